This design comes from an exercise in tuning for small area on the open sky130 flow, not from production work. Function was checked by simulation only, so behaviour that the tests miss may differ from the original. The runs stand in the order in which they began. Some may have run side by side, so a run need not build on the results above it, and the first need not be the original design. Some runs may be left out. An edit can pass the tests and still lose a function that they never use. No driver is modelled on the clock port, so clocking that relies on it looks cheaper here than on a real chip. Power figures rest on the tool's default switching activity, not on a simulated workload.

==> design.v <==
`timescale 1ns / 1ps
module btn_debounce(
    input clk,
    input reset,
    input i_btn,
    output o_btn
    );
    reg [7:0] q_reg, q_next;     
    reg edge_detect;
    wire btn_debounce;
    parameter DB_COUNT = 16;
    reg [$clog2(DB_COUNT)-1:0] counter;
    reg r_1khz;
    always @(posedge clk, posedge reset) begin
        if (reset) begin
            counter <= 0;
            r_1khz <=0;
        end else begin
            if (counter == DB_COUNT - 1) begin
                counter <= 0;
                r_1khz <= 1'b1;  
            end else begin   
                counter <= counter + 1;
                r_1khz <= 1'b0; 
            end
        end
    end
    always @(posedge clk, posedge reset) begin
        if (reset) begin
            q_reg <= 0;
        end else if (r_1khz) begin
            q_reg <= q_next;
        end
    end
    always @(i_btn, r_1khz) begin    
        q_next = {i_btn,q_reg[7:1]} ;    
    end
    assign btn_debounce = &q_reg;
    always @(posedge clk, posedge reset) begin
        if (reset) begin
            edge_detect <= 1'b0;
        end else begin
            edge_detect <= btn_debounce;
        end
    end
    assign o_btn = btn_debounce & (~edge_detect);
endmodule
`timescale 1ns / 1ps
module stopwatch_cu (
    input clk,
    input reset,
    input mode,
    input i_btn_run,
    input i_btn_clear,
    output reg o_run,
    output reg o_clear
);
    parameter STOP = 2'b00, RUN = 2'b01, CLEAR = 2'b10;
    reg [1:0] state, next;
    always @(posedge clk, posedge reset) begin
        if (reset) begin
            state <= STOP;
        end else begin
            state <= next;
        end
    end
    always @(*) begin
        next = state;
        case (state)
            STOP: begin
                if (!mode & i_btn_run) begin
                    next = RUN;
                end else if (!mode & i_btn_clear) begin
                    next = CLEAR;
                end
            end
            RUN: begin
                if (!mode & i_btn_run) begin
                    next = STOP;
                end
            end
            CLEAR: begin
                if (!mode & i_btn_clear == 0) begin
                    next = STOP;
                end
            end
            default: next = state;
        endcase
    end
    always @(*) begin
        o_run   = 0;
        o_clear = 0;
        case (state)
            STOP: begin
                o_run   = 1'b0;
                o_clear = 1'b0;
            end
            RUN: begin
                o_run   = 1'b1;
                o_clear = 1'b0;
            end
            CLEAR: begin
                o_clear = 1'b1;
            end
        endcase
    end
endmodule
`timescale 1ns / 1ps
module stopwatch_dp (
    input clk,
    input reset,
    input run,
    input clear,
    output [6:0] msec,
    output [6:0] sec,
    output [6:0] min,
    output [6:0] hour
);
    wire w_clk_100hz, tick_sec, tick_min;
    clk_div_100 clk_div_100 (
        .clk  (clk),
        .reset(reset),
        .run  (run),
        .clear(clear),
        .o_clk(w_clk_100hz)
    );
    time_counter #(
        .TICK_COUNT(100)
    ) time_counter_msec (
        .clk(clk),
        .reset(reset),
        .tick(w_clk_100hz),
        .clear(clear),
        .o_time(msec),
        .o_tick(tick_msec)
    );
    time_counter #(
        .TICK_COUNT(60)
    ) time_counter_sec (
        .clk(clk),
        .reset(reset),
        .tick(tick_msec),
        .clear(clear),
        .o_time(sec),
        .o_tick(tick_sec)
    );
    time_counter #(
        .TICK_COUNT(60)
    ) time_counter_min (
        .clk(clk),
        .reset(reset),
        .tick(tick_sec),
        .clear(clear),
        .o_time(min),
        .o_tick(tick_min)
    );
    time_counter #(
        .TICK_COUNT(24)
    ) time_counter_hour (
        .clk(clk),
        .reset(reset),
        .tick(tick_min),
        .clear(clear),
        .o_time(hour),
        .o_tick()
    );
endmodule
module time_counter (
    input clk,
    input reset,
    input tick,
    input clear,
    output [6:0] o_time,
    output o_tick
);
    parameter TICK_COUNT = 100;
    reg [$clog2(TICK_COUNT)-1:0] count_reg, count_next;
    reg tick_reg, tick_next;
    assign o_time = count_reg;
    assign o_tick = tick_reg;
    always @(posedge clk, posedge reset) begin
        if (reset) begin
            count_reg <= 0;
            tick_reg  <= 0;
        end else begin
            count_reg <= count_next;
            tick_reg  <= tick_next;
        end
    end
    always @(*) begin
        count_next = count_reg;
        tick_next  = 1'b0;
        if (clear) begin
            count_next = 0;
        end else if (tick) begin
            if (count_reg == TICK_COUNT - 1) begin
                count_next = 0;
                tick_next  = 1'b1;
            end else begin
                count_next = count_reg + 1;
                tick_next  = 1'b0;
            end
        end
    end
endmodule
module clk_div_100 (
    input  clk,
    input  reset,
    input  run,
    input  clear,
    output o_clk
);
    parameter FCOUNT = 2;   
    reg [$clog2(FCOUNT)-1:0] count_reg, count_next;
    reg clk_reg, clk_next;
    assign o_clk = clk_reg;
    always @(posedge clk, posedge reset) begin
        if (reset) begin
            count_reg <= 0;
            clk_reg   <= 0;
        end else begin
            count_reg <= count_next;
            clk_reg   <= clk_next;
        end
    end
    always @(*) begin
        count_next = count_reg;
        clk_next   = 1'b0;
        if (clear == 1'b1) begin
            count_next = 0;
            clk_next   = 0;
        end else if (run == 1'b1) begin
            if (count_reg == FCOUNT - 1) begin
                count_next = 0;
                clk_next   = 1'b1;
            end else begin
                count_next = count_reg + 1;
                clk_next   = 1'b0;
            end
        end
    end
endmodule
`timescale 1ns / 1ps
module watch_cu (
    input clk,
    input reset,
    input mode,
    input i_btn_sec,
    input i_btn_min,
    input i_btn_hour,
    output reg o_btn_sec,
    output reg o_btn_min,
    output reg o_btn_hour
);
    parameter WATCH = 2'b00, SEC_UP = 2'b01, MIN_UP = 2'b10, HOUR_UP = 2'b11;
    reg [1:0] state, next;
    always @(posedge clk, posedge reset) begin
        if (reset) begin
            state <= WATCH;
        end else begin
            state <= next;
        end
    end
    always @(*) begin
        next = state;
        case (state)
            WATCH: begin
                if (mode & i_btn_sec) begin
                    next = SEC_UP;
                end else if (mode & i_btn_min) begin
                    next = MIN_UP;
                end else if (mode & i_btn_hour) begin
                    next = HOUR_UP;
                end
            end
            SEC_UP: begin
                if (mode & i_btn_sec == 0) begin
                    next = WATCH;
                end
            end
            MIN_UP: begin
                if (mode & i_btn_min == 0) begin
                    next = WATCH;
                end
            end
            HOUR_UP: begin
                if (mode & i_btn_hour == 0) begin
                    next = WATCH;
                end
            end
            default: next = state;
        endcase
    end
    always @(*) begin
        o_btn_sec  = 0;
        o_btn_min  = 0;
        o_btn_hour = 0;
        case (state)
            WATCH: begin
                o_btn_sec  = 1'b0;
                o_btn_min  = 1'b0;
                o_btn_hour = 1'b0;
            end
            SEC_UP: begin
                o_btn_sec  = 1'b1;
                o_btn_min  = 1'b0;
                o_btn_hour = 1'b0;
            end
            MIN_UP: begin
                o_btn_sec  = 1'b0;
                o_btn_min  = 1'b1;
                o_btn_hour = 1'b0;
            end
            HOUR_UP: begin
                o_btn_sec  = 1'b0;
                o_btn_min  = 1'b0;
                o_btn_hour = 1'b1;
            end
        endcase
    end
endmodule
`timescale 1ns / 1ps
module watch_dp (
    input clk,
    input reset,
    input btn_sec,
    input btn_min,
    input btn_hour,
    output [6:0] msec,
    output [6:0] sec,
    output [6:0] min,
    output [6:0] hour
);
    wire w_clk_100hz, tick_sec, tick_min;
    clk_div_100 clk_div_100 (
        .clk  (clk),
        .reset(reset),
        .run  (1),
        .clear(0),
        .o_clk(w_clk_100hz)
    );
    time_show #(
        .TICK_COUNT(100),
        .INITIAL_VALUE(0)
    ) time_msec (
        .clk(clk),
        .reset(reset),
        .tick(w_clk_100hz),
        .btn_up(1'b0),
        .o_time(msec),
        .o_tick(tick_msec)
    );
    time_show #(
        .TICK_COUNT(60),
        .INITIAL_VALUE(0)
    ) time_sec (
        .clk(clk),
        .reset(reset),
        .tick(tick_msec),
        .btn_up(btn_sec),
        .o_time(sec),
        .o_tick(tick_sec)
    );
    time_show #(
        .TICK_COUNT(60),
        .INITIAL_VALUE(0)
    ) time_min (
        .clk(clk),
        .reset(reset),
        .tick(tick_sec),
        .btn_up(btn_min),
        .o_time(min),
        .o_tick(tick_min)
    );
    time_show #(
        .TICK_COUNT(24),
        .INITIAL_VALUE(12)
    ) time_hour (
        .clk(clk),
        .reset(reset),
        .tick(tick_min),
        .btn_up(btn_hour),
        .o_time(hour),
        .o_tick()
    );
endmodule
module time_show (
    input clk,
    input reset,
    input tick,
    input btn_up,
    output [6:0] o_time,
    output o_tick
);
    parameter TICK_COUNT = 100, INITIAL_VALUE = 0;
    reg [$clog2(TICK_COUNT)-1:0] count_reg, count_next;
    reg tick_reg, tick_next;
    assign o_time = count_reg;
    assign o_tick = tick_reg;
    always @(posedge clk, posedge reset) begin
        if (reset) begin
            count_reg <= INITIAL_VALUE;
            tick_reg  <= 0;
        end else begin
            count_reg <= count_next;
            tick_reg  <= tick_next;
        end
    end
    always @(*) begin
        count_next = count_reg;
        tick_next  = 1'b0;
        if (btn_up) begin
            count_next = count_reg + 1;
        end  
        if (tick) begin
            if (count_reg == TICK_COUNT - 1) begin
                count_next = 0;
                tick_next  = 1'b1;
            end else begin
                count_next = count_reg + 1;
                tick_next  = 1'b0;
            end
        end
        if(count_next >= TICK_COUNT) begin
            count_next = 0;
            tick_next = 1'b1;
        end
    end
endmodule
`timescale 1ns / 1ps
module fnd_controller (
    input clk,
    input reset,
    input sw_time_mode,
    input [6:0] msec,
    input [6:0] sec,
    input [6:0] min,
    input [6:0] hour,
    output [7:0] fnd_font,
    output [3:0] fnd_comm
);
    wire [3:0]  w_bcd, w_bcd1, w_bcd2, w_dot,
                w_digit_msec_1, w_digit_msec_10, 
                w_digit_sec_1, w_digit_sec_10,
                w_digit_min_1, w_digit_min_10,
                w_digit_hour_1, w_digit_hour_10;
    wire [2:0] w_seg_sel;
    wire w_clk_100hz;
    clk_divider U_Clk_Divider (
        .clk  (clk),
        .reset(reset),
        .o_clk(w_clk_100hz)
    );
    counter_8 U_Counter_8 (
        .clk  (clk),
        .en   (w_clk_100hz),
        .reset(reset),
        .o_sel(w_seg_sel)
    );
    decoder_3x8 U_decoder_3x8 (
        .seg_sel (w_seg_sel),
        .seg_comm(fnd_comm)
    );
    digit_splitter U_Msec_ds (
        .bcd(msec),
        .digit_1(w_digit_msec_1),
        .digit_10(w_digit_msec_10)
    );
    digit_splitter U_sec_ds (
        .bcd(sec),
        .digit_1(w_digit_sec_1),
        .digit_10(w_digit_sec_10)
    );
    digit_splitter U_min_ds (
        .bcd(min),
        .digit_1(w_digit_min_1),
        .digit_10(w_digit_min_10)
    );
    digit_splitter U_hour_ds (
        .bcd(hour),
        .digit_1(w_digit_hour_1),
        .digit_10(w_digit_hour_10)
    );
    comparator_msec U_Comp_dot (
        .msec(msec),
        .dot (w_dot)
    );
    mux_8x1 U_Mux_8x1_msec_sec (
        .sel(w_seg_sel),
        .x_0(w_digit_msec_1),
        .x_1(w_digit_msec_10),
        .x_2(w_digit_sec_1),
        .x_3(w_digit_sec_10),
        .x_4(4'ha),
        .x_5(4'ha),
        .x_6(w_dot),
        .x_7(4'ha),
        .y  (w_bcd1)
    );
    mux_8x1 U_Mux_8x1_min_hour (
        .sel(w_seg_sel),
        .x_0(w_digit_min_1),
        .x_1(w_digit_min_10),
        .x_2(w_digit_hour_1),
        .x_3(w_digit_hour_10),
        .x_4(4'ha),
        .x_5(4'ha),
        .x_6(w_dot),
        .x_7(4'ha),
        .y  (w_bcd2)
    );
    mux_2x1 U_mux_2x1 (
        .sel(sw_time_mode),
        .x_0(w_bcd1),
        .x_1(w_bcd2),
        .y  (w_bcd)
    );
    bcdtoseg U_bcdtoseg (
        .bcd(w_bcd),     
        .seg(fnd_font)
    );
endmodule
module clk_divider (
    input  clk,
    input  reset,
    output o_clk
);
    parameter FCOUNT = 4;   
    reg [$clog2(FCOUNT)-1:0] r_counter;
    reg r_clk;
    assign o_clk = r_clk;
    always @(posedge clk, posedge reset) begin
        if (reset) begin  
            r_counter <= 0;   
            r_clk <= 1'b0;
        end else begin
            if (r_counter == FCOUNT - 1) begin
                r_counter <= 0;
                r_clk <= 1'b1;   
            end else begin
                r_counter <= r_counter + 1;
                r_clk <= 1'b0;   
            end
        end
    end
endmodule
module comparator_msec (
    input  [6:0] msec,
    output [3:0] dot
);
    assign dot = (msec < 50) ? 4'hf : 4'ha;
endmodule
module counter_8 (
    input        clk,
    input        en,
    input        reset,
    output [3:0] o_sel
);
    reg [3:0] r_counter;
    assign o_sel = r_counter;
    always @(posedge clk, posedge reset) begin
        if (reset) begin
            r_counter <= 0;
        end else if (en) begin
            r_counter <= r_counter + 1;
        end
    end
endmodule
module digit_splitter (
    input  [6:0] bcd,
    output [3:0] digit_1,
    output [3:0] digit_10
);
    assign digit_1  = bcd % 10;   
    assign digit_10 = bcd / 10 % 10;   
endmodule
module decoder_3x8 (
    input [2:0] seg_sel,
    output reg [3:0] seg_comm
);
    always @(seg_sel) begin
        case (seg_sel)
            3'b000:  seg_comm = 4'b1110;
            3'b001:  seg_comm = 4'b1101;
            3'b010:  seg_comm = 4'b1011;
            3'b011:  seg_comm = 4'b0111;
            3'b100:  seg_comm = 4'b1110;
            3'b101:  seg_comm = 4'b1101;
            3'b110:  seg_comm = 4'b1011;
            3'b111:  seg_comm = 4'b0111;
            default: seg_comm = 4'b1110;
        endcase
    end
endmodule
module mux_8x1 (
    input [2:0] sel,
    input [3:0] x_0,
    input [3:0] x_1,
    input [3:0] x_2,
    input [3:0] x_3,
    input [3:0] x_4,
    input [3:0] x_5,
    input [3:0] x_6,
    input [3:0] x_7,
    output reg [3:0] y
);
    always @(*) begin
        case (sel)
            3'b000:  y = x_0;
            3'b001:  y = x_1;
            3'b010:  y = x_2;
            3'b011:  y = x_3;
            3'b100:  y = x_4;
            3'b101:  y = x_5;
            3'b110:  y = x_6;
            3'b111:  y = x_7;
            default: y = 4'bx;
        endcase
    end
endmodule
module mux_2x1 (
    input sel,
    input [3:0] x_0,
    input [3:0] x_1,
    output reg [3:0] y
);
    always @(*) begin
        case (sel)
            1'b0: y = x_0;
            1'b1: y = x_1;
            default: y = 4'bx;
        endcase
    end
endmodule
module bcdtoseg (
    input [3:0] bcd,   
    output reg [7:0] seg
);
    always @(bcd) begin
        case (bcd)
            4'h0: seg = 8'hc0;
            4'h1: seg = 8'hF9;
            4'h2: seg = 8'hA4;
            4'h3: seg = 8'hB0;
            4'h4: seg = 8'h99;
            4'h5: seg = 8'h92;
            4'h6: seg = 8'h82;
            4'h7: seg = 8'hf8;
            4'h8: seg = 8'h80;
            4'h9: seg = 8'h90;
            4'hf: seg = 8'h7f;  
            default: seg = 8'hff;  
        endcase
    end
endmodule
module Top_stopwatch (
    input clk,
    input reset,
    input btnL,
    input btnR,
    input btnU,
    input btnD,
    input sw_mode,
    input sw_time_mode,
    output [3:0] led,
    output [3:0] fnd_comm,
    output [7:0] fnd_font
);
    assign led = (sw_mode)? (sw_time_mode)?4'b1000:4'b0100:(sw_time_mode)?4'b0010:4'b0001;
    wire w_btnL, w_btnR, run, clear;
    wire [6:0] s_msec, s_sec, s_min, s_hour;
    wire [6:0] w_msec, w_sec, w_min, w_hour;
    wire [6:0] o_msec, o_sec, o_min, o_hour;
    btn_debounce U_btn_left (
        .clk  (clk),
        .reset(reset),
        .i_btn(btnL),
        .o_btn(w_btnL)
    );
    btn_debounce U_btn_right (
        .clk  (clk),
        .reset(reset),
        .i_btn(btnR),
        .o_btn(w_btnR)
    );
    btn_debounce U_btn_up (
        .clk  (clk),
        .reset(reset),
        .i_btn(btnU),
        .o_btn(w_btnU)
    );
    btn_debounce U_btn_down (
        .clk  (clk),
        .reset(reset),
        .i_btn(btnD),
        .o_btn(w_btnD)
    );
    stopwatch_cu Stopwatch_CU (
        .clk(clk),
        .reset(reset),
        .mode(sw_mode),
        .i_btn_run(w_btnL),
        .i_btn_clear(w_btnR),
        .o_run(run),
        .o_clear(clear)
    );
    stopwatch_dp Stopwatch_DP (
        .clk  (clk),
        .reset(reset),
        .run  (run),
        .clear(clear),
        .msec (s_msec),
        .sec  (s_sec),
        .min  (s_min),
        .hour (s_hour)
    );
    watch_cu U_Watch_CU (
        .clk(clk),
        .reset(reset),
        .mode(sw_mode),
        .i_btn_sec(w_btnU),
        .i_btn_min(w_btnD),
        .i_btn_hour(w_btnL),
        .o_btn_sec(w_btn_sec),
        .o_btn_min(w_btn_min),
        .o_btn_hour(w_btn_hour)
    );
    watch_dp Watch_DP (
        .clk(clk),
        .reset(reset),
        .btn_sec(w_btn_sec),
        .btn_min(w_btn_min),
        .btn_hour(w_btn_hour),
        .msec(w_msec),
        .sec(w_sec),
        .min(w_min),
        .hour(w_hour)
    );
    mux_2x1_watch U_mux_watch_sw (
        .sel(sw_mode),
        .s_msec(s_msec),
        .s_sec(s_sec),
        .s_min(s_min),
        .s_hour(s_hour),
        .w_msec(w_msec),
        .w_sec(w_sec),
        .w_min(w_min),
        .w_hour(w_hour),
        .o_msec(o_msec),
        .o_sec(o_sec),
        .o_min(o_min),
        .o_hour(o_hour)
    );
    fnd_controller U_Fnd_Ctrl (
        .clk(clk),
        .reset(reset),
        .sw_time_mode(sw_time_mode),
        .msec(o_msec),
        .sec(o_sec),
        .min(o_min),
        .hour(o_hour),
        .fnd_font(fnd_font),
        .fnd_comm(fnd_comm)
    );
endmodule
module mux_2x1_watch (
    input sel,
    input [6:0] s_msec,
    input [6:0] s_sec,
    input [6:0] s_min,
    input [6:0] s_hour,
    input [6:0] w_msec,
    input [6:0] w_sec,
    input [6:0] w_min,
    input [6:0] w_hour,
    output reg [6:0] o_msec,
    output reg [6:0] o_sec,
    output reg [6:0] o_min,
    output reg [6:0] o_hour
);
    always @(*) begin
        case (sel)
            1'b0: begin
                o_msec = s_msec;
                o_sec  = s_sec;
                o_min  = s_min;
                o_hour = s_hour;
            end
            1'b1: begin
                o_msec = w_msec;
                o_sec  = w_sec;
                o_min  = w_min;
                o_hour = w_hour;
            end
        endcase
    end
endmodule
==> run.sh <==
#!/bin/bash
# synth_recipe.tcl (not shown) runs the flow's synth.tcl, then flattens the netlist and writes it again
# the make line also repeats each setting of config.mk as NAME=value (left out here)
make -C /OpenROAD-flow-scripts/flow DESIGN_CONFIG=/design/flow/config.mk WORK_HOME=/design/flow/orfs CLKGATE_MAP_FILE= SYNTH_SCRIPT=/design/flow/synth_recipe.tcl finish
==> config.mk <==
export PLATFORM = sky130hd
export DESIGN_NAME = Top_stopwatch
export DESIGN_NICKNAME = Top_stopwatch
export VERILOG_FILES = /design/flow/design.v
export SDC_FILE = /design/flow/constraint.sdc
export NUM_CORES = 4
export LEC_CHECK = 0
export CAP_MARGIN = 20
export CORE_MARGIN = 2
export CORE_UTILIZATION = 40
export SLEW_MARGIN = 20
==> constraint.sdc <==
create_clock -name core_clock -period 15.0 [get_ports {clk}]
set_input_delay 3.0000 -clock core_clock [delete_from_list [all_inputs] [get_ports {clk}]]
set_output_delay 3.0000 -clock core_clock [all_outputs]
set_load 0.01 [all_outputs]
==> impl_results.md, run 1 <==
- H-tree Lvls: 4
- Initial antenna violation count: 0
- Reg-to-reg endpoint: Watch_DP.time_msec.count_reg[4]$_DFF_PP0_
- Worst slew pin tran: 1.03 ns
- Crit path from: sw_mode
- I/O pins: 24
- Largest family of logic cells by synthesized area: compound AO/OA/AOI/OAI gates
- Min-Delay Startpoint: Watch_DP.clk_div_100.count_reg$_DFF_PP0_
- Layout cell share with drive strength beyond 1: 0.121
- Final hold vios: 0
- R2R Path Start: Watch_DP.time_msec.count_reg[0]$_DFF_PP0_
- Seq/Total Area, Yosys: 0.369
- Worst setup SP type: input pin
- Slew HR: 0.314
- WP data required: about 12 ns
- Sw Share: 0.252
- Post-CTS Setup Inserts: 0
- Starting Density: 0.404
- Hold depth: 0
- Post-Synthesis Cell Area: 8410 um^2
- Number of diodes: 0
- RSZ-0062 raised after global routing: no
- Vias: roughly 6,700
- Clock buffer depth: 2
- Syn Nets: ~950
- Simple-gate share of the synthesized area: 0.181
- CTS tree: built
- Site row count: 53
- Seq. cell area: 3110 um^2
- Run status: finished clean
- WL/cell: 15.0 um
- Synthesis Warnings: 27
- Setup TNS: 0 ns
- Post-layout worst setup margin: 2.89 ns
- GPL Wtd Cong: 0.871
- Post-synth EDFFs: 0
- Dpl cell area: 8760 um^2
- Vias in the first global route: 6,157
- Min Tclk post-route: approximately 12 ns
- Post-synth top area share: 0.363
- I/O Buffers: 23
- Initial drt markers: 433
- Largest cells by area after synthesis: dfrtp_1 36%, ha_1 6.0%, mux2_2 5.2%
- Syn_area_per_cell: just over 9 um^2
- Synthesized instance count: 901
- Root Buffer: clkbuf_16
- Critical path arrival: ~9.1 ns
- Most used DFF post-synth: dfrtp_1
- Clk_skew: 0.00579 ns
- Yosys reg bits: 124
- Internal power: 590 uW
- Synth unique cells: between 90 and 100
- Final routed DRC violation total: 0
- Fmax: 82.6 MHz
- Nets: 943
- Pre-CTS setup slack: 2.93 ns
- Worst skew pair latency: 0.42 ns
- Post-cts sizing count: 0
- Final setup viols: 0
- Detailed Routing Iterations Pass 1: 5
- Clock Power Share: 0.484
- Pwr Total: 789 uW
- Largest net degree at the start of global routing: 81
- Pleak: between 3 and 4 nW
- Critical path peak fanout: 31
- Total CTS buffers: 17
- DRT antenna net count: 0
- Avg Vias per Cell: 5.66
- Max-cap violations: 0
- Synth Area in XOR/XNOR: 0.0323
- Pins Over Slew Limit: 0
- Fin crit share: 0.807
- Crit. End Element: primary output
- Complex-gate fraction of the synthesized area: 0.187
- Multiplexer share of the synthesized area: 0.118
- R2R cell count: 10
- Flop-to-flop setup slack: 12.75 ns
- Post-synth ARST share: 1.00
- Worst Hold Class: reg -> reg
- Worst hold endpoint: Watch_DP.clk_div_100.clk_reg$_DFF_PP0_
- Cell area after layout: ~9300 um^2
- Clk pin slew, worst setup/hold paths: 0.05 ns
- Core Box Area: between 20,000 and 25,000 um^2
- GRT Resource Usage Total: 0.168
- VDD IR-drop max: 0.111 mV
- Multi-input logic area: 4880 um^2
- Area grow syn2layout: 10.8%
- Overall die width: roughly 150 um
- Largest area contributor in the netlist: dfrtp_1
- Hold buffers post-CTS: 0
- Dpl hpwl: 12,700 um
- Die area: 22,200 um^2
- Sequential Power Share: 0.437
- Power Density: 84.6 nW/um^2
- Crit path kind: in -> out
- Hold_ws: 0.373 ns
- Gr ovfl total: 0
- Comb pwr share: 0.079
- First-pass GRT wire length: around 30,000 um
- Final Routed Wirelength: approximately 18,000 um
- Fill count: about 2,000
- # clock sinks: 124
- Synth Area in Adders: 0.0619
- Die Y: about 150 um
- Sw Pwr: 199 uW
-- layer usage --
layer | share of wire | track usage | up-vias
met3 | 0.040 | 0.0312 | 23
met4 | 0.015 | 0.0552 | 0
met5 | 0 | 0 | -
met1 | 0.49 | 0.238 | 3205
met2 | 0.45 | 0.259 | 147
li1 | - | - | 3320
-- synthesized netlist by cell type, drive strengths merged (5+ instances only) --
master	count
mux4	9
o21ai	50
buf	22
nand2b	13
nor2	94
inv	43
dfrtp	122
a31oi	5
o22ai	7
nand2	61
clkbuf	31
o211ai	5
mux2	39
xor2	20
a211oi	15
and3	8
a21oi	46
or3	5
nand4	30
o21bai	5
nor3	22
ha	40
nand3	27
a21o	9
a21boi	6
nor2b	6
xnor2	11
a311oi	8
nor3b	10
o31ai	6
mux2i	35
o32ai	7
-- per-stage QoR --
step | utilization | cells
finish | 0.448 | 1183
global route | 0.448 | 1183
CTS | 0.447 | 1183
detailed placement | 0.421 | 1151
global placement | 0.421 | 1151
floorplan | - | 901
-- cell type report --
cell class              instances  share of cell area
clock buffers                  19              0.0465
repair buffers                 28              0.0286
multi-input cells             680               0.524
inverters                      44              0.0180
flip-flops and latches        124               0.333
clock inverters                13              0.0130
well taps                     275              0.0369
-- worst max-delay path by stage --
stage / slack, ns / to
global placement: 3.01 / fnd_font[3]
floorplan: 4.46 / fnd_font[3]
detailed placement: 2.93 / fnd_font[3]
finish: 2.89 / fnd_font[3]
CTS: 2.93 / fnd_font[3]
global route: 2.47 / fnd_font[3]
-- worst max-delay path, cell delays in order --
cell and delay, ns:
buf_2 0.59, buf_4 0.41, mux2i_1 0.18, o32ai_2 0.54, inv_2 0.19, ha_1 0.30, nand2b_1 0.16, ha_1 0.26
nand2b_1 0.19, nor2_1 0.16, o31a_1 0.36, nor4_1 0.11, a211o_1 0.28, a21oi_1 0.19, mux2i_1 0.10, a21oi_1 0.17
a21boi_2 0.45, inv_1 0.16, ha_1 0.31, inv_1 0.04, and4b_1 0.20, a211oi_2 0.14, clkdlybuf4s50_1 0.56
-- cell usage in the layout, fill, tap and decap left out, types with 5 or more instances in the layout --
| cell | count |
|---|---|
| nand2_1 | 61 |
| nand3_1 | 27 |
| clkdlybuf4s50_1 | 22 |
| o211ai_1 | 5 |
| a21o_1 | 9 |
| or3_1 | 5 |
| a21oi_1 | 46 |
| mux4_2 | 9 |
| o31ai_1 | 6 |
| xnor2_1 | 11 |
| inv_1 | 38 |
| nor3_1 | 22 |
| mux2i_1 | 35 |
| a311oi_1 | 8 |
| nor3b_1 | 10 |
| clkinvlp_4 | 5 |
| o21ai_1 | 7 |
| nand4_1 | 30 |
| nor2_1 | 93 |
| mux2_2 | 39 |
| ha_1 | 40 |
| xor2_1 | 20 |
| clkbuf_16 | 17 |
| o22ai_1 | 7 |
| a211oi_1 | 10 |
| nand2b_1 | 13 |
| nor2b_1 | 6 |
| dfrtp_1 | 122 |
| o21bai_1 | 5 |
| o32ai_1 | 5 |
| o21ai_0 | 42 |
| and3_1 | 8 |
-- power by group through the flow --
stage | Combinational [mW] | Clock [mW] | Sequential [mW]
6_report | 0.0621 | 0.382 | 0.345
3_3_place_gp | 0.0630 | 0 | 0.351
5_1_grt | 0.0706 | 0.406 | 0.346
4_1_cts | 0.0632 | 0.391 | 0.345
3_5_place_dp | 0.0629 | 0 | 0.351
2_1_floorplan | 0.0496 | 0 | 0.350
-- cell families after synthesis --
logic type	count (synthesis)
XOR/XNOR	31
buffers and inverters	97
AO/OA/AOI/OAI	219
AND/OR/NAND/NOR	305
multiplexers	83
adder cells (fa/ha/maj)	42
flip-flops	124
==> inputs of run 2 (changes only) <==
==> design.v (replaced) <==
module btn_debounce (
    input  clk,
    input  reset,
    input  smp,
    input  pcyc,
    input  i_btn,
    output o_btn
);
    reg [3:0] r;
    always @(posedge clk, posedge reset) begin
        if (reset) begin
            r <= 4'd0;
        end else if (smp) begin
            if (!i_btn)    r <= 4'd0;
            else if (r[3]) r <= 4'd9;
            else           r <= r + 4'd1;
        end
    end
    assign o_btn = pcyc & r[3] & ~r[0];
endmodule
module stopwatch_cu (
    input clk,
    input reset,
    input mode,
    input i_btn_run,
    input i_btn_clear,
    output reg o_run,
    output reg o_clear
);
    always @(posedge clk, posedge reset) begin
        if (reset) begin
            o_run   <= 1'b0;
            o_clear <= 1'b0;
        end else if (!mode) begin
            if (o_clear) begin
                if (!i_btn_clear) o_clear <= 1'b0;
            end else if (o_run) begin
                if (i_btn_run) o_run <= 1'b0;
            end else if (i_btn_run) begin
                o_run <= 1'b1;
            end else if (i_btn_clear) begin
                o_clear <= 1'b1;
            end
        end
    end
endmodule
module stopwatch_dp (
    input clk,
    input reset,
    input run,
    input clear,
    input ph,
    output reg [3:0] msec_u,
    output reg [3:0] msec_t,
    output reg [3:0] sec_u,
    output reg [2:0] sec_t,
    output reg [3:0] min_u,
    output reg [2:0] min_t,
    output reg [3:0] hour_u,
    output reg [1:0] hour_t
);
    reg tk, tk_msec, tk_sec, tk_min;
    wire msec_u9 = msec_u[3] & msec_u[0];
    wire msec_t9 = msec_t[3] & msec_t[0];
    wire sec_u9  = sec_u[3] & sec_u[0];
    wire sec_t5  = sec_t[2] & sec_t[0];
    wire min_u9  = min_u[3] & min_u[0];
    wire min_t5  = min_t[2] & min_t[0];
    wire hour_u9 = hour_u[3] & hour_u[0];
    wire hour_23 = hour_t[1] & hour_u[1] & hour_u[0];
    always @(posedge clk, posedge reset) begin
        if (reset) begin
            tk <= 1'b0; tk_msec <= 1'b0; tk_sec <= 1'b0; tk_min <= 1'b0;
            msec_u <= 0; msec_t <= 0; sec_u <= 0; sec_t <= 0;
            min_u <= 0; min_t <= 0; hour_u <= 0; hour_t <= 0;
        end else begin
            tk      <= run & ~ph;
            tk_msec <= ~clear & tk & msec_t9 & msec_u9;
            tk_sec  <= ~clear & tk_msec & sec_t5 & sec_u9;
            tk_min  <= ~clear & tk_sec & min_t5 & min_u9;
            if (clear) begin
                msec_u <= 0; msec_t <= 0; sec_u <= 0; sec_t <= 0;
                min_u <= 0; min_t <= 0; hour_u <= 0; hour_t <= 0;
            end else begin
                if (tk) begin
                    msec_u <= msec_u9 ? 4'd0 : msec_u + 4'd1;
                    if (msec_u9) msec_t <= msec_t9 ? 4'd0 : msec_t + 4'd1;
                end
                if (tk_msec) begin
                    sec_u <= sec_u9 ? 4'd0 : sec_u + 4'd1;
                    if (sec_u9) sec_t <= sec_t5 ? 3'd0 : sec_t + 3'd1;
                end
                if (tk_sec) begin
                    min_u <= min_u9 ? 4'd0 : min_u + 4'd1;
                    if (min_u9) min_t <= min_t5 ? 3'd0 : min_t + 3'd1;
                end
                if (tk_min) begin
                    if (hour_23) begin
                        hour_u <= 0; hour_t <= 0;
                    end else if (hour_u9) begin
                        hour_u <= 0; hour_t <= hour_t + 2'd1;
                    end else begin
                        hour_u <= hour_u + 4'd1;
                    end
                end
            end
        end
    end
endmodule
module watch_cu (
    input clk,
    input reset,
    input mode,
    input i_btn_sec,
    input i_btn_min,
    input i_btn_hour,
    output o_btn_sec,
    output o_btn_min,
    output o_btn_hour
);
    parameter WATCH = 2'b00, SEC_UP = 2'b01, MIN_UP = 2'b10, HOUR_UP = 2'b11;
    reg [1:0] state;
    always @(posedge clk, posedge reset) begin
        if (reset) begin
            state <= WATCH;
        end else if (mode) begin
            case (state)
                WATCH:
                    if (i_btn_sec)       state <= SEC_UP;
                    else if (i_btn_min)  state <= MIN_UP;
                    else if (i_btn_hour) state <= HOUR_UP;
                SEC_UP:  if (!i_btn_sec)  state <= WATCH;
                MIN_UP:  if (!i_btn_min)  state <= WATCH;
                HOUR_UP: if (!i_btn_hour) state <= WATCH;
            endcase
        end
    end
    assign o_btn_sec  = state == SEC_UP;
    assign o_btn_min  = state == MIN_UP;
    assign o_btn_hour = state == HOUR_UP;
endmodule
module watch_dp (
    input clk,
    input reset,
    input tick,
    input btn_sec,
    input btn_min,
    input btn_hour,
    output reg [3:0] msec_u,
    output reg [3:0] msec_t,
    output reg [3:0] sec_u,
    output reg [2:0] sec_t,
    output reg [3:0] min_u,
    output reg [2:0] min_t,
    output reg [3:0] hour_u,
    output reg [1:0] hour_t
);
    reg tk_msec, tk_sec, tk_min;
    wire msec_u9 = msec_u[3] & msec_u[0];
    wire msec_t9 = msec_t[3] & msec_t[0];
    wire sec_u9  = sec_u[3] & sec_u[0];
    wire sec_t5  = sec_t[2] & sec_t[0];
    wire min_u9  = min_u[3] & min_u[0];
    wire min_t5  = min_t[2] & min_t[0];
    wire hour_u9 = hour_u[3] & hour_u[0];
    wire hour_23 = hour_t[1] & hour_u[1] & hour_u[0];
    wire i_sec  = tk_msec | btn_sec;
    wire i_min  = tk_sec | btn_min;
    wire i_hour = tk_min | btn_hour;
    always @(posedge clk, posedge reset) begin
        if (reset) begin
            tk_msec <= 1'b0; tk_sec <= 1'b0; tk_min <= 1'b0;
            msec_u <= 0; msec_t <= 0; sec_u <= 0; sec_t <= 0;
            min_u <= 0; min_t <= 0; hour_u <= 4'd2; hour_t <= 2'd1;
        end else begin
            tk_msec <= tick & msec_t9 & msec_u9;
            tk_sec  <= i_sec & sec_t5 & sec_u9;
            tk_min  <= i_min & min_t5 & min_u9;
            if (tick) begin
                msec_u <= msec_u9 ? 4'd0 : msec_u + 4'd1;
                if (msec_u9) msec_t <= msec_t9 ? 4'd0 : msec_t + 4'd1;
            end
            if (i_sec) begin
                sec_u <= sec_u9 ? 4'd0 : sec_u + 4'd1;
                if (sec_u9) sec_t <= sec_t5 ? 3'd0 : sec_t + 3'd1;
            end
            if (i_min) begin
                min_u <= min_u9 ? 4'd0 : min_u + 4'd1;
                if (min_u9) min_t <= min_t5 ? 3'd0 : min_t + 3'd1;
            end
            if (i_hour) begin
                if (hour_23) begin
                    hour_u <= 0; hour_t <= 0;
                end else if (hour_u9) begin
                    hour_u <= 0; hour_t <= hour_t + 2'd1;
                end else begin
                    hour_u <= hour_u + 4'd1;
                end
            end
        end
    end
endmodule
module fnd_controller (
    input [2:0] sel,
    input sw_mode,
    input sw_time_mode,
    input [3:0] s_msec_u, input [3:0] s_msec_t, input [3:0] s_sec_u, input [2:0] s_sec_t,
    input [3:0] s_min_u,  input [2:0] s_min_t,  input [3:0] s_hour_u, input [1:0] s_hour_t,
    input [3:0] w_msec_u, input [3:0] w_msec_t, input [3:0] w_sec_u, input [2:0] w_sec_t,
    input [3:0] w_min_u,  input [2:0] w_min_t,  input [3:0] w_hour_u, input [1:0] w_hour_t,
    output reg [7:0] fnd_font,
    output reg [3:0] fnd_comm
);
    wire [3:0] msec_t = sw_mode ? w_msec_t : s_msec_t;
    wire dot = ~(msec_t[3] | (msec_t[2] & (msec_t[1] | msec_t[0])));   
    reg [3:0] digit;
    always @(*) begin
        case ({sw_mode, sw_time_mode, sel[1:0]})
            4'b0000: digit = s_msec_u;
            4'b0001: digit = s_msec_t;
            4'b0010: digit = s_sec_u;
            4'b0011: digit = {1'b0, s_sec_t};
            4'b0100: digit = s_min_u;
            4'b0101: digit = {1'b0, s_min_t};
            4'b0110: digit = s_hour_u;
            4'b0111: digit = {2'b0, s_hour_t};
            4'b1000: digit = w_msec_u;
            4'b1001: digit = w_msec_t;
            4'b1010: digit = w_sec_u;
            4'b1011: digit = {1'b0, w_sec_t};
            4'b1100: digit = w_min_u;
            4'b1101: digit = {1'b0, w_min_t};
            4'b1110: digit = w_hour_u;
            default: digit = {2'b0, w_hour_t};
        endcase
    end
    always @(*) begin
        case (sel[1:0])
            2'd0: fnd_comm = 4'b1110;
            2'd1: fnd_comm = 4'b1101;
            2'd2: fnd_comm = 4'b1011;
            default: fnd_comm = 4'b0111;
        endcase
    end
    always @(*) begin
        if (sel[2]) begin
            fnd_font = (sel[1:0] == 2'd2 && dot) ? 8'h7f : 8'hff;
        end else begin
            case (digit)
                4'h0: fnd_font = 8'hc0;
                4'h1: fnd_font = 8'hf9;
                4'h2: fnd_font = 8'ha4;
                4'h3: fnd_font = 8'hb0;
                4'h4: fnd_font = 8'h99;
                4'h5: fnd_font = 8'h92;
                4'h6: fnd_font = 8'h82;
                4'h7: fnd_font = 8'hf8;
                4'h8: fnd_font = 8'h80;
                default: fnd_font = 8'h90;
            endcase
        end
    end
endmodule
module Top_stopwatch (
    input clk,
    input reset,
    input btnL,
    input btnR,
    input btnU,
    input btnD,
    input sw_mode,
    input sw_time_mode,
    output [3:0] led,
    output [3:0] fnd_comm,
    output [7:0] fnd_font
);
    assign led = (sw_mode)? (sw_time_mode)?4'b1000:4'b0100:(sw_time_mode)?4'b0010:4'b0001;
    reg       s;
    reg [4:0] d;
    always @(posedge clk, posedge reset) begin
        if (reset) begin
            s <= 1'b0;
            d <= 5'd31;
        end else begin
            s <= 1'b1;
            d <= d + 5'd1;
        end
    end
    wire smp  = s & (&d[3:0]);
    wire pcyc = ~|d[3:0];
    wire w_btnL, w_btnR, w_btnU, w_btnD;
    btn_debounce U_btn_left  (.clk(clk), .reset(reset), .smp(smp), .pcyc(pcyc), .i_btn(btnL), .o_btn(w_btnL));
    btn_debounce U_btn_right (.clk(clk), .reset(reset), .smp(smp), .pcyc(pcyc), .i_btn(btnR), .o_btn(w_btnR));
    btn_debounce U_btn_up    (.clk(clk), .reset(reset), .smp(smp), .pcyc(pcyc), .i_btn(btnU), .o_btn(w_btnU));
    btn_debounce U_btn_down  (.clk(clk), .reset(reset), .smp(smp), .pcyc(pcyc), .i_btn(btnD), .o_btn(w_btnD));
    wire run, clear;
    stopwatch_cu Stopwatch_CU (
        .clk(clk), .reset(reset), .mode(sw_mode),
        .i_btn_run(w_btnL), .i_btn_clear(w_btnR),
        .o_run(run), .o_clear(clear)
    );
    wire [3:0] s_msec_u, s_msec_t, s_sec_u, s_min_u, s_hour_u;
    wire [2:0] s_sec_t, s_min_t;
    wire [1:0] s_hour_t;
    stopwatch_dp Stopwatch_DP (
        .clk(clk), .reset(reset), .run(run), .clear(clear), .ph(d[0]),
        .msec_u(s_msec_u), .msec_t(s_msec_t), .sec_u(s_sec_u), .sec_t(s_sec_t),
        .min_u(s_min_u), .min_t(s_min_t), .hour_u(s_hour_u), .hour_t(s_hour_t)
    );
    wire w_btn_sec, w_btn_min, w_btn_hour;
    watch_cu U_Watch_CU (
        .clk(clk), .reset(reset), .mode(sw_mode),
        .i_btn_sec(w_btnU), .i_btn_min(w_btnD), .i_btn_hour(w_btnL),
        .o_btn_sec(w_btn_sec), .o_btn_min(w_btn_min), .o_btn_hour(w_btn_hour)
    );
    wire [3:0] w_msec_u, w_msec_t, w_sec_u, w_min_u, w_hour_u;
    wire [2:0] w_sec_t, w_min_t;
    wire [1:0] w_hour_t;
    watch_dp Watch_DP (
        .clk(clk), .reset(reset), .tick(s & d[0]),
        .btn_sec(w_btn_sec), .btn_min(w_btn_min), .btn_hour(w_btn_hour),
        .msec_u(w_msec_u), .msec_t(w_msec_t), .sec_u(w_sec_u), .sec_t(w_sec_t),
        .min_u(w_min_u), .min_t(w_min_t), .hour_u(w_hour_u), .hour_t(w_hour_t)
    );
    fnd_controller U_Fnd_Ctrl (
        .sel({3{s}} & d[4:2]), .sw_mode(sw_mode), .sw_time_mode(sw_time_mode),
        .s_msec_u(s_msec_u), .s_msec_t(s_msec_t), .s_sec_u(s_sec_u), .s_sec_t(s_sec_t),
        .s_min_u(s_min_u), .s_min_t(s_min_t), .s_hour_u(s_hour_u), .s_hour_t(s_hour_t),
        .w_msec_u(w_msec_u), .w_msec_t(w_msec_t), .w_sec_u(w_sec_u), .w_sec_t(w_sec_t),
        .w_min_u(w_min_u), .w_min_t(w_min_t), .w_hour_u(w_hour_u), .w_hour_t(w_hour_t),
        .fnd_font(fnd_font), .fnd_comm(fnd_comm)
    );
endmodule
==> impl_results.md, run 2 <==
- Clk pin slew, worst setup/hold paths: 0.06 ns (about the same)
- Count leader, synth: dfrtp_1
- Power Density: 128 nW/um^2 (+52%)
- Worst Path Buf+Inv: 2 (-4)
- Starting Density: 0.406 (+0.00226)
- Initial antenna violation count: 0 (unchanged)
- Site row count: 41 (-23%)
- Setup TNS: 0 ns (unchanged)
- Most frequent cells in the layout: 82 x dfrtp_1, 70 x nand2_1, 45 x nor2_1, 45 x o21ai_0, 31 x nand3_1
- CTS tree: built
- Die area: 13,600 um^2 (-39%)
- Seq/Total Area, Yosys: 0.442 (+0.0724)
- Initial drt markers: 223 (-48%)
- CP Capture Point: fnd_font[4]
- Post-synth EDFFs: 0 (unchanged)
- Crit path from: sw_mode
- Critical path's most frequent cell: clkdlybuf4s50_1
- Post-synth top area share: 0.405 (+0.0423)
- Dpl hpwl: 7910 um (-38%)
- Final Non-Filler Cells: 738 (-38%)
- RSZ-0062 raised after global routing: no
- Nets: 598 (-37%)
- Largest cells by area after synthesis: dfrtp_1 41%, ha_1 7.2%, nand2_1 5.2%
- Worst setup SP type: input pin
- WP data required: 12.00 ns (about the same)
- Clk_skew: 0.00703 ns (+0.00123 ns)
- Reg-to-reg endpoint: U_btn_left.r[2]$_DFFE_PP0P_
- Yosys reg bits: 89 (-28%)
- Vias: 3,893 (-42%)
- H-tree Lvls: 3 (-1)
- Root Buffer: clkbuf_16
- Complex-gate fraction of the synthesized area: 0.150 (-0.0369)
- Clock Power Share: 0.335 (-0.149)
- Core Box Area: 12,500 um^2 (-40%)
- Largest family of logic cells by synthesized area: simple AND/OR/NAND/NOR gates
- Die Y: 116 um (-22%)
- Synthesized instance count: 544 (-40%)
- Most used DFF post-synth: dfrtp_1
- Max-cap violations: 0 (unchanged)
- Largest net degree at the start of global routing: 76 (-6.2%)
- Final hold vios: 0 (unchanged)
- Pleak: 2.50 nW (-37%)
- Post-synth ARST share: 1.00 (unchanged)
- Worst skew pair latency: 0.35 ns (-0.07 ns)
- Top cells by count, synth: 82 x dfrtp_1, 70 x nand2_1, 45 x nor2_1, 45 x o21ai_0, 31 x nand3_1
- Internal power: 513 uW (-13%)
- R2R Path Start: d[3]$_DFF_PP1_
- Crit. End Element: primary output
- First-pass GRT wire length: 18,700 um (-38%)
- WL/cell: 15.1 um (+0.76%)
- # clock sinks: 89 (-28%)
- Avg Vias per Cell: 5.28 (-6.8%)
- CP Cell Sequence: clkdlybuf4s50_1, nand2_1, or4b_1, o211a_1, o221a_2, ha_1, nor3b_1, o31ai_1, clkdlybuf4s50_1
- Flop-to-flop setup slack: 12.84 ns (+0.09 ns)
- Detailed Routing Iterations Pass 1: 4 (-1)
- DRT antenna net count: 0 (unchanged)
- Slowest-stage cell, CP: clkdlybuf4s50_1
- Post-CTS Setup Inserts: 0 (unchanged)
- I/O pins: 24 (unchanged)
- Largest register FFs: 5
- Largest Register: d
- Final setup viols: 0 (unchanged)
- Final Routed Wirelength: 11,200 um (-37%)
- Multiplexer share of the synthesized area: 0.0509 (-0.0671)
- Layout cell share with drive strength beyond 1: 0.0813 (-0.0399)
- GRT Resource Usage Total: 0.179 (+0.0109)
- Min-Delay Startpoint: Stopwatch_CU.o_run$_DFFE_PP0P_
- Vias in the first global route: 3,741 (-39%)
- Worst Hold Class: reg -> reg
- Crit path kind: in -> out
- Post-cts sizing count: 0 (unchanged)
- Sw Share: 0.305 (+0.0533)
- Critical Path Max Stage Delay: 1.11 ns (+0.52 ns)
- Post-Synthesis Cell Area: 5060 um^2 (-40%)
- Fmax: 105 MHz (+27%)
- Fin crit share: 0.634 (-0.174)
- Critical path arrival: 6.50 ns (-2.61 ns)
- Placed Instances: 721 (-37%)
- Synth unique cells: 61 (-33%)
- Hold buffers post-CTS: 0 (unchanged)
- Total CTS buffers: 9 (-8)
- Clock buffer depth: 2 (unchanged)
- Synth Area in XOR/XNOR: 0.0450 (+0.0127)
- Sw Pwr: 225 uW (+13%)
- Synthesis Warnings: 7 (-74%)
- R2R cell count: 4 (-6)
- Syn_area_per_cell: 9.30 um^2 (-0.29%)
- Sequential Power Share: 0.446 (+0.009)
- Simple-gate share of the synthesized area: 0.200 (+0.0184)
- Critical path peak fanout: 27 (-13%)
- VDD IR-drop max: 0.0693 mV (-38%)
- Run status: finished clean
- Syn Nets: 581 (-39%)
- Overall die width: 116 um (-22%)
- Number of diodes: 0 (unchanged)
- Worst slew pin tran: 0.978 ns (-0.0512 ns)
- WP depth: 9 (-61%)
- Comb pwr share: 0.219 (+0.140)
- Area grow syn2layout: 13.7%
- Final routed DRC violation total: 0 (unchanged)
- Largest area contributor in the netlist: dfrtp_1
- Crit-path leading delay family: buffers and inverters
- Slew HR: 0.346 (+0.0321)
- GPL Wtd Cong: 0.841 (-3.5%)
- Min Tclk post-route: 9.50 ns (-2.61 ns)
- Synth Area in Adders: 0.0717 (+0.00978)
- Pins Over Slew Limit: 0 (unchanged)
- Commonest non-fill, non-tap cell in the layout: dfrtp_1
- I/O Buffers: 23 (unchanged)
- Gr ovfl total: 0 (unchanged)
run 2: cell count changes after synthesis, sizes merged, moves of 25 or more:
cell,before,now
dfrtp,122,82
nand4,30,3
mux2i,35,10
nor2,94,45
mux2,39,10
run 2: through the flow:
| stage | setup WS [ns] | total power [mW] | utilization | hold WS [ns] | area (um^2) |
|---|---|---|---|---|---|
| after floorplan | 7.02 | 0.442 | - | 0.456 | 5060 |
| after global placement | 5.57 | 0.486 | 0.435 | 0.470 | 5420 |
| after detailed placement | 5.54 | 0.496 | 0.435 | 0.485 | 5420 |
| after CTS | 5.51 | 0.746 | 0.461 | 0.495 | 5750 |
| after global routing | 5.27 | 0.784 | 0.462 | 0.532 | 5760 |
| final | 5.50 | 0.738 | 0.462 | 0.495 | 5760 |
run 2: cell type report:
type,instances,area (um^2)
inverters,27,103
clock buffers,14,264
repair buffers,26,256
fillers,1206,6710
multi-input cells,408,2620
flip-flops and latches,89,2240
well taps,172,215
clock inverters,2,60.1
run 2: worst min-delay path by stage:
stage / end / slack, ns / cells past startpoint
CTS: Stopwatch_CU.o_run$_DFFE_PP0P_ / 0.49 / 1
finish: Stopwatch_CU.o_run$_DFFE_PP0P_ / 0.49 / 1
detailed placement: Stopwatch_CU.o_run$_DFFE_PP0P_ / 0.49 / 1
global route: Stopwatch_CU.o_run$_DFFE_PP0P_ / 0.53 / 1
global placement: Stopwatch_CU.o_run$_DFFE_PP0P_ / 0.47 / 1
floorplan: Stopwatch_CU.o_run$_DFFE_PP0P_ / 0.46 / 1
run 2: per-layer routing:
metal,track usage,vias up,routed length [um]
met5,0,-,0
met4,0.0651,0,204
li1,-,1937,-
met1,0.234,1873,5380
met2,0.286,64,5180
met3,0.0472,19,411
run 2: cell families after synthesis:
logic type	count (synthesis)
compound gates	121
xor+xnor	26
fa+ha+maj	29
buf+inv	47
flops	89
mux	22
other cells	1
simple gates	209
run 2: power by group through the flow:
stage               clock, mW  sequential, mW  combinational, mW
finish                  0.247           0.329              0.162
global route            0.262           0.336              0.186
CTS                     0.254           0.329              0.163
detailed placement          0           0.334              0.162
global placement            0           0.332              0.154
floorplan                   0           0.316              0.127
==> inputs of run 3 (changes only) <==
==> design.v (replaced) <==
module btn_debounce (
    input  clk,
    input  reset,
    input  smp,
    input  pcyc,
    input  i_btn,
    output o_btn
);
    reg [3:0] r;
    always @(posedge clk, posedge reset) begin
        if (reset) begin
            r <= 4'd0;
        end else if (smp) begin
            if (!i_btn)    r <= 4'd0;
            else if (r[3]) r <= 4'd9;
            else           r <= r + 4'd1;
        end
    end
    assign o_btn = pcyc & r[3] & ~r[0];
endmodule
module stopwatch_cu (
    input clk,
    input reset,
    input mode,
    input i_btn_run,
    input i_btn_clear,
    output reg o_run,
    output reg o_clear
);
    always @(posedge clk, posedge reset) begin
        if (reset) begin
            o_run   <= 1'b0;
            o_clear <= 1'b0;
        end else if (!mode) begin
            if (o_clear) begin
                if (!i_btn_clear) o_clear <= 1'b0;
            end else if (o_run) begin
                if (i_btn_run) o_run <= 1'b0;
            end else if (i_btn_run) begin
                o_run <= 1'b1;
            end else if (i_btn_clear) begin
                o_clear <= 1'b1;
            end
        end
    end
endmodule
module stopwatch_dp (
    input clk,
    input reset,
    input run,
    input clear,
    input ph,
    output reg [6:0] msec,
    output reg [5:0] sec,
    output reg [5:0] min,
    output reg [4:0] hour
);
    reg tk, tk_msec, tk_sec, tk_min;
    wire msec_w = msec[6] & msec[5] & msec[1] & msec[0];       
    wire sec_w  = sec[5] & sec[4] & sec[3] & sec[1] & sec[0];  
    wire min_w  = min[5] & min[4] & min[3] & min[1] & min[0];
    wire hour_w = hour[4] & hour[2] & hour[1] & hour[0];       
    always @(posedge clk, posedge reset) begin
        if (reset) begin
            tk <= 1'b0; tk_msec <= 1'b0; tk_sec <= 1'b0; tk_min <= 1'b0;
            msec <= 0; sec <= 0; min <= 0; hour <= 0;
        end else begin
            tk      <= run & ~ph;
            tk_msec <= ~clear & tk & msec_w;
            tk_sec  <= ~clear & tk_msec & sec_w;
            tk_min  <= ~clear & tk_sec & min_w;
            if (clear) begin
                msec <= 0; sec <= 0; min <= 0; hour <= 0;
            end else begin
                if (tk)      msec <= msec_w ? 7'd0 : msec + 7'd1;
                if (tk_msec) sec  <= sec_w  ? 6'd0 : sec + 6'd1;
                if (tk_sec)  min  <= min_w  ? 6'd0 : min + 6'd1;
                if (tk_min)  hour <= hour_w ? 5'd0 : hour + 5'd1;
            end
        end
    end
endmodule
module watch_cu (
    input clk,
    input reset,
    input mode,
    input i_btn_sec,
    input i_btn_min,
    input i_btn_hour,
    output reg o_btn_sec,
    output reg o_btn_min,
    output reg o_btn_hour
);
    wire idle = ~(o_btn_sec | o_btn_min | o_btn_hour);
    always @(posedge clk, posedge reset) begin
        if (reset) begin
            o_btn_sec  <= 1'b0;
            o_btn_min  <= 1'b0;
            o_btn_hour <= 1'b0;
        end else if (mode) begin
            o_btn_sec  <= i_btn_sec & (idle | o_btn_sec);
            o_btn_min  <= i_btn_min & ((idle & ~i_btn_sec) | o_btn_min);
            o_btn_hour <= i_btn_hour & ((idle & ~i_btn_sec & ~i_btn_min) | o_btn_hour);
        end
    end
endmodule
module watch_dp (
    input clk,
    input reset,
    input tick,
    input btn_sec,
    input btn_min,
    input btn_hour,
    output reg [6:0] msec,
    output reg [5:0] sec,
    output reg [5:0] min,
    output reg [4:0] hour
);
    reg tk_msec, tk_sec, tk_min;
    wire msec_w = msec[6] & msec[5] & msec[1] & msec[0];
    wire sec_w  = sec[5] & sec[4] & sec[3] & sec[1] & sec[0];
    wire min_w  = min[5] & min[4] & min[3] & min[1] & min[0];
    wire hour_w = hour[4] & hour[2] & hour[1] & hour[0];
    wire i_sec  = tk_msec | btn_sec;
    wire i_min  = tk_sec | btn_min;
    wire i_hour = tk_min | btn_hour;
    always @(posedge clk, posedge reset) begin
        if (reset) begin
            tk_msec <= 1'b0; tk_sec <= 1'b0; tk_min <= 1'b0;
            msec <= 0; sec <= 0; min <= 0; hour <= 5'd12;
        end else begin
            tk_msec <= tick & msec_w;
            tk_sec  <= i_sec & sec_w;
            tk_min  <= i_min & min_w;
            if (tick)   msec <= msec_w ? 7'd0 : msec + 7'd1;
            if (i_sec)  sec  <= sec_w  ? 6'd0 : sec + 6'd1;
            if (i_min)  min  <= min_w  ? 6'd0 : min + 6'd1;
            if (i_hour) hour <= hour_w ? 5'd0 : hour + 5'd1;
        end
    end
endmodule
module fnd_controller (
    input [2:0] sel,
    input sw_time_mode,
    input [6:0] msec,
    input [5:0] sec,
    input [5:0] min,
    input [4:0] hour,
    output reg [7:0] fnd_font,
    output reg [3:0] fnd_comm
);
    reg [6:0] v;
    always @(*) begin
        case ({sw_time_mode, sel[1]})
            2'b00: v = msec;
            2'b01: v = {1'b0, sec};
            2'b10: v = {1'b0, min};
            default: v = {2'b0, hour};
        endcase
    end
    reg [3:0] tens, units;
    integer k;
    always @(*) begin
        tens = 0; units = 0;
        for (k = 6; k >= 0; k = k - 1) begin
            if (tens >= 5) tens = tens + 3;
            if (units >= 5) units = units + 3;
            tens = {tens[2:0], units[3]};
            units = {units[2:0], v[k]};
        end
    end
    wire [3:0] digit = sel[0] ? tens : units;
    wire dot = msec < 7'd50;
    always @(*) begin
        case (sel[1:0])
            2'd0: fnd_comm = 4'b1110;
            2'd1: fnd_comm = 4'b1101;
            2'd2: fnd_comm = 4'b1011;
            default: fnd_comm = 4'b0111;
        endcase
    end
    always @(*) begin
        if (sel[2]) begin
            fnd_font = (sel[1:0] == 2'd2 && dot) ? 8'h7f : 8'hff;
        end else begin
            case (digit)
                4'h0: fnd_font = 8'hc0;
                4'h1: fnd_font = 8'hf9;
                4'h2: fnd_font = 8'ha4;
                4'h3: fnd_font = 8'hb0;
                4'h4: fnd_font = 8'h99;
                4'h5: fnd_font = 8'h92;
                4'h6: fnd_font = 8'h82;
                4'h7: fnd_font = 8'hf8;
                4'h8: fnd_font = 8'h80;
                default: fnd_font = 8'h90;
            endcase
        end
    end
endmodule
module Top_stopwatch (
    input clk,
    input reset,
    input btnL,
    input btnR,
    input btnU,
    input btnD,
    input sw_mode,
    input sw_time_mode,
    output [3:0] led,
    output [3:0] fnd_comm,
    output [7:0] fnd_font
);
    assign led = (sw_mode)? (sw_time_mode)?4'b1000:4'b0100:(sw_time_mode)?4'b0010:4'b0001;
    reg       s;
    reg [4:0] d;
    always @(posedge clk, posedge reset) begin
        if (reset) begin
            s <= 1'b0;
            d <= 5'd31;
        end else begin
            s <= 1'b1;
            d <= d + 5'd1;
        end
    end
    wire smp  = s & (&d[3:0]);
    wire pcyc = ~|d[3:0];
    wire w_btnL, w_btnR, w_btnU, w_btnD;
    btn_debounce U_btn_left  (.clk(clk), .reset(reset), .smp(smp), .pcyc(pcyc), .i_btn(btnL), .o_btn(w_btnL));
    btn_debounce U_btn_right (.clk(clk), .reset(reset), .smp(smp), .pcyc(pcyc), .i_btn(btnR), .o_btn(w_btnR));
    btn_debounce U_btn_up    (.clk(clk), .reset(reset), .smp(smp), .pcyc(pcyc), .i_btn(btnU), .o_btn(w_btnU));
    btn_debounce U_btn_down  (.clk(clk), .reset(reset), .smp(smp), .pcyc(pcyc), .i_btn(btnD), .o_btn(w_btnD));
    wire run, clear;
    stopwatch_cu Stopwatch_CU (.clk(clk), .reset(reset), .mode(sw_mode), .i_btn_run(w_btnL), .i_btn_clear(w_btnR), .o_run(run), .o_clear(clear));
    wire [6:0] s_msec; wire [5:0] s_sec, s_min; wire [4:0] s_hour;
    stopwatch_dp Stopwatch_DP (.clk(clk), .reset(reset), .run(run), .clear(clear), .ph(d[0]), .msec(s_msec), .sec(s_sec), .min(s_min), .hour(s_hour));
    wire w_btn_sec, w_btn_min, w_btn_hour;
    watch_cu U_Watch_CU (.clk(clk), .reset(reset), .mode(sw_mode), .i_btn_sec(w_btnU), .i_btn_min(w_btnD), .i_btn_hour(w_btnL),
        .o_btn_sec(w_btn_sec), .o_btn_min(w_btn_min), .o_btn_hour(w_btn_hour));
    wire [6:0] w_msec; wire [5:0] w_sec, w_min; wire [4:0] w_hour;
    watch_dp Watch_DP (.clk(clk), .reset(reset), .tick(s & d[0]), .btn_sec(w_btn_sec), .btn_min(w_btn_min), .btn_hour(w_btn_hour),
        .msec(w_msec), .sec(w_sec), .min(w_min), .hour(w_hour));
    wire [6:0] o_msec = sw_mode ? w_msec : s_msec;
    wire [5:0] o_sec  = sw_mode ? w_sec  : s_sec;
    wire [5:0] o_min  = sw_mode ? w_min  : s_min;
    wire [4:0] o_hour = sw_mode ? w_hour : s_hour;
    fnd_controller U_Fnd_Ctrl (.sel({3{s}} & d[4:2]), .sw_time_mode(sw_time_mode), .msec(o_msec), .sec(o_sec), .min(o_min), .hour(o_hour),
        .fnd_font(fnd_font), .fnd_comm(fnd_comm));
endmodule
==> flow/run.sh (new file) <==
#!/bin/bash
# Standard ORFS flow, with two changes:
#  - after the standard synthesis, the combinational logic is re-mapped by ABC
#    with an area-oriented script (registers untouched);
#  - CTS without dummy loads, port buffers of the smallest buffer.
set -euo pipefail
R=orfs/results/sky130hd/Top_stopwatch/base
bash standard.sh synth > std_synth.log 2>&1
cp $R/1_2_yosys.v std_1_2_yosys.v
bash flow/resynth.sh std_1_2_yosys.v $R/1_2_yosys.v flow/area.abc resynth.log
rm -f $R/1_synth.odb
bash standard.sh synth > synth_odb.log 2>&1
bash standard.sh finish \
  "CTS_ARGS=-sink_clustering_enable -repair_clock_nets -dont_use_dummy_load" \
  "BUFFER_PORTS_ARGS=-buffer_cell sky130_fd_sc_hd__buf_1" > finish.log 2>&1
==> flow/area.abc (new file) <==
strash
 &get -n
 &deepsyn -T 30
 &dch -f
 &nf -a -R 1000
 &put
==> flow/resynth.sh (new file) <==
#!/bin/bash
# Re-map the combinational logic of the standard synthesis netlist for area.
# The registers (instances, names, cell types) and ports are left as they are.
# usage: resynth.sh IN.v OUT.v ABC_SCRIPT LOG
set -euo pipefail
IN=$1; OUT=$2; ABCS=$3; LOG=$4
LIB=$FLOW_HOME/platforms/sky130hd/lib/sky130_fd_sc_hd__tt_025C_1v80.lib
CFG=$FLOW_HOME/platforms/sky130hd/config.mk
DU=""
for c in $(sed -n '/DONT_USE_CELLS/,/^$/p' $CFG | grep -o 'sky130_fd_sc_hd__[a-z0-9_]*'); do DU="$DU -dont_use $c"; done
cat > resynth.ys <<EOY
read_liberty -ignore_miss_func $LIB
read_verilog $IN
hierarchy -top $FLOW_TOP
setattr -mod -set keep_hierarchy 1 sky130_fd_sc_hd__df* sky130_fd_sc_hd__sdf* sky130_fd_sc_hd__edf* sky130_fd_sc_hd__dl*
flatten
opt_clean -purge
abc -script $ABCS -liberty $LIB $DU
setundef -zero
opt_clean -purge
hilomap -singleton -hicell sky130_fd_sc_hd__conb_1 HI -locell sky130_fd_sc_hd__conb_1 LO
insbuf -buf sky130_fd_sc_hd__buf_4 A X
splitnets
opt_clean -purge
setattr -mod -set blackbox 1 sky130_fd_sc_hd__*
stat -liberty $LIB
write_verilog -noattr -nohex -nodec $OUT
EOY
yosys -s resynth.ys > $LOG 2>&1
==> standard.sh (new file) <==
#!/bin/bash
# synth_recipe.tcl (not shown) runs the flow's synth.tcl, then flattens the netlist and writes it again
# the make line also repeats each setting of config.mk as NAME=value (left out here)
make -C /OpenROAD-flow-scripts/flow DESIGN_CONFIG=/design/flow/config.mk WORK_HOME=/design/flow/orfs CLKGATE_MAP_FILE= SYNTH_SCRIPT=/design/flow/synth_recipe.tcl "${@:-finish}"
removed: run.sh
==> impl_results.md, run 3 <==
- Run status: finished clean
- Worst skew pair latency: 0.35 ns (about the same)
- Min-Delay Startpoint: Stopwatch_CU.o_run$_DFFE_PP0P_
- Area grow syn2layout: 9.99%
- CTS tree: built
- Root Buffer: clkbuf_8
- Vias: 3,114 (-20%)
- Slew HR: 0.395 (+0.0492)
- Post-CTS Setup Inserts: 0 (unchanged)
- Final hold vios: 0 (unchanged)
- Sw Share: 0.344 (+0.0389)
- Clock Power Share: 0.214 (-0.121)
- Die area: 10,500 um^2 (-22%)
- GRT Resource Usage Total: 0.180 (+0.00149)
- I/O pins: 24 (unchanged)
- Sequential Power Share: 0.530 (+0.084)
- Min Tclk post-route: 10.40 ns (+0.898 ns)
- Starting Density: 0.406 (about the same)
- Sw Pwr: 199 uW (-12%)
- Worst Path Buf+Inv: 4 (+2)
- Crit path kind: in -> out
- Overall die width: 103 um (-12%)
- Biggest regs: Stopwatch_DP.msec x7, Watch_DP.msec x7
- Grt met3 use: 0.0393 (-0.00790)
- Synthesized instance count: 411 (-24%)
- Hold buffers post-CTS: 0 (unchanged)
- Dpl hpwl: 6230 um (-21%)
- Detailed Routing Iterations Pass 1: 5 (+1)
- GR Util met2: 0.269 (-0.0166)
- Power Density: 135 nW/um^2 (+5.3%)
- Commonest non-fill, non-tap cell in the layout: dfrtp_1
- R2R Path Start: d[3]$_DFF_PP1_
- Initial antenna violation count: 0 (unchanged)
- H-tree Lvls: 3 (unchanged)
- WL/cell: 14.8 um (-2.1%)
- # clock sinks: 82 (-7.9%)
- Site row count: 36 (-12%)
- Pwr Total: 578 uW (-22%)
- Layout cell share with drive strength beyond 1: 0.0405 (-0.0407)
- Fin util: 0.447 (-0.0153)
- Initial drt markers: 194 (-13%)
- Setup TNS: 0 ns (unchanged)
- Fmax: 96.1 MHz (-8.6%)
- Core Box Area: 9590 um^2 (-23%)
- Worst setup SP type: input pin
- Worst slew pin tran: 0.904 ns (-0.0740 ns)
- Critical path arrival: 7.40 ns (+0.90 ns)
- RSZ-0062 raised after global routing: no
- WP data required: 12.00 ns (about the same)
- Worst Hold Class: reg -> reg
- Avg Vias per Cell: 5.40 (+2.3%)
- Met1 Resource Use GR: 0.254 (+0.0202)
- Clock buffer depth: 2 (unchanged)
- Post-Synthesis Cell Area: 3890 um^2 (-23%)
- Pins Over Slew Limit: 0 (unchanged)
- Syn Nets: 419 (-28%)
- Number of diodes: 0 (unchanged)
- First-pass GRT wire length: 14,600 um (-22%)
- Synthesis Warnings: 7 (unchanged)
- Clk_skew: 0.0171 ns (+0.0101 ns)
- VDD IR-drop max: 0.0550 mV (-21%)
- Total CTS buffers: 9 (unchanged)
- Gr busiest metal: met2
- Comb pwr share: 0.256 (+0.037)
- Gr ovfl total: 0 (unchanged)
- Fin crit share: 0.693 (+0.0599)
- Vias in the first global route: 2,961 (-21%)
- GPL Wtd Cong: 0.794 (-5.6%)
- Syn_area_per_cell: 9.48 um^2 (+1.9%)
- Final setup viols: 0 (unchanged)
- Crit path from: sw_mode
- Critical Path Max Stage Delay: 0.57 ns (-0.54 ns)
- Internal power: 379 uW (-26%)
- Clk pin slew, worst setup/hold paths: 0.08 ns (+0.02 ns)
- Final Routed Wirelength: 8560 um (-23%)
- Most frequent cells in the layout: 75 x dfrtp_1, 62 x a21oi_1, 57 x nor2_1
- Final routed DRC violation total: 0 (unchanged)
- Max-cap violations: 0 (unchanged)
- Crit. End Element: primary output
- Nets: 454 (-24%)
- Crit-path leading delay family: compound AO/OA/AOI/OAI gates
- Post-cts sizing count: 0 (unchanged)
- CP Cell Sequence: buf_1, nand2b_1, clkinv_1, a222oi_1, nand2_1, nor4_1, a21oi_1, o21ai_0, xor2_1, xnor2_1, nand2_1, o31ai_1, clkinv_1, nor2_1, a311oi_1, a21boi_0, a21oi_1, o21a_1, nor2b_1, buf_1
- Critical path peak fanout: 18 (-33%)
- Die Y: 103 um (-12%)
- Slowest-stage cell, CP: buf_1
- I/O Buffers: 23 (unchanged)
- Largest net degree at the start of global routing: 83 (+9.2%)
- DRT antenna net count: 0 (unchanged)
- Pleak: 1.90 nW (-24%)
-- run 3: changes by cell type in the layout (fill, tap and decap cells not counted), moves of 14 or more --
cell / previous run / this run
nand2_1: 70 / 31
a21oi_1: 27 / 62
o21ai_0: 45 / 11
ha_1: 29 / 0
nand3_1: 31 / 3
inv_1: 26 / 0
buf_1: 0 / 23
clkdlybuf4s50_1: 23 / 0
and3_1: 5 / 19
o21a_1: 0 / 14
-- run 3: stage by stage --
step	setup WS, ns	instance area [um^2]	hold slack [ns]	instances
final	4.60	4280	0.493	577
after global routing	3.96	4280	0.520	577
after CTS	4.67	4280	0.500	577
after detailed placement	4.70	4160	0.488	568
after global placement	4.88	4160	0.478	568
after floorplan	5.69	3890	0.455	411
-- run 3: cell type report --
cell class	count	area, um^2
flip-flops and latches	82	2060
fillers	913	5310
repair buffers	24	97.6
clock buffers	9	124
multi-input cells	318	1790
well taps	133	166
inverters	11	42.5
-- run 3: worst paths after layout --
| kind | slack (ns) | cells after the start | end |
|---|---|---|---|
| setup reg to reg | 12.75 | 5 | U_btn_left.r[2]$_DFFE_PP0P_ |
| hold / removal | 0.49 | 1 | Stopwatch_CU.o_run$_DFFE_PP0P_ |
| hold reg to reg | 0.49 | 1 | Stopwatch_CU.o_run$_DFFE_PP0P_ |
| max in group asynchronous | 11.67 | 3 | Watch_DP.tk_msec$_DFF_PP0_ |
| min in group asynchronous | 2.83 | 3 | Stopwatch_DP.sec[5]$_DFFE_PP0P_ |
| setup / recovery | 4.60 | 20 | fnd_font[0] |
-- run 3: worst reg2reg max path, cell delays in order (launching register included) --
cell,delay (ns)
dfstp_2,0.58
nand2_1,0.25
nor2_1,0.79
and3_1,0.33
a21oi_1,0.08
o21a_1,0.10
-- run 3: metal layers --
layer | share of wire | vias to the layer above
li1 | - | 1558
met2 | 0.44 | 64
met5 | 0 | -
met4 | 0.023 | 0
met3 | 0.039 | 19
met1 | 0.49 | 1473
-- run 3: power by group through the flow --
| stage | registers (mW) | clock network (mW) | logic, mW |
|---|---|---|---|
| 3_5_place_dp | 0.311 | 0 | 0.148 |
| 5_1_grt | 0.314 | 0.138 | 0.172 |
| 4_1_cts | 0.307 | 0.128 | 0.148 |
| 3_3_place_gp | 0.310 | 0 | 0.142 |
| 2_1_floorplan | 0.293 | 0 | 0.119 |
| 6_report | 0.307 | 0.124 | 0.148 |
==> inputs of run 4 (changes only) <==
--- a/design.v
+++ b/design.v
@@ -57,4 +57,4 @@
 );
-    reg tk, tk_msec, tk_sec, tk_min;
-    wire msec_w = msec[6] & msec[5] & msec[1] & msec[0];       
+    reg tk, tk_sec, tk_min;
+    wire msec_p = msec[6] & msec[5] & msec[2];                 
     wire sec_w  = sec[5] & sec[4] & sec[3] & sec[1] & sec[0];  
@@ -64,3 +64,3 @@
         if (reset) begin
-            tk <= 1'b0; tk_msec <= 1'b0; tk_sec <= 1'b0; tk_min <= 1'b0;
+            tk <= 1'b0; tk_sec <= 1'b0; tk_min <= 1'b0;
             msec <= 0; sec <= 0; min <= 0; hour <= 0;
@@ -68,4 +68,3 @@
             tk      <= run & ~ph;
-            tk_msec <= ~clear & tk & msec_w;
-            tk_sec  <= ~clear & tk_msec & sec_w;
+            tk_sec  <= ~clear & msec_p & sec_w;
             tk_min  <= ~clear & tk_sec & min_w;
@@ -74,4 +73,5 @@
             end else begin
-                if (tk)      msec <= msec_w ? 7'd0 : msec + 7'd1;
-                if (tk_msec) sec  <= sec_w  ? 6'd0 : sec + 6'd1;
+                if (msec_p)  msec <= 7'd0;
+                else if (tk) msec <= msec + 7'd1;
+                if (msec_p)  sec  <= sec_w  ? 6'd0 : sec + 6'd1;
                 if (tk_sec)  min  <= min_w  ? 6'd0 : min + 6'd1;
@@ -118,4 +118,4 @@
 );
-    reg tk_msec, tk_sec, tk_min;
-    wire msec_w = msec[6] & msec[5] & msec[1] & msec[0];
+    reg tk_sec, tk_min;
+    wire msec_p = msec[6] & msec[5] & msec[2];
     wire sec_w  = sec[5] & sec[4] & sec[3] & sec[1] & sec[0];
@@ -123,3 +123,3 @@
     wire hour_w = hour[4] & hour[2] & hour[1] & hour[0];
-    wire i_sec  = tk_msec | btn_sec;
+    wire i_sec  = msec_p | btn_sec;
     wire i_min  = tk_sec | btn_min;
@@ -128,9 +128,9 @@
         if (reset) begin
-            tk_msec <= 1'b0; tk_sec <= 1'b0; tk_min <= 1'b0;
+            tk_sec <= 1'b0; tk_min <= 1'b0;
             msec <= 0; sec <= 0; min <= 0; hour <= 5'd12;
         end else begin
-            tk_msec <= tick & msec_w;
             tk_sec  <= i_sec & sec_w;
             tk_min  <= i_min & min_w;
-            if (tick)   msec <= msec_w ? 7'd0 : msec + 7'd1;
+            if (msec_p)    msec <= 7'd0;
+            else if (tick) msec <= msec + 7'd1;
             if (i_sec)  sec  <= sec_w  ? 6'd0 : sec + 6'd1;
@@ -172,3 +172,3 @@
     wire [3:0] digit = sel[0] ? tens : units;
-    wire dot = msec < 7'd50;
+    wire dot = (msec < 7'd50) | (msec[6] & msec[5] & msec[2]);
     always @(*) begin
==> flow/run.sh (replaced) <==
#!/bin/bash
# Standard ORFS flow, with two changes:
#  - after the standard synthesis, the combinational logic is re-mapped by ABC
#    for area (registers untouched), see resynth.sh;
#  - CTS without dummy loads, port buffers of the smallest buffer.
set -euo pipefail
R=orfs/results/sky130hd/Top_stopwatch/base
bash standard.sh synth > std_synth.log 2>&1
cp $R/1_2_yosys.v std_1_2_yosys.v
bash flow/resynth.sh std_1_2_yosys.v $R/1_2_yosys.v
rm -f $R/1_synth.odb
bash standard.sh synth > synth_odb.log 2>&1
bash standard.sh finish \
  "CTS_ARGS=-sink_clustering_enable -repair_clock_nets -dont_use_dummy_load -buf_list sky130_fd_sc_hd__clkbuf_8" \
  "BUFFER_PORTS_ARGS=-buffer_cell sky130_fd_sc_hd__buf_1" > finish.log 2>&1
==> flow/abc/ds1.abc (new file) <==
strash
&get -n
&deepsyn -J 150 -S 1 -T 300
&dch -f
&nf -a -R 1000
&put
==> flow/abc/ds2.abc (new file) <==
strash
&get -n
&deepsyn -J 150 -S 2 -T 300
&dch -f
&nf -a -R 1000
&put
==> flow/abc/ds3.abc (new file) <==
strash
&get -n
&deepsyn -J 150 -S 3 -T 300
&dch -f
&nf -a -R 1000
&put
==> flow/abc/ds4.abc (new file) <==
strash
&get -n
&deepsyn -J 150 -S 4 -T 300
&dch -f
&nf -a -R 1000
&put
==> flow/abc/ds5.abc (new file) <==
strash
&get -n
&deepsyn -J 150 -S 5 -T 300
&dch -f
&nf -a -R 1000
&put
==> flow/abc/ds6.abc (new file) <==
strash
&get -n
&deepsyn -J 150 -S 6 -T 300
&dch -f
&nf -a -R 1000
&put
==> flow/abc/ds7.abc (new file) <==
strash
&get -n
&deepsyn -J 150 -S 7 -T 300
&dch -f
&nf -a -R 1000
&put
==> flow/abc/ds8.abc (new file) <==
strash
&get -n
&deepsyn -J 150 -S 8 -T 300
&dch -f
&nf -a -R 1000
&put
--- a/flow/resynth.sh
+++ b/flow/resynth.sh
@@ -3,5 +3,8 @@
 # The registers (instances, names, cell types) and ports are left as they are.
-# usage: resynth.sh IN.v OUT.v ABC_SCRIPT LOG
+# Several ABC scripts (flow/abc/*.abc) are tried in parallel; the netlist with
+# the smallest cell area is kept.
+# usage: resynth.sh IN.v OUT.v
 set -euo pipefail
-IN=$1; OUT=$2; ABCS=$3; LOG=$4
+IN=$(readlink -f $1); OUT=$(readlink -f $2)
+HERE=$(cd $(dirname $0) && pwd)
 LIB=$FLOW_HOME/platforms/sky130hd/lib/sky130_fd_sc_hd__tt_025C_1v80.lib
@@ -10,3 +13,4 @@
 for c in $(sed -n '/DONT_USE_CELLS/,/^$/p' $CFG | grep -o 'sky130_fd_sc_hd__[a-z0-9_]*'); do DU="$DU -dont_use $c"; done
-cat > resynth.ys <<EOY
+mkdir -p resynth
+cat > resynth/pre.ys <<EOY
 read_liberty -ignore_miss_func $LIB
@@ -17,3 +21,10 @@
 opt_clean -purge
-abc -script $ABCS -liberty $LIB $DU
+write_rtlil resynth/pre.il
+EOY
+yosys -s resynth/pre.ys > resynth_pre.log 2>&1
+for S in $HERE/abc/*.abc; do
+  N=$(basename $S .abc)
+  cat > resynth/$N.ys <<EOY
+read_rtlil resynth/pre.il
+abc -script $S -liberty $LIB $DU
 setundef -zero
@@ -25,5 +36,17 @@
 setattr -mod -set blackbox 1 sky130_fd_sc_hd__*
-stat -liberty $LIB
-write_verilog -noattr -nohex -nodec $OUT
+tee -o resynth/$N.stat stat -liberty $LIB
+write_verilog -noattr -nohex -nodec resynth/$N.v
 EOY
-yosys -s resynth.ys > $LOG 2>&1
+  ( timeout 900 yosys -s resynth/$N.ys > resynth_$N.log 2>&1 || true ) &
+  while [ $(jobs -r | wc -l) -ge 4 ]; do sleep 1; done
+done
+wait
+BEST=""; BA=""
+for S in $HERE/abc/*.abc; do
+  N=$(basename $S .abc)
+  A=$(grep -o "Chip area for module '\\\\$FLOW_TOP': [0-9.]*" resynth/$N.stat 2>/dev/null | grep -o '[0-9.]*$' || true)
+  echo "$N ${A:-failed}" >> resynth_summary.log
+  if [ -n "$A" ] && { [ -z "$BA" ] || awk "BEGIN{exit !($A < $BA)}"; }; then BA=$A; BEST=$N; fi
+done
+echo "best: $BEST $BA" >> resynth_summary.log
+cp resynth/$BEST.v $OUT
removed: flow/area.abc
==> impl_results.md, run 4 <==
- Multi-input logic area: 1760 um^2 (-1.9%)
- Biggest regs: Stopwatch_DP.msec x7, Watch_DP.msec x7
- Syn Nets: 408 (-2.6%)
- Critical path peak fanout: 14 (-4)
- Critical path arrival: 7.73 ns (+0.33 ns)
- Run status: finished clean
- Clk pin slew, worst setup/hold paths: 0.07 ns (about the same)
- CTS tree: built
- Vias in the first global route: 2,969 (+0.27%)
- Hold depth: 2 (+1)
- First-pass GRT wire length: 15,000 um (+2.2%)
- Post-layout worst setup margin: 4.27 ns (-0.330 ns)
- Die area: 10,300 um^2 (-2.1%)
- Most frequent cells in the layout: 73 x dfrtp_1, 64 x a21oi_1, 51 x nor2_1
- Pleak: 1.81 nW (-4.4%)
- Fmax: 93.2 MHz (-3.1%)
- GPL Wtd Cong: 0.940 (+18%)
- Initial drt markers: 203 (+4.6%)
- Worst Hold Class: reg -> reg
- Fin crit share: 0.715 (+0.0220)
- Commonest non-fill, non-tap cell in the layout: dfrtp_1
- Area grow syn2layout: 10.1% (about the same)
- Post-CTS Setup Inserts: 0 (unchanged)
- Detailed Routing Iterations Pass 1: 6 (+1)
- Min-Delay Startpoint: Watch_DP.tk_min$_DFF_PP0_
- Initial antenna violation count: 0 (unchanged)
- Core Box Area: 9240 um^2 (-3.7%)
- Synthesized instance count: 400 (-2.7%)
- Worst hold endpoint: Watch_DP.hour[0]$_DFFE_PP0P_
- I/O Buffers: 23 (unchanged)
- WL/cell: 15.8 um (+6.4%)
- # clock sinks: 80 (-2.4%)
- Setup TNS: 0 ns (unchanged)
- Crit. End Element: primary output
- Seq. cell area: 2010 um^2 (-2.4%)
- Max-cap violations: 0 (unchanged)
- Dpl hpwl: 6420 um (+3.1%)
- Gr ovfl total: 0 (unchanged)
- Power Density: 136 nW/um^2 (+0.86%)
- Largest net degree at the start of global routing: 81 (-2.4%)
- WP data required: 12.00 ns (about the same)
- Worst setup SP type: input pin
- H-tree Lvls: 3 (unchanged)
- I/O pins: 24 (unchanged)
- Nets: 443 (-2.4%)
- Slew HR: 0.344 (-0.0511)
- Post-cts sizing count: 0 (unchanged)
- Final hold vios: 0 (unchanged)
- Total CTS buffers: 9 (unchanged)
- Worst skew pair latency: 0.34 ns (about the same)
- Min Tclk post-route: 10.73 ns (+0.330 ns)
- Die Y: 102 um (-1.0%)
- Fill count: 894 (-2.1%)
- Hold buffers post-CTS: 0 (unchanged)
- Synthesis Warnings: 7 (unchanged)
- Clock buffer depth: 2 (unchanged)
- Reg-to-reg endpoint: U_btn_left.r[2]$_DFFE_PP0P_
- Starting Density: 0.412 (+0.00648)
- Clk_skew: 0.0185 ns (+0.00142 ns)
- Avg Vias per Cell: 5.51 (+2.0%)
- Pins Over Slew Limit: 0 (unchanged)
- Final setup viols: 0 (unchanged)
- R2R Path Start: d[3]$_DFF_PP1_
- Vias: 3,095 (-0.61%)
- Fin util: 0.454 (+0.00750)
- RSZ-0062 raised after global routing: no
- Syn_area_per_cell: 9.53 um^2 (+0.54%)
- Layout cell share with drive strength beyond 1: 0.0416 (+0.00103)
- Post-Synthesis Cell Area: 3810 um^2 (-2.2%)
- Flop-to-flop setup slack: 12.67 ns (-0.08 ns)
- GRT Resource Usage Total: 0.186 (+0.00619)
- Number of diodes: 0 (unchanged)
- Site row count: 35 (-2.8%)
- Pre-CTS setup slack: 4.44 ns (-0.265 ns)
- Root Buffer: clkbuf_8
- Overall die width: 102 um (-1.0%)
- Crit path kind: in -> out
- VDD IR-drop max: 0.0588 mV (+7.0%)
- Final Routed Wirelength: 8870 um (+3.7%)
- DRT antenna net count: 0 (unchanged)
- Worst slew pin tran: 0.981 ns (+0.0763 ns)
- Final routed DRC violation total: 0 (unchanged)
- R2R cell count: 5 (unchanged)
-- run 4: worst max-delay path: stages --
cell	delay [ns]
buf_1	0.47
nor2b_1	0.79
a22oi_1	0.24
o21ai_0	0.27
a21oi_1	0.10
or3_1	0.37
clkinv_1	0.06
nor2_1	0.07
a21oi_1	0.17
nor2_1	0.06
o32ai_1	0.45
o21ai_0	0.22
a21o_1	0.20
o211ai_1	0.15
nor2_1	0.10
o21ai_0	0.23
o21ai_0	0.17
a22oi_1	0.23
clkinv_1	0.11
and2_0	0.16
buf_1	0.12
-- run 4: per-stage QoR --
step           std cells  total power [mW]  area (um^2)  hold WS (ns)
2_1_floorplan        400             0.404         3810         0.456
3_3_place_gp         553             0.445         4070         0.476
3_5_place_dp         553             0.451         4070         0.484
4_1_cts              562             0.575         4190         0.505
5_1_grt              562             0.610         4200         0.514
6_report             562             0.571         4200         0.496
-- run 4: area by class of cell --
class | count | share of cell area
Inverter | 11 | 0.0101
Multi-Input combinational cell | 309 | 0.419
Clock buffer | 9 | 0.0295
Timing Repair Buffer | 24 | 0.0233
Sequential cell | 80 | 0.479
Tap cell | 129 | 0.0385
-- run 4: worst max path at each step --
| stage | from | slack [ns] | to | cells after the start |
|---|---|---|---|---|
| after global placement | sw_mode | 4.89 | fnd_font[0] | 21 |
| after floorplan | sw_mode | 5.44 | fnd_font[0] | 19 |
| after CTS | sw_mode | 4.43 | fnd_font[0] | 21 |
| after detailed placement | sw_mode | 4.44 | fnd_font[0] | 21 |
| final | sw_mode | 4.27 | fnd_font[0] | 21 |
| after global routing | sw_mode | 3.84 | fnd_font[0] | 21 |
-- run 4: metal layers --
layer | share of wire | global-route usage | vias to the layer above
met3 | 0.058 | 0.0469 | 18
li1 | - | - | 1528
met4 | 0.023 | 0.0624 | 0
met5 | 0 | 0 | -
met2 | 0.44 | 0.279 | 88
met1 | 0.48 | 0.265 | 1461
-- run 4: power breakdown --
group          internal (mW)  switching (mW)
logic                 0.0633          0.0809
registers              0.256          0.0482
clock network         0.0537          0.0693
total                  0.373           0.198
==> inputs of run 5 (changes only) <==
--- a/design.v
+++ b/design.v
@@ -55,26 +55,25 @@
     output reg [5:0] min,
-    output reg [4:0] hour
-);
-    reg tk, tk_sec, tk_min;
-    wire msec_p = msec[6] & msec[5] & msec[2];                 
-    wire sec_w  = sec[5] & sec[4] & sec[3] & sec[1] & sec[0];  
-    wire min_w  = min[5] & min[4] & min[3] & min[1] & min[0];
-    wire hour_w = hour[4] & hour[2] & hour[1] & hour[0];       
-    always @(posedge clk, posedge reset) begin
-        if (reset) begin
-            tk <= 1'b0; tk_sec <= 1'b0; tk_min <= 1'b0;
+    output reg [4:0] hour,
+    output sec_p,
+    output min_p
+);
+    reg tk;
+    wire msec_p = msec[6] & msec[5] & msec[2];                
+    assign sec_p = sec[5] & sec[4] & sec[3] & sec[2];         
+    assign min_p = min[5] & min[4] & min[3] & min[2];         
+    wire hour_w = hour[4] & hour[2] & hour[1] & hour[0];      
+    always @(posedge clk, posedge reset) begin
+        if (reset) begin
+            tk <= 1'b0;
             msec <= 0; sec <= 0; min <= 0; hour <= 0;
         end else begin
-            tk      <= run & ~ph;
-            tk_sec  <= ~clear & msec_p & sec_w;
-            tk_min  <= ~clear & tk_sec & min_w;
-            if (clear) begin
-                msec <= 0; sec <= 0; min <= 0; hour <= 0;
-            end else begin
-                if (msec_p)  msec <= 7'd0;
-                else if (tk) msec <= msec + 7'd1;
-                if (msec_p)  sec  <= sec_w  ? 6'd0 : sec + 6'd1;
-                if (tk_sec)  min  <= min_w  ? 6'd0 : min + 6'd1;
-                if (tk_min)  hour <= hour_w ? 5'd0 : hour + 5'd1;
-            end
+            tk <= run & ~ph;
+            if (clear | msec_p) msec <= 7'd0;
+            else if (tk)        msec <= msec + 7'd1;
+            if (clear | sec_p)  sec <= 6'd0;
+            else if (msec_p)    sec <= sec + 6'd1;
+            if (clear | min_p)  min <= 6'd0;
+            else if (sec_p)     min <= min + 6'd1;
+            if (clear)          hour <= 5'd0;
+            else if (min_p)     hour <= hour_w ? 5'd0 : hour + 5'd1;
         end
@@ -143,7 +142,7 @@
     input [2:0] sel,
+    input sw_mode,
     input sw_time_mode,
-    input [6:0] msec,
-    input [5:0] sec,
-    input [5:0] min,
-    input [4:0] hour,
+    input [6:0] s_msec, input [5:0] s_sec, input [5:0] s_min, input [4:0] s_hour,
+    input s_sec_p, input s_min_p,
+    input [6:0] w_msec, input [5:0] w_sec, input [5:0] w_min, input [4:0] w_hour,
     output reg [7:0] fnd_font,
@@ -153,9 +152,16 @@
     always @(*) begin
-        case ({sw_time_mode, sel[1]})
-            2'b00: v = msec;
-            2'b01: v = {1'b0, sec};
-            2'b10: v = {1'b0, min};
-            default: v = {2'b0, hour};
+        case ({sw_mode, sw_time_mode, sel[1]})
+            3'b000: v = s_msec;
+            3'b001: v = s_sec_p ? 7'd0 : {1'b0, s_sec};
+            3'b010: v = s_min_p ? 7'd0 : {1'b0, s_min};
+            3'b011: v = {2'b0, s_hour};
+            3'b100: v = w_msec;
+            3'b101: v = {1'b0, w_sec};
+            3'b110: v = {1'b0, w_min};
+            default: v = {2'b0, w_hour};
         endcase
     end
+    wire s_dot = (s_msec < 7'd50) | (s_msec[6] & s_msec[5] & s_msec[2]);
+    wire w_dot = (w_msec < 7'd50) | (w_msec[6] & w_msec[5] & w_msec[2]);
+    wire dot = sw_mode ? w_dot : s_dot;
     reg [3:0] tens, units;
@@ -172,3 +178,2 @@
     wire [3:0] digit = sel[0] ? tens : units;
-    wire dot = (msec < 7'd50) | (msec[6] & msec[5] & msec[2]);
     always @(*) begin
@@ -235,3 +240,5 @@
     wire [6:0] s_msec; wire [5:0] s_sec, s_min; wire [4:0] s_hour;
-    stopwatch_dp Stopwatch_DP (.clk(clk), .reset(reset), .run(run), .clear(clear), .ph(d[0]), .msec(s_msec), .sec(s_sec), .min(s_min), .hour(s_hour));
+    wire s_sec_p, s_min_p;
+    stopwatch_dp Stopwatch_DP (.clk(clk), .reset(reset), .run(run), .clear(clear), .ph(d[0]), .msec(s_msec), .sec(s_sec), .min(s_min), .hour(s_hour),
+        .sec_p(s_sec_p), .min_p(s_min_p));
     wire w_btn_sec, w_btn_min, w_btn_hour;
@@ -242,7 +249,5 @@
         .msec(w_msec), .sec(w_sec), .min(w_min), .hour(w_hour));
-    wire [6:0] o_msec = sw_mode ? w_msec : s_msec;
-    wire [5:0] o_sec  = sw_mode ? w_sec  : s_sec;
-    wire [5:0] o_min  = sw_mode ? w_min  : s_min;
-    wire [4:0] o_hour = sw_mode ? w_hour : s_hour;
-    fnd_controller U_Fnd_Ctrl (.sel({3{s}} & d[4:2]), .sw_time_mode(sw_time_mode), .msec(o_msec), .sec(o_sec), .min(o_min), .hour(o_hour),
+    fnd_controller U_Fnd_Ctrl (.sel({3{s}} & d[4:2]), .sw_mode(sw_mode), .sw_time_mode(sw_time_mode),
+        .s_msec(s_msec), .s_sec(s_sec), .s_min(s_min), .s_hour(s_hour), .s_sec_p(s_sec_p), .s_min_p(s_min_p),
+        .w_msec(w_msec), .w_sec(w_sec), .w_min(w_min), .w_hour(w_hour),
         .fnd_font(fnd_font), .fnd_comm(fnd_comm));
--- a/flow/run.sh
+++ b/flow/run.sh
@@ -13,3 +13,4 @@
 bash standard.sh finish \
-  "CTS_ARGS=-sink_clustering_enable -repair_clock_nets -dont_use_dummy_load -buf_list sky130_fd_sc_hd__clkbuf_8" \
+  "CTS_ARGS=-sink_clustering_enable -repair_clock_nets -dont_use_dummy_load -buf_list sky130_fd_sc_hd__clkbuf_16" \
+  "PRE_CTS_TCL=$PWD/flow/pre_cts.tcl" \
   "BUFFER_PORTS_ARGS=-buffer_cell sky130_fd_sc_hd__buf_1" > finish.log 2>&1
==> flow/pre_cts.tcl (new file) <==
# Clock buffering in place of TritonCTS: the clock port drives NG buffers,
# each placed at the centre of a group of flip-flops (k-means on their
# positions) and driving that group's clock pins. TritonCTS then finds the
# clock already buffered and leaves it as it is.
set ng   [expr {[info exists ::env(CLK_GROUPS)] ? $::env(CLK_GROUPS) : 3}]
set bufc [expr {[info exists ::env(CLK_BUF)] ? $::env(CLK_BUF) : "sky130_fd_sc_hd__clkbuf_16"}]
set block [ord::get_db_block]
set clknet [$block findNet clk]
set pins {}
foreach it [$clknet getITerms] {
  if {[$it isInputSignal]} {
    set inst [$it getInst]
    set bb [$inst getBBox]
    lappend pins [list [$inst getName]/[[$it getMTerm] getName] \
      [expr {([$bb xMin] + [$bb xMax]) / 2.0}] [expr {([$bb yMin] + [$bb yMax]) / 2.0}]]
  }
}
set n [llength $pins]
puts "clock sinks: $n, groups: $ng"
# k-means, seeded with points spread along the sorted x order
set sorted [lsort -real -index 1 $pins]
set cx {}; set cy {}
for {set g 0} {$g < $ng} {incr g} {
  set p [lindex $sorted [expr {int(($g + 0.5) * $n / $ng)}]]
  lappend cx [lindex $p 1]; lappend cy [lindex $p 2]
}
for {set iter 0} {$iter < 50} {incr iter} {
  set asg {}
  foreach p $pins {
    set best 0; set bd 1e30
    for {set g 0} {$g < $ng} {incr g} {
      set dx [expr {[lindex $p 1] - [lindex $cx $g]}]; set dy [expr {[lindex $p 2] - [lindex $cy $g]}]
      set d [expr {$dx*$dx + $dy*$dy}]
      if {$d < $bd} { set bd $d; set best $g }
    }
    lappend asg $best
  }
  set ncx {}; set ncy {}
  for {set g 0} {$g < $ng} {incr g} {
    set sx 0; set sy 0; set c 0
    foreach p $pins a $asg { if {$a == $g} { set sx [expr {$sx + [lindex $p 1]}]; set sy [expr {$sy + [lindex $p 2]}]; incr c } }
    if {$c > 0} { lappend ncx [expr {$sx / $c}]; lappend ncy [expr {$sy / $c}] } else { lappend ncx [lindex $cx $g]; lappend ncy [lindex $cy $g] }
  }
  set cx $ncx; set cy $ncy
}
set dbu [$block getDbUnitsPerMicron]
for {set g 0} {$g < $ng} {incr g} {
  set lp {}
  foreach p $pins a $asg { if {$a == $g} { lappend lp [get_pins [lindex $p 0]] } }
  if {[llength $lp] == 0} { continue }
  set x [expr {[lindex $cx $g] / $dbu}]; set y [expr {[lindex $cy $g] / $dbu}]
  puts "clock group $g: [llength $lp] sinks at ($x, $y)"
  insert_buffer -buffer_cell $bufc -net clk -load_pins $lp -location [list $x $y] -buffer_name clkbuf_g$g -net_name clk_g$g
}
==> impl_results.md, run 5 <==
- Syn Nets: 409 (+0.25%)
- GRT Resource Usage Total: 0.169 (-0.0173)
- Core Box Area: 9200 um^2 (-0.47%)
- Hold_ws: 0.493 ns (-0.00385 ns)
- Clk pin slew, worst setup/hold paths: 0.08 ns (about the same)
- VDD IR-drop max: 0.0627 mV (+6.7%)
- DRT antenna net count: 0 (unchanged)
- Pleak: 1.74 nW (-4.3%)
- Fin crit share: 0.723 (+0.00792)
- WL/cell: 15.5 um (-2.1%)
- Worst skew pair latency: 0.18 ns (-0.16 ns)
- Dpl hpwl: 6320 um (-1.6%)
- Sw Pwr: 171 uW (-14%)
- Gr ovfl total: 0 (unchanged)
- Post-CTS Setup Inserts: 0 (unchanged)
- Max-cap violations: 0 (unchanged)
- Setup TNS: 0 ns (unchanged)
- Post-cts sizing count: 0 (unchanged)
- Synthesized instance count: 401 (+0.25%)
- Critical path's most frequent cell: o21ai_0
- Fmax: 92.2 MHz (-1.1%)
- Site row count: 35 (unchanged)
- Run status: finished clean
- Final Routed Wirelength: 8330 um (-6.1%)
- Avg Vias per Cell: 5.69 (+3.4%)
- Synthesis Warnings: 7 (unchanged)
- Nets: 438 (-1.1%)
- Area grow syn2layout: 8.15%
- Pre-CTS setup slack: 4.24 ns (-0.194 ns)
- Sw Share: 0.331 (-0.0160)
- Critical Path Max Stage Delay: 0.73 ns (-0.06 ns)
- Crit path kind: in -> out
- Starting Density: 0.411 (-0.00185)
- I/O Buffers: 23 (unchanged)
- Critical path peak fanout: 15 (+1)
- I/O pins: 24 (unchanged)
- Slew HR: 0.354 (+0.00972)
- Slowest-stage cell, CP: nor2b_1
- Detailed Routing Iterations Pass 1: 5 (-1)
- Worst setup SP type: input pin
- Biggest regs: Stopwatch_DP.msec x7, Watch_DP.msec x7
- Critical path arrival: 7.85 ns (+0.12 ns)
- Clk_skew: 0.0353 ns (+0.0168 ns)
- RSZ-0062 raised after global routing: no
- Commonest non-fill, non-tap cell in the layout: dfrtp_1
- Crit-path leading delay family: compound AO/OA/AOI/OAI gates
- Clock Power Share: 0.172 (-0.043)
- Hold depth: 1 (-1)
- Sequential Power Share: 0.568 (+0.036)
- Crit. End Element: primary output
- Final setup viols: 0 (unchanged)
- Initial antenna violation count: 0 (unchanged)
- Die area: 10,200 um^2 (-0.88%)
- Number of diodes: 0 (unchanged)
- Pwr Total: 515 uW (-9.8%)
- Die Y: 101 um (-0.44%)
- Cell area after layout: 4080 um^2 (-2.7%)
- Post-Synthesis Cell Area: 3780 um^2 (-0.92%)
- Worst slew pin tran: 0.970 ns (-0.0110 ns)
- Initial drt markers: 214 (+5.4%)
- Min Tclk post-route: 10.85 ns (+0.119 ns)
- Power Density: 126 nW/um^2 (-7.3%)
- Largest net degree at the start of global routing: 79 (-2.5%)
- Vias: 3,068 (-0.87%)
- CP Cell Sequence: buf_1, nor2b_1, a221o_1, a21oi_1, a31oi_1, a21oi_1, a31oi_1, clkinv_1, nand2_1, xnor2_1, or3b_1, o21ai_0, o21ai_0, and3_1, o31ai_1, o21ai_0, nand3_1, o21ai_0, o21a_1, o21ai_0, buf_1
- Worst Hold Class: reg -> reg
- GPL Wtd Cong: 0.807 (-14%)
- Comb pwr share: 0.261 (+0.009)
- WP data required: 12.00 ns (about the same)
- Dpl cell area: 4010 um^2 (-1.4%)
- WP depth: 21 (unchanged)
- First-pass GRT wire length: 14,300 um (-4.1%)
- Layout cell share with drive strength beyond 1: 0.0280 (-0.0135)
- Internal power: 345 uW (-7.6%)
- Pins Over Slew Limit: 0 (unchanged)
- Vias in the first global route: 2,925 (-1.5%)
- Worst Path Buf+Inv: 3 (-1)
- Syn_area_per_cell: 9.42 um^2 (-1.2%)
- R2R cell count: 5 (unchanged)
- Hold buffers post-CTS: 0 (unchanged)
- Final hold vios: 0 (unchanged)
- Post-layout worst setup margin: 4.15 ns (-0.119 ns)
- Overall die width: 101 um (-0.44%)
- Final routed DRC violation total: 0 (unchanged)
- Most frequent cells in the layout: 71 x dfrtp_1, 58 x a21oi_1, 49 x nor2_1
run 5: final cells by class, without the clock buffers:
| cell class | instances | area [um^2] |
|---|---|---|
| fillers | 924 | 5110 |
| inverters | 12 | 45.0 |
| multi-input cells | 311 | 1770 |
| flip-flops and latches | 78 | 1960 |
| well taps | 111 | 139 |
| repair buffers | 24 | 93.8 |
run 5: worst paths after layout:
check	from	endpoint	slack (ns)
worst max-delay path	sw_mode	fnd_font[1]	4.15
worst min-delay path	Stopwatch_CU.o_run$_DFFE_PP0P_	Stopwatch_CU.o_run$_DFFE_PP0P_	0.49
worst max register to register	d[3]$_DFF_PP1_	U_btn_right.r[2]$_DFFE_PP0P_	12.76
worst min register to register	Stopwatch_CU.o_run$_DFFE_PP0P_	Stopwatch_CU.o_run$_DFFE_PP0P_	0.49
max in group asynchronous	reset	Stopwatch_CU.o_clear$_DFFE_PP0N_	11.27
min in group asynchronous	reset	Watch_DP.tk_sec$_DFF_PP0_	3.09
run 5: power groups by stage:
stage	Sequential, mW	Clock [mW]	Combinational, mW
after global routing	0.299	0.0999	0.153
final	0.293	0.0884	0.134
after detailed placement	0.297	0	0.135
after CTS	0.297	0.0675	0.135
after global placement	0.296	0	0.130
after floorplan	0.281	0	0.108
run 5: routing by layer:
layer	wire [um]	part of all wire	vias up	track usage
met3	438	0.053	13	0.0104
met2	3770	0.45	63	0.285
met4	141	0.017	0	0.0239
met1	3980	0.48	1463	0.247
li1	-	-	1529	-
met5	0	0	-	0
run 5: per-stage QoR:
stage,std cells,utilization
after floorplan,401,-
after global placement,536,0.436
after detailed placement,536,0.436
after CTS,539,0.444
after global routing,539,0.444
final,539,0.444
==> inputs of run 6 (changes only) <==
--- a/design.v
+++ b/design.v
@@ -9,2 +9,3 @@
     reg [3:0] r;
+    wire [3:0] n = {r[0], ~r[1], ~r[0] & ~r[3], r[2]};
     always @(posedge clk, posedge reset) begin
@@ -13,8 +14,6 @@
         end else if (smp) begin
-            if (!i_btn)    r <= 4'd0;
-            else if (r[3]) r <= 4'd9;
-            else           r <= r + 4'd1;
-        end
-    end
-    assign o_btn = pcyc & r[3] & ~r[0];
+            r <= i_btn ? n : 4'd0;
+        end
+    end
+    assign o_btn = pcyc & r[0] & ~r[1] & ~r[3];
 endmodule
@@ -88,18 +87,26 @@
     input i_btn_hour,
-    output reg o_btn_sec,
-    output reg o_btn_min,
-    output reg o_btn_hour
-);
-    wire idle = ~(o_btn_sec | o_btn_min | o_btn_hour);
-    always @(posedge clk, posedge reset) begin
-        if (reset) begin
-            o_btn_sec  <= 1'b0;
-            o_btn_min  <= 1'b0;
-            o_btn_hour <= 1'b0;
+    output o_btn_sec,
+    output o_btn_min,
+    output o_btn_hour
+);
+    parameter WATCH = 2'b00, SEC_UP = 2'b01, MIN_UP = 2'b10, HOUR_UP = 2'b11;
+    reg [1:0] state;
+    always @(posedge clk, posedge reset) begin
+        if (reset) begin
+            state <= WATCH;
         end else if (mode) begin
-            o_btn_sec  <= i_btn_sec & (idle | o_btn_sec);
-            o_btn_min  <= i_btn_min & ((idle & ~i_btn_sec) | o_btn_min);
-            o_btn_hour <= i_btn_hour & ((idle & ~i_btn_sec & ~i_btn_min) | o_btn_hour);
-        end
-    end
+            case (state)
+                WATCH:
+                    if (i_btn_sec)       state <= SEC_UP;
+                    else if (i_btn_min)  state <= MIN_UP;
+                    else if (i_btn_hour) state <= HOUR_UP;
+                SEC_UP:  if (!i_btn_sec)  state <= WATCH;
+                MIN_UP:  if (!i_btn_min)  state <= WATCH;
+                HOUR_UP: if (!i_btn_hour) state <= WATCH;
+            endcase
+        end
+    end
+    assign o_btn_sec  = state == SEC_UP;
+    assign o_btn_min  = state == MIN_UP;
+    assign o_btn_hour = state == HOUR_UP;
 endmodule
@@ -152,3 +159,3 @@
     always @(*) begin
-        case ({sw_mode, sw_time_mode, sel[1]})
+        case ({sw_mode, sw_time_mode & ~sel[2], sel[1] & ~sel[2]})
             3'b000: v = s_msec;
@@ -163,5 +170,2 @@
     end
-    wire s_dot = (s_msec < 7'd50) | (s_msec[6] & s_msec[5] & s_msec[2]);
-    wire w_dot = (w_msec < 7'd50) | (w_msec[6] & w_msec[5] & w_msec[2]);
-    wire dot = sw_mode ? w_dot : s_dot;
     reg [3:0] tens, units;
@@ -178,2 +182,3 @@
     wire [3:0] digit = sel[0] ? tens : units;
+    wire dot = ~(tens[3] | (tens[2] & (tens[1] | tens[0])));
     always @(*) begin
@@ -220,3 +225,3 @@
     reg       s;
-    reg [4:0] d;
+    reg [4:0] e;
     always @(posedge clk, posedge reset) begin
@@ -224,8 +229,9 @@
             s <= 1'b0;
-            d <= 5'd31;
+            e <= 5'd0;
         end else begin
             s <= 1'b1;
-            d <= d + 5'd1;
-        end
-    end
+            e <= e - 5'd1;
+        end
+    end
+    wire [4:0] d = ~e;
     wire smp  = s & (&d[3:0]);
--- a/flow/run.sh
+++ b/flow/run.sh
@@ -4,3 +4,4 @@
 #    for area (registers untouched), see resynth.sh;
-#  - CTS without dummy loads, port buffers of the smallest buffer.
+#  - the clock is buffered by pre_cts.tcl (a few clkbuf_16, one per group of
+#    flip-flops) instead of TritonCTS; port buffers of the smallest buffer.
 set -euo pipefail
==> impl_results.md, run 6 <==
- Flop-to-flop setup slack: 12.89 ns (+0.13 ns)
- Number of diodes: 0 (unchanged)
- GRT Resource Usage Total: 0.174 (+0.00475)
- WP data required: 12.00 ns (about the same)
- Pins Over Slew Limit: 0 (unchanged)
- Worst hold endpoint: U_btn_left.r[2]$_DFFE_PP0P_
- Final Routed Wirelength: 8790 um (+5.6%)
- Die area: 10,100 um^2 (-0.96%)
- Nets: 429 (-2.1%)
- Pre-CTS setup slack: 4.45 ns (+0.202 ns)
- Site row count: 35 (unchanged)
- Most frequent cells in the layout: 75 x dfrtp_1, 42 x nor2_1, 37 x nand2_1
- Largest net degree at the start of global routing: 78 (-1.3%)
- Fill count: 899 (-2.7%)
- I/O Buffers: 23 (unchanged)
- Area grow syn2layout: 8.43%
- Post-Synthesis Cell Area: 3740 um^2 (-0.99%)
- Min-Delay Startpoint: U_btn_left.r[2]$_DFFE_PP0P_
- Die Y: 101 um (-0.48%)
- Post-cts sizing count: 0 (unchanged)
- Critical Path Max Stage Delay: 0.49 ns (-0.24 ns)
- Detailed Routing Iterations Pass 1: 6 (+1)
- Max-cap violations: 0 (unchanged)
- Slew HR: 0.378 (+0.0247)
- Core Box Area: 9150 um^2 (-0.48%)
- Worst skew pair latency: 0.17 ns (about the same)
- Avg Vias per Cell: 5.87 (+3.1%)
- GPL Wtd Cong: 0.863 (+7.0%)
- Crit path kind: in -> out
- Clk_skew: 0.0209 ns (-0.0144 ns)
- Crit. End Element: primary output
- Crit path from: sw_mode
- Synthesis Warnings: 7 (unchanged)
- Post-layout worst setup margin: 4.33 ns (+0.176 ns)
- Worst setup SP type: input pin
- Hold depth: 2 (+1)
- Post-CTS Setup Inserts: 0 (unchanged)
- Reg-to-reg endpoint: U_btn_up.r[0]$_DFFE_PP0P_
- Multi-input logic area: 1780 um^2 (+0.49%)
- Vias in the first global route: 2,886 (-1.3%)
- Synthesized instance count: 391 (-2.5%)
- Worst Hold Class: reg -> reg
- Vias: 3,109 (+1.3%)
- Pwr Total: 517 uW (+0.39%)
- Fin util: 0.443 (-0.00116)
- VDD IR-drop max: 0.0555 mV (-12%)
- R2R Path Start: e[2]$_DFF_PP0_
- Power Density: 128 nW/um^2 (+1.1%)
- Initial drt markers: 146 (-32%)
- Critical path peak fanout: 17 (+2)
- Final hold vios: 0 (unchanged)
- Final routed DRC violation total: 0 (unchanged)
- Hold buffers post-CTS: 0 (unchanged)
- Gr ovfl total: 0 (unchanged)
- Commonest non-fill, non-tap cell in the layout: dfrtp_1
- Syn_area_per_cell: 9.56 um^2 (+1.5%)
- WL/cell: 16.6 um (+7.4%)
- RSZ-0062 raised after global routing: no
- Fmax: 93.7 MHz (+1.7%)
- Worst slew pin tran: 0.933 ns (-0.0371 ns)
- Pleak: 1.77 nW (+1.9%)
- Run status: finished clean
- Min Tclk post-route: 10.67 ns (-0.176 ns)
- First-pass GRT wire length: 14,500 um (+1.1%)
- Clk pin slew, worst setup/hold paths: 0.11 ns (+0.03 ns)
- Fin crit share: 0.712 (-0.0118)
- Critical path arrival: 7.67 ns (-0.18 ns)
- I/O pins: 24 (unchanged)
- DRT antenna net count: 0 (unchanged)
- Final setup viols: 0 (unchanged)
- CP Cell Sequence: buf_1, nor2b_1, nand2_1, nor2_1, a22o_1, a221oi_1, o31a_1, nor2_1, and2_0, nor2b_1, o22ai_1, a21oi_1, a21oi_1, or2_0, clkinv_1, o21ai_0, a31oi_1, o21a_1, a211o_1, o21ai_0, a22o_1, a21boi_0, buf_1
- Syn Nets: 399 (-2.4%)
- Layout cell share with drive strength beyond 1: 0.0191 (-0.00894)
- R2R cell count: 3 (-2)
- Starting Density: 0.408 (-0.00214)
- Overall die width: 101 um (-0.48%)
- Slowest-stage cell, CP: buf_1
- Biggest regs: Stopwatch_DP.msec x7, Watch_DP.msec x7
- Dpl hpwl: 6520 um (+3.1%)
- Seq. cell area: 1930 um^2 (-1.6%)
- Initial antenna violation count: 0 (unchanged)
- Setup TNS: 0 ns (unchanged)
[run 6: power breakdown]
group          switching (mW)  internal (mW)
logic                  0.0802         0.0606
clock network          0.0514         0.0369
registers              0.0450          0.243
[run 6: layout make-up, without the clock buffers]
cell class                 count  area share
inverter                       8     0.00741
multi-input combinational    306       0.439
sequential                    77       0.476
tap                          111      0.0343
timing repair buffer          25      0.0250
[run 6: worst max path at each step]
stage,endpoint,slack (ns),cells past startpoint
after floorplan,fnd_font[0],5.32,21
after global placement,fnd_font[0],4.83,23
after detailed placement,fnd_font[0],4.45,23
after CTS,fnd_font[0],4.44,23
after global routing,fnd_font[0],3.97,23
final,fnd_font[0],4.33,23
[run 6: worst max-delay path, delay by kind of cell]
family                 cells  cell delay [ns]
AOI/OAI and AO/OA         13             2.78
buffers and inverters      3             0.76
and+or+nand+nor            7             1.12
[run 6: metal layers]
metal  vias to the layer above  wire length [um]  track usage
met1                      1525              4070        0.245
met4                         0               133       0.0253
met3                        14               340       0.0153
li1                       1499                 -            -
met2                        71              4250        0.299
met5                         -                 0            0
[run 6: stage by stage]
stage	hold WS, ns	instances	area [um^2]
after floorplan	0.448	391	3740
after global routing	0.529	530	4050
after detailed placement	0.478	527	3980
final	0.501	530	4050
after CTS	0.480	530	4050
after global placement	0.472	527	3980
==> inputs of run 7 (changes only) <==
--- a/design.v
+++ b/design.v
@@ -122,23 +122,23 @@
     output reg [5:0] min,
-    output reg [4:0] hour
-);
-    reg tk_sec, tk_min;
-    wire msec_p = msec[6] & msec[5] & msec[2];
-    wire sec_w  = sec[5] & sec[4] & sec[3] & sec[1] & sec[0];
-    wire min_w  = min[5] & min[4] & min[3] & min[1] & min[0];
-    wire hour_w = hour[4] & hour[2] & hour[1] & hour[0];
+    output reg [4:0] hour,
+    output sec_p,
+    output min_p
+);
+    wire msec_p = msec[6] & msec[5] & msec[2];                
+    assign sec_p = sec[5] & sec[4] & sec[3] & sec[2];         
+    assign min_p = min[5] & min[4] & min[3] & min[2];         
+    wire hour_w = hour[4] & hour[2] & hour[1] & hour[0];      
     wire i_sec  = msec_p | btn_sec;
-    wire i_min  = tk_sec | btn_min;
-    wire i_hour = tk_min | btn_hour;
-    always @(posedge clk, posedge reset) begin
-        if (reset) begin
-            tk_sec <= 1'b0; tk_min <= 1'b0;
+    wire i_min  = sec_p | btn_min;
+    wire i_hour = min_p | btn_hour;
+    wire [5:0] sec_b = sec_p ? 6'd0 : sec;
+    wire [5:0] min_b = min_p ? 6'd0 : min;
+    always @(posedge clk, posedge reset) begin
+        if (reset) begin
             msec <= 0; sec <= 0; min <= 0; hour <= 5'd12;
         end else begin
-            tk_sec  <= i_sec & sec_w;
-            tk_min  <= i_min & min_w;
             if (msec_p)    msec <= 7'd0;
             else if (tick) msec <= msec + 7'd1;
-            if (i_sec)  sec  <= sec_w  ? 6'd0 : sec + 6'd1;
-            if (i_min)  min  <= min_w  ? 6'd0 : min + 6'd1;
+            sec <= i_sec ? sec_b + 6'd1 : sec_b;
+            min <= i_min ? min_b + 6'd1 : min_b;
             if (i_hour) hour <= hour_w ? 5'd0 : hour + 5'd1;
@@ -154,2 +154,3 @@
     input [6:0] w_msec, input [5:0] w_sec, input [5:0] w_min, input [4:0] w_hour,
+    input w_sec_p, input w_min_p,
     output reg [7:0] fnd_font,
@@ -165,4 +166,4 @@
             3'b100: v = w_msec;
-            3'b101: v = {1'b0, w_sec};
-            3'b110: v = {1'b0, w_min};
+            3'b101: v = w_sec_p ? 7'd0 : {1'b0, w_sec};
+            3'b110: v = w_min_p ? 7'd0 : {1'b0, w_min};
             default: v = {2'b0, w_hour};
@@ -253,7 +254,8 @@
     wire [6:0] w_msec; wire [5:0] w_sec, w_min; wire [4:0] w_hour;
+    wire w_sec_p, w_min_p;
     watch_dp Watch_DP (.clk(clk), .reset(reset), .tick(s & d[0]), .btn_sec(w_btn_sec), .btn_min(w_btn_min), .btn_hour(w_btn_hour),
-        .msec(w_msec), .sec(w_sec), .min(w_min), .hour(w_hour));
+        .msec(w_msec), .sec(w_sec), .min(w_min), .hour(w_hour), .sec_p(w_sec_p), .min_p(w_min_p));
     fnd_controller U_Fnd_Ctrl (.sel({3{s}} & d[4:2]), .sw_mode(sw_mode), .sw_time_mode(sw_time_mode),
         .s_msec(s_msec), .s_sec(s_sec), .s_min(s_min), .s_hour(s_hour), .s_sec_p(s_sec_p), .s_min_p(s_min_p),
-        .w_msec(w_msec), .w_sec(w_sec), .w_min(w_min), .w_hour(w_hour),
+        .w_msec(w_msec), .w_sec(w_sec), .w_min(w_min), .w_hour(w_hour), .w_sec_p(w_sec_p), .w_min_p(w_min_p),
         .fnd_font(fnd_font), .fnd_comm(fnd_comm));
==> impl_results.md, run 7 <==
- Worst slew pin tran: 0.982 ns (+0.0495 ns)
- Post-layout worst setup margin: 4.56 ns (+0.231 ns)
- Dpl cell area: 3890 um^2 (-2.1%)
- RSZ-0062 raised after global routing: no
- Worst Hold Class: reg -> reg
- I/O pins: 24 (unchanged)
- Gr ovfl total: 0 (unchanged)
- Fill count: 856 (-4.8%)
- Initial drt markers: 220 (+51%)
- Layout cell share with drive strength beyond 1: 0.0169 (-0.00223)
- Initial antenna violation count: 0 (unchanged)
- Area grow syn2layout: 8.29%
- Detailed Routing Iterations Pass 1: 5 (-1)
- Slew HR: 0.344 (-0.0344)
- Post-CTS Setup Inserts: 0 (unchanged)
- Crit path from: sw_mode
- Crit. End Element: primary output
- CP Capture Point: fnd_font[5]
- Site row count: 34 (-2.9%)
- Synthesis Warnings: 7 (unchanged)
- Vias: 3,032 (-2.5%)
- Die Y: 99.7 um (-0.93%)
- I/O Buffers: 23 (unchanged)
- Critical path peak fanout: 17 (unchanged)
- Pleak: 1.77 nW (about the same)
- Largest net degree at the start of global routing: 76 (-2.6%)
- Syn_area_per_cell: 9.45 um^2 (-1.2%)
- Reg-to-reg endpoint: U_btn_right.r[0]$_DFFE_PP0P_
- GRT Resource Usage Total: 0.174 (+0.000570)
- Final hold vios: 0 (unchanged)
- Syn Nets: 396 (-0.75%)
- Core Box Area: 8810 um^2 (-3.8%)
- Final setup viols: 0 (unchanged)
- Pwr Total: 474 uW (-8.4%)
- GPL Wtd Cong: 0.887 (+2.8%)
- Clk_skew: 0.0103 ns (-0.0106 ns)
- Flop-to-flop setup slack: 12.66 ns (-0.23 ns)
- Max-cap violations: 0 (unchanged)
- Final Non-Filler Cells: 523 (-1.3%)
- VDD IR-drop max: 0.0747 mV (+35%)
- Overall die width: 99.7 um (-0.93%)
- Multi-input logic area: 1760 um^2 (-1.1%)
- DRT antenna net count: 0 (unchanged)
- WL/cell: 16.3 um (-1.8%)
- Pre-CTS setup slack: 4.68 ns (+0.238 ns)
- Avg Vias per Cell: 5.80 (-1.2%)
- Placed Instances: 520 (-1.3%)
- Starting Density: 0.416 (+0.00784)
- Pins Over Slew Limit: 0 (unchanged)
- First-pass GRT wire length: 14,200 um (-1.7%)
- Post-Synthesis Cell Area: 3670 um^2 (-1.9%)
- Final Routed Wirelength: 8520 um (-3.1%)
- Setup TNS: 0 ns (unchanged)
- Biggest regs: Stopwatch_DP.msec x7, Watch_DP.msec x7
- Number of diodes: 0 (unchanged)
- Post-cts sizing count: 0 (unchanged)
- Seq. cell area: 1880 um^2 (-2.6%)
- Vias in the first global route: 2,788 (-3.4%)
- Most frequent cells in the layout: 73 x dfrtp_1, 45 x nand2_1, 40 x a21oi_1
- R2R Path Start: e[3]$_DFF_PP0_
- Fmax: 95.8 MHz (+2.2%)
- Crit path kind: in -> out
- Die area: 9950 um^2 (-1.9%)
- Clk pin slew, worst setup/hold paths: 0.09 ns (-0.02 ns)
- Run status: finished clean
- Worst skew pair latency: 0.16 ns (about the same)
- Dpl hpwl: 6200 um (-4.9%)
- Worst setup SP type: input pin
- Min Tclk post-route: 10.44 ns (-0.231 ns)
- Hold buffers post-CTS: 0 (unchanged)
- Final routed DRC violation total: 0 (unchanged)
- R2R cell count: 3 (unchanged)
- WP data required: 12.00 ns (about the same)
- Power Density: 119 nW/um^2 (-6.4%)
- Fin crit share: 0.696 (-0.0154)
- Critical path arrival: 7.44 ns (-0.23 ns)
- Cell area after layout: 3970 um^2 (-2.1%)
- Nets: 425 (-0.93%)
- Commonest non-fill, non-tap cell in the layout: dfrtp_1
- Synthesized instance count: 388 (-0.77%)
## run 7: worst min-delay path by stage
| stage | cells after the start | end | slack [ns] | start |
|---|---|---|---|---|
| after floorplan | 1 | Stopwatch_DP.msec[0]$_DFFE_PP0P_ | 0.45 | Stopwatch_DP.tk$_DFF_PP0_ |
| after global placement | 2 | U_btn_right.r[2]$_DFFE_PP0P_ | 0.47 | U_btn_right.r[2]$_DFFE_PP0P_ |
| after detailed placement | 1 | Stopwatch_CU.o_run$_DFFE_PP0P_ | 0.48 | Stopwatch_CU.o_run$_DFFE_PP0P_ |
| after CTS | 1 | Stopwatch_CU.o_run$_DFFE_PP0P_ | 0.48 | Stopwatch_CU.o_run$_DFFE_PP0P_ |
| after global routing | 1 | U_btn_left.r[1]$_DFFE_PP0P_ | 0.52 | U_btn_left.r[3]$_DFFE_PP0P_ |
| final | 1 | U_btn_left.r[1]$_DFFE_PP0P_ | 0.49 | U_btn_left.r[3]$_DFFE_PP0P_ |
## run 7: where the power goes
group,internal [mW],switching [mW],leakage [nW]
logic,0.0502,0.0777,0.765
registers,0.228,0.0307,0.965
clock network,0.0369,0.0511,0.0370
total,0.315,0.159,1.77
## run 7: area by class of cell, without the clock buffers
| type | instances | area share |
|---|---|---|
| inverters | 7 | 0.00662 |
| multi-input cells | 306 | 0.443 |
| flip-flops and latches | 75 | 0.473 |
| well taps | 108 | 0.0340 |
| repair buffers | 24 | 0.0236 |
## run 7: stage by stage
| step | hold WS [ns] | utilization |
|---|---|---|
| 2_1_floorplan | 0.447 | - |
| 3_3_place_gp | 0.467 | 0.442 |
| 3_5_place_dp | 0.479 | 0.442 |
| 4_1_cts | 0.479 | 0.451 |
| 5_1_grt | 0.515 | 0.451 |
| 6_report | 0.489 | 0.451 |
## run 7: worst max-delay path, stage by stage
cell and delay, ns:
buf_1 0.30, nor2b_1 0.35, nor3b_1 0.61, a22oi_1 0.12
and3_1 0.29, or2_0 0.25, o21ai_0 0.28, mux2i_1 0.21
nor2_1 0.14, nor2_1 0.07, nand2_1 0.11, o21ai_0 0.11
nor2_1 0.23, nor2_1 0.07, nor2_1 0.22, nand2_1 0.08
o21ai_0 0.18, clkinv_1 0.15, o21ai_0 0.24, nand3_1 0.13
nand2_1 0.11, nand2_1 0.05, buf_1 0.13
## run 7: layer usage
metal	part of all wire	GRT usage	up-vias
met1	0.51	0.273	1464
met2	0.43	0.279	68
met5	0	0	-
met3	0.049	0.00914	5
met4	0.011	0.0158	0
li1	-	-	1495
==> inputs of run 8 (changes only) <==
--- a/flow/run.sh
+++ b/flow/run.sh
@@ -4,3 +4,3 @@
 #    for area (registers untouched), see resynth.sh;
-#  - the clock is buffered by pre_cts.tcl (a few clkbuf_16, one per group of
+#  - the clock is buffered by pre_cts.tcl (four clkbuf_8, one per group of
 #    flip-flops) instead of TritonCTS; port buffers of the smallest buffer.
@@ -14,3 +14,3 @@
 bash standard.sh finish \
-  "CTS_ARGS=-sink_clustering_enable -repair_clock_nets -dont_use_dummy_load -buf_list sky130_fd_sc_hd__clkbuf_16" \
+  "CTS_ARGS=-sink_clustering_enable -repair_clock_nets -dont_use_dummy_load -buf_list sky130_fd_sc_hd__clkbuf_8" \
   "PRE_CTS_TCL=$PWD/flow/pre_cts.tcl" \
==> flow/abc/ds10.abc (new file) <==
strash
&get -n
&deepsyn -J 150 -S 10 -T 300
&dch -f
&nf -a -R 1000
&put
==> flow/abc/ds11.abc (new file) <==
strash
&get -n
&deepsyn -J 150 -S 11 -T 300
&dch -f
&nf -a -R 1000
&put
==> flow/abc/ds12.abc (new file) <==
strash
&get -n
&deepsyn -J 150 -S 12 -T 300
&dch -f
&nf -a -R 1000
&put
==> flow/abc/ds13.abc (new file) <==
strash
&get -n
&deepsyn -J 150 -S 13 -T 300
&dch -f
&nf -a -R 1000
&put
==> flow/abc/ds14.abc (new file) <==
strash
&get -n
&deepsyn -J 150 -S 14 -T 300
&dch -f
&nf -a -R 1000
&put
==> flow/abc/ds15.abc (new file) <==
strash
&get -n
&deepsyn -J 150 -S 15 -T 300
&dch -f
&nf -a -R 1000
&put
==> flow/abc/ds16.abc (new file) <==
strash
&get -n
&deepsyn -J 150 -S 16 -T 300
&dch -f
&nf -a -R 1000
&put
==> flow/abc/ds9.abc (new file) <==
strash
&get -n
&deepsyn -J 150 -S 9 -T 300
&dch -f
&nf -a -R 1000
&put
--- a/flow/pre_cts.tcl
+++ b/flow/pre_cts.tcl
@@ -4,4 +4,4 @@
 # clock already buffered and leaves it as it is.
-set ng   [expr {[info exists ::env(CLK_GROUPS)] ? $::env(CLK_GROUPS) : 3}]
-set bufc [expr {[info exists ::env(CLK_BUF)] ? $::env(CLK_BUF) : "sky130_fd_sc_hd__clkbuf_16"}]
+set ng   [expr {[info exists ::env(CLK_GROUPS)] ? $::env(CLK_GROUPS) : 4}]
+set bufc [expr {[info exists ::env(CLK_BUF)] ? $::env(CLK_BUF) : "sky130_fd_sc_hd__clkbuf_8"}]
 set block [ord::get_db_block]
@@ -27,11 +27,21 @@
 for {set iter 0} {$iter < 50} {incr iter} {
-  set asg {}
+  # balanced assignment: closest (sink, group) pairs first, each group
+  # taking at most ceil(n / ng) sinks
+  set cap [expr {($n + $ng - 1) / $ng}]
+  set pairs {}
+  set i 0
   foreach p $pins {
-    set best 0; set bd 1e30
     for {set g 0} {$g < $ng} {incr g} {
       set dx [expr {[lindex $p 1] - [lindex $cx $g]}]; set dy [expr {[lindex $p 2] - [lindex $cy $g]}]
-      set d [expr {$dx*$dx + $dy*$dy}]
-      if {$d < $bd} { set bd $d; set best $g }
+      lappend pairs [list [expr {$dx*$dx + $dy*$dy}] $i $g]
     }
-    lappend asg $best
+    incr i
+  }
+  set asg [lrepeat $n -1]
+  set cnt [lrepeat $ng 0]
+  foreach pr [lsort -real -index 0 $pairs] {
+    lassign $pr d i g
+    if {[lindex $asg $i] >= 0 || [lindex $cnt $g] >= $cap} { continue }
+    lset asg $i $g
+    lset cnt $g [expr {[lindex $cnt $g] + 1}]
   }
--- a/config.mk
+++ b/config.mk
@@ -9,3 +9,4 @@
 export CORE_MARGIN = 2
-export CORE_UTILIZATION = 40
+export CORE_UTILIZATION = 70
+export PLACE_DENSITY = 0.85
 export SLEW_MARGIN = 20
==> impl_results.md, run 8 <==
- Syn_area_per_cell: 9.21 um^2 (-2.5%)
- Multi-input logic area: 1730 um^2 (-1.5%)
- Vias in the first global route: 2,935 (+5.3%)
- RSZ-0062 raised after global routing: no
- Setup TNS: 0 ns (unchanged)
- Worst skew pair latency: 0.17 ns (about the same)
- Final Routed Wirelength: 8140 um (-4.5%)
- Max-cap violations: 0 (unchanged)
- R2R cell count: 3 (unchanged)
- First-pass GRT wire length: 13,700 um (-3.9%)
- Initial drt markers: 351 (+60%)
- Worst setup SP type: input pin
- Avg Vias per Cell: 6.39 (+10%)
- Hold depth: 1 (unchanged)
- Layout cell share with drive strength beyond 1: 0.0189 (+0.00200)
- Detailed Routing Iterations Pass 1: 6 (+1)
- Post-cts sizing count: 0 (unchanged)
- Synthesized instance count: 396 (+2.1%)
- WP data required: 12.00 ns (about the same)
- I/O pins: 24 (unchanged)
- I/O Buffers: 23 (unchanged)
- Post-CTS Setup Inserts: 0 (unchanged)
- Biggest regs: Stopwatch_DP.msec x7, Watch_DP.msec x7
- Fin crit share: 0.710 (+0.0136)
- Core Box Area: 5070 um^2 (-42%)
- Flop-to-flop setup slack: 12.83 ns (+0.17 ns)
- Critical path arrival: 7.65 ns (+0.21 ns)
- Final routed DRC violation total: 0 (unchanged)
- Fill count: 354 (-59%)
- R2R Path Start: e[2]$_DFF_PP0_
- Worst hold endpoint: U_btn_right.r[1]$_DFFE_PP0P_
- Most frequent cells in the layout: 73 x dfrtp_1, 56 x nand2_1, 44 x a21oi_1
- Area grow syn2layout: 6.48%
- Metal-1 WL: 3620 um (-16%)
- Slew HR: 0.386 (+0.0423)
- Crit path kind: in -> out
- Synthesis Warnings: 7 (unchanged)
- Pwr Total: 439 uW (-7.5%)
- Final hold vios: 0 (unchanged)
- Placed Instances: 490 (-5.8%)
- Fmax: 93.9 MHz (-1.9%)
- Final setup viols: 0 (unchanged)
- Max layer used: met4
- Vias: 3,159 (+4.2%)
- Post-Synthesis Cell Area: 3650 um^2 (-0.51%)
- Routed length on met3: 508 um (+22%)
- GRT Resource Usage Total: 0.280 (+0.106)
- Critical path peak fanout: 15 (-2)
- Die Y: 76.2 um (-24%)
- Site row count: 26 (-24%)
- Syn Nets: 404 (+2.0%)
- Pleak: 1.75 nW (-1.3%)
- DRT antenna net count: 0 (unchanged)
- Power Density: 113 nW/um^2 (-5.4%)
- Crit. End Element: primary output
- Clk_skew: 0.0123 ns (+0.00201 ns)
- VDD IR-drop max: 0.0922 mV (+23%)
- Fin util: 0.765 (+0.314)
- Hold buffers post-CTS: 0 (unchanged)
- Pins Over Slew Limit: 0 (unchanged)
- Gr ovfl total: 0 (unchanged)
- Overall die width: 76.2 um (-24%)
- Worst slew pin tran: 0.921 ns (-0.0614 ns)
- Dpl hpwl: 6010 um (-3.1%)
- Run status: finished clean
- Min-Delay Startpoint: U_btn_right.r[3]$_DFFE_PP0P_
- Min Tclk post-route: 10.65 ns (+0.204 ns)
- Die area: 5800 um^2 (-42%)
- Clk pin slew, worst setup/hold paths: 0.10 ns (about the same)
- Commonest non-fill, non-tap cell in the layout: dfrtp_1
- Number of diodes: 0 (unchanged)
- Seq. cell area: 1880 um^2 (unchanged)
- GPL Wtd Cong: 0.891 (+0.52%)
- Largest net degree at the start of global routing: 76 (unchanged)
- Nets: 434 (+2.1%)
- Worst Hold Class: reg -> reg
- Final Non-Filler Cells: 494 (-5.5%)
- Initial antenna violation count: 0 (unchanged)
- WL/cell: 16.5 um (+1.1%)
- Starting Density: 0.719 (+0.302)
- WL met2: 3900 um (+5.4%)
- Reg-to-reg endpoint: U_btn_right.r[3]$_DFFE_PP0P_
-- run 8: worst max path at each step --
stage / start / end / slack [ns] / depth (start not counted)
after detailed placement: sw_mode / fnd_font[0] / 4.43 / 24
after floorplan: sw_time_mode / fnd_font[0] / 5.12 / 21
after global routing: sw_mode / fnd_font[1] / 3.83 / 24
after global placement: sw_mode / fnd_font[0] / 4.79 / 24
after CTS: sw_mode / fnd_font[0] / 4.42 / 24
final: sw_mode / fnd_font[0] / 4.35 / 24
-- run 8: stage by stage --
| step | area [um^2] | worst slack, ns | hold WS, ns |
|---|---|---|---|
| 2_1_floorplan | 3650 | 5.12 | 0.447 |
| 3_3_place_gp | 3830 | 4.79 | 0.469 |
| 3_5_place_dp | 3830 | 4.43 | 0.476 |
| 4_1_cts | 3880 | 4.42 | 0.478 |
| 5_1_grt | 3880 | 3.83 | 0.510 |
| 6_report | 3880 | 4.35 | 0.492 |
-- run 8: area by class of cell, without the clock buffers --
cell class / instances / area share
inverter: 9 / 0.00870
multi-input combinational: 312 / 0.447
sequential: 75 / 0.484
tap: 70 / 0.0226
timing repair buffer: 24 / 0.0242
-- run 8: power by group --
| part | switching (mW) | internal [mW] | total, mW | leakage, nW |
|---|---|---|---|---|
| Clock | 0.0499 | 0.0250 | 0.0749 | 0.0288 |
| Sequential | 0.0221 | 0.222 | 0.245 | 0.971 |
| Combinational | 0.0726 | 0.0467 | 0.119 | 0.746 |
-- run 8: routing by layer --
layer  global-route usage  vias up
met4               0.0382        0
met2                0.479      130
met5                    0        -
met3               0.0178       18
met1                0.414     1510
li1                     -     1501
-- run 8: critical path, cell delays in order --
cell	delay (ns)
buf_1	0.24
and2_0	0.35
and3_1	0.30
a222oi_1	0.35
a21boi_0	0.21
o21ai_0	0.19
and2_0	0.22
nor2_1	0.18
nor2_1	0.09
xor2_1	0.14
nor2_1	0.23
mux2i_1	0.33
nand2_1	0.10
a21oi_1	0.22
nand2b_1	0.16
o311a_1	0.16
a21oi_1	0.06
clkinv_1	0.09
nor2_1	0.06
nor2_1	0.11
a31oi_1	0.13
a21boi_0	0.32
a21boi_0	0.23
buf_1	0.17
==> inputs of run 9 (changes only) <==
--- a/config.mk
+++ b/config.mk
@@ -9,4 +9,4 @@
 export CORE_MARGIN = 2
-export CORE_UTILIZATION = 70
-export PLACE_DENSITY = 0.85
+export CORE_UTILIZATION = 85
+export PLACE_DENSITY = 0.92
 export SLEW_MARGIN = 20
==> impl_results.md, run 9 <==
- Overall die width: 69.5 um (-8.8%)
- Stop stage: global placement without I/O
- Run status: stopped before the end
- Syn Nets: 404 (unchanged)
- Syn_area_per_cell: 9.21 um^2 (unchanged)
- Die Y: 69.5 um (-8.8%)
- Err: [ERROR GPL-0301] Utilization 102.500 % exceeds 100%.
- Synthesis Warnings: 7 (unchanged)
- Synthesized instance count: 396 (unchanged)
- Site row count: 23 (-12%)
- Post-Synthesis Cell Area: 3650 um^2 (unchanged)
- Starting Density: 0.899 (+0.180)
==> inputs of run 10 (changes only) <==
--- a/design.v
+++ b/design.v
@@ -171,15 +171,6 @@
     end
-    reg [3:0] tens, units;
-    integer k;
-    always @(*) begin
-        tens = 0; units = 0;
-        for (k = 6; k >= 0; k = k - 1) begin
-            if (tens >= 5) tens = tens + 3;
-            if (units >= 5) units = units + 3;
-            tens = {tens[2:0], units[3]};
-            units = {units[2:0], v[k]};
-        end
-    end
+    wire [3:0] tens = v / 7'd10;
+    wire [3:0] units = v[3:0] - {tens[2:0], 1'b0} - {tens[0], 3'b0};
     wire [3:0] digit = sel[0] ? tens : units;
-    wire dot = ~(tens[3] | (tens[2] & (tens[1] | tens[0])));
+    wire dot = ~(tens[3] & ~tens[1] | (tens[2] & (tens[1] | tens[0])));
     always @(*) begin
@@ -206,3 +197,4 @@
                 4'h8: fnd_font = 8'h80;
-                default: fnd_font = 8'h90;
+                4'h9: fnd_font = 8'h90;
+                default: fnd_font = 8'hc0;
             endcase
--- a/flow/run.sh
+++ b/flow/run.sh
@@ -10,3 +10,10 @@
 cp $R/1_2_yosys.v std_1_2_yosys.v
-bash flow/resynth.sh std_1_2_yosys.v $R/1_2_yosys.v
+# the same synthesis without the adder mapping, and with ABC's area script,
+# as other starting points for the re-mapping (same registers)
+sed "s|WORK_HOME=[^ ]*|WORK_HOME=$PWD/orfs_na|" standard.sh > std_na.sh
+sed "s|WORK_HOME=[^ ]*|WORK_HOME=$PWD/orfs_aa|" standard.sh > std_aa.sh
+bash std_na.sh synth ADDER_MAP_FILE= > na_synth.log 2>&1 || true
+bash std_aa.sh synth ABC_AREA=1 > aa_synth.log 2>&1 || true
+B=results/sky130hd/Top_stopwatch/base
+bash flow/resynth.sh $R/1_2_yosys.v std_1_2_yosys.v orfs_na/$B/1_2_yosys.v orfs_aa/$B/1_2_yosys.v
 rm -f $R/1_synth.odb
==> flow/resynth.sh (replaced) <==
#!/bin/bash
# Re-map the combinational logic of synthesis netlists for area. Each input
# netlist (the standard synthesis, and the same synthesis with other ORFS
# settings, which gives the same registers) is flattened to simple gates, its
# registers (instances, names, cell types) kept as they are; then several
# ABC scripts (flow/abc/*.abc) are tried on each, in parallel. The netlist with
# the smallest cell area whose registers equal the standard synthesis's is kept.
# usage: resynth.sh OUT.v STD.v [OTHER.v ...]
set -euo pipefail
OUT=$(readlink -f $1); shift
HERE=$(cd $(dirname $0) && pwd)
LIB=$FLOW_HOME/platforms/sky130hd/lib/sky130_fd_sc_hd__tt_025C_1v80.lib
CFG=$FLOW_HOME/platforms/sky130hd/config.mk
DU=""
for c in $(sed -n '/DONT_USE_CELLS/,/^$/p' $CFG | grep -o 'sky130_fd_sc_hd__[a-z0-9_]*'); do DU="$DU -dont_use $c"; done
flops() { grep -oE 'sky130_fd_sc_hd__(df|sdf|edf|dlx|dlr)[a-z0-9_]* +[^ ]+' $1 | sed 's/  */ /g' | sort; }
mkdir -p resynth
flops $1 > resynth/std_flops.txt
k=0
for IN in "$@"; do
  [ -s "$IN" ] || continue
  k=$((k+1))
  cat > resynth/pre$k.ys <<EOY
read_liberty -ignore_miss_func $LIB
read_verilog $(readlink -f $IN)
hierarchy -top $FLOW_TOP
setattr -mod -set keep_hierarchy 1 sky130_fd_sc_hd__df* sky130_fd_sc_hd__sdf* sky130_fd_sc_hd__edf* sky130_fd_sc_hd__dlx* sky130_fd_sc_hd__dlr*
flatten
opt_clean -purge
write_rtlil resynth/pre$k.il
EOY
  yosys -s resynth/pre$k.ys > resynth_pre$k.log 2>&1 || continue
  for S in $HERE/abc/*.abc; do
    N=p$k.$(basename $S .abc)
    cat > resynth/$N.ys <<EOY
read_rtlil resynth/pre$k.il
abc -script $S -liberty $LIB $DU
setundef -zero
opt_clean -purge
hilomap -singleton -hicell sky130_fd_sc_hd__conb_1 HI -locell sky130_fd_sc_hd__conb_1 LO
insbuf -buf sky130_fd_sc_hd__buf_4 A X
splitnets
opt_clean -purge
setattr -mod -set blackbox 1 sky130_fd_sc_hd__*
tee -o resynth/$N.stat stat -liberty $LIB
write_verilog -noattr -nohex -nodec resynth/$N.v
EOY
    ( timeout 900 yosys -s resynth/$N.ys > resynth_$N.log 2>&1 || true ) &
    while [ $(jobs -r | wc -l) -ge 4 ]; do sleep 1; done
  done
done
wait
BEST=""; BA=""
for ST in resynth/*.stat; do
  N=$(basename $ST .stat)
  A=$(grep -o "Chip area for module '\\\\$FLOW_TOP': [0-9.]*" $ST | grep -o '[0-9.]*$' || true)
  if [ -n "$A" ] && ! cmp -s <(flops resynth/$N.v) resynth/std_flops.txt; then A=""; echo "$N registers differ" >> resynth_summary.log; fi
  echo "$N ${A:-failed}" >> resynth_summary.log
  if [ -n "$A" ] && { [ -z "$BA" ] || awk "BEGIN{exit !($A < $BA)}"; }; then BA=$A; BEST=$N; fi
done
echo "best: $BEST $BA" >> resynth_summary.log
cp resynth/$BEST.v $OUT
--- a/config.mk
+++ b/config.mk
@@ -9,4 +9,4 @@
 export CORE_MARGIN = 2
-export CORE_UTILIZATION = 85
-export PLACE_DENSITY = 0.92
+export CORE_UTILIZATION = 70
+export PLACE_DENSITY = 0.85
 export SLEW_MARGIN = 20
==> impl_results.md, run 10 <==
- Pleak: 1.73 nW
- Commonest non-fill, non-tap cell in the layout: dfrtp_1
- Worst slew pin tran: 0.974 ns
- Multi-input logic area: 1730 um^2
- Run status: finished clean
- RSZ-0062 raised after global routing: no
- Overall die width: 76.1 um (+9.5%)
- Core Box Area: 5070 um^2
- Die area: 5790 um^2
- Critical Path Max Stage Delay: about 0.57 ns
- Site row count: 26 (+13%)
- Avg Vias per Cell: 6.45
- GPL Wtd Cong: 0.946
- Final hold vios: 0
- Fill count: 392
- CP Cell Sequence: buf_1, nand2_1, nor3_1, a221oi_1, nand2_1, o21ai_0, a22oi_1, nor2_1, xnor2_1, xor2_1, a31oi_1, o21ai_0, a21oi_1, a21boi_0, nand2_1, or3_1, buf_1
- Worst Hold Class: reg -> reg
- Die Y: 76.1 um (+9.5%)
- Worst Path Buf+Inv: 2
- Crit-path leading delay family: compound AO/OA/AOI/OAI gates
- Internal power: 333 uW
- Nets: 428
- Slowest-stage cell, CP: buf_1
- Final Routed Wirelength: 8100 um
- Sw Share: 0.376
- I/O pins: 24
- Critical path arrival: 7.43 ns
- Final routed DRC violation total: 0
- Largest net degree at the start of global routing: 76
- Biggest regs: Stopwatch_DP.msec x7, Watch_DP.msec x7
- Clk_skew: 0.00567 ns
- Post-Synthesis Cell Area: 3640 um^2 (-0.24%)
- Crit path kind: in -> out
- Clk pin slew, worst setup/hold paths: approximately 0.11 ns
- Fmax: roughly 96 MHz
- Slew HR: 0.349
- Vias in the first global route: 2,873
- Area grow syn2layout: 6.50%
- Initial antenna violation count: 0
- Vias: 3,148
- Sw Pwr: 200 uW
- Post-cts sizing count: 0
- Hold_ws: around 0.50 ns
- Hold depth: 1
- Critical path's most frequent cell: nand2_1
- Synthesized instance count: 390 (-1.5%)
- Post-CTS Setup Inserts: 0
- Final setup viols: 0
- Clock Power Share: 0.140
- R2R cell count: 3
- Worst setup SP type: input pin
- I/O Buffers: 23
- WL/cell: between 15 and 20 um
- Starting Density: 0.717 (-0.182)
- Dpl hpwl: 6010 um
- WP depth: 17
- WP data required: 12.00 ns
- Syn Nets: 398 (-1.5%)
- Worst skew pair latency: 0.17 ns
- Seq. cell area: 1880 um^2
- Setup TNS: 0 ns
- Sequential Power Share: 0.529
- First-pass GRT wire length: about 14,000 um
- Number of diodes: 0
- Crit. End Element: primary output
- Critical path peak fanout: 20
- Dpl cell area: 3820 um^2
- Synthesis Warnings: 7 (unchanged)
- DRT antenna net count: 0
- Fin crit share: 0.695
- GRT Resource Usage Total: 0.282
- Detailed Routing Iterations Pass 1: 5
- Gr ovfl total: 0
- Comb pwr share: 0.331
- Syn_area_per_cell: 9.33 um^2 (+1.3%)
- Max-cap violations: 0
- Power Density: 138 nW/um^2
- Hold buffers post-CTS: 0
- Pins Over Slew Limit: 0
- Layout cell share with drive strength beyond 1: 0.0191
- Min Tclk post-route: 10.43 ns
- Cell area after layout: 3870 um^2
- Most frequent cells in the layout: 73 x dfrtp_1, 49 x nand2_1, 40 x a21oi_1
- VDD IR-drop max: 0.0896 mV
- Initial drt markers: 367
## run 10: power groups by stage
| stage | clock (mW) | combinational (mW) | sequential (mW) |
|---|---|---|---|
| 5_1_grt | 0.0837 | 0.203 | 0.287 |
| 2_1_floorplan | 0 | 0.138 | 0.269 |
| 6_report | 0.0747 | 0.177 | 0.283 |
| 3_3_place_gp | 0 | 0.168 | 0.283 |
| 3_5_place_dp | 0 | 0.174 | 0.284 |
| 4_1_cts | 0.0547 | 0.175 | 0.285 |
## run 10: layout make-up, without the clock buffers
| class | instances | area share |
|---|---|---|
| inverter | 9 | 0.00872 |
| multi-input combinational | 306 | 0.445 |
| sequential | 75 | 0.485 |
| tap | 70 | 0.0226 |
| timing repair buffer | 24 | 0.0242 |
## run 10: final timing paths
path,startpoint,to,slack (ns)
worst max-delay path,sw_mode,fnd_font[4],4.57
worst min-delay path,U_btn_right.r[3]$_DFFE_PP0P_,U_btn_right.r[1]$_DFFE_PP0P_,0.50
worst max register to register,s$_DFF_PP0_,U_btn_left.r[0]$_DFFE_PP0P_,12.72
worst min register to register,U_btn_right.r[3]$_DFFE_PP0P_,U_btn_right.r[1]$_DFFE_PP0P_,0.50
max in group asynchronous,reset,Stopwatch_DP.msec[2]$_DFFE_PP0P_,11.34
min in group asynchronous,reset,U_btn_right.r[1]$_DFFE_PP0P_,3.09
## run 10: metrics by stage
stage | std cells | utilization | worst slack, ns | power, mW
4_1_cts | 488 | 0.764 | 4.70 | 0.515
5_1_grt | 488 | 0.764 | 4.01 | 0.574
3_3_place_gp | 484 | 0.753 | 5.00 | 0.451
6_report | 488 | 0.764 | 4.57 | 0.534
3_5_place_dp | 484 | 0.753 | 4.75 | 0.459
2_1_floorplan | 390 | - | 5.60 | 0.407
## run 10: layer usage
metal  vias up  part of all wire  GRT usage
li1       1502                 -          -
met1      1518              0.42      0.412
met2       117              0.50      0.479
met3        11             0.063     0.0225
met4         0             0.012     0.0491
met5         -                 0          0
==> inputs of run 11 (changes only) <==
--- a/design.v
+++ b/design.v
@@ -171,6 +171,15 @@
     end
-    wire [3:0] tens = v / 7'd10;
-    wire [3:0] units = v[3:0] - {tens[2:0], 1'b0} - {tens[0], 3'b0};
+    reg [3:0] tens, units;
+    integer k;
+    always @(*) begin
+        tens = 0; units = 0;
+        for (k = 6; k >= 0; k = k - 1) begin
+            if (tens >= 5) tens = tens + 3;
+            if (units >= 5) units = units + 3;
+            tens = {tens[2:0], units[3]};
+            units = {units[2:0], v[k]};
+        end
+    end
     wire [3:0] digit = sel[0] ? tens : units;
-    wire dot = ~(tens[3] & ~tens[1] | (tens[2] & (tens[1] | tens[0])));
+    wire dot = ~(tens[3] | (tens[2] & (tens[1] | tens[0])));
     always @(*) begin
@@ -197,4 +206,3 @@
                 4'h8: fnd_font = 8'h80;
-                4'h9: fnd_font = 8'h90;
-                default: fnd_font = 8'hc0;
+                default: fnd_font = 8'h90;
             endcase
==> impl_results.md, run 11 <==
- Run status: finished clean
- WL/cell: 16.5 um (-0.75%)
- CP Cell Sequence: buf_1, and2_0, and3_1, a222oi_1, a21boi_0, o21ai_0, and2_0, nor2_1, nor2_1, xor2_1, nor2_1, mux2i_1, nand2_1, a21oi_1, nand2b_1, o311a_1, a21oi_1, clkinv_1, nor2_1, nor2_1, a31oi_1, a21boi_0, a21boi_0, buf_1
- Final routed DRC violation total: 0 (unchanged)
- Vias in the first global route: 2,935 (+2.2%)
- Crit-path leading delay family: compound AO/OA/AOI/OAI gates
- Area grow syn2layout: 6.48% (about the same)
- Metal-1 WL: 3620 um (+5.9%)
- Crit path kind: in -> out
- First-pass GRT wire length: 13,700 um (+1.1%)
- I/O Buffers: 23 (unchanged)
- Worst Hold Class: reg -> reg
- Synthesis Warnings: 7 (unchanged)
- Nets: 434 (+1.4%)
- Syn_area_per_cell: 9.21 um^2 (-1.3%)
- Slew HR: 0.386 (+0.0369)
- Commonest non-fill, non-tap cell in the layout: dfrtp_1
- GRT Resource Usage Total: 0.280 (-0.00189)
- Worst skew pair latency: 0.17 ns (about the same)
- Final Routed Wirelength: 8140 um (+0.47%)
- Pleak: 1.75 nW (+0.76%)
- Die Y: 76.2 um (+0.11%)
- Worst slew pin tran: 0.921 ns (-0.0534 ns)
- Fin crit share: 0.710 (+0.0145)
- Hold buffers post-CTS: 0 (unchanged)
- Pins Over Slew Limit: 0 (unchanged)
- Initial antenna violation count: 0 (unchanged)
- Die area: 5800 um^2 (+0.22%)
- Critical path's most frequent cell: nor2_1
- Fmax: 93.9 MHz (-2.0%)
- Final hold vios: 0 (unchanged)
- VDD IR-drop max: 0.0922 mV (+2.9%)
- Seq. cell area: 1880 um^2 (unchanged)
- WP data required: 12.00 ns (about the same)
- Min-Delay Startpoint: U_btn_right.r[3]$_DFFE_PP0P_
- Max layer used: met4
- Avg Vias per Cell: 6.39 (-0.87%)
- Syn Nets: 404 (+1.5%)
- Slowest-stage cell, CP: and2_0
- Crit. End Element: primary output
- Crit path from: sw_mode
- Worst Path Buf+Inv: 3 (+1)
- Setup TNS: 0 ns (unchanged)
- R2R Path Start: e[2]$_DFF_PP0_
- Core Box Area: 5070 um^2 (unchanged)
- Max-cap violations: 0 (unchanged)
- Worst setup SP type: input pin
- Fill count: 354 (-9.7%)
- Critical path arrival: 7.65 ns (+0.22 ns)
- Number of diodes: 0 (unchanged)
- Critical Path Max Stage Delay: 0.35 ns (-0.22 ns)
- Synthesized instance count: 396 (+1.5%)
- Gr ovfl total: 0 (unchanged)
- Post-Synthesis Cell Area: 3650 um^2 (+0.24%)
- Site row count: 26 (unchanged)
- Layout cell share with drive strength beyond 1: 0.0189 (-0.000271)
- Min Tclk post-route: 10.65 ns (+0.217 ns)
- Clk_skew: 0.0123 ns (+0.00660 ns)
- Critical path peak fanout: 15 (-25%)
- I/O pins: 24 (unchanged)
- Final setup viols: 0 (unchanged)
- Detailed Routing Iterations Pass 1: 6 (+1)
- Multi-input logic area: 1730 um^2 (+0.51%)
- Biggest regs: Stopwatch_DP.msec x7, Watch_DP.msec x7
- Placed Instances: 490 (+1.2%)
- Clk pin slew, worst setup/hold paths: 0.10 ns (about the same)
- Vias: 3,159 (+0.35%)
- Power Density: 113 nW/um^2 (-18%)
- Dpl hpwl: 6010 um (about the same)
- Initial drt markers: 351 (-4.4%)
- Starting Density: 0.719 (+0.00173)
- Post-CTS Setup Inserts: 0 (unchanged)
- GPL Wtd Cong: 0.891 (-5.8%)
- Post-cts sizing count: 0 (unchanged)
- WL met2: 3900 um (-4.3%)
- RSZ-0062 raised after global routing: no
- DRT antenna net count: 0 (unchanged)
- Routed length on met3: 508 um (-0.78%)
- Most frequent cells in the layout: 73 x dfrtp_1, 56 x nand2_1, 44 x a21oi_1
- Final Non-Filler Cells: 494 (+1.2%)
- Overall die width: 76.2 um (+0.11%)
- Largest net degree at the start of global routing: 76 (unchanged)
[run 11: final timing paths]
path / slack, ns / cells after the start / end
min: 0.49 / 1 / U_btn_right.r[1]$_DFFE_PP0P_
min reg2reg: 0.49 / 1 / U_btn_right.r[1]$_DFFE_PP0P_
max: 4.35 / 24 / fnd_font[0]
max in group asynchronous: 11.33 / 3 / Stopwatch_DP.min[1]$_DFFE_PP0P_
max reg2reg: 12.83 / 3 / U_btn_right.r[3]$_DFFE_PP0P_
min in group asynchronous: 3.08 / 3 / e[3]$_DFF_PP0_
[run 11: area by class of cell, without the clock buffers]
cell class,instances,area share
inverters,9,0.00870
repair buffers,24,0.0242
multi-input cells,312,0.447
flip-flops and latches,75,0.484
well taps,70,0.0226
[run 11: worst register-to-register path, cell delays in order (launching register included)]
cell     delay [ns]
dfrtp_1        0.46
nor3_1         0.70
nand2_1        0.52
a22o_1         0.38
[run 11: per-stage QoR]
step / instance area, um^2 / worst slack (ns) / total power, mW / hold slack, ns / util
2_1_floorplan: 3650 / 5.12 / 0.332 / 0.447 / -
3_3_place_gp: 3830 / 4.79 / 0.359 / 0.469 / 0.754
3_5_place_dp: 3830 / 4.43 / 0.366 / 0.476 / 0.754
4_1_cts: 3880 / 4.42 / 0.421 / 0.478 / 0.765
5_1_grt: 3880 / 3.83 / 0.463 / 0.510 / 0.765
6_report: 3880 / 4.35 / 0.439 / 0.492 / 0.765
[run 11: power by group]
group	internal (mW)	switching [mW]	total, mW
Clock	0.0250	0.0499	0.0749
Sequential	0.222	0.0221	0.245
Combinational	0.0467	0.0726	0.119
Total	0.294	0.145	0.439
[run 11: routing by layer]
| metal | GRT usage | vias up |
|---|---|---|
| li1 | - | 1501 |
| met1 | 0.414 | 1510 |
| met2 | 0.479 | 130 |
| met3 | 0.0178 | 18 |
| met4 | 0.0382 | 0 |
| met5 | 0 | - |
==> inputs of run 12 (changes only) <==
--- a/design.v
+++ b/design.v
@@ -91,3 +91,3 @@
 );
-    parameter WATCH = 2'b00, SEC_UP = 2'b01, MIN_UP = 2'b10, HOUR_UP = 2'b11;
+    localparam WATCH = 2'd1, SEC_UP = 2'd3, MIN_UP = 2'd2, HOUR_UP = 2'd0;
     reg [1:0] state;
@@ -104,3 +104,3 @@
                 MIN_UP:  if (!i_btn_min)  state <= WATCH;
-                HOUR_UP: if (!i_btn_hour) state <= WATCH;
+                default: if (!i_btn_hour) state <= WATCH;
             endcase
@@ -171,15 +171,6 @@
     end
-    reg [3:0] tens, units;
-    integer k;
-    always @(*) begin
-        tens = 0; units = 0;
-        for (k = 6; k >= 0; k = k - 1) begin
-            if (tens >= 5) tens = tens + 3;
-            if (units >= 5) units = units + 3;
-            tens = {tens[2:0], units[3]};
-            units = {units[2:0], v[k]};
-        end
-    end
+    wire [3:0] tens = v / 7'd10;
+    wire [3:0] units = v[3:0] - {tens[2:0], 1'b0} - {tens[0], 3'b0};
     wire [3:0] digit = sel[0] ? tens : units;
-    wire dot = ~(tens[3] | (tens[2] & (tens[1] | tens[0])));
+    wire dot = ~(tens[3] & ~tens[1] | (tens[2] & (tens[1] | tens[0])));
     always @(*) begin
@@ -206,3 +197,4 @@
                 4'h8: fnd_font = 8'h80;
-                default: fnd_font = 8'h90;
+                4'h9: fnd_font = 8'h90;
+                default: fnd_font = 8'hc0;
             endcase
==> flow/abc/ds17.abc (new file) <==
strash
&get -n
&deepsyn -J 150 -S 17 -T 300
&dch -f
&nf -a -R 1000
&put
==> flow/abc/ds18.abc (new file) <==
strash
&get -n
&deepsyn -J 150 -S 18 -T 300
&dch -f
&nf -a -R 1000
&put
==> flow/abc/ds19.abc (new file) <==
strash
&get -n
&deepsyn -J 150 -S 19 -T 300
&dch -f
&nf -a -R 1000
&put
==> flow/abc/ds20.abc (new file) <==
strash
&get -n
&deepsyn -J 150 -S 20 -T 300
&dch -f
&nf -a -R 1000
&put
==> flow/abc/ds21.abc (new file) <==
strash
&get -n
&deepsyn -J 150 -S 21 -T 300
&dch -f
&nf -a -R 1000
&put
==> flow/abc/ds22.abc (new file) <==
strash
&get -n
&deepsyn -J 150 -S 22 -T 300
&dch -f
&nf -a -R 1000
&put
==> flow/abc/ds23.abc (new file) <==
strash
&get -n
&deepsyn -J 150 -S 23 -T 300
&dch -f
&nf -a -R 1000
&put
==> flow/abc/ds24.abc (new file) <==
strash
&get -n
&deepsyn -J 150 -S 24 -T 300
&dch -f
&nf -a -R 1000
&put
==> impl_results.md, run 12 <==
- Run status: finished clean
- Fmax: 88.2 MHz (-6.1%)
- Hold depth: 1 (unchanged)
- Power Density: 129 nW/um^2 (+14%)
- Vias in the first global route: 3,020 (+2.9%)
- Die area: 5810 um^2 (+0.17%)
- Critical path arrival: 8.33 ns (+0.68 ns)
- Initial drt markers: 308 (-12%)
- Min-Delay Startpoint: U_btn_right.r[3]$_DFFE_PP0P_
- Syn_area_per_cell: 9.23 um^2 (+0.17%)
- Max-cap violations: 0 (unchanged)
- Nets: 434 (unchanged)
- VDD IR-drop max: 0.0771 mV (-16%)
- DRT antenna net count: 0 (unchanged)
- Syn Nets: 404 (unchanged)
- Seq. cell area: 1880 um^2 (about the same)
- Pins Over Slew Limit: 0 (unchanged)
- Post-CTS Setup Inserts: 0 (unchanged)
- Dpl hpwl: 6190 um (+3.2%)
- Final Non-Filler Cells: 494 (unchanged)
- Worst skew pair latency: 0.17 ns (about the same)
- Final routed DRC violation total: 0 (unchanged)
- Worst hold endpoint: U_btn_right.r[1]$_DFFE_PP0P_
- Clk pin slew, worst setup/hold paths: 0.11 ns (about the same)
- Worst Hold Class: reg -> reg
- Worst setup SP type: input pin
- Final Routed Wirelength: 8270 um (+1.7%)
- Post-Synthesis Cell Area: 3650 um^2 (+0.17%)
- WP data required: 12.00 ns (about the same)
- Commonest non-fill, non-tap cell in the layout: dfrtp_1
- Overall die width: 76.2 um (about the same)
- Site row count: 26 (unchanged)
- Vias: 3,149 (-0.32%)
- Worst slew pin tran: 1.01 ns (+0.0918 ns)
- Crit path from: sw_time_mode
- Core Box Area: 5070 um^2 (unchanged)
- GRT Resource Usage Total: 0.297 (+0.0167)
- Final setup viols: 0 (unchanged)
- Min Tclk post-route: 11.33 ns (+0.687 ns)
- Most frequent cells in the layout: 72 x dfrtp_1, 46 x nand2_1, 40 x nor2_1
- Hold buffers post-CTS: 0 (unchanged)
- Die Y: 76.2 um (about the same)
- Crit path kind: in -> out
- GPL Wtd Cong: 0.966 (+8.3%)
- Pre-CTS setup slack: 3.84 ns (-0.590 ns)
- Flop-to-flop setup slack: 12.83 ns (about the same)
- Starting Density: 0.720 (+0.00123)
- I/O Buffers: 23 (unchanged)
- Critical path peak fanout: 7 (-8)
- Placed Instances: 490 (unchanged)
- Largest net degree at the start of global routing: 76 (unchanged)
- Biggest regs: Stopwatch_DP.msec x7, Watch_DP.msec x7
- Initial antenna violation count: 0 (unchanged)
- Reg-to-reg endpoint: U_btn_right.r[3]$_DFFE_PP0P_
- R2R Path Start: e[3]$_DFF_PP0_
- Fin crit share: 0.756 (+0.0458)
- Crit. End Element: primary output
- RSZ-0062 raised after global routing: no
- Synthesized instance count: 396 (unchanged)
- Final hold vios: 0 (unchanged)
- Layout cell share with drive strength beyond 1: 0.0212 (+0.00236)
- R2R cell count: 3 (unchanged)
- Gr ovfl total: 0 (unchanged)
- Pleak: 1.73 nW (-1.1%)
- Fin util: 0.767 (+0.00123)
- Multi-input logic area: 1730 um^2 (-0.14%)
- Clk_skew: 0.00902 ns (-0.00326 ns)
- Synthesis Warnings: 7 (unchanged)
- Number of diodes: 0 (unchanged)
- I/O pins: 24 (unchanged)
- Detailed Routing Iterations Pass 1: 8 (+2)
- Post-layout worst setup margin: 3.67 ns (-0.687 ns)
- First-pass GRT wire length: 14,400 um (+4.9%)
- Setup TNS: 0 ns (unchanged)
- Post-cts sizing count: 0 (unchanged)
- WL/cell: 16.7 um (+1.7%)
- Fill count: 381 (+7.6%)
- Slew HR: 0.319 (-0.0674)
- Area grow syn2layout: 6.47% (about the same)
- Avg Vias per Cell: 6.37 (-0.32%)
run 12: power breakdown:
| part | switching, mW | leakage (nW) | internal [mW] |
|---|---|---|---|
| logic | 0.0915 | 0.744 | 0.0586 |
| registers | 0.0387 | 0.953 | 0.239 |
| clock network | 0.0497 | 0.0288 | 0.0250 |
| total | 0.180 | 1.73 | 0.322 |
run 12: worst max-delay path by stage:
stage,depth (start not counted),slack [ns],endpoint
floorplan,21,5.16,fnd_font[6]
global placement,23,4.17,fnd_font[6]
detailed placement,24,3.84,fnd_font[6]
CTS,24,3.84,fnd_font[6]
global route,24,3.06,fnd_font[6]
finish,24,3.67,fnd_font[6]
run 12: critical path, cell delays in order:
cell and delay [ns]:
buf_1 0.25, clkinv_1 0.30, nor4_1 0.93, a21oi_1 0.25
and3_1 0.22, nor3_1 0.43, nor3_1 0.13, o21bai_1 0.21
nor2b_1 0.25, clkinv_1 0.13, nand2_1 0.07, o21ai_0 0.13
and2_0 0.20, nor2_1 0.21, xnor2_1 0.15, o21ai_0 0.13
and2_0 0.21, o21ai_0 0.22, o311a_1 0.28, o21ai_0 0.12
and2_0 0.22, o21ai_0 0.09, mux2i_1 0.08, buf_1 0.13
run 12: through the flow:
| stage | area [um^2] | power, mW | hold WS, ns |
|---|---|---|---|
| 2_1_floorplan | 3650 | 0.382 | 0.451 |
| 3_3_place_gp | 3830 | 0.419 | 0.465 |
| 3_5_place_dp | 3830 | 0.429 | 0.476 |
| 4_1_cts | 3890 | 0.484 | 0.479 |
| 5_1_grt | 3890 | 0.537 | 0.519 |
| 6_report | 3890 | 0.502 | 0.495 |
run 12: area by class of cell, without the clock buffers:
cell class / instances / area share
flip-flops and latches: 75 / 0.483
multi-input cells: 310 / 0.445
inverters: 11 / 0.0106
repair buffers: 24 / 0.0241
well taps: 70 / 0.0225
run 12: per-layer routing:
metal  GRT usage  wire length [um]
met1       0.430              3640
met2       0.481              3910
met3      0.0391               513
met4      0.0782               214
met5           0                 0

re-timing with driven ports:
No port has a modelled driver above. Below, the same layouts with a new extraction and two added sets of constraints. Step 1: set_driving_cell puts a clkbuf_16 on clk and a buf_2 on each other input, an assumption about the parent block. Step 2 also shifts input and output timing later by t, the mid clock arrival at the registers, as if the neighbouring blocks saw the same clock. Three values: ideal ports, drivers, drivers and shift; two values: the first two.
run	t (ns)	setup slack, ns	worst setup path after step 2	worst data-port slew with drivers (ns)	cell pins on the clock port's net
run 1	0.458	2.888 / 2.865 / 2.865	input to output	0.03	1
run 2	0.382	5.497 / 5.470 / 5.470	input to output	0.03	1
run 3	0.370	4.598 / 4.567 / 4.567	input to output	0.03	1
run 4	0.365	4.269 / 4.240 / 4.240	input to output	0.03	1
run 5	0.223	4.150 / 4.126 / 4.126	input to output	0.03	3
run 6	0.226	4.326 / 4.301 / 4.301	input to output	0.03	3
run 7	0.223	4.557 / 4.537 / 4.537	input to output	0.04	3
run 8	0.225	4.354 / 4.334 / 4.334	input to output	0.03	4
run 10	0.221	4.571 / 4.547 / 4.547	input to output	0.04	4
run 11	0.225	4.354 / 4.334 / 4.334	input to output	0.03	4
run 12	0.223	3.666 / 3.628 / 3.628	input to output	0.04	4
After both steps every run listed still meets setup and hold. For run 12, which loses most, drivers alone change the setup slack by -0.038 ns; drivers and shift together by -0.038 ns.
